This design comes from an exercise in tuning for a short achievable clock period and few clock cycles on the open sky130 flow, not from production work.
Where RTL was checked, it was by simulation tests only, not by an equivalence proof against the original.
The runs stand in the order in which they began. Some may have run side by side, so a run need not build on the results above it, and the first need not be the original design.
The series may have gaps, and a smaller design here may also do less where the tests do not look.
The RTL of run 2 was laid out without a check of its function.

$ cat flow/constraint.sdc
create_clock -name core_clock -period 10.5 [get_ports {clk}]
set_input_delay 2.1000 -clock core_clock [delete_from_list [all_inputs] [get_ports {clk}]]
set_output_delay 2.1000 -clock core_clock [all_outputs]
set_load 0.01 [all_outputs]
$ cat flow/run.sh
#!/bin/bash
# synth_recipe.tcl (not shown) runs the flow's synth.tcl, then flattens the netlist and writes it again
# the make line also repeats each setting of config.mk as NAME=value (left out here)
make -C /OpenROAD-flow-scripts/flow DESIGN_CONFIG=/design/flow/config.mk WORK_HOME=/design/flow/orfs CLKGATE_MAP_FILE= SYNTH_SCRIPT=/design/flow/synth_recipe.tcl finish
$ cat flow/config.mk
export PLATFORM = sky130hd
export DESIGN_NAME = mips_singlecycle
export DESIGN_NICKNAME = mips_singlecycle
export VERILOG_FILES = /design/flow/design.v
export SDC_FILE = /design/flow/constraint.sdc
export NUM_CORES = 8
export LEC_CHECK = 0
export CAP_MARGIN = 20
export CORE_MARGIN = 2
export CORE_UTILIZATION = 30
export SETUP_SLACK_MARGIN = 0.2
export SLEW_MARGIN = 20
$ cat flow/design.v
`timescale 1ns / 1ps
module adder4(
        input[3:0] A,B,
        input Cin, mode,
        output[3:0] S,
        output CF, OF
    );
    wire[3:0] xb, p, g;
    xor(xb[0], B[0], mode);  
    xor(xb[1], B[1], mode);
    xor(xb[2], B[2], mode);
    xor(xb[3], B[3], mode);
    and(g[0], A[0], xb[0]);     
    and(g[1], A[1], xb[1]);
    and(g[2], A[2], xb[2]);
    and(g[3], A[3], xb[3]);
    or(p[0], A[0], xb[0]);  
    or(p[1], A[1], xb[1]);
    or(p[2], A[2], xb[2]);
    or(p[3], A[3], xb[3]);
    xor(S[0], A[0], xb[0], Cin);  
    wire u1, u2;
    and(u1, p[0], Cin);
    or(u2, g[0], u1);
    xor(S[1], A[1], xb[1], u2);  
    wire v1, v2, v3;
    and(v1, p[1], g[0]);
    and(v2, p[1], p[0], Cin);
    or(v3, g[1], v1, v2);
    xor(S[2], A[2], xb[2], v3);  
    wire w1, w2, w3, w4;
    and(w1, p[2], g[1]);
    and(w2, p[2], p[1], g[0]);
    and(w3, p[2], p[1], p[0], Cin);
    or(w4, g[2], w1, w2, w3);
    xor(S[3], A[3], xb[3], w4);  
    wire x1, x2, x3, x4;
    and(x1, p[3], g[2]);
    and(x2, p[3], p[2], g[1]);
    and(x3, p[3], p[2], p[1], g[0]);
    and(x4, p[3], p[2], p[1], p[0], Cin);
    or(CF, g[3], x1, x2, x3, x4);     
    xor(OF, w4, CF);
endmodule
`timescale 1ns / 1ps
module adder32(
        input[31:0] A, B,
        input Cin, mode,
        output[31:0] S,
        output CF, OF
    );
     wire t1, t2, t3, t4, t5, t6, t7;
     adder4 add1(A[3:0], B[3:0], Cin, mode, S[3:0], t1, w1);
     adder4 add2(A[7:4], B[7:4], t1, mode, S[7:4], t2, w2);
     adder4 add3(A[11:8], B[11:8], t2, mode, S[11:8], t3, w3);
     adder4 add4(A[15:12], B[15:12], t3, mode, S[15:12], t4, w4);
     adder4 add5(A[19:16], B[19:16], t4, mode, S[19:16], t5, w5);
     adder4 add6(A[23:20], B[23:20], t5, mode, S[23:20], t6, w6);
     adder4 add7(A[27:24], B[27:24], t6, mode, S[27:24], t7, w7);
     adder4 add8(A[31:28], B[31:28], t7, mode, S[31:28], CF, OF);
endmodule
`timescale 1ns / 1ps
module and32(result, num1, num2);
    input [31:0]num1, num2;
    output [31:0]result;
    assign result[0] = num1[0] & num2[0];
    assign result[1] = num1[1] & num2[1];
    assign result[2] = num1[2] & num2[2];
    assign result[3] = num1[3] & num2[3];
    assign result[4] = num1[4] & num2[4];
    assign result[5] = num1[5] & num2[5];
    assign result[6] = num1[6] & num2[6];
    assign result[7] = num1[7] & num2[7];
    assign result[8] = num1[8] & num2[8];
    assign result[9] = num1[9] & num2[9];
    assign result[10] = num1[10] & num2[10];
    assign result[11] = num1[11] & num2[11];
    assign result[12] = num1[12] & num2[12];
    assign result[13] = num1[13] & num2[13];
    assign result[14] = num1[14] & num2[14];
    assign result[15] = num1[15] & num2[15];
    assign result[16] = num1[16] & num2[16];
    assign result[17] = num1[17] & num2[17];
    assign result[18] = num1[18] & num2[18];
    assign result[19] = num1[19] & num2[19];
    assign result[20] = num1[20] & num2[20];
    assign result[21] = num1[21] & num2[21];
    assign result[22] = num1[22] & num2[22];
    assign result[23] = num1[23] & num2[23];
    assign result[24] = num1[24] & num2[24];
    assign result[25] = num1[25] & num2[25];
    assign result[26] = num1[26] & num2[26];
    assign result[27] = num1[27] & num2[27];
    assign result[28] = num1[28] & num2[28];
    assign result[29] = num1[29] & num2[29];
    assign result[30] = num1[30] & num2[30];
    assign result[31] = num1[31] & num2[31];
endmodule
`timescale 1ns / 1ps
module or32(result, num1, num2);
    input [31:0]num1, num2;
    output [31:0]result;
    assign result[0] = num1[0] | num2[0];
    assign result[1] = num1[1] | num2[1];
    assign result[2] = num1[2] | num2[2];
    assign result[3] = num1[3] | num2[3];
    assign result[4] = num1[4] | num2[4];
    assign result[5] = num1[5] | num2[5];
    assign result[6] = num1[6] | num2[6];
    assign result[7] = num1[7] | num2[7];
    assign result[8] = num1[8] | num2[8];
    assign result[9] = num1[9] | num2[9];
    assign result[10] = num1[10] | num2[10];
    assign result[11] = num1[11] | num2[11];
    assign result[12] = num1[12] | num2[12];
    assign result[13] = num1[13] | num2[13];
    assign result[14] = num1[14] | num2[14];
    assign result[15] = num1[15] | num2[15];
    assign result[16] = num1[16] | num2[16];
    assign result[17] = num1[17] | num2[17];
    assign result[18] = num1[18] | num2[18];
    assign result[19] = num1[19] | num2[19];
    assign result[20] = num1[20] | num2[20];
    assign result[21] = num1[21] | num2[21];
    assign result[22] = num1[22] | num2[22];
    assign result[23] = num1[23] | num2[23];
    assign result[24] = num1[24] | num2[24];
    assign result[25] = num1[25] | num2[25];
    assign result[26] = num1[26] | num2[26];
    assign result[27] = num1[27] | num2[27];
    assign result[28] = num1[28] | num2[28];
    assign result[29] = num1[29] | num2[29];
    assign result[30] = num1[30] | num2[30];
    assign result[31] = num1[31] | num2[31];
endmodule
`timescale 1ns / 1ps
module mux2x1(A, B, Ctrl, S);
	parameter N=32;
	input wire [N-1:0] A, B;
	input wire Ctrl;
	output wire [N-1:0] S;
	assign S = Ctrl? B : A;
endmodule
`timescale 1ns / 1ps
module mux4x1(        
        input [31:0]A,
        input [31:0]B,
        input [31:0]C,
        input [31:0]D,
        input [1:0]ctrl,
        output [31:0]S
    );
    wire [31:0]ta, tb, tc, td;
    and(ta[0], A[0], ~ctrl[0], ~ctrl[1]);
    and(ta[1], A[1], ~ctrl[0], ~ctrl[1]);
    and(ta[2], A[2], ~ctrl[0], ~ctrl[1]);
    and(ta[3], A[3], ~ctrl[0], ~ctrl[1]);
    and(ta[4], A[4], ~ctrl[0], ~ctrl[1]);
    and(ta[5], A[5], ~ctrl[0], ~ctrl[1]);
    and(ta[6], A[6], ~ctrl[0], ~ctrl[1]);
    and(ta[7], A[7], ~ctrl[0], ~ctrl[1]);
    and(ta[8], A[8], ~ctrl[0], ~ctrl[1]);
    and(ta[9], A[9], ~ctrl[0], ~ctrl[1]);
    and(ta[10], A[10], ~ctrl[0], ~ctrl[1]);
    and(ta[11], A[11], ~ctrl[0], ~ctrl[1]);
    and(ta[12], A[12], ~ctrl[0], ~ctrl[1]);
    and(ta[13], A[13], ~ctrl[0], ~ctrl[1]);
    and(ta[14], A[14], ~ctrl[0], ~ctrl[1]);
    and(ta[15], A[15], ~ctrl[0], ~ctrl[1]);
    and(ta[16], A[16], ~ctrl[0], ~ctrl[1]);
    and(ta[17], A[17], ~ctrl[0], ~ctrl[1]);
    and(ta[18], A[18], ~ctrl[0], ~ctrl[1]);
    and(ta[19], A[19], ~ctrl[0], ~ctrl[1]);
    and(ta[20], A[20], ~ctrl[0], ~ctrl[1]);
    and(ta[21], A[21], ~ctrl[0], ~ctrl[1]);
    and(ta[22], A[22], ~ctrl[0], ~ctrl[1]);
    and(ta[23], A[23], ~ctrl[0], ~ctrl[1]);
    and(ta[24], A[24], ~ctrl[0], ~ctrl[1]);
    and(ta[25], A[25], ~ctrl[0], ~ctrl[1]);
    and(ta[26], A[26], ~ctrl[0], ~ctrl[1]);
    and(ta[27], A[27], ~ctrl[0], ~ctrl[1]);
    and(ta[28], A[28], ~ctrl[0], ~ctrl[1]);
    and(ta[29], A[29], ~ctrl[0], ~ctrl[1]);
    and(ta[30], A[30], ~ctrl[0], ~ctrl[1]);
    and(ta[31], A[31], ~ctrl[0], ~ctrl[1]);
    and(tb[0], B[0], ctrl[0], ~ctrl[1]);
    and(tb[1], B[1], ctrl[0], ~ctrl[1]);
    and(tb[2], B[2], ctrl[0], ~ctrl[1]);
    and(tb[3], B[3], ctrl[0], ~ctrl[1]);
    and(tb[4], B[4], ctrl[0], ~ctrl[1]);
    and(tb[5], B[5], ctrl[0], ~ctrl[1]);
    and(tb[6], B[6], ctrl[0], ~ctrl[1]);
    and(tb[7], B[7], ctrl[0], ~ctrl[1]);
    and(tb[8], B[8], ctrl[0], ~ctrl[1]);
    and(tb[9], B[9], ctrl[0], ~ctrl[1]);
    and(tb[10], B[10], ctrl[0], ~ctrl[1]);
    and(tb[11], B[11], ctrl[0], ~ctrl[1]);
    and(tb[12], B[12], ctrl[0], ~ctrl[1]);
    and(tb[13], B[13], ctrl[0], ~ctrl[1]);
    and(tb[14], B[14], ctrl[0], ~ctrl[1]);
    and(tb[15], B[15], ctrl[0], ~ctrl[1]);
    and(tb[16], B[16], ctrl[0], ~ctrl[1]);
    and(tb[17], B[17], ctrl[0], ~ctrl[1]);
    and(tb[18], B[18], ctrl[0], ~ctrl[1]);
    and(tb[19], B[19], ctrl[0], ~ctrl[1]);
    and(tb[20], B[20], ctrl[0], ~ctrl[1]);
    and(tb[21], B[21], ctrl[0], ~ctrl[1]);
    and(tb[22], B[22], ctrl[0], ~ctrl[1]);
    and(tb[23], B[23], ctrl[0], ~ctrl[1]);
    and(tb[24], B[24], ctrl[0], ~ctrl[1]);
    and(tb[25], B[25], ctrl[0], ~ctrl[1]);
    and(tb[26], B[26], ctrl[0], ~ctrl[1]);
    and(tb[27], B[27], ctrl[0], ~ctrl[1]);
    and(tb[28], B[28], ctrl[0], ~ctrl[1]);
    and(tb[29], B[29], ctrl[0], ~ctrl[1]);
    and(tb[30], B[30], ctrl[0], ~ctrl[1]);
    and(tb[31], B[31], ctrl[0], ~ctrl[1]);
    and(tc[0], C[0], ~ctrl[0], ctrl[1]);
    and(tc[1], C[1], ~ctrl[0], ctrl[1]);
    and(tc[2], C[2], ~ctrl[0], ctrl[1]);
    and(tc[3], C[3], ~ctrl[0], ctrl[1]);
    and(tc[4], C[4], ~ctrl[0], ctrl[1]);
    and(tc[5], C[5], ~ctrl[0], ctrl[1]);
    and(tc[6], C[6], ~ctrl[0], ctrl[1]);
    and(tc[7], C[7], ~ctrl[0], ctrl[1]);
    and(tc[8], C[8], ~ctrl[0], ctrl[1]);
    and(tc[9], C[9], ~ctrl[0], ctrl[1]);
    and(tc[10], C[10], ~ctrl[0], ctrl[1]);
    and(tc[11], C[11], ~ctrl[0], ctrl[1]);
    and(tc[12], C[12], ~ctrl[0], ctrl[1]);
    and(tc[13], C[13], ~ctrl[0], ctrl[1]);
    and(tc[14], C[14], ~ctrl[0], ctrl[1]);
    and(tc[15], C[15], ~ctrl[0], ctrl[1]);
    and(tc[16], C[16], ~ctrl[0], ctrl[1]);
    and(tc[17], C[17], ~ctrl[0], ctrl[1]);
    and(tc[18], C[18], ~ctrl[0], ctrl[1]);
    and(tc[19], C[19], ~ctrl[0], ctrl[1]);
    and(tc[20], C[20], ~ctrl[0], ctrl[1]);
    and(tc[21], C[21], ~ctrl[0], ctrl[1]);
    and(tc[22], C[22], ~ctrl[0], ctrl[1]);
    and(tc[23], C[23], ~ctrl[0], ctrl[1]);
    and(tc[24], C[24], ~ctrl[0], ctrl[1]);
    and(tc[25], C[25], ~ctrl[0], ctrl[1]);
    and(tc[26], C[26], ~ctrl[0], ctrl[1]);
    and(tc[27], C[27], ~ctrl[0], ctrl[1]);
    and(tc[28], C[28], ~ctrl[0], ctrl[1]);
    and(tc[29], C[29], ~ctrl[0], ctrl[1]);
    and(tc[30], C[30], ~ctrl[0], ctrl[1]);
    and(tc[31], C[31], ~ctrl[0], ctrl[1]);
    and(td[0], D[0], ctrl[0], ctrl[1]);
    and(td[1], D[1], ctrl[0], ctrl[1]);
    and(td[2], D[2], ctrl[0], ctrl[1]);
    and(td[3], D[3], ctrl[0], ctrl[1]);
    and(td[4], D[4], ctrl[0], ctrl[1]);
    and(td[5], D[5], ctrl[0], ctrl[1]);
    and(td[6], D[6], ctrl[0], ctrl[1]);
    and(td[7], D[7], ctrl[0], ctrl[1]);
    and(td[8], D[8], ctrl[0], ctrl[1]);
    and(td[9], D[9], ctrl[0], ctrl[1]);
    and(td[10], D[10], ctrl[0], ctrl[1]);
    and(td[11], D[11], ctrl[0], ctrl[1]);
    and(td[12], D[12], ctrl[0], ctrl[1]);
    and(td[13], D[13], ctrl[0], ctrl[1]);
    and(td[14], D[14], ctrl[0], ctrl[1]);
    and(td[15], D[15], ctrl[0], ctrl[1]);
    and(td[16], D[16], ctrl[0], ctrl[1]);
    and(td[17], D[17], ctrl[0], ctrl[1]);
    and(td[18], D[18], ctrl[0], ctrl[1]);
    and(td[19], D[19], ctrl[0], ctrl[1]);
    and(td[20], D[20], ctrl[0], ctrl[1]);
    and(td[21], D[21], ctrl[0], ctrl[1]);
    and(td[22], D[22], ctrl[0], ctrl[1]);
    and(td[23], D[23], ctrl[0], ctrl[1]);
    and(td[24], D[24], ctrl[0], ctrl[1]);
    and(td[25], D[25], ctrl[0], ctrl[1]);
    and(td[26], D[26], ctrl[0], ctrl[1]);
    and(td[27], D[27], ctrl[0], ctrl[1]);
    and(td[28], D[28], ctrl[0], ctrl[1]);
    and(td[29], D[29], ctrl[0], ctrl[1]);
    and(td[30], D[30], ctrl[0], ctrl[1]);
    and(td[31], D[31], ctrl[0], ctrl[1]);
    or(S[0], ta[0], tb[0], tc[0], td[0]);
    or(S[1], ta[1], tb[1], tc[1], td[1]);
    or(S[2], ta[2], tb[2], tc[2], td[2]);
    or(S[3], ta[3], tb[3], tc[3], td[3]);
    or(S[4], ta[4], tb[4], tc[4], td[4]);
    or(S[5], ta[5], tb[5], tc[5], td[5]);
    or(S[6], ta[6], tb[6], tc[6], td[6]);
    or(S[7], ta[7], tb[7], tc[7], td[7]);
    or(S[8], ta[8], tb[8], tc[8], td[8]);
    or(S[9], ta[9], tb[9], tc[9], td[9]);
    or(S[10], ta[10], tb[10], tc[10], td[10]);
    or(S[11], ta[11], tb[11], tc[11], td[11]);
    or(S[12], ta[12], tb[12], tc[12], td[12]);
    or(S[13], ta[13], tb[13], tc[13], td[13]);
    or(S[14], ta[14], tb[14], tc[14], td[14]);
    or(S[15], ta[15], tb[15], tc[15], td[15]);
    or(S[16], ta[16], tb[16], tc[16], td[16]);
    or(S[17], ta[17], tb[17], tc[17], td[17]);
    or(S[18], ta[18], tb[18], tc[18], td[18]);
    or(S[19], ta[19], tb[19], tc[19], td[19]);
    or(S[20], ta[20], tb[20], tc[20], td[20]);
    or(S[21], ta[21], tb[21], tc[21], td[21]);
    or(S[22], ta[22], tb[22], tc[22], td[22]);
    or(S[23], ta[23], tb[23], tc[23], td[23]);
    or(S[24], ta[24], tb[24], tc[24], td[24]);
    or(S[25], ta[25], tb[25], tc[25], td[25]);
    or(S[26], ta[26], tb[26], tc[26], td[26]);
    or(S[27], ta[27], tb[27], tc[27], td[27]);
    or(S[28], ta[28], tb[28], tc[28], td[28]);
    or(S[29], ta[29], tb[29], tc[29], td[29]);
    or(S[30], ta[30], tb[30], tc[30], td[30]);
    or(S[31], ta[31], tb[31], tc[31], td[31]);
endmodule
`timescale 1ns / 1ps
module extend(
        input [15:0]in,
        output [31:0]out
    );
    assign out = {{16{in[15]}}, in[15:0]};
endmodule
`timescale 1ns / 1ps
module ALUctr(
        input[1:0] ALUop,
        input[5:0] Func,
        output[2:0] ALUoper
    );
    wire t1, t2;
    or (t1, Func[0], Func[3]);
    and (t2, Func[1], ALUop[1]);
    or (ALUoper[2], t2, ALUop[0]);
    or (ALUoper[1], ~Func[2], ~ALUop[1]);
    and (ALUoper[0], t1, ALUop[1]);
endmodule
`timescale 1ns / 1ps
module ALUnit(Adat, Bdat, ALUoper, Result, zero, carryout, overflow);
    input [31:0] Adat;
    input [31:0] Bdat;
    output [31:0] Result;
    input [2:0] ALUoper;
    output zero, carryout, overflow;
    wire slt, caryt, overf, cyt;
    wire[31:0] andt, orxt, addsub;  
    and32 an1(andt, Adat, Bdat);  
    or32 or1(orxt, Adat, Bdat);  
    adder32 add32(Adat, Bdat, ALUoper[2], ALUoper[2], addsub, caryt, overf);  
    xor(cyt, caryt, ALUoper[2]);  
    xor(slt, overf, addsub[31]);  
    mux4x1 mx4(andt, orxt, addsub, {31'h0,slt}, {ALUoper[1],ALUoper[0]}, Result);
    and(carryout, ALUoper[1], ~ALUoper[0], cyt);  
    and(overflow, ALUoper[1], ~ALUoper[0], overf);  
    nor(zero, Result[0], Result[ 1], Result[ 2], Result[ 3],
              Result[ 4], Result[ 5], Result[ 6], Result[ 7],
              Result[ 8], Result[ 9], Result[10], Result[11],
              Result[12], Result[13], Result[14], Result[15],
              Result[16], Result[17], Result[18], Result[19],
              Result[20], Result[21], Result[22], Result[23],
              Result[24], Result[25], Result[26], Result[27],
              Result[28], Result[29], Result[30], Result[31]);
endmodule
`timescale 1ns / 1ps
module pc(clk, rst, i_pc, o_pc);
    parameter N = 9;
    input wire clk, rst;
    input wire[N-1:0] i_pc;
    output wire[N-1:0] o_pc;
    reg[N-1:0] t_pc;
    assign o_pc = rst ? {N{1'b1}}: t_pc;
    always @(posedge clk) begin
        t_pc <= i_pc;
    end
endmodule
`timescale 1ns / 1ps
module pc4(i_pc, o_pc);
    parameter N = 9;
    input  wire[N-1:0] i_pc;
    output wire[N-1:0] o_pc;
    assign o_pc = i_pc + 1;
endmodule
`timescale 1ns / 1ps
module regFile(
        input clk,
        input rst,
        input [4:0]regA,
        input [4:0]regB,
        input [4:0]regC,
        input [4:0]regW,
        input [31:0]Wdat,
        input RegWrite,
        output [31:0]Adat,
        output [31:0]Bdat,
        output [31:0]Cdat
    );
    reg [31:0]RegMem[31:0];
    assign Adat = RegMem[regA];
    assign Bdat = RegMem[regB];
    assign Cdat = RegMem[regC];
    always @(posedge clk or posedge rst) begin
		if (rst == 1'b1) begin
			RegMem[0] <= {32{1'b0}};
			RegMem[1] <= {32{1'b0}};
			RegMem[2] <= {32{1'b0}};
			RegMem[3] <= {32{1'b0}};
			RegMem[4] <= {32{1'b0}};
			RegMem[5] <= {32{1'b0}};
			RegMem[6] <= {32{1'b0}};
			RegMem[7] <= {32{1'b0}};
			RegMem[8] <= {32{1'b0}};
			RegMem[9] <= {32{1'b0}};
			RegMem[10] <= {32{1'b0}};
			RegMem[11] <= {32{1'b0}};
			RegMem[12] <= {32{1'b0}};
			RegMem[13] <= {32{1'b0}};
			RegMem[14] <= {32{1'b0}};
			RegMem[15] <= {32{1'b0}};
			RegMem[16] <= {32{1'b0}};
			RegMem[17] <= {32{1'b0}};
			RegMem[18] <= {32{1'b0}};
			RegMem[19] <= {32{1'b0}};
			RegMem[20] <= {32{1'b0}};
			RegMem[21] <= {32{1'b0}};
			RegMem[22] <= {32{1'b0}};
			RegMem[23] <= {32{1'b0}};
			RegMem[24] <= {32{1'b0}};
			RegMem[25] <= {32{1'b0}};
			RegMem[26] <= {32{1'b0}};
			RegMem[27] <= {32{1'b0}};
			RegMem[28] <= {32{1'b0}};
			RegMem[29] <= {32{1'b0}};
			RegMem[30] <= {32{1'b0}};
			RegMem[31] <= {32{1'b0}};
		end
		else if (RegWrite) 
			RegMem[regW] <= (regW == {5{1'b0}})? {32{1'b0}}: Wdat;
    end
endmodule
`timescale 1ns / 1ps
module control(OP, ALUop, RegDst, RegWrite, Branch, Jump, MemtoReg, MemRead, MemWrite, ALUsrc, rst);
    input  wire      rst;
    input  wire[5:0] OP;
    output wire[1:0] ALUop;
    output wire RegDst, RegWrite, ALUsrc, Branch, Jump;
    output wire MemtoReg, MemRead, MemWrite;
    wire R, LW, SW, BEQ;
    assign R  = ~OP[0]&~OP[1]&~OP[2]&~OP[3]&~OP[4]&~OP[5];
    assign LW =  OP[0]& OP[1]&~OP[2]&~OP[3]&~OP[4]& OP[5];
    assign SW =  OP[0]& OP[1]&~OP[2]& OP[3]&~OP[4]& OP[5];
    assign BEQ= ~OP[0]&~OP[1]& OP[2]&~OP[3]&~OP[4]&~OP[5];
    assign J  = ~OP[0]& OP[1]&~OP[2]&~OP[3]&~OP[4]&~OP[5];
    assign ALUop[0] = ~rst & BEQ;
    assign ALUop[1] = ~rst & R;
    assign RegDst   = ~rst & R; 
    assign RegWrite = ~rst & (R | LW); 
    assign Branch   = ~rst & BEQ;
    assign ALUsrc   = ~rst & (SW | LW); 
    assign Jump     = ~rst & J; 
    assign MemtoReg = ~rst & LW; 
    assign MemRead  = ~rst & LW;
    assign MemWrite = ~rst & SW;
endmodule
`timescale 1ns / 1ps
module mips_singlecycle (
        input clk, rst,
        output [8:0]  imem_addr,
        input  [31:0] imem_rdata,
        output [8:0]  dmem_addr,
        output [31:0] dmem_wdata,
        output        dmem_we,
        input  [31:0] dmem_rdata,
        input  [4:0]  dbg_sel,
        output [31:0] dbg_data
    );
    wire [31:0] inst_one;
    wire [31:0] pc_0, pc_4, pc_new;
    wire [1:0] ALUop;
    wire RegDst, RegWrite, ALUsrc, Branch, Jump;
    wire MemtoReg, MemRead, MemWrite;
    wire [4:0] i_wreg;
    wire [31:0] i_wdata, o_rdata1, o_rdata2;
    wire [31:0] reg_display;  
    wire [31:0] alu_op2, alu_result;
    wire zero_flag;
    wire carryout_flag;
    wire overflow_flag;
    wire [2:0] alu_ctrl;
    wire [31:0] out_ext32;
    wire brh_ctr;
    wire [31:0] pc_4_j;
    wire [31:0] j_brh_0;
    wire carray_out_flag_j, overflow_flag_j;
    wire [31:0] Dmdata;
    assign pc_0[31:11] = 21'b0;
    assign pc_0[1:0] = 2'b0;
    assign pc_4[31:11] = 21'b0;
    assign pc_4[1:0] = 2'b0;
    pc p(clk, rst, pc_new[10:2], pc_0[10:2]);
    pc4 p4(pc_0[10:2], pc_4[10:2]);
    assign imem_addr = pc_0[10:2];
    assign inst_one = imem_rdata;
    adder32 add(pc_4, {out_ext32[29:0], 2'b00}, 1'b0, 1'b0, pc_4_j, carray_out_flag_j, overflow_flag_j);
    control sc(inst_one[31:26], ALUop, RegDst, RegWrite, Branch, Jump, MemtoReg, MemRead, MemWrite, ALUsrc, rst);
    regFile sg(clk, rst, inst_one[25:21], inst_one[20:16], dbg_sel, i_wreg, i_wdata, RegWrite, o_rdata1, o_rdata2, reg_display);
    assign dbg_data = reg_display;
    ALUnit sa(o_rdata1, alu_op2, alu_ctrl, alu_result, zero_flag, carryout_flag, overflow_flag);
    ALUctr sac(ALUop, inst_one[5:0], alu_ctrl);
    mux2x1 #(5) sm0(inst_one[20:16], inst_one[15:11], RegDst, i_wreg);  
    mux2x1 sm1(o_rdata2, out_ext32, ALUsrc, alu_op2);  
    mux2x1 sm2(alu_result, Dmdata, MemtoReg, i_wdata);  
    mux2x1 sm3(pc_4, pc_4_j, brh_ctr, j_brh_0);  
    mux2x1 sm4(j_brh_0, {pc_4[31:28], inst_one[25:0], 2'b00}, Jump, pc_new);  
    extend ext(inst_one[15:0], out_ext32);  
    assign dmem_addr = alu_result[10:2];
    assign dmem_wdata = o_rdata2;
    assign dmem_we = MemWrite;
    assign Dmdata = dmem_rdata;
    and (brh_ctr, Branch, zero_flag);  
endmodule
==> impl_metrics.json, run 1 <==
{
  "hpwlAfterDp_microns": 325000,
  "cts.clk_slew.worst_paths_ns": 0.06,
  "cts_buffer_depth": 3,
  "holdCritPathClass": "reg2reg",
  "rows": 163,
  "grt_max_degree": 160,
  "final_common_cell": "nand2_1",
  "mappedNetlistArea_sq_um": 59700,
  "postLayoutCoreUtil_pct": 36.2,
  "path_depth": 23,
  "path_cells": "clkdlybuf4s50_1 -> buf_4 -> nor2b_2 -> a22o_1 -> a21oi_1 -> o31ai_1 -> nor3_1 -> buf_4 -> nor2_1 -> mux2i_1 -> xnor2_1 -> ha_1 -> a21oi_1 -> nor2_1 -> nor2_1 -> nor2_1 -> nor2_1 -> nand2_1 -> fa_1 -> xor2_1 -> a32oi_1 -> o31ai_1 -> clkdlybuf4s50_1",
  "avgSynthCellArea_sq_um": 8.50,
  "drv_cap": 0,
  "synth-compound-area-share_pct": 30.9,
  "synthSimpleGateAreaFrac_pct": 16.6,
  "synth_top_family_by_area": "compound AO/OA/AOI/OAI gates",
  "cpMostUsedCell": "nor2_1",
  "worst_setup_path_start_kind": "input pin",
  "r2r_cells": 28,
  "area_growth_pct": 19.7,
  "endpoint_kind": "output port",
  "detail_route.wl_per_cell_microns": 48.1,
  "whs_path_depth": 2,
  "synth_cell_type_count": 91,
  "synth-adder-area-share_pct": 2.34,
  "cpLargestDelayFamily": "buffers and inverters",
  "drive_gt1_share_pct": 12.4,
  "gp_congestion": 1.11,
  "post-route-min-period_ns": 10.27,
  "nNetsFinal": 7297,
  "setup_violations": 0,
  "fin_skew_ns": 0.0816,
  "clock-sinks": 1033,
  "slowest_delay_ns": 0.82,
  "synth_top_area_share_pct": 42.9,
  "htree_levels": 3,
  "holdBufCountCts": 0,
  "fin_cells": 9916,
  "nFillCells": 20200,
  "antenna_found_initial": 55,
  "status": "complete, no violations",
  "yosys_warnings": 11,
  "critical_path_arrival_ns": 8.17,
  "path_class": "in2out",
  "die_w_microns": 450,
  "timing.final.crit_share_pct": 97.8,
  "placedCellCount": 9654,
  "yosys_most_used_dff": "dfrtp_1",
  "final-hold-violation-count": 0,
  "cts_tree": "yes",
  "synthMuxAreaShare_pct": 1.02,
  "coreArea_sq_um": 198000,
  "postSynthCellCount": 7031,
  "ys_seq_area_share_pct": 43.2,
  "synth-xor-area-share_pct": 0.836,
  "first_global_vias": 65200,
  "fmax_ghz": 0.0974,
  "slowest_stage": "nor2b_2",
  "ios": 154,
  "detail-route-antenna-nets": 0,
  "routed_wirelength_microns": 477000,
  "dr.pass1.iters": 14,
  "drc": 0,
  "grt.total_usage_pct": 45.5,
  "pre_cts_ws_ns": -0.127,
  "vias": 71100,
  "root_buffer": "clkbuf_16",
  "synth_edf_count": 0,
  "layout_common_cells": "nand2_1 (1,252), dfrtp_1 (1,024), o21ai_0 (990)",
  "grt_pass1_wl_microns": 626000,
  "viasPerCell": 7.17,
  "die_h_microns": 450,
  "start_util_pct": 30.2,
  "ys_seq_elements": 1033,
  "cp_max_fo": 18,
  "worst_slack_ns": 0.233,
  "setup_tns_ns": 0,
  "grt_overflow_total": 0,
  "slew_headroom_pct": 12.8,
  "ys_async_sr_fraction_pct": 99.1,
  "clk_latency_ns": 0.83,
  "worstMarginPinSlew_ns": 1.30,
  "cp.required_ns": 8.40,
  "die_area_sq_um": 203000,
  "drt_iter0_drc": 14400,
  "portBuffers": 153,
  "yosys-top-cells-area": "dfrtp_1 (43%), a22oi_1 (12%), o21ai_0 (8.3%)",
  "rsz0062_at_grt": "yes",
  "drv_slew": 0,
  "worst-path-buf-inv": 4,
  "synth_top_cell_by_area": "dfrtp_1",
  "numCtsBuffers": 119
}
## final cells by class
type	count	area, sq um	area share, %
Sequential cell	1033	25800	36.1
Antenna cell	38	95.1	0.133
Inverter	112	424	0.593
Tap cell	2640	3300	4.62
Timing Repair Buffer	652	5780	8.08
Multi-Input combinational cell	5220	31900	44.6
Clock inverter	64	872	1.22
Clock buffer	157	3330	4.66
## path summary, 6_finish.rpt
path | end | slack [ns] | start
worst max register to register | p.t_pc[2]$_DFF_P_ | 2.92 | sg.RegMem[12][8]$_DFFE_PP0P_
worst max-delay path | dmem_addr[7] | 0.23 | imem_rdata[19]
max in group asynchronous | sg.RegMem[3][7]$_DFFE_PP0P_ | 6.47 | rst
min in group asynchronous | sg.RegMem[17][24]$_DFFE_PP0P_ | 1.93 | rst
worst min register to register | sg.RegMem[31][17]$_DFFE_PP0P_ | 0.54 | sg.RegMem[31][17]$_DFFE_PP0P_
worst min-delay path | sg.RegMem[31][17]$_DFFE_PP0P_ | 0.54 | sg.RegMem[31][17]$_DFFE_PP0P_
## per-layer routing
layer	part of all wire, %	vias up	global-route usage, %
met3	15	2424	21.5
li1	-	26500	-
met4	8.9	46	31.2
met5	0.16	-	1.78
met2	38	7277	61.3
met1	37	34900	56.5
## synthesized netlist by cell type, types with 43 or more instances
master	instances
a31oi_1	43
o21ai_0	994
ha_1	78
buf_1	50
a221oi_1	190
nand2_1	1282
clkbuf_1	582
a22o_1	197
a22oi_1	961
nor3_1	87
mux2i_1	46
and2_1	43
dfrtp_1	1024
a21oi_1	175
nand4_1	162
nand3_1	148
nor2_1	294
o32a_1	43
inv_1	112
## worst reg2reg max path, delay by kind of cell, from the launching register on
family / cells / cell delay, ns
mux: 2 / 0.57
buf+inv: 2 / 0.37
xor+xnor: 1 / 0.16
compound gates: 9 / 1.97
fa+ha+maj: 2 / 0.68
flops: 1 / 0.48
simple gates: 12 / 3.24
## flip-flops by register name, indices dropped and copies added, names as in the netlist
register	flops
p.t_pc	9
sg.RegMem	1024
## repair_timing
action,4_1_cts,5_1_grt
buffers inserted,0,3
setup endpoints to repair,0,5
hold endpoints to repair,0,0
gates resized for setup,0,5
## kinds of logic after synthesis
| logic type | count (synthesis) |
|---|---|
| compound gates | 2760 |
| xor+xnor | 57 |
| fa+ha+maj | 110 |
| buf+inv | 778 |
| flops | 1033 |
| mux | 58 |
| simple gates | 2235 |
## through the flow
stage	instance area, sq um	hold slack [ns]
3_3_place_gp	67100	0.517
2_1_floorplan	59700	0.483
4_1_cts	71300	0.535
3_5_place_dp	67100	0.522
5_1_grt	71400	0.562
6_report	71500	0.542
Testbench counts, summed over its fixed seeds: cycles 153,632.
Power of run 1 is not shown: the default activity estimate is doubtful for this run.
==> inputs of run 2 (changes only) <==
==> flow/design.v (replaced) <==
`timescale 1ns / 1ps
module mips_singlecycle (
        input clk, rst,
        output [8:0]  imem_addr,
        input  [31:0] imem_rdata,
        output [8:0]  dmem_addr,
        output [31:0] dmem_wdata,
        output        dmem_we,
        input  [31:0] dmem_rdata,
        input  [4:0]  dbg_sel,
        output [31:0] dbg_data
    );
    reg  [8:0]  pc;
    reg  [31:0] rf [1:31];
    reg         ex_wen;      
    reg  [4:0]  ex_rd;
    reg         ex_ld;       
    reg  [1:0]  ex_sel;      
    reg         ex_sub;      
    reg  [31:0] ex_a, ex_b;
    reg  [8:0]  ma;          
    reg  [31:0] wd;          
    reg         we;          
    wire [31:0] bx  = ex_b ^ {32{ex_sub}};
    wire [32:0] sum = {1'b0, ex_a} + {1'b0, bx} + {32'b0, ex_sub};
    wire        lt  = (ex_a[31] ^ ex_b[31]) ? ex_a[31] : sum[31];
    reg  [31:0] alu;
    always @(*) begin
        case (ex_sel)
            2'd0: alu = sum[31:0];
            2'd1: alu = ex_a & ex_b;
            2'd2: alu = ex_a | ex_b;
            default: alu = {31'b0, lt};
        endcase
    end
    wire [31:0] ex_res = ex_ld ? dmem_rdata : alu;
    integer i;
    always @(posedge clk or posedge rst) begin
        if (rst) begin
            for (i = 1; i < 32; i = i + 1) rf[i] <= 32'b0;
        end else if (ex_wen) begin
            rf[ex_rd] <= ex_res;
        end
    end
    wire [31:0] ins = imem_rdata;
    wire [5:0]  op  = ins[31:26];
    wire [4:0]  rs  = ins[25:21];
    wire [4:0]  rt  = ins[20:16];
    wire [4:0]  rd  = ins[15:11];
    wire [5:0]  fn  = ins[5:0];
    wire is_r   = (op == 6'h00);
    wire is_lw  = (op == 6'h23);
    wire is_sw  = (op == 6'h2B);
    wire is_beq = (op == 6'h04);
    wire is_j   = (op == 6'h02);
    function [31:0] rfread(input [4:0] a);
        rfread = (a == 5'd0) ? 32'b0 : rf[a];
    endfunction
    wire [31:0] rs_rf = rfread(rs);
    wire [31:0] rt_rf = rfread(rt);
    wire [31:0] rs_v  = (ex_wen && ex_rd == rs) ? ex_res : rs_rf;
    wire [31:0] rt_v  = (ex_wen && ex_rd == rt) ? ex_res : rt_rf;
    wire        taken = is_beq && (rs_v == rt_v);
    wire [8:0]  pc1   = pc + 9'd1;
    wire [8:0]  pc_n  = is_j ? ins[8:0] : taken ? pc1 + ins[8:0] : pc1;
    wire [10:0] ea    = rs_v[10:0] + ins[10:0];
    always @(posedge clk or posedge rst) begin
        if (rst) begin
            pc     <= 9'd0;
            ex_wen <= 1'b0;
            we     <= 1'b0;
        end else begin
            pc     <= pc_n;
            ex_wen <= (is_r && rd != 5'd0) || (is_lw && rt != 5'd0);
            we     <= is_sw;
        end
    end
    always @(posedge clk) begin
        ex_rd  <= is_r ? rd : rt;
        ex_ld  <= is_lw;
        ex_sub <= fn[1];
        ex_sel <= fn[3] ? 2'd3 : fn[2] ? (fn[0] ? 2'd2 : 2'd1) : 2'd0;
        ex_a   <= rs_v;
        ex_b   <= rt_v;
        ma     <= ea[10:2];
        wd     <= rt_v;
    end
    assign imem_addr  = pc;
    assign dmem_addr  = ma;
    assign dmem_wdata = wd;
    assign dmem_we    = we;
    assign dbg_data   = rfread(dbg_sel);
endmodule
--- a/flow/config.mk
+++ b/flow/config.mk
@@ -7,2 +7,3 @@
 export LEC_CHECK = 0
+export ABC_CLOCK_PERIOD_IN_PS = 5000
 export CAP_MARGIN = 20
@@ -10,3 +11,3 @@
 export CORE_UTILIZATION = 30
-export SETUP_SLACK_MARGIN = 0.2
+export SETUP_SLACK_MARGIN = 5
 export SLEW_MARGIN = 20
==> run 2 against run 1 <==
Still clean on timing, DRC and antenna. Via count up 11%. Worst hold slack worse by 0.0098 ns. Die area up 4.1%. Final cell count up 7.1%. Clock skew down 0.030 ns. Global-route usage up 2.9 points.
==> impl_metrics.json, run 2 <==
{
  "fmax_ghz": 0.152,
  "cp_max_fo": 6,
  "whs_path_depth": 2,
  "synth_top_area_share_pct": 40.3,
  "gp_congestion": 1.09,
  "netlist_top_cells_count": "nand2_1 (1,240), o21ai_0 (1,006), dfrtp_1 (1,003)",
  "mappedNetlistArea_sq_um": 62200,
  "routed_wirelength_microns": 533000,
  "yosys_most_used_dff": "dfrtp_1",
  "die_h_microns": 459,
  "reg.largest.list": "rf x992, ex_a x32, wd x32",
  "synth_top_cell_by_area": "dfrtp_1",
  "clk_latency_ns": 0.91,
  "path_class": "in2out",
  "vias": 79000,
  "worst_setup_path_start_kind": "input pin",
  "synth_most_common_cell": "nand2_1",
  "final-hold-violation-count": 0,
  "nFillCells": 20100,
  "cts.clk_slew.worst_paths_ns": 0.06,
  "drv_cap": 0,
  "holdBufCountCts": 0,
  "path_depth": 13,
  "grt.total_usage_pct": 48.4,
  "rows": 167,
  "postLayoutCoreUtil_pct": 40.7,
  "slew_headroom_pct": 11.8,
  "die_area_sq_um": 211000,
  "fin_skew_ns": 0.0521,
  "largest_reg_flops": 992,
  "drt_iter0_drc": 16300,
  "drc": 0,
  "yosys_warnings": 2,
  "dr.pass1.iters": 17,
  "detail_route.wl_per_cell_microns": 50.2,
  "detail-route-antenna-nets": 0,
  "hpwlAfterDp_microns": 318000,
  "ys_seq_elements": 1085,
  "met1_usage_pct": 56.6,
  "antenna_found_initial": 75,
  "die_w_microns": 459,
  "htree_levels": 3,
  "layout_common_cells": "nand2_1 (1,201), dfrtp_1 (1,003), o21ai_0 (991)",
  "yosys-top-cells-area": "dfrtp_1 (40%), a22oi_1 (8.6%), o21ai_0 (8.1%)",
  "fin_hold_ws_ns": 0.533,
  "numCtsBuffers": 120,
  "busiest_layer": "met2",
  "drv_slew": 0,
  "r2r_cells": 20,
  "placedCellCount": 9732,
  "cp.required_ns": 8.40,
  "rsz0062_at_grt": "yes",
  "endpoint_kind": "output port",
  "ys_async_sr_fraction_pct": 92.4,
  "nNetsFinal": 7866,
  "critical_path_arrival_ns": 4.49,
  "clock-sinks": 1085,
  "grt_use_met3_pct": 26.7,
  "coreArea_sq_um": 207000,
  "status": "complete, no violations",
  "final_common_cell": "nand2_1",
  "portBuffers": 153,
  "first_global_vias": 70300,
  "worstMarginPinSlew_ns": 1.32,
  "drive_gt1_share_pct": 23.1,
  "grt_overflow_total": 0,
  "setup_violations": 0,
  "slowest_stage": "a21oi_4",
  "avgSynthCellArea_sq_um": 8.57,
  "slowest_delay_ns": 0.30,
  "worst-path-buf-inv": 6,
  "cpLargestDelayFamily": "buffers and inverters",
  "ys_seq_area_share_pct": 43.0,
  "post-route-min-period_ns": 6.59,
  "area_growth_pct": 35.1,
  "start_util_pct": 30.1,
  "viasPerCell": 7.43,
  "synth_edf_count": 0,
  "cts_buffer_depth": 3,
  "cts_tree": "yes",
  "timing.final.crit_share_pct": 62.7,
  "grt_max_degree": 152,
  "synth_cell_type_count": 101,
  "cpMostUsedCell": "buf_4",
  "root_buffer": "clkbuf_16",
  "holdCritPathClass": "reg2reg",
  "grt_pass1_wl_microns": 685000,
  "largest-register": "rf",
  "postSynthCellCount": 7264,
  "path_cells": "buf_12 -> nand3b_1 -> buf_4 -> buf_6 -> nor2_4 -> buf_8 -> buf_4 -> a22o_1 -> a221oi_1 -> nand4_1 -> nor3_2 -> a21oi_4 -> buf_4",
  "fin_cells": 10600,
  "ios": 154,
  "met2_usage_pct": 62.3
}
==> run 2: cell count changes after synthesis, moves of 63 or more <==
| cell | before | now |
|---|---|---|
| nor2_1 | 294 | 208 |
| a2111oi_0 | 7 | 80 |
| inv_1 | 112 | 49 |
| nand3_1 | 148 | 250 |
| buf_2 | 17 | 93 |
| dfxtp_1 | 9 | 82 |
| mux2_2 | 11 | 76 |
| a22oi_1 | 961 | 716 |
| and3_1 | 17 | 242 |
==> run 2: kinds of logic (layout without fill, tap and decap cells) <==
group                      Yosys count  count (layout)  synth area share [%]
AOI/OAI and AO/OA                 2697            2699                  29.1
and+or+nand+nor                   2475            2478                  18.8
xor gates and xnor gates            95              95                  1.34
muxes                              105             105                  1.84
DFF                               1085            1085                  43.0
other                                0              75                     0
buffers and inverters              751            1327                  4.84
adders and majority gates           56              56                  1.15
==> run 2: final timing paths <==
check / slack (ns) / start / to
worst max-delay path: 3.91 / dbg_sel[3] / dbg_data[0]
worst min-delay path: 0.53 / rf[1][24]$_DFFE_PP0P_ / rf[1][24]$_DFFE_PP0P_
worst max register to register: 4.48 / ex_sub$_DFF_P_ / pc[6]$_DFF_PP0_
worst min register to register: 0.53 / rf[1][24]$_DFFE_PP0P_ / rf[1][24]$_DFFE_PP0P_
max in group asynchronous: 6.62 / rst / rf[30][21]$_DFFE_PP0P_
min in group asynchronous: 1.74 / rst / rf[20][1]$_DFFE_PP0P_
==> run 2: layer usage <==
metal  vias to the layer above  wire length [microns]
li1                      28400                      -
met1                     38600                 186000
met2                      8806                 198000
met3                      3090                  87400
met4                        58                  60000
met5                         -                   1660
==> run 2: worst min-delay path: stages (launching register included) <==
cell     delay (ns)
dfrtp_1        0.38
nand2_1        0.05
o21ai_0        0.06
==> run 2: area by class of cell <==
class | count | area, sq um | share of cell area [%]
multi-input cells | 5433 | 36500 | 43.5
inverters | 50 | 191 | 0.228
repair buffers | 1049 | 12600 | 15.0
clock buffers | 160 | 3440 | 4.09
well taps | 2704 | 3380 | 4.02
diodes | 75 | 188 | 0.223
flip-flops and latches | 1085 | 26700 | 31.8
clock inverters | 68 | 977 | 1.16
==> run 2: repair_timing <==
action                                 CTS  global route
setup endpoints to repair               69            44
setup buffers                          479            61
cloned                                  38             9
gates resized for setup                993           171
endpoints found under the hold margin    0             0
pin swaps                              266           121
==> run 2: per-stage QoR <==
stage | area, sq um | setup TNS (ns) | setup slack [ns]
after global placement | 68200 | 0 | 1.01
after CTS | 82300 | 0 | 4.13
after detailed placement | 68300 | 0 | 0.952
after global routing | 84000 | 0 | 3.99
final | 84100 | 0 | 3.91
after floorplan | 62700 | -5436.46 | -5.42
Power of run 2 is not shown: the default activity estimate is doubtful for this run.
==> inputs of run 3 (changes only) <==
==> flow/design.v (replaced) <==
`timescale 1ns / 1ps
module rd_dec #(parameter W = 2) (input [W-1:0] s, output [(1<<W)-1:0] o);
    assign o = 1 << s;
endmodule
module rd_or #(parameter N = 4) (input [N-1:0] sel, input [N-1:0] d, output y);
    assign y = |(sel & d);
endmodule
module rd_bit (input [4:0] s, input [31:0] d, output y);
    wire [3:0] lo;
    wire [7:0] hi;
    wire [7:0] grp;
    rd_dec #(2) dlo (s[1:0], lo);
    rd_dec #(3) dhi (s[4:2], hi);
    genvar g;
    generate for (g = 0; g < 8; g = g + 1) begin : grps
        rd_or #(4) m (lo, d[4*g+3:4*g], grp[g]);
    end endgenerate
    rd_or #(8) mo (hi, grp, y);
endmodule
module rd_bitn (input [4:0] s, input [31:0] dn, output y);
    wire [3:0] lo;
    wire [7:0] hi;
    wire [7:0] grp;
    rd_dec #(2) dlo (s[1:0], lo);
    rd_dec #(3) dhi (s[4:2], hi);
    genvar g;
    generate for (g = 0; g < 8; g = g + 1) begin : grps
        rd_orn #(4) m (lo, dn[4*g+3:4*g], grp[g]);
    end endgenerate
    rd_or #(8) mo (hi, grp, y);
endmodule
module rd_orn #(parameter N = 4) (input [N-1:0] sel, input [N-1:0] dn, output y);
    assign y = |(sel & ~dn);
endmodule
module rd_port (input [1023:0] r, input [4:0] s, output [31:0] y);
    genvar b, j;
    generate for (b = 0; b < 32; b = b + 1) begin : bits
        wire [31:0] d;
        for (j = 0; j < 32; j = j + 1) begin : dj
            assign d[j] = r[32*j+b];
        end
        rd_bit m (s, d, y[b]);
    end endgenerate
endmodule
module addr_add (input [10:0] a, input [10:0] b, output [8:0] w);
    wire [10:0] s = a + b;
    assign w = s[10:2];
endmodule
`timescale 1ns / 1ps
module mips_singlecycle (
        input clk, rst,
        output [8:0]  imem_addr,
        input  [31:0] imem_rdata,
        output [8:0]  dmem_addr,
        output [31:0] dmem_wdata,
        output        dmem_we,
        input  [31:0] dmem_rdata,
        input  [4:0]  dbg_sel,
        output [31:0] dbg_data
    );
    localparam NF = 16;          
    localparam NB = 4;           
    reg  [8:0]  pc;
    reg  [31:0] rf [1:31];
    reg         a_wen, b_wen;    
    reg  [4:0]  a_rd, b_rd;
    reg         a_ld, b_ld;      
    reg  [1:0]  a_sel, b_sel;    
    reg         a_sub, b_sub;    
    reg  [31:0] a_x, a_y, b_x, b_y;
    reg  [10:0] m_base, m_imm;   
    reg  [31:0] wd;              
    reg         we;              
    reg         bv;          
    reg         bf;          
    reg         bm;          
    reg         bp;          
    reg  [8:0]  balt;        
    reg  [4:0]  bra, brb;
    reg  [NB-1:0] bent;      
    reg  [NF-1:0] fd_v, fd_c, fd_o, fd_pt;
    reg  [8:0]    fd_tag [0:NF-1];
    reg  [8:0]    fd_tgt [0:NF-1];
    reg  [4:0]    fd_ra  [0:NF-1];
    reg  [4:0]    fd_rb  [0:NF-1];
    reg  [4:0]    fd_rd  [0:NF-1];
    reg  [NF-1:0] fd_wen, fd_ld, fd_st, fd_sub;
    reg  [1:0]    fd_sel [0:NF-1];
    reg  [10:0]   fd_imm [0:NF-1];
    reg           pu_v, pu_t;
    reg  [NB-1:0] pu_e;
    function [31:0] alu(input [31:0] x, input [31:0] y, input [1:0] sel, input sub);
        reg [31:0] yy;
        reg [31:0] s;
        reg        lt;
        begin
            yy = y ^ {32{sub}};
            s  = x + yy + {31'b0, sub};
            lt = (x[31] ^ y[31]) ? x[31] : s[31];
            case (sel)
                2'd0: alu = s;
                2'd1: alu = x & y;
                2'd2: alu = x | y;
                default: alu = {31'b0, lt};
            endcase
        end
    endfunction
    wire [31:0] a_res = a_ld ? dmem_rdata : alu(a_x, a_y, a_sel, a_sub);
    wire [31:0] b_res = b_ld ? dmem_rdata : alu(b_x, b_y, b_sel, b_sub);
    integer i;
    always @(posedge clk or posedge rst) begin
        if (rst) begin
            for (i = 1; i < 32; i = i + 1) rf[i] <= 32'b0;
        end else begin
            for (i = 1; i < 32; i = i + 1)
                if (b_wen && b_rd == i) rf[i] <= b_res;
                else if (a_wen && a_rd == i) rf[i] <= a_res;
        end
    end
    reg         da_wen, db_wen;
    reg  [4:0]  da_rd, db_rd;
    reg  [31:0] da_res, db_res;
    always @(posedge clk or posedge rst) begin
        if (rst) begin
            da_wen <= 1'b0;
            db_wen <= 1'b0;
        end else begin
            da_wen <= a_wen;
            db_wen <= b_wen;
        end
    end
    always @(posedge clk) begin
        da_rd  <= a_rd;
        db_rd  <= b_rd;
        da_res <= a_res;
        db_res <= b_res;
    end
    reg  [31:0] rfn [1:31];
    always @(posedge clk or posedge rst) begin
        if (rst) begin
            for (i = 1; i < 32; i = i + 1) rfn[i] <= 32'hFFFFFFFF;
        end else begin
            for (i = 1; i < 32; i = i + 1)
                if (db_wen && db_rd == i) rfn[i] <= ~db_res;
                else if (da_wen && da_rd == i) rfn[i] <= ~da_res;
        end
    end
    function [31:0] fwd(input [4:0] r, input [31:0] v);
        fwd = (b_wen && b_rd == r) ? b_res : (a_wen && a_rd == r) ? a_res : v;
    endfunction
    wire [1023:0] rflat;
    assign rflat[31:0] = 32'b0;
    genvar gj;
    generate for (gj = 1; gj < 32; gj = gj + 1) begin : rfl
        assign rflat[32*gj+31:32*gj] = rf[gj];
    end endgenerate
    wire [31:0] va    = (b_wen && b_rd == bra) ? b_res : (a_wen && a_rd == bra) ? a_res : bm ? 32'b0 : b_x;
    wire [31:0] vb    = (b_wen && b_rd == brb) ? b_res : (a_wen && a_rd == brb) ? a_res : bm ? 32'b0 : b_y;
    wire        b_eq  = bf ? (va == vb) : (a_x == a_y);
    wire        mp    = bv && (b_eq != bp);
    wire [31:0] ins = imem_rdata;
    wire [5:0]  op  = ins[31:26];
    wire [4:0]  rs  = ins[25:21];
    wire [4:0]  rt  = ins[20:16];
    wire [4:0]  rd  = ins[15:11];
    wire [5:0]  fn  = ins[5:0];
    wire is_r   = (op == 6'h00);
    wire is_lw  = (op == 6'h23);
    wire is_sw  = (op == 6'h2B);
    wire is_beq = (op == 6'h04);
    wire is_j   = (op == 6'h02);
    wire [31:0] rs_rf, rt_rf;
    rd_port prs (rflat, rs, rs_rf);
    rd_port prt (rflat, rt, rt_rf);
    wire [31:0] rs_v  = fwd(rs, rs_rf);
    wire [31:0] rt_v  = fwd(rt, rt_rf);
    wire [4:0]  x_rd  = is_r ? rd : rt;
    wire        x_wen = (is_r && rd != 5'd0) || (is_lw && rt != 5'd0);
    wire [1:0]  x_sel = fn[3] ? 2'd3 : fn[2] ? (fn[0] ? 2'd2 : 2'd1) : 2'd0;
    wire [8:0]  pc1   = pc + 9'd1;
    wire [8:0]  pc2   = pc + 9'd2;
    wire [8:0]  pcm1  = pc - 9'd1;
    wire [8:0]  btgt  = pc1 + ins[8:0];
    wire        b_nop = is_beq && ins[15:0] == 16'd0;      
    wire        b_alw = is_beq && rs == rt && !b_nop;      
    wire        b_cnd = is_beq && rs != rt && !b_nop;      
    wire        redir = is_j || b_alw;
    wire [8:0]  r_tgt = is_j ? ins[8:0] : btgt;
    wire [NB-1:0] i1 = pc[NB-1:0];
    wire [NB-1:0] i2 = pc1[NB-1:0];
    wire [NB-1:0] i0 = pcm1[NB-1:0];
    wire [NF-1:0] r2_v, r2_o, r2_c, r2_pt, r3_v, r3_o, r3_c, r0_v;
    wire [8:0]    r2_tag [0:NF-1];
    wire [8:0]    r2_tgt [0:NF-1];
    wire [4:0]    r2_ra  [0:NF-1];
    wire [4:0]    r2_rb  [0:NF-1];
    wire [8:0]    r3_tag [0:NF-1];
    wire [8:0]    r3_tgt [0:NF-1];
    wire [8:0]    r0_tag [0:NF-1];
    genvar gk;
    generate for (gk = 0; gk < NF; gk = gk + 1) begin : rot
        assign r2_v[gk]   = fd_v[(gk+1)%NF];
        assign r2_o[gk]   = fd_o[(gk+1)%NF];
        assign r2_c[gk]   = fd_c[(gk+1)%NF];
        assign r2_pt[gk]  = fd_pt[(gk+1)%NF];
        assign r2_tag[gk] = fd_tag[(gk+1)%NF];
        assign r2_tgt[gk] = fd_tgt[(gk+1)%NF];
        assign r2_ra[gk]  = fd_ra[(gk+1)%NF];
        assign r2_rb[gk]  = fd_rb[(gk+1)%NF];
        assign r3_v[gk]   = fd_v[(gk+2)%NF];
        assign r3_o[gk]   = fd_o[(gk+2)%NF];
        assign r3_c[gk]   = fd_c[(gk+2)%NF];
        assign r3_tag[gk] = fd_tag[(gk+2)%NF];
        assign r3_tgt[gk] = fd_tgt[(gk+2)%NF];
        assign r0_v[gk]   = fd_v[(gk+NF-1)%NF];
        assign r0_tag[gk] = fd_tag[(gk+NF-1)%NF];
    end endgenerate
    wire        h1    = fd_v[i1] && fd_tag[i1] == pc;
    wire        h1c   = fd_c[i1];
    wire        h1o   = fd_o[i1];
    wire        h1p   = fd_pt[i1];
    wire [8:0]  h1t   = fd_tgt[i1];
    wire [4:0]  h1a   = fd_ra[i1];
    wire [4:0]  h1b   = fd_rb[i1];
    wire [4:0]  h1d   = fd_rd[i1];
    wire        h1w   = fd_wen[i1];
    wire        h1l   = fd_ld[i1];
    wire        h1s   = fd_st[i1];
    wire        h1u   = fd_sub[i1];
    wire [1:0]  h1sel = fd_sel[i1];
    wire [10:0] h1i   = fd_imm[i1];
    wire [NB-1:0] h1e = i1;
    wire        h2    = r2_v[i1] && !r2_o[i1] && r2_tag[i1] == pc1;
    wire        h2c   = r2_c[i1];
    wire        h2p   = r2_pt[i1];
    wire [8:0]  h2t   = r2_tgt[i1];
    wire [4:0]  h2a   = r2_ra[i1];
    wire [4:0]  h2b   = r2_rb[i1];
    wire [NB-1:0] h2e = i2;
    wire        h3    = r3_v[i1] && !r3_o[i1] && !r3_c[i1] && r3_tag[i1] == pc2;
    wire [8:0]  h3t   = r3_tgt[i1];
    wire        known = r0_v[i1] && r0_tag[i1] == pcm1;
    wire [8:0]  pc3   = pc + 9'd3;
    wire        h2u   = h2 && !h2c;
    wire [8:0]  f_nt  = h2u ? h2t : pc2;          
    wire [8:0]  f_nt2 = h3 ? h3t : pc3;           
    wire [31:0] ya_rf, yb_rf;
    rd_port pya (rflat, h1a, ya_rf);
    rd_port pyb (rflat, h1b, yb_rf);
    wire [31:0] ya_v  = fwd(h1a, ya_rf);
    wire [31:0] yb_v  = fwd(h1b, yb_rf);
    wire        x_mem = is_lw || is_sw;
    wire        y_dep = x_wen && (x_rd == h1a || x_rd == h1b);
    wire        nofold = redir || b_cnd;
    wire        use_u = h1 && !h1c && !h1o && !redir;
    wire        use_c = h1 && h1c && !nofold;
    wire        use_o = h1 && h1o && !nofold && !y_dep && !(x_mem && (h1l || h1s));
    wire        h2a_k = h2a == 5'd0 || (x_wen && x_rd == h2a) || (h1w && h1d == h2a);
    wire        h2b_k = h2b == 5'd0 || (x_wen && x_rd == h2b) || (h1w && h1d == h2b);
    wire        use_c2 = h2c && h2a_k && h2b_k;
    reg  [8:0]  pc_n;
    always @(*) begin
        if (mp)                 pc_n = balt;
        else if (redir)         pc_n = r_tgt;
        else if (use_u)         pc_n = h1t;
        else if (use_c)         pc_n = h1p ? h1t : f_nt;
        else if (use_o)         pc_n = use_c2 ? (h2p ? h2t : f_nt2) : h2c ? pc2 : f_nt;
        else                    pc_n = pc1;
    end
    wire        l_unc = is_j || b_alw || b_nop || (is_r && rd == 5'd0) || (is_lw && rt == 5'd0);
    wire        l_op  = !l_unc && (is_r || is_lw || is_sw);
    wire        learn = (l_unc || b_cnd || l_op) && !known;
    always @(posedge clk or posedge rst) begin
        if (rst) begin
            fd_v   <= {NF{1'b0}};
        end else begin
            if (pu_v) fd_pt[pu_e] <= pu_t;
            if (learn) begin
                fd_v[i0]   <= 1'b1;
                fd_c[i0]   <= b_cnd;
                fd_o[i0]   <= l_op;
                fd_pt[i0]  <= 1'b0;
                fd_tag[i0] <= pcm1;
            end
        end
    end
    always @(posedge clk) begin
        if (learn) begin
            fd_tgt[i0] <= is_j ? ins[8:0] : (b_alw || b_cnd) ? btgt : pc1;
            fd_ra[i0]  <= rs;
            fd_rb[i0]  <= rt;
            fd_rd[i0]  <= x_rd;
            fd_wen[i0] <= x_wen;
            fd_ld[i0]  <= is_lw;
            fd_st[i0]  <= is_sw;
            fd_sub[i0] <= fn[1];
            fd_sel[i0] <= x_sel;
            fd_imm[i0] <= ins[10:0];
        end
    end
    always @(posedge clk or posedge rst) begin
        if (rst) pu_v <= 1'b0;
        else     pu_v <= bv && bf;
    end
    always @(posedge clk) begin
        pu_t <= b_eq;
        pu_e <= bent;
    end
    always @(posedge clk or posedge rst) begin
        if (rst) begin
            pc    <= 9'd0;
            a_wen <= 1'b0;
            b_wen <= 1'b0;
            we    <= 1'b0;
            bv    <= 1'b0;
        end else begin
            pc    <= pc_n;
            a_wen <= !mp && x_wen;
            b_wen <= !mp && use_o && h1w;
            we    <= !mp && (is_sw || (use_o && h1s));
            bv    <= !mp && (b_cnd || use_c || (use_o && use_c2));
        end
    end
    always @(posedge clk) begin
        a_rd  <= x_rd;
        a_ld  <= is_lw;
        a_sub <= fn[1];
        a_sel <= x_sel;
        a_x   <= rs_v;
        a_y   <= rt_v;
        b_rd  <= h1d;
        b_ld  <= h1l;
        b_sub <= h1u;
        b_sel <= h1sel;
        b_x   <= ya_v;
        b_y   <= yb_v;
        m_base <= x_mem ? rs_v[10:0] : ya_v[10:0];
        m_imm  <= x_mem ? ins[10:0] : h1i;
        wd    <= x_mem ? rt_v : yb_v;
        bf    <= !b_cnd;
        bm    <= !use_c;
        bp    <= b_cnd ? 1'b0 : use_c ? h1p : h2p;
        balt  <= b_cnd ? btgt : use_c ? (h1p ? f_nt : h1t) : (h2p ? f_nt2 : h2t);
        bra   <= use_c ? h1a : h2a;
        brb   <= use_c ? h1b : h2b;
        bent  <= use_c ? h1e : h2e;
    end
    assign imem_addr  = pc;
    addr_add madd (m_base, m_imm, dmem_addr);
    assign dmem_wdata = wd;
    assign dmem_we    = we;
    genvar gb, gr;
    generate for (gb = 0; gb < 32; gb = gb + 1) begin : dbg
        wire [31:0] d;
        assign d[0] = 1'b1;
        for (gr = 1; gr < 32; gr = gr + 1) begin : r
            assign d[gr] = rfn[gr][gb];
        end
        rd_bitn m (dbg_sel, d, dbg_data[gb]);
    end endgenerate
endmodule
--- a/flow/config.mk
+++ b/flow/config.mk
@@ -7,7 +7,9 @@
 export LEC_CHECK = 0
-export ABC_CLOCK_PERIOD_IN_PS = 5000
+export ABC_CLOCK_PERIOD_IN_PS = 1000
 export CAP_MARGIN = 20
 export CORE_MARGIN = 2
-export CORE_UTILIZATION = 30
+export CORE_UTILIZATION = 35
 export SETUP_SLACK_MARGIN = 5
 export SLEW_MARGIN = 20
+export SYNTH_HIERARCHICAL = 1
+export SYNTH_MINIMUM_KEEP_SIZE = 0
==> run 3 against run 2 <==
Worst setup slack gained 0.20 ns. Non-clock buffer count shrank 77. Final cell count grew to 2.9 times the previous value. Core utilization barely moved. Die area rose to 2.9 times the previous value. Maximum frequency increased by 3.1%. Routed wire length increased by 100%. First-iteration DRC count grew 97%. Critical path depth is 5 lower. Critical endpoint is now dbg_data[23]. Clock-buffer cell count is 320 higher.
==> impl_metrics.json, run 3 <==
{
  "status": "complete, no violations",
  "netlist_top_cells_count": "a22oi_1 (2,916), nand2_1 (2,800), nor2_1 (1,655)",
  "reg2reg_from": "a_rd[0]$_DFF_P_",
  "grt_max_degree": 173,
  "synth-compound-area-share_pct": 25.8,
  "setup_tns_ns": 0,
  "cp_max_fo": 8,
  "worst_setup_path_start_kind": "input pin",
  "drive_gt1_share_pct": 25.1,
  "clock-sinks": 3169,
  "final-hold-violation-count": 0,
  "whs_endpoint": "pu_e[2]$_DFF_P_",
  "synthSimpleGateAreaFrac_pct": 19.5,
  "synth_cell_type_count": 116,
  "synth_edf_count": 848,
  "drv_slew": 0,
  "met1_usage_pct": 43.3,
  "drt_iter0_drc": 32200,
  "fin_cells": 31200,
  "grt_pass1_wl_microns": 1470000,
  "post-route-min-period_ns": 6.39,
  "area_growth_pct": 15.9,
  "reg2reg_slack_ns": 4.73,
  "cts_tree": "yes",
  "endpoint_kind": "output port",
  "ys_seq_elements": 3169,
  "worstMarginPinSlew_ns": 1.27,
  "ios": 154,
  "ys_async_sr_fraction_pct": 63.6,
  "synth_top_cell_by_area": "dfstp_2",
  "nNetsFinal": 23000,
  "cp.required_ns": 8.40,
  "holdBufCountCts": 0,
  "antenna_found_initial": 89,
  "synth_top_family_by_area": "compound AO/OA/AOI/OAI gates",
  "pre_cts_ws_ns": 2.18,
  "hpwlAfterDp_microns": 637000,
  "synthMuxAreaShare_pct": 9.19,
  "drv_cap": 0,
  "die_w_microns": 778,
  "gp_congestion": 1.00,
  "synth_most_common_cell": "a22oi_1",
  "hp-start": "bent[2]$_DFF_P_",
  "htree_levels": 5,
  "coreArea_sq_um": 597000,
  "slew_headroom_pct": 15.1,
  "yosys-top-cells-area": "dfstp_2 (12%), dfrtp_1 (12%), edfxtp_1 (12%)",
  "yosys_most_used_dff": "dfrtp_1",
  "reg.largest.list": "rf x992, rfn x992, fd_imm x176",
  "fmax_ghz": 0.157,
  "grt_use_met3_pct": 9.92,
  "die_h_microns": 778,
  "postSynthCellCount": 22800,
  "vias": 205000,
  "holdCritPathClass": "reg2reg",
  "synth_top_area_share_pct": 12.4,
  "r2r_cells": 18,
  "dpl_cell_area_sq_um": 222000,
  "drc": 0,
  "whs_path_depth": 0,
  "mappedNetlistArea_sq_um": 210000,
  "clk_latency_ns": 1.11,
  "root_buffer": "clkbuf_16",
  "ys_seq_area_share_pct": 39.7,
  "yosys_warnings": 10,
  "viasPerCell": 6.57,
  "synth-adder-area-share_pct": 1.00,
  "rsz0062_at_grt": "yes",
  "die_area_sq_um": 605000,
  "detail_route.wl_per_cell_microns": 34.2,
  "start_util_pct": 35.1,
  "routed_wirelength_microns": 1070000,
  "avgSynthCellArea_sq_um": 9.20,
  "timing.final.crit_share_pct": 60.8,
  "worst_slack_ns": 4.11,
  "worstReg2RegEnd": "pc[5]$_DFF_PP0_",
  "cts_buffer_depth": 4,
  "first_global_vias": 188000,
  "met2_usage_pct": 47.5,
  "cts.clk_slew.worst_paths_ns": 0.06,
  "grt.total_usage_pct": 33.5,
  "synth-xor-area-share_pct": 1.09,
  "detail-route-antenna-nets": 0,
  "busiest_layer": "met2",
  "dr.pass1.iters": 10,
  "fin_skew_ns": 0.109,
  "layout_common_cells": "a22oi_1 (2,845), nand2_1 (2,724), nor2_1 (1,524)",
  "path_class": "in2out",
  "final_common_cell": "a22oi_1",
  "grt_overflow_total": 0,
  "portBuffers": 153,
  "fin_area_sq_um": 243000,
  "rows": 284,
  "setup_violations": 0,
  "critical_path_arrival_ns": 4.29,
  "placedCellCount": 30100,
  "numCtsBuffers": 376
}
-- run 3: area by class of cell --
type / count / area (sq um)
clock inverters: 221 / 2930
fillers: 58400 / 354000
well taps: 8008 / 10000
diodes: 169 / 423
clock buffers: 480 / 10400
flip-flops and latches: 3169 / 83300
repair buffers: 972 / 10100
inverters: 463 / 1780
repair inverters: 2 / 10.0
multi-input cells: 17700 / 124000
-- run 3: cells by family after synthesis --
group                    Yosys count
XOR/XNOR                         261
buffers and inverters           2036
AND/OR/NAND/NOR                 7857
flip-flops                      3169
adder cells (fa/ha/maj)          166
other                              2
AO/OA/AOI/OAI                   7786
multiplexers                    1492
-- run 3: worst max-delay path, stage by stage --
cell and delay [ns]:
buf_16 0.14, buf_16 0.20, and2_4 0.19, inv_1 0.07
o2111ai_2 0.14, a22oi_2 0.21, nand4_1 0.74, buf_2 0.42
-- run 3: Yosys stat by module, one instance, submodules excluded, excerpt --
module            flip-flops and latches  area [sq um]
mips_singlecycle                    3169        160000
addr_add                               0           365
-- run 3: through the flow --
step | hold slack, ns | util [%]
after detailed placement | 0.316 | 37.2
after floorplan | 0.310 | -
after global placement | 0.316 | 37.2
final | 0.327 | 40.7
after CTS | 0.327 | 40.2
after global routing | 0.332 | 40.6
-- run 3: how the worst max path moves through the flow --
stage,startpoint,to,slack (ns),cells past startpoint
2_1_floorplan,rst,fd_pt[0]$_DFFE_PN_,-24.84,1
3_3_place_gp,dmem_rdata[7],pc[1]$_DFF_PP0_,2.24,15
3_5_place_dp,dmem_rdata[7],pc[8]$_DFF_PP0_,2.18,15
4_1_cts,dbg_sel[1],dbg_data[23],4.21,8
5_1_grt,dbg_sel[1],dbg_data[13],4.15,10
6_report,dbg_sel[0],dbg_data[23],4.11,8
-- run 3: per-layer routing --
metal  vias up  share of wire [%]
li1      85900                  -
met3      3418                 12
met1    101000                 38
met2     14600                 41
met4        40                8.6
met5         -              0.046
-- run 3: what timing repair did --
item                                    CTS  global route
buffers inserted                        163            65
setup endpoints to repair              1121           593
gates resized for setup                 673           306
gates cloned                             45             9
pin swaps                               111           130
endpoints found under the hold margin     0             0
Testbench counts for the RTL of run 3, summed over its fixed seeds: cycles 116,063.
Power of run 3 is not shown: the default activity estimate is doubtful for this run.
==> inputs of run 4 (changes only) <==
--- a/flow/design.v
+++ b/flow/design.v
@@ -19,14 +19,2 @@
 endmodule
-module rd_bitn (input [4:0] s, input [31:0] dn, output y);
-    wire [3:0] lo;
-    wire [7:0] hi;
-    wire [7:0] grp;
-    rd_dec #(2) dlo (s[1:0], lo);
-    rd_dec #(3) dhi (s[4:2], hi);
-    genvar g;
-    generate for (g = 0; g < 8; g = g + 1) begin : grps
-        rd_orn #(4) m (lo, dn[4*g+3:4*g], grp[g]);
-    end endgenerate
-    rd_or #(8) mo (hi, grp, y);
-endmodule
 module rd_orn #(parameter N = 4) (input [N-1:0] sel, input [N-1:0] dn, output y);
@@ -48,2 +36,16 @@
 endmodule
+module rd_quadn (input [4:0] s, input [127:0] dn, output [3:0] y);
+    wire [3:0] lo;
+    wire [7:0] hi;
+    rd_dec #(2) dlo (s[1:0], lo);
+    rd_dec #(3) dhi (s[4:2], hi);
+    genvar b, g;
+    generate for (b = 0; b < 4; b = b + 1) begin : bits
+        wire [7:0] grp;
+        for (g = 0; g < 8; g = g + 1) begin : grps
+            rd_orn #(4) m (lo, dn[32*b+4*g+3:32*b+4*g], grp[g]);
+        end
+        rd_or #(8) mo (hi, grp, y[b]);
+    end endgenerate
+endmodule
 `timescale 1ns / 1ps
@@ -60,5 +62,9 @@
     );
-    localparam NF = 16;          
-    localparam NB = 4;           
+    localparam NF = 32;          
+    localparam NB = 5;           
+    localparam PFD = 9'd24;      
     reg  [8:0]  pc;
+    reg  [8:0]  pf;              
+    reg         tm_r;            
+    wire [8:0]  pfm1 = pf - 9'd1;
     reg  [31:0] rf [1:31];
@@ -81,4 +87,4 @@
     reg  [NF-1:0] fd_v, fd_c, fd_o, fd_pt;
-    reg  [8:0]    fd_tag [0:NF-1];
-    reg  [8:0]    fd_tgt [0:NF-1];
+    reg  [8-NB:0] fd_tag [0:NF-1];
+    reg  [10:0]   fd_val [0:NF-1];
     reg  [4:0]    fd_ra  [0:NF-1];
@@ -88,3 +94,2 @@
     reg  [1:0]    fd_sel [0:NF-1];
-    reg  [10:0]   fd_imm [0:NF-1];
     reg           pu_v, pu_t;
@@ -107,2 +112,22 @@
     endfunction
+    function eqk(input [31:0] x, input [31:0] y, input [1:0] sel, input sub, input ld, input [31:0] k);
+        reg [31:0] yy, z, c;
+        reg [31:0] s;
+        reg        lt;
+        begin
+            yy = y ^ {32{sub}};
+            z  = x ^ yy ^ k;
+            c  = {(x[30:0] & yy[30:0]) | ((x[30:0] ^ yy[30:0]) & ~k[30:0]), sub};
+            s  = x + yy + {31'b0, sub};
+            lt = (x[31] ^ y[31]) ? x[31] : s[31];
+            if (ld)
+                eqk = dmem_rdata == k;
+            else case (sel)
+                2'd0: eqk = z == c;
+                2'd1: eqk = (x & y) == k;
+                2'd2: eqk = (x | y) == k;
+                default: eqk = k == {31'b0, lt};
+            endcase
+        end
+    endfunction
     wire [31:0] a_res = a_ld ? dmem_rdata : alu(a_x, a_y, a_sel, a_sub);
@@ -138,9 +163,10 @@
     reg  [31:0] rfn [1:31];
+    integer n;
     always @(posedge clk or posedge rst) begin
         if (rst) begin
-            for (i = 1; i < 32; i = i + 1) rfn[i] <= 32'hFFFFFFFF;
+            for (n = 1; n < 32; n = n + 1) rfn[n] <= 32'hFFFFFFFF;
         end else begin
-            for (i = 1; i < 32; i = i + 1)
-                if (db_wen && db_rd == i) rfn[i] <= ~db_res;
-                else if (da_wen && da_rd == i) rfn[i] <= ~da_res;
+            for (n = 1; n < 32; n = n + 1)
+                if (db_wen && db_rd == n) rfn[n] <= ~db_res;
+                else if (da_wen && da_rd == n) rfn[n] <= ~da_res;
         end
@@ -156,5 +182,17 @@
     end endgenerate
-    wire [31:0] va    = (b_wen && b_rd == bra) ? b_res : (a_wen && a_rd == bra) ? a_res : bm ? 32'b0 : b_x;
-    wire [31:0] vb    = (b_wen && b_rd == brb) ? b_res : (a_wen && a_rd == brb) ? a_res : bm ? 32'b0 : b_y;
-    wire        b_eq  = bf ? (va == vb) : (a_x == a_y);
+    wire [31:0] ka    = bm ? 32'b0 : b_x;         
+    wire [31:0] kb    = bm ? 32'b0 : b_y;
+    wire        ra_b  = b_wen && b_rd == bra;
+    wire        ra_a  = !ra_b && a_wen && a_rd == bra;
+    wire        rb_b  = b_wen && b_rd == brb;
+    wire        rb_a  = !rb_b && a_wen && a_rd == brb;
+    reg         b_eq;
+    always @(*) begin
+        if (!bf)        b_eq = a_x == a_y;
+        else if (ra_b)  b_eq = eqk(b_x, b_y, b_sel, b_sub, b_ld, kb);
+        else if (ra_a)  b_eq = eqk(a_x, a_y, a_sel, a_sub, a_ld, kb);
+        else if (rb_b)  b_eq = eqk(b_x, b_y, b_sel, b_sub, b_ld, ka);
+        else if (rb_a)  b_eq = eqk(a_x, a_y, a_sel, a_sub, a_ld, ka);
+        else            b_eq = ka == kb;
+    end
     wire        mp    = bv && (b_eq != bp);
@@ -162,28 +200,18 @@
     wire [5:0]  op  = ins[31:26];
-    wire [4:0]  rs  = ins[25:21];
-    wire [4:0]  rt  = ins[20:16];
-    wire [4:0]  rd  = ins[15:11];
-    wire [5:0]  fn  = ins[5:0];
-    wire is_r   = (op == 6'h00);
-    wire is_lw  = (op == 6'h23);
-    wire is_sw  = (op == 6'h2B);
-    wire is_beq = (op == 6'h04);
-    wire is_j   = (op == 6'h02);
-    wire [31:0] rs_rf, rt_rf;
-    rd_port prs (rflat, rs, rs_rf);
-    rd_port prt (rflat, rt, rt_rf);
-    wire [31:0] rs_v  = fwd(rs, rs_rf);
-    wire [31:0] rt_v  = fwd(rt, rt_rf);
-    wire [4:0]  x_rd  = is_r ? rd : rt;
-    wire        x_wen = (is_r && rd != 5'd0) || (is_lw && rt != 5'd0);
-    wire [1:0]  x_sel = fn[3] ? 2'd3 : fn[2] ? (fn[0] ? 2'd2 : 2'd1) : 2'd0;
+    wire [4:0]  i_rs = ins[25:21];
+    wire [4:0]  i_rt = ins[20:16];
+    wire [4:0]  i_rd = ins[15:11];
+    wire [5:0]  fn   = ins[5:0];
+    wire i_r    = (op == 6'h00);
+    wire i_lw   = (op == 6'h23);
+    wire i_sw   = (op == 6'h2B);
+    wire i_beq  = (op == 6'h04);
+    wire i_j    = (op == 6'h02);
+    wire [4:0]  i_xrd  = i_r ? i_rd : i_rt;
+    wire        i_wen  = (i_r && i_rd != 5'd0) || (i_lw && i_rt != 5'd0);
+    wire [1:0]  i_sel  = fn[3] ? 2'd3 : fn[2] ? (fn[0] ? 2'd2 : 2'd1) : 2'd0;
     wire [8:0]  pc1   = pc + 9'd1;
     wire [8:0]  pc2   = pc + 9'd2;
+    wire [8:0]  pc3   = pc + 9'd3;
     wire [8:0]  pcm1  = pc - 9'd1;
-    wire [8:0]  btgt  = pc1 + ins[8:0];
-    wire        b_nop = is_beq && ins[15:0] == 16'd0;      
-    wire        b_alw = is_beq && rs == rt && !b_nop;      
-    wire        b_cnd = is_beq && rs != rt && !b_nop;      
-    wire        redir = is_j || b_alw;
-    wire [8:0]  r_tgt = is_j ? ins[8:0] : btgt;
     wire [NB-1:0] i1 = pc[NB-1:0];
@@ -191,4 +219,5 @@
     wire [NB-1:0] i0 = pcm1[NB-1:0];
-    wire [NF-1:0] r2_v, r2_o, r2_c, r2_pt, r3_v, r3_o, r3_c, r0_v;
-    wire [8:0]    r2_tag [0:NF-1];
+    wire [NF-1:0] r2_v, r2_o, r2_c, r2_pt, r3_v, r3_o, r3_c;
+    wire [NF-1:0] r0_v, r0_o, r0_w, r0_l, r0_s, r0_u;
+    wire [8-NB:0] r2_tag [0:NF-1];
     wire [8:0]    r2_tgt [0:NF-1];
@@ -196,5 +225,10 @@
     wire [4:0]    r2_rb  [0:NF-1];
-    wire [8:0]    r3_tag [0:NF-1];
+    wire [8-NB:0] r3_tag [0:NF-1];
     wire [8:0]    r3_tgt [0:NF-1];
-    wire [8:0]    r0_tag [0:NF-1];
+    wire [8-NB:0] r0_tag [0:NF-1];
+    wire [4:0]    r0_ra  [0:NF-1];
+    wire [4:0]    r0_rb  [0:NF-1];
+    wire [4:0]    r0_rd  [0:NF-1];
+    wire [1:0]    r0_sel [0:NF-1];
+    wire [10:0]   r0_val [0:NF-1];
     genvar gk;
@@ -206,3 +240,3 @@
         assign r2_tag[gk] = fd_tag[(gk+1)%NF];
-        assign r2_tgt[gk] = fd_tgt[(gk+1)%NF];
+        assign r2_tgt[gk] = fd_val[(gk+1)%NF][8:0];
         assign r2_ra[gk]  = fd_ra[(gk+1)%NF];
@@ -213,7 +247,20 @@
         assign r3_tag[gk] = fd_tag[(gk+2)%NF];
-        assign r3_tgt[gk] = fd_tgt[(gk+2)%NF];
+        assign r3_tgt[gk] = fd_val[(gk+2)%NF][8:0];
         assign r0_v[gk]   = fd_v[(gk+NF-1)%NF];
+        assign r0_o[gk]   = fd_o[(gk+NF-1)%NF];
+        assign r0_w[gk]   = fd_wen[(gk+NF-1)%NF];
+        assign r0_l[gk]   = fd_ld[(gk+NF-1)%NF];
+        assign r0_s[gk]   = fd_st[(gk+NF-1)%NF];
+        assign r0_u[gk]   = fd_sub[(gk+NF-1)%NF];
         assign r0_tag[gk] = fd_tag[(gk+NF-1)%NF];
+        assign r0_ra[gk]  = fd_ra[(gk+NF-1)%NF];
+        assign r0_rb[gk]  = fd_rb[(gk+NF-1)%NF];
+        assign r0_rd[gk]  = fd_rd[(gk+NF-1)%NF];
+        assign r0_sel[gk] = fd_sel[(gk+NF-1)%NF];
+        assign r0_val[gk] = fd_val[(gk+NF-1)%NF];
     end endgenerate
-    wire        h1    = fd_v[i1] && fd_tag[i1] == pc;
+    wire        h0    = r0_v[i1] && r0_tag[i1] == pcm1[8:NB];
+    wire        h2o   = r2_v[i1] && r2_o[i1] && r2_tag[i1] == pc1[8:NB];
+    wire        h3o   = r3_v[i1] && r3_o[i1] && r3_tag[i1] == pc2[8:NB];
+    wire        h1    = fd_v[i1] && fd_tag[i1] == pc[8:NB];
     wire        h1c   = fd_c[i1];
@@ -221,3 +268,3 @@
     wire        h1p   = fd_pt[i1];
-    wire [8:0]  h1t   = fd_tgt[i1];
+    wire [8:0]  h1t   = fd_val[i1][8:0];
     wire [4:0]  h1a   = fd_ra[i1];
@@ -230,6 +277,6 @@
     wire [1:0]  h1sel = fd_sel[i1];
-    wire [10:0] h1i   = fd_imm[i1];
+    wire [10:0] h1i   = fd_val[i1];
     wire [NB-1:0] h1e = i1;
-    wire        h2    = r2_v[i1] && !r2_o[i1] && r2_tag[i1] == pc1;
-    wire        h2c   = r2_c[i1];
+    wire        h2    = r2_v[i1] && !r2_o[i1] && r2_tag[i1] == pc1[8:NB];
+    wire        h2c   = h2 && r2_c[i1];
     wire        h2p   = r2_pt[i1];
@@ -239,6 +286,4 @@
     wire [NB-1:0] h2e = i2;
-    wire        h3    = r3_v[i1] && !r3_o[i1] && !r3_c[i1] && r3_tag[i1] == pc2;
+    wire        h3    = r3_v[i1] && !r3_o[i1] && !r3_c[i1] && r3_tag[i1] == pc2[8:NB];
     wire [8:0]  h3t   = r3_tgt[i1];
-    wire        known = r0_v[i1] && r0_tag[i1] == pcm1;
-    wire [8:0]  pc3   = pc + 9'd3;
     wire        h2u   = h2 && !h2c;
@@ -246,2 +291,28 @@
     wire [8:0]  f_nt2 = h3 ? h3t : pc3;           
+    wire        tm    = tm_r;
+    wire [8:0]  pfd   = pf - pc;                  
+    wire        pf_ok = pfd != 9'd0 && !pfd[8];
+    wire        pf_go = tm && pf_ok && pfd <= PFD;
+    wire [8:0]  ia    = pf_go ? pf : pc;
+    wire [4:0]  rs    = tm ? r0_ra[i1]  : i_rs;
+    wire [4:0]  rt    = tm ? r0_rb[i1]  : i_rt;
+    wire [4:0]  x_rd  = tm ? r0_rd[i1]  : i_xrd;
+    wire        x_wen = tm ? r0_w[i1]   : i_wen;
+    wire        x_ld  = tm ? r0_l[i1]   : i_lw;
+    wire        x_st  = tm ? r0_s[i1]   : i_sw;
+    wire        x_sub = tm ? r0_u[i1]   : fn[1];
+    wire [1:0]  x_sel = tm ? r0_sel[i1] : i_sel;
+    wire [10:0] x_imm = tm ? r0_val[i1] : ins[10:0];
+    wire        x_mem = x_ld || x_st;
+    wire [31:0] rs_rf, rt_rf;
+    rd_port prs (rflat, rs, rs_rf);
+    rd_port prt (rflat, rt, rt_rf);
+    wire [31:0] rs_v  = fwd(rs, rs_rf);
+    wire [31:0] rt_v  = fwd(rt, rt_rf);
+    wire [8:0]  btgt  = pc1 + ins[8:0];
+    wire        b_nop = !tm && i_beq && ins[15:0] == 16'd0;      
+    wire        b_alw = !tm && i_beq && i_rs == i_rt && !b_nop;  
+    wire        b_cnd = !tm && i_beq && i_rs != i_rt && !b_nop;  
+    wire        redir = !tm && (i_j || b_alw);
+    wire [8:0]  r_tgt = i_j ? ins[8:0] : btgt;
     wire [31:0] ya_rf, yb_rf;
@@ -251,3 +322,2 @@
     wire [31:0] yb_v  = fwd(h1b, yb_rf);
-    wire        x_mem = is_lw || is_sw;
     wire        y_dep = x_wen && (x_rd == h1a || x_rd == h1b);
@@ -259,15 +329,52 @@
     wire        h2b_k = h2b == 5'd0 || (x_wen && x_rd == h2b) || (h1w && h1d == h2b);
-    wire        use_c2 = h2c && h2a_k && h2b_k;
+    wire        h2a_w = h2a != 5'd0;              
+    wire        h2b_w = h2b != 5'd0;
+    wire        use_c2 = h2c && h2a_k && h2b_k && !(h2a_w && h2b_w);
+    wire [8:0]  pf1   = pf + 9'd1;
+    wire [8:0]  ia1   = pf_go ? pf1 : pc1;
+    wire [8:0]  iam1  = pf_go ? pfm1 : pcm1;
+    wire [NB-1:0] il  = iam1[NB-1:0];
+    wire        hp    = r0_v[pf[NB-1:0]] && r0_tag[pf[NB-1:0]] == pfm1[8:NB];
+    wire        known = pf_go ? hp : h0;
+    wire        l_bnop = i_beq && ins[15:0] == 16'd0;
+    wire        l_balw = i_beq && i_rs == i_rt && !l_bnop;
+    wire        l_bcnd = i_beq && i_rs != i_rt && !l_bnop;
+    wire [8:0]  pf_bt  = pf1 + ins[8:0];
+    wire [8:0]  l_btgt = pf_go ? pf_bt : btgt;
+    wire        l_unc = i_j || l_balw || l_bnop || (i_r && i_rd == 5'd0) || (i_lw && i_rt == 5'd0);
+    wire        l_op  = !l_unc && (i_r || i_lw || i_sw);
+    wire        learn = (l_unc || l_bcnd || l_op) && !known && (pf_go || !tm);
+    function tgt_o(input [8:0] t);
+        reg [NB-1:0] lo;
+        reg [8-NB:0] hi;
+        begin
+            lo = t[NB-1:0] - 1'b1;                
+            hi = t[8:NB] - 1'b1;
+            tgt_o = r0_v[t[NB-1:0]] && r0_o[t[NB-1:0]] &&
+                    r0_tag[t[NB-1:0]] == (t[NB-1:0] == 0 ? hi : t[8:NB]) &&
+                    !(learn && il == lo);
+        end
+    endfunction
+    wire        o_h1t = tgt_o(h1t);
+    wire        o_h2t = tgt_o(h2t);
+    wire        o_h3t = tgt_o(h3t);
+    wire        o_rtg = tgt_o(r_tgt);
+    wire        o_alt = tgt_o(balt);
+    wire        o_pc1 = h1 && h1o && !(learn && il == pc[NB-1:0]);
+    wire        o_pc2 = h2o && !(learn && il == pc1[NB-1:0]);
+    wire        o_pc3 = h3o && !(learn && il == pc2[NB-1:0]);
     reg  [8:0]  pc_n;
+    reg         tm_n;        
     always @(*) begin
-        if (mp)                 pc_n = balt;
-        else if (redir)         pc_n = r_tgt;
-        else if (use_u)         pc_n = h1t;
-        else if (use_c)         pc_n = h1p ? h1t : f_nt;
-        else if (use_o)         pc_n = use_c2 ? (h2p ? h2t : f_nt2) : h2c ? pc2 : f_nt;
-        else                    pc_n = pc1;
-    end
-    wire        l_unc = is_j || b_alw || b_nop || (is_r && rd == 5'd0) || (is_lw && rt == 5'd0);
-    wire        l_op  = !l_unc && (is_r || is_lw || is_sw);
-    wire        learn = (l_unc || b_cnd || l_op) && !known;
+        tm_n = 1'b0;
+        if (mp)                 begin pc_n = balt; tm_n = o_alt; end
+        else if (redir)         begin pc_n = r_tgt; tm_n = o_rtg; end
+        else if (use_u)         begin pc_n = h1t; tm_n = o_h1t; end
+        else if (use_c)         begin pc_n = h1p ? h1t : f_nt;
+                                      tm_n = h1p ? o_h1t : h2u ? o_h2t : o_pc2; end
+        else if (use_o)         begin pc_n = use_c2 ? (h2p ? h2t : f_nt2) : h2c ? pc2 : f_nt;
+                                      tm_n = use_c2 ? (h2p ? o_h2t : h3 ? o_h3t : o_pc3) :
+                                             h2c ? 1'b0 : h2u ? o_h2t : o_pc2; end
+        else                    begin pc_n = pc1; tm_n = o_pc1; end
+    end
     always @(posedge clk or posedge rst) begin
@@ -278,7 +385,7 @@
             if (learn) begin
-                fd_v[i0]   <= 1'b1;
-                fd_c[i0]   <= b_cnd;
-                fd_o[i0]   <= l_op;
-                fd_pt[i0]  <= 1'b0;
-                fd_tag[i0] <= pcm1;
+                fd_v[il]   <= 1'b1;
+                fd_c[il]   <= l_bcnd;
+                fd_o[il]   <= l_op;
+                fd_pt[il]  <= 1'b0;
+                fd_tag[il] <= iam1[8:NB];
             end
@@ -288,14 +395,21 @@
         if (learn) begin
-            fd_tgt[i0] <= is_j ? ins[8:0] : (b_alw || b_cnd) ? btgt : pc1;
-            fd_ra[i0]  <= rs;
-            fd_rb[i0]  <= rt;
-            fd_rd[i0]  <= x_rd;
-            fd_wen[i0] <= x_wen;
-            fd_ld[i0]  <= is_lw;
-            fd_st[i0]  <= is_sw;
-            fd_sub[i0] <= fn[1];
-            fd_sel[i0] <= x_sel;
-            fd_imm[i0] <= ins[10:0];
+            fd_val[il] <= l_op ? ins[10:0] : {2'b0, i_j ? ins[8:0] : (l_balw || l_bcnd) ? l_btgt : ia1};
+            fd_ra[il]  <= i_rs;
+            fd_rb[il]  <= i_rt;
+            fd_rd[il]  <= i_xrd;
+            fd_wen[il] <= i_wen;
+            fd_ld[il]  <= i_lw;
+            fd_st[il]  <= i_sw;
+            fd_sub[il] <= fn[1];
+            fd_sel[il] <= i_sel;
         end
     end
+    wire [8:0]  pf_jt = i_j ? ins[8:0] : pf_bt;
+    wire [8:0]  pf_jd = pf_jt - pf;
+    wire        pf_fj = (i_j || l_balw) && pf_jd != 9'd0 && !pf_jd[8];
+    always @(posedge clk or posedge rst) begin
+        if (rst)         pf <= 9'd1;
+        else if (!pf_ok) pf <= pc1;
+        else if (pf_go)  pf <= pf_fj ? pf_jt : pf1;
+    end
     always @(posedge clk or posedge rst) begin
@@ -309,2 +423,6 @@
     always @(posedge clk or posedge rst) begin
+        if (rst) tm_r <= 1'b0;
+        else     tm_r <= tm_n;
+    end
+    always @(posedge clk or posedge rst) begin
         if (rst) begin
@@ -319,3 +437,3 @@
             b_wen <= !mp && use_o && h1w;
-            we    <= !mp && (is_sw || (use_o && h1s));
+            we    <= !mp && (x_st || (use_o && h1s));
             bv    <= !mp && (b_cnd || use_c || (use_o && use_c2));
@@ -325,4 +443,4 @@
         a_rd  <= x_rd;
-        a_ld  <= is_lw;
-        a_sub <= fn[1];
+        a_ld  <= x_ld;
+        a_sub <= x_sub;
         a_sel <= x_sel;
@@ -337,3 +455,3 @@
         m_base <= x_mem ? rs_v[10:0] : ya_v[10:0];
-        m_imm  <= x_mem ? ins[10:0] : h1i;
+        m_imm  <= x_mem ? x_imm : h1i;
         wd    <= x_mem ? rt_v : yb_v;
@@ -347,3 +465,3 @@
     end
-    assign imem_addr  = pc;
+    assign imem_addr  = ia;
     addr_add madd (m_base, m_imm, dmem_addr);
@@ -352,9 +470,12 @@
     genvar gb, gr;
-    generate for (gb = 0; gb < 32; gb = gb + 1) begin : dbg
-        wire [31:0] d;
-        assign d[0] = 1'b1;
-        for (gr = 1; gr < 32; gr = gr + 1) begin : r
-            assign d[gr] = rfn[gr][gb];
+    generate for (gb = 0; gb < 8; gb = gb + 1) begin : dbg
+        wire [127:0] d;
+        for (gr = 0; gr < 128; gr = gr + 1) begin : r
+            if (gr % 32 == 0) begin : z
+                assign d[gr] = 1'b1;
+            end else begin : v
+                assign d[gr] = rfn[gr % 32][4*gb + gr / 32];
+            end
         end
-        rd_bitn m (dbg_sel, d, dbg_data[gb]);
+        rd_quadn m (dbg_sel, d, dbg_data[4*gb+3:4*gb]);
     end endgenerate
==> run 4 against run 3 <==
Still clean on timing, DRC and antenna. Final area grew 29%. Routed wire length grew 47%. Global-route usage grew 6.7 points. Area after synthesis grew 21%. Critical endpoint is now tm_r$_DFF_PP0_. Largest cell class unchanged.
==> impl_metrics.json, run 4 <==
{
  "seq_area_sq_um": 96100,
  "synth_edf_count": 1248,
  "routed_wirelength_microns": 1560000,
  "die_w_microns": 854,
  "path_cells": "inv_12 -> buf_4 -> buf_6 -> nand2_1 -> o21ai_0 -> nor3_4 -> buf_4 -> buf_4 -> a31oi_1 -> xor2_1 -> nor4_1 -> a31oi_2 -> a2111oi_4 -> buf_6 -> o21ai_2 -> or4_4 -> o311ai_4 -> nand3b_1 -> a41oi_2",
  "drt_iter0_drc": 49500,
  "layout_common_cells": "nand2_1 (2,964), a22oi_1 (2,611), nor2_1 (1,571)",
  "fin_hold_ws_ns": 0.324,
  "die_h_microns": 854,
  "status": "complete, no violations",
  "fin_skew_ns": 0.169,
  "slowest_delay_ns": 0.61,
  "detail-route-antenna-nets": 0,
  "nNetsFinal": 28200,
  "numCtsBuffers": 419,
  "yosys_warnings": 10,
  "final_common_cell": "nand2_1",
  "grt_pass1_wl_microns": 2070000,
  "timing.final.crit_share_pct": 62.1,
  "hpwlAfterDp_microns": 910000,
  "worstMarginPinSlew_ns": 1.33,
  "ys_async_sr_fraction_pct": 56.8,
  "post-route-min-period_ns": 6.52,
  "fmax_ghz": 0.153,
  "drv_cap": 0,
  "rows": 312,
  "yosys-top-cells-area": "edfxtp_1 (15%), dfrtp_1 (10%), dfstp_2 (10%)",
  "mappedNetlistArea_sq_um": 253000,
  "final-hold-violation-count": 0,
  "synth_top_area_share_pct": 14.8,
  "cts_buffer_depth": 4,
  "clk_latency_ns": 1.23,
  "worst_setup_path_start_kind": "register",
  "setup_tns_ns": 0,
  "clock-sinks": 3597,
  "area_growth_pct": 23.5,
  "cp.required_ns": 11.56,
  "htree_levels": 5,
  "ys_seq_elements": 3597,
  "synth_most_common_cell": "a22oi_1",
  "multiInputGateArea_sq_um": 158000,
  "holdBufCountCts": 0,
  "slew_headroom_pct": 10.6,
  "endpoint_kind": "register",
  "root_buffer": "clkbuf_16",
  "coreArea_sq_um": 721000,
  "cts_tree": "yes",
  "postSynthCellCount": 27100,
  "grt.total_usage_pct": 40.2,
  "netlist_top_cells_count": "a22oi_1 (3,237), nand2_1 (3,069), nor2_1 (1,798)",
  "cts.clk_slew.worst_paths_ns": 0.07,
  "slowest_stage": "nand2_1",
  "grt_overflow_total": 0,
  "vias": 268000,
  "nFillCells": 68600,
  "die_area_sq_um": 729000,
  "first_global_vias": 241000,
  "critical_path_arrival_ns": 7.58,
  "yosys_most_used_dff": "edfxtp_1",
  "drive_gt1_share_pct": 29.7,
  "antenna_found_initial": 176,
  "avgSynthCellArea_sq_um": 9.33,
  "holdCritPathClass": "reg2reg",
  "grt_max_degree": 167,
  "ys_seq_area_share_pct": 38.0,
  "drv_slew": 0,
  "portBuffers": 153,
  "reg.largest.list": "rf x992, rfn x992, fd_val x352",
  "ios": 154,
  "synth_cell_type_count": 121,
  "gp_congestion": 1.04,
  "detail_route.wl_per_cell_microns": 41.1,
  "setup_violations": 0,
  "drc": 0,
  "cp_max_fo": 22,
  "synth_top_cell_by_area": "edfxtp_1",
  "dr.pass1.iters": 15,
  "viasPerCell": 7.04,
  "path_class": "reg2reg",
  "start_util_pct": 35.1,
  "rsz0062_at_grt": "yes",
  "cpMostUsedCell": "buf_4"
}
run 4: path summary, 6_finish.rpt:
path | startpoint | end | slack, ns | depth (start not counted)
max in group asynchronous | rst | rfn[8][18]$_DFFE_PP1P_ | 5.92 | 7
max reg2reg | pc[4]$_DFF_PP0_ | tm_r$_DFF_PP0_ | 3.98 | 19
min | bent[3]$_DFF_P_ | pu_e[3]$_DFF_P_ | 0.32 | 0
min in group asynchronous | rst | pc[1]$_DFF_PP0_ | 1.72 | 4
min reg2reg | bent[3]$_DFF_P_ | pu_e[3]$_DFF_P_ | 0.32 | 0
max | pc[4]$_DFF_PP0_ | tm_r$_DFF_PP0_ | 3.98 | 19
run 4: through the flow:
step / util [%] / worst slack [ns] / cell area, sq um / instances
3_5_place_dp: 37.3 / 1.91 / 269000 / 35800
4_1_cts: 41.7 / 4.16 / 301000 / 37400
3_3_place_gp: 37.3 / 1.97 / 269000 / 35800
2_1_floorplan: - / -26.22 / 253000 / 27200
6_report: 43.3 / 3.98 / 312000 / 38100
5_1_grt: 43.3 / 4.06 / 312000 / 38000
run 4: final cells by class:
cell class	instances	share of cell area [%]
Multi-Input combinational cell	20900	50.7
Sequential cell	3597	30.8
Antenna cell	339	0.272
Clock buffer	557	3.80
Timing Repair Buffer	2149	8.67
Timing Repair inverter	24	0.135
Inverter	690	0.942
Tap cell	9577	3.84
Clock inverter	231	0.872
run 4: logic make-up after synthesis:
kind of cell	Yosys count	synth area share, %
AOI/OAI and AO/OA	9019	25.0
and+or+nand+nor	8590	17.4
DFF	3597	38.0
buffers and inverters	2776	4.28
muxes	2065	10.8
xor gates and xnor gates	678	2.37
adders and majority gates	363	2.18
other	2	0.00297
run 4: timing repair:
item,in CTS,in global routing
gates resized for setup,1959,1514
cloned,196,59
setup endpoints to repair,2305,1660
pin swaps,437,669
setup buffers,570,302
run 4: modules after synthesis (local to each module, per instance), a selection:
module | flip-flops and latches | area (sq um) | times used
addr_add | 0 | 365 | 1
mips_singlecycle | 3597 | 205000 | 1
run 4: worst max-delay path: cells and delay by family (launching register included):
family	cells	cell delay, ns
compound gates	7	2.32
simple gates	5	1.76
buf+inv	6	1.52
flops	1	0.55
xor+xnor	1	0.15
run 4: routing by layer:
metal	global-route usage, %	share of wire (%)	wire (microns)	up-vias
met5	3.21	0.24	3710	-
met4	29.5	9.6	150000	135
met3	18.2	15	238000	6894
met2	54.1	39	607000	24300
met1	49.9	36	566000	132000
li1	-	-	-	105000
Testbench counts for the RTL of run 4, summed over its fixed seeds: cycles 98,478.
Power of run 4 is not shown: the default activity estimate is doubtful for this run.
==> inputs of run 5 (changes only) <==
--- a/flow/design.v
+++ b/flow/design.v
@@ -62,5 +62,5 @@
     );
-    localparam NF = 32;          
-    localparam NB = 5;           
-    localparam PFD = 9'd24;      
+    localparam NF = 64;          
+    localparam NB = 6;           
+    localparam PFD = 9'd48;      
     reg  [8:0]  pc;
@@ -68,2 +68,3 @@
     reg         tm_r;            
+    reg         dok_r;           
     wire [8:0]  pfm1 = pf - 9'd1;
@@ -76,5 +77,9 @@
     reg  [31:0] a_x, a_y, b_x, b_y;
-    reg  [10:0] m_base, m_imm;   
-    reg  [31:0] wd;              
-    reg         we;              
+    reg  [10:0] l_base, l_imm;
+    reg         s_v;             
+    reg  [10:0] s_base, s_imm;
+    reg  [31:0] s_data;
+    reg         sb_v;
+    reg  [8:0]  sb_a;
+    reg  [31:0] sb_d;
     reg         bv;          
@@ -123,3 +128,3 @@
             if (ld)
-                eqk = dmem_rdata == k;
+                eqk = ld_fb ? sb_d == k : dmem_rdata == k;
             else case (sel)
@@ -132,4 +137,32 @@
     endfunction
-    wire [31:0] a_res = a_ld ? dmem_rdata : alu(a_x, a_y, a_sel, a_sub);
-    wire [31:0] b_res = b_ld ? dmem_rdata : alu(b_x, b_y, b_sel, b_sub);
+    wire [8:0]  l_addr, s_addr;
+    addr_add ladd (l_base, l_imm, l_addr);
+    addr_add sadd (s_base, s_imm, s_addr);
+    wire        has_ld = a_ld || b_ld;
+    function addr_eq(input [10:0] a, input [10:0] b, input [8:0] k);
+        reg [10:0] kk, z, c;
+        reg [1:0]  lo;
+        begin
+            lo = a[1:0] + b[1:0];                
+            kk = {k, lo};
+            z  = a ^ b ^ kk;
+            c  = {(a[9:0] & b[9:0]) | ((a[9:0] ^ b[9:0]) & ~kk[9:0]), 1'b0};
+            addr_eq = z[10:2] == c[10:2];
+        end
+    endfunction
+    wire        ld_fb   = sb_v && addr_eq(l_base, l_imm, sb_a);
+    wire [31:0] ld_data = ld_fb ? sb_d : dmem_rdata;
+    wire        sb_vn  = has_ld ? (sb_v || s_v) : (sb_v && s_v);
+    always @(posedge clk or posedge rst) begin
+        if (rst) sb_v <= 1'b0;
+        else     sb_v <= sb_vn;
+    end
+    always @(posedge clk) begin
+        if (s_v && (has_ld || sb_v)) begin
+            sb_a <= s_addr;
+            sb_d <= s_data;
+        end
+    end
+    wire [31:0] a_res = a_ld ? ld_data : alu(a_x, a_y, a_sel, a_sub);
+    wire [31:0] b_res = b_ld ? ld_data : alu(b_x, b_y, b_sel, b_sub);
     integer i;
@@ -261,6 +294,16 @@
     end endgenerate
-    wire        h0    = r0_v[i1] && r0_tag[i1] == pcm1[8:NB];
-    wire        h2o   = r2_v[i1] && r2_o[i1] && r2_tag[i1] == pc1[8:NB];
-    wire        h3o   = r3_v[i1] && r3_o[i1] && r3_tag[i1] == pc2[8:NB];
-    wire        h1    = fd_v[i1] && fd_tag[i1] == pc[8:NB];
+    wire [8-NB:0] ph  = pc[8:NB];
+    wire [8-NB:0] php = ph + 1'b1;
+    wire [8-NB:0] phm = ph - 1'b1;
+    wire [NF-1:0] m0, m1, m2, m3;
+    generate for (gk = 0; gk < NF; gk = gk + 1) begin : tagm
+        assign m0[gk] = r0_v[gk] && r0_tag[gk] == (gk == 0 ? phm : ph);
+        assign m1[gk] = fd_v[gk] && fd_tag[gk] == ph;
+        assign m2[gk] = r2_v[gk] && r2_tag[gk] == (gk == NF-1 ? php : ph);
+        assign m3[gk] = r3_v[gk] && r3_tag[gk] == (gk >= NF-2 ? php : ph);
+    end endgenerate
+    wire        h0    = m0[i1];
+    wire        h2o   = m2[i1] && r2_o[i1];
+    wire        h3o   = m3[i1] && r3_o[i1];
+    wire        h1    = m1[i1];
     wire        h1c   = fd_c[i1];
@@ -279,3 +322,3 @@
     wire [NB-1:0] h1e = i1;
-    wire        h2    = r2_v[i1] && !r2_o[i1] && r2_tag[i1] == pc1[8:NB];
+    wire        h2    = m2[i1] && !r2_o[i1];
     wire        h2c   = h2 && r2_c[i1];
@@ -286,3 +329,3 @@
     wire [NB-1:0] h2e = i2;
-    wire        h3    = r3_v[i1] && !r3_o[i1] && !r3_c[i1] && r3_tag[i1] == pc2[8:NB];
+    wire        h3    = m3[i1] && !r3_o[i1] && !r3_c[i1];
     wire [8:0]  h3t   = r3_tgt[i1];
@@ -294,3 +337,3 @@
     wire        pf_ok = pfd != 9'd0 && !pfd[8];
-    wire        pf_go = tm && pf_ok && pfd <= PFD;
+    wire        pf_go = tm && dok_r;               
     wire [8:0]  ia    = pf_go ? pf : pc;
@@ -326,3 +369,4 @@
     wire        use_c = h1 && h1c && !nofold;
-    wire        use_o = h1 && h1o && !nofold && !y_dep && !(x_mem && (h1l || h1s));
+    wire        m_ok  = !(x_mem && (h1l || h1s)) || (x_ld && h1s && !sb_vn);
+    wire        use_o = h1 && h1o && !nofold && !y_dep && m_ok;
     wire        h2a_k = h2a == 5'd0 || (x_wen && x_rd == h2a) || (h1w && h1d == h2a);
@@ -345,3 +389,6 @@
     wire        l_op  = !l_unc && (i_r || i_lw || i_sw);
-    wire        learn = (l_unc || l_bcnd || l_op) && !known && (pf_go || !tm);
+    wire        pf_col = (pfm1[NB-1:0] == pc[NB-1:0]  && pfm1 != pc)  ||
+                         (pfm1[NB-1:0] == pc1[NB-1:0] && pfm1 != pc1) ||
+                         (pfm1[NB-1:0] == pc2[NB-1:0] && pfm1 != pc2);
+    wire        learn = (l_unc || l_bcnd || l_op) && !known && (pf_go ? !pf_col : !tm);
     function tgt_o(input [8:0] t);
@@ -360,7 +407,6 @@
     wire        o_h3t = tgt_o(h3t);
-    wire        o_rtg = tgt_o(r_tgt);
     wire        o_alt = tgt_o(balt);
-    wire        o_pc1 = h1 && h1o && !(learn && il == pc[NB-1:0]);
-    wire        o_pc2 = h2o && !(learn && il == pc1[NB-1:0]);
-    wire        o_pc3 = h3o && !(learn && il == pc2[NB-1:0]);
+    wire        o_pc1 = h1 && h1o;
+    wire        o_pc2 = h2o;
+    wire        o_pc3 = h3o;
     reg  [8:0]  pc_n;
@@ -370,3 +416,3 @@
         if (mp)                 begin pc_n = balt; tm_n = o_alt; end
-        else if (redir)         begin pc_n = r_tgt; tm_n = o_rtg; end
+        else if (redir)         pc_n = r_tgt;
         else if (use_u)         begin pc_n = h1t; tm_n = o_h1t; end
@@ -410,2 +456,6 @@
     always @(posedge clk or posedge rst) begin
+        if (rst) dok_r <= 1'b0;
+        else     dok_r <= pf_ok && pfd <= PFD + 9'd2;
+    end
+    always @(posedge clk or posedge rst) begin
         if (rst)         pf <= 9'd1;
@@ -431,3 +481,5 @@
             b_wen <= 1'b0;
-            we    <= 1'b0;
+            s_v   <= 1'b0;
+            a_ld  <= 1'b0;
+            b_ld  <= 1'b0;
             bv    <= 1'b0;
@@ -437,3 +489,5 @@
             b_wen <= !mp && use_o && h1w;
-            we    <= !mp && (x_st || (use_o && h1s));
+            s_v   <= !mp && (x_st || (use_o && h1s));
+            a_ld  <= !mp && x_ld;
+            b_ld  <= !mp && use_o && h1l;
             bv    <= !mp && (b_cnd || use_c || (use_o && use_c2));
@@ -443,3 +497,2 @@
         a_rd  <= x_rd;
-        a_ld  <= x_ld;
         a_sub <= x_sub;
@@ -449,3 +502,2 @@
         b_rd  <= h1d;
-        b_ld  <= h1l;
         b_sub <= h1u;
@@ -454,5 +506,7 @@
         b_y   <= yb_v;
-        m_base <= x_mem ? rs_v[10:0] : ya_v[10:0];
-        m_imm  <= x_mem ? x_imm : h1i;
-        wd    <= x_mem ? rt_v : yb_v;
+        l_base <= x_ld ? rs_v[10:0] : ya_v[10:0];
+        l_imm  <= x_ld ? x_imm : h1i;
+        s_base <= x_st ? rs_v[10:0] : ya_v[10:0];
+        s_imm  <= x_st ? x_imm : h1i;
+        s_data <= x_st ? rt_v : yb_v;
         bf    <= !b_cnd;
@@ -466,5 +520,5 @@
     assign imem_addr  = ia;
-    addr_add madd (m_base, m_imm, dmem_addr);
-    assign dmem_wdata = wd;
-    assign dmem_we    = we;
+    assign dmem_addr  = has_ld ? l_addr : sb_v ? sb_a : s_addr;
+    assign dmem_wdata = sb_v ? sb_d : s_data;
+    assign dmem_we    = !has_ld && (sb_v || s_v);
     genvar gb, gr;
--- a/flow/config.mk
+++ b/flow/config.mk
@@ -8,6 +8,6 @@
 export ABC_CLOCK_PERIOD_IN_PS = 1000
-export CAP_MARGIN = 20
+export CAP_MARGIN = 30
 export CORE_MARGIN = 2
 export CORE_UTILIZATION = 35
-export SETUP_SLACK_MARGIN = 5
+export SETUP_SLACK_MARGIN = 4.5
 export SLEW_MARGIN = 20
==> run 5 against run 4 <==
Area after synthesis grew 26%. Critical endpoint unchanged. Clock skew shrank 0.034 ns. Sequential cell count grew 1283. Die area grew 26%. Final area grew 22%. Highest routed layer unchanged. Core utilization shrank 1.4 points.
==> impl_metrics.json, run 5 <==
{
  "grt.total_usage_pct": 41.9,
  "slew_headroom_pct": 21.4,
  "drv_cap": 0,
  "slowest_stage": "dfrtp_4",
  "holdBufCountCts": 0,
  "yosys_most_used_dff": "edfxtp_1",
  "final-hold-violation-count": 0,
  "avgSynthCellArea_sq_um": 10.1,
  "cp.required_ns": 11.49,
  "root_buffer": "clkbuf_16",
  "path_class": "reg2reg",
  "hpwlAfterDp_microns": 1290000,
  "cts_buffer_depth": 5,
  "setup_violations": 0,
  "layout_common_cells": "a22oi_1 (4,044), nand2_1 (3,454), edfxtp_1 (2,473)",
  "die_area_sq_um": 920000,
  "synth_most_common_cell": "a22oi_1",
  "timing.final.crit_share_pct": 67.3,
  "htree_levels": 6,
  "yosys-top-cells-area": "edfxtp_1 (23%), a22oi_1 (10%), dfrtp_1 (8.5%)",
  "reg.largest.list": "rf x992, rfn x992, fd_val x704",
  "cts.clk_slew.worst_paths_ns": 0.06,
  "drv_slew": 0,
  "gp_congestion": 1.07,
  "coreArea_sq_um": 909000,
  "nNetsFinal": 33100,
  "dr.pass1.iters": 12,
  "ys_seq_elements": 4880,
  "rows": 350,
  "grt_max_degree": 185,
  "fin_skew_ns": 0.135,
  "detail_route.wl_per_cell_microns": 45.0,
  "numCtsBuffers": 614,
  "clock-sinks": 4880,
  "worst_setup_path_start_kind": "register",
  "postSynthCellCount": 31800,
  "die_h_microns": 959,
  "cpMostUsedCell": "buf_4",
  "routed_wirelength_microns": 2050000,
  "ys_seq_area_share_pct": 42.0,
  "ios": 154,
  "busiest_layer": "met2",
  "rsz0062_at_grt": "yes",
  "critical_path_arrival_ns": 8.05,
  "start_util_pct": 35.1,
  "synth_edf_count": 2473,
  "grt_pass1_wl_microns": 2670000,
  "synth_cell_type_count": 126,
  "die_w_microns": 959,
  "status": "complete, no violations",
  "clk_latency_ns": 1.18,
  "yosys_warnings": 10,
  "final_common_cell": "a22oi_1",
  "dpl_cell_area_sq_um": 343000,
  "mappedNetlistArea_sq_um": 319000,
  "cp_max_fo": 23,
  "area_growth_pct": 19.2,
  "slowest_delay_ns": 0.56,
  "grt_overflow_total": 0,
  "holdCritPathClass": "reg2reg",
  "first_global_vias": 294000,
  "met2_usage_pct": 57.8,
  "portBuffers": 153,
  "grt_use_met3_pct": 17.1,
  "synth_top_area_share_pct": 23.2,
  "synth_top_cell_by_area": "edfxtp_1",
  "vias": 325000,
  "ys_async_sr_fraction_pct": 42.6,
  "drt_iter0_drc": 59800,
  "detail-route-antenna-nets": 0,
  "cts_tree": "yes",
  "nFillCells": 86900,
  "drive_gt1_share_pct": 26.4,
  "netlist_top_cells_count": "a22oi_1 (4,321), nand2_1 (3,533), edfxtp_1 (2,473)",
  "fmax_ghz": 0.142,
  "antenna_found_initial": 200,
  "worstMarginPinSlew_ns": 1.17,
  "viasPerCell": 7.13,
  "met1_usage_pct": 52.1,
  "drc": 0,
  "post-route-min-period_ns": 7.06,
  "setup_tns_ns": 0,
  "fin_area_sq_um": 381000,
  "endpoint_kind": "register"
}
## run 5: what timing repair did
action / 4_1_cts / 5_1_grt
setup endpoints to repair: 3648 / 2972
gates resized for setup: 894 / 974
cloned: 52 / 73
hold endpoints to repair: 0 / 0
pin swaps: 208 / 227
setup buffers: 417 / 230
## run 5: logic make-up after synthesis
group | count (synthesis) | share of synthesized area [%]
XOR/XNOR | 923 | 2.53
buffers and inverters | 3001 | 3.70
multiplexers | 2597 | 12.3
AO/OA/AOI/OAI | 10000 | 21.9
adder cells (fa/ha/maj) | 372 | 1.78
AND/OR/NAND/NOR | 9941 | 15.8
flip-flops | 4880 | 42.0
other | 2 | 0.00235
## run 5: path summary, 6_finish.rpt
check                                start                endpoint  slack, ns  depth (start not counted)
min reg2reg                bent[1]$_DFF_P_         pu_e[1]$_DFF_P_       0.31                          0
max reg2reg                pc[1]$_DFF_PP0_          tm_r$_DFF_PP0_       3.44                         28
min                        bent[1]$_DFF_P_         pu_e[1]$_DFF_P_       0.31                          0
max in group asynchronous              rst  rfn[2][18]$_DFFE_PP1P_       5.83                          6
max                        pc[1]$_DFF_PP0_          tm_r$_DFF_PP0_       3.44                         28
min in group asynchronous              rst    fd_v[31]$_DFFE_PP0P_       1.80                          2
## run 5: worst max-delay path, delay by kind of cell, from the launching register on
kind,cells,cell delay [ns]
flip-flops,1,0.56
XOR/XNOR,1,0.19
adder cells (fa/ha/maj),2,0.41
buffers and inverters,9,1.96
AND/OR/NAND/NOR,8,1.77
AO/OA/AOI/OAI,8,2.02
## run 5: modules after synthesis (local to each module, per instance), excerpt
module	cells inside	cell area, sq um
mips_singlecycle	24900	272000
addr_add	45	365
## run 5: final cells by class
class,instances,area (sq um),share of cell area (%)
repair buffers,2343,25600,6.74
diodes,398,996,0.262
clock buffers,814,16900,4.44
repair inverters,13,233,0.0611
multi-input cells,24100,182000,47.8
flip-flops and latches,4880,134000,35.2
well taps,12100,15200,3.99
inverters,714,3010,0.792
clock inverters,252,2610,0.686
## run 5: routing by layer
layer	vias up	part of all wire (%)
met5	-	0.10
met4	101	9.6
met3	8154	14
met2	29900	40
met1	163000	36
li1	124000	-
## run 5: stage by stage
| step | hold WS (ns) | cells | worst slack, ns | util (%) |
|---|---|---|---|---|
| 6_report | 0.312 | 45600 | 3.44 | 41.9 |
| 4_1_cts | 0.271 | 44900 | 4.01 | 40.8 |
| 3_5_place_dp | 0.314 | 43300 | 1.58 | 37.7 |
| 2_1_floorplan | 0.310 | 31900 | -26.58 | - |
| 3_3_place_gp | 0.311 | 43200 | 1.41 | 37.6 |
| 5_1_grt | 0.301 | 45500 | 3.60 | 41.8 |
Testbench counts for the RTL of run 5, summed over its fixed seeds: cycles 94,134.
Power of run 5 is not shown: the default activity estimate is doubtful for this run.
==> inputs of run 6 (changes only) <==
--- a/flow/design.v
+++ b/flow/design.v
@@ -167,10 +167,15 @@
     wire [31:0] b_res = b_ld ? ld_data : alu(b_x, b_y, b_sel, b_sub);
+    reg  [31:1] rv;
     integer i;
+    always @(posedge clk) begin
+        for (i = 1; i < 32; i = i + 1)
+            if (b_wen && b_rd == i) rf[i] <= b_res;
+            else if (a_wen && a_rd == i) rf[i] <= a_res;
+    end
     always @(posedge clk or posedge rst) begin
         if (rst) begin
-            for (i = 1; i < 32; i = i + 1) rf[i] <= 32'b0;
+            rv <= 31'b0;
         end else begin
             for (i = 1; i < 32; i = i + 1)
-                if (b_wen && b_rd == i) rf[i] <= b_res;
-                else if (a_wen && a_rd == i) rf[i] <= a_res;
+                if ((b_wen && b_rd == i) || (a_wen && a_rd == i)) rv[i] <= 1'b1;
         end
@@ -196,10 +201,15 @@
     reg  [31:0] rfn [1:31];
+    reg  [31:1] dv;              
     integer n;
+    always @(posedge clk) begin
+        for (n = 1; n < 32; n = n + 1)
+            if (db_wen && db_rd == n) rfn[n] <= ~db_res;
+            else if (da_wen && da_rd == n) rfn[n] <= ~da_res;
+    end
     always @(posedge clk or posedge rst) begin
         if (rst) begin
-            for (n = 1; n < 32; n = n + 1) rfn[n] <= 32'hFFFFFFFF;
+            dv <= 31'b0;
         end else begin
             for (n = 1; n < 32; n = n + 1)
-                if (db_wen && db_rd == n) rfn[n] <= ~db_res;
-                else if (da_wen && da_rd == n) rfn[n] <= ~da_res;
+                if ((db_wen && db_rd == n) || (da_wen && da_rd == n)) dv[n] <= 1'b1;
         end
@@ -213,3 +223,3 @@
     generate for (gj = 1; gj < 32; gj = gj + 1) begin : rfl
-        assign rflat[32*gj+31:32*gj] = rf[gj];
+        assign rflat[32*gj+31:32*gj] = rf[gj] & {32{rv[gj]}};
     end endgenerate
@@ -406,3 +416,3 @@
     wire        o_h2t = tgt_o(h2t);
-    wire        o_h3t = tgt_o(h3t);
+    wire        o_h3t = 1'b0;                  
     wire        o_alt = tgt_o(balt);
@@ -530,3 +540,3 @@
             end else begin : v
-                assign d[gr] = rfn[gr % 32][4*gb + gr / 32];
+                assign d[gr] = rfn[gr % 32][4*gb + gr / 32] | !dv[gr % 32];
             end
==> run 6 against run 5 <==
Clock-buffer cell count decreased by 58. Final cell count shrank 2.9%. Die area is 0.46% higher. Synthesized cell count shrank 5.3%. Critical endpoint unchanged. Via count is 1.9% lower. The layout now fails its checks (antenna rules). Register-to-register slack hardly changed. Core utilization is 0.15 points higher.
==> impl_metrics.json, run 6 <==
{
  "die_w_microns": 962,
  "start_util_pct": 35.1,
  "die_h_microns": 962,
  "rows": 351,
  "nNetsFinal": 31500,
  "ys_async_sr_fraction_pct": 3.16,
  "area_growth_pct": 19.6,
  "mappedNetlistArea_sq_um": 321000,
  "final-hold-violation-count": 0,
  "fin_cells": 44300,
  "placedCellCount": 41900,
  "numCtsBuffers": 590,
  "yosys-top-cells-area": "edfxtp_1 (42%), a22oi_1 (10%), mux4_2 (6.5%)",
  "dr.pass1.iters": 17,
  "fin_skew_ns": 0.114,
  "yosys_most_used_dff": "edfxtp_1",
  "ys_seq_area_share_pct": 45.0,
  "worstMarginPinSlew_ns": 1.26,
  "post-route-min-period_ns": 7.05,
  "timing.final.crit_share_pct": 67.2,
  "layout_common_cells": "edfxtp_1 (4,457), a22oi_1 (4,014), nand2_1 (2,381)",
  "portBuffers": 153,
  "rsz0062_at_grt": "yes",
  "hpwlAfterDp_microns": 1320000,
  "htree_levels": 6,
  "ys_seq_elements": 4942,
  "setup_violations": 0,
  "detail_route.wl_per_cell_microns": 47.7,
  "critical_path_arrival_ns": 8.16,
  "synth_most_common_cell": "edfxtp_1",
  "ios": 154,
  "final_common_cell": "edfxtp_1",
  "postSynthCellCount": 30100,
  "drc": 0,
  "cp_max_fo": 18,
  "netlist_top_cells_count": "edfxtp_1 (4,457), a22oi_1 (4,331), nand2_1 (2,420)",
  "setup_tns_ns": 0,
  "holdCritPathClass": "reg2reg",
  "grt.total_usage_pct": 43.0,
  "status": "finished with violations",
  "cpMostUsedCell": "buf_4",
  "path_cells": "buf_4 -> and3b_1 -> buf_4 -> and3_1 -> a2111oi_2 -> nand4_1 -> nor4_4 -> buf_4 -> nand2_2 -> a32o_1 -> buf_4 -> a22oi_2 -> buf_4 -> buf_4 -> nand3_1 -> o31ai_2 -> nand3_1 -> nor4_4 -> buf_4 -> a211oi_2 -> xnor2_1 -> o311a_1 -> o41ai_2",
  "drv_slew": 0,
  "routed_wirelength_microns": 2110000,
  "slowest_stage": "dfrtp_4",
  "vias": 319000,
  "root_buffer": "clkbuf_16",
  "grt_overflow_total": 0,
  "viasPerCell": 7.20,
  "antenna_found_initial": 278,
  "grt_pass1_wl_microns": 2720000,
  "avgSynthCellArea_sq_um": 10.7,
  "synth_edf_count": 4457,
  "endpoint_kind": "register",
  "first_global_vias": 287000,
  "reg.largest.list": "rf x992, rfn x992, fd_val x704",
  "slew_headroom_pct": 16.2,
  "cts.clk_slew.worst_paths_ns": 0.06,
  "nFillCells": 86500,
  "drive_gt1_share_pct": 21.6,
  "synth_cell_type_count": 126,
  "clk_latency_ns": 1.27,
  "slowest_delay_ns": 0.64,
  "holdBufCountCts": 0,
  "drt_iter0_drc": 63100,
  "synth_top_area_share_pct": 41.7,
  "die_area_sq_um": 925000,
  "gp_congestion": 1.10,
  "worst_setup_path_start_kind": "register",
  "path_class": "reg2reg",
  "cts_tree": "yes",
  "fmax_ghz": 0.142,
  "drv_cap": 0,
  "grt_max_degree": 154,
  "yosys_warnings": 10,
  "cp.required_ns": 11.61,
  "clock-sinks": 4942,
  "cts_buffer_depth": 4,
  "detail-route-antenna-nets": 3,
  "coreArea_sq_um": 913000,
  "violations": "antenna rules",
  "synth_top_cell_by_area": "edfxtp_1"
}
[run 6: cell count changes in the layout (fill, tap and decap cells not counted), moves of 993 or more]
| cell | previous run | this run |
|---|---|---|
| nand2b_1 | 852 | 1850 |
| nand2_1 | 3454 | 2381 |
| edfxtp_1 | 2473 | 4457 |
| mux2_2 | 1208 | 164 |
| o21ai_0 | 1779 | 665 |
| dfstp_2 | 993 | 0 |
[run 6: logic make-up (layout without fill, tap and decap cells)]
kind of cell / after synthesis / after routing / synth area share [%]
flip-flops: 4942 / 4942 / 45.0
XOR/XNOR: 905 / 905 / 2.47
adder cells (fa/ha/maj): 367 / 367 / 1.75
AO/OA/AOI/OAI: 7973 / 7975 / 17.8
buffers and inverters: 2700 / 4002 / 3.31
multiplexers: 2522 / 2526 / 11.6
AND/OR/NAND/NOR: 10700 / 10700 / 18.1
other: 2 / 732 / 0.00234
[run 6: critical path, delay by kind of cell (launching register included)]
family,cells,cell delay (ns)
xor+xnor,1,0.21
buf+inv,7,1.59
compound gates,7,2.10
flops,1,0.64
simple gates,8,2.30
[run 6: layout make-up]
cell class	count	area (sq um)	area share, %
Sequential cell	4942	145000	37.6
Clock inverter	335	3800	0.989
Timing Repair Buffer	2249	24500	6.39
Inverter	646	2690	0.700
Tap cell	12200	15200	3.97
Multi-Input combinational cell	22600	175000	45.7
Clock buffer	756	16000	4.17
Timing Repair inverter	16	234	0.0609
Antenna cell	572	1430	0.373
[run 6: metal layers]
| layer | up-vias | global-route usage (%) | part of all wire, % |
|---|---|---|---|
| met1 | 157000 | 51.7 | 34 |
| met3 | 9613 | 18.3 | 15 |
| met2 | 33300 | 59.2 | 40 |
| met5 | - | 1.96 | 0.10 |
| met4 | 123 | 35.9 | 11 |
| li1 | 119000 | - | - |
[run 6: path summary, 6_finish.rpt]
kind	from	to	slack (ns)	cells after the start
min	bent[1]$_DFF_P_	pu_e[1]$_DFF_P_	0.33	0
max reg2reg	pc[4]$_DFF_PP0_	tm_r$_DFF_PP0_	3.45	23
min reg2reg	bent[1]$_DFF_P_	pu_e[1]$_DFF_P_	0.33	0
max in group asynchronous	rst	dv[20]$_DFFE_PP0P_	7.19	5
max	pc[4]$_DFF_PP0_	tm_r$_DFF_PP0_	3.45	23
min in group asynchronous	rst	fd_v[26]$_DFFE_PP0P_	1.49	3
[run 6: per-module statistics from Yosys (local to each module, per instance), excerpt]
module	copies in the design	cells
mips_singlecycle	1	23200
addr_add	2	49
[run 6: per-stage QoR]
step | hold slack, ns | worst slack, ns | utilization, % | instance area [sq um]
after floorplan | 0.310 | 2.03 | - | 322000
after global placement | 0.317 | 1.38 | 37.7 | 345000
after detailed placement | 0.319 | 1.61 | 37.9 | 346000
after CTS | 0.335 | 3.95 | 41.1 | 375000
after global routing | 0.345 | 3.63 | 41.9 | 383000
final | 0.330 | 3.45 | 42.0 | 384000
[run 6: repair_timing]
action / CTS / global route
endpoints found under the setup margin: 3453 / 1657
buffers inserted: 396 / 230
pin swaps: 193 / 266
hold endpoints to repair: 0 / 0
cloned: 76 / 50
gates resized for setup: 976 / 871
Testbench counts for the RTL of run 6, summed over its fixed seeds: cycles 95,641.
Power of run 6 is not shown: the default activity estimate is doubtful for this run.
==> inputs of run 7 (changes only) <==
--- a/flow/design.v
+++ b/flow/design.v
@@ -62,5 +62,5 @@
     );
-    localparam NF = 64;          
-    localparam NB = 6;           
-    localparam PFD = 9'd48;      
+    localparam NF = 32;          
+    localparam NB = 5;           
+    localparam PFD = 9'd24;      
     reg  [8:0]  pc;
@@ -416,3 +416,3 @@
     wire        o_h2t = tgt_o(h2t);
-    wire        o_h3t = 1'b0;                  
+    wire        o_h3t = tgt_o(h3t);
     wire        o_alt = tgt_o(balt);
==> run 7 against run 6 <==
The run now finishes clean. Routed wire length down 31%. Core utilization down 1.1 points. Clock-buffer cell count down 205. Clock skew up 0.047 ns. Final cell count down 18%. Maximum frequency up 12%. Register-to-register slack better by 0.76 ns. Area after synthesis down 20%. First-iteration DRC count down 24%.
==> impl_metrics.json, run 7 <==
{
  "critical_path_arrival_ns": 7.37,
  "timing.final.crit_share_pct": 60.0,
  "coreArea_sq_um": 732000,
  "detail_route.wl_per_cell_microns": 40.5,
  "grt_pass1_wl_microns": 1930000,
  "clock-sinks": 3724,
  "synth_top_cell_by_area": "edfxtp_1",
  "htree_levels": 5,
  "r2r_cells": 22,
  "numCtsBuffers": 429,
  "yosys-top-cells-area": "edfxtp_1 (38%), a22oi_1 (9.1%), mux2i_1 (5.4%)",
  "fmax_ghz": 0.159,
  "drc": 0,
  "clk_latency_ns": 1.21,
  "synth_most_common_cell": "edfxtp_1",
  "grt_overflow_total": 0,
  "worst_setup_path_start_kind": "register",
  "die_w_microns": 861,
  "mappedNetlistArea_sq_um": 257000,
  "ys_seq_area_share_pct": 41.9,
  "fin_cells": 36100,
  "postSynthCellCount": 25300,
  "crit_start": "pc[3]$_DFF_PP0_",
  "hpwlAfterDp_microns": 944000,
  "holdCritPathClass": "reg2reg",
  "rows": 314,
  "holdBufCountCts": 0,
  "portBuffers": 153,
  "final-hold-violation-count": 0,
  "synth_edf_count": 3273,
  "drt_iter0_drc": 48200,
  "rsz0062_at_grt": "yes",
  "synth_top_area_share_pct": 38.2,
  "ys_async_sr_fraction_pct": 3.33,
  "vias": 248000,
  "nNetsFinal": 26100,
  "reg.largest.list": "rf x992, rfn x992, fd_val x352",
  "placedCellCount": 34600,
  "whs_path_depth": 0,
  "cts_tree": "yes",
  "yosys_warnings": 10,
  "post-route-min-period_ns": 6.30,
  "die_area_sq_um": 742000,
  "root_buffer": "clkbuf_16",
  "routed_wirelength_microns": 1460000,
  "antenna_found_initial": 158,
  "grt.total_usage_pct": 37.2,
  "viasPerCell": 6.85,
  "ys_seq_elements": 3724,
  "worst_slack_ns": 4.20,
  "drv_cap": 0,
  "netlist_top_cells_count": "edfxtp_1 (3,273), a22oi_1 (3,127), nand2_1 (1,910)",
  "synth_cell_type_count": 134,
  "cp.required_ns": 11.58,
  "setup_violations": 0,
  "layout_common_cells": "edfxtp_1 (3,273), a22oi_1 (3,040), nand2_1 (1,886)",
  "dr.pass1.iters": 17,
  "die_h_microns": 861,
  "avgSynthCellArea_sq_um": 10.2,
  "yosys_most_used_dff": "edfxtp_1",
  "worstMarginPinSlew_ns": 1.17,
  "ios": 154,
  "endpoint_kind": "register",
  "cts_buffer_depth": 4,
  "pre_cts_ws_ns": 2.22,
  "fin_skew_ns": 0.160,
  "drive_gt1_share_pct": 18.1,
  "drv_slew": 0,
  "cts.clk_slew.worst_paths_ns": 0.07,
  "slew_headroom_pct": 21.7,
  "cp_max_fo": 46,
  "grt_max_degree": 118,
  "final_common_cell": "edfxtp_1",
  "status": "complete, no violations",
  "gp_congestion": 1.09,
  "hp-start": "s_data[1]$_DFF_P_",
  "reg2reg_slack_ns": 4.20,
  "detail-route-antenna-nets": 0,
  "first_global_vias": 224000,
  "setup_tns_ns": 0,
  "start_util_pct": 35.2,
  "path_class": "reg2reg",
  "area_growth_pct": 16.5,
  "reg2reg_from": "pc[3]$_DFF_PP0_"
}
==> run 7: changes by cell type in the layout (fill, tap and decap cells not counted), moves of 232 or more <==
cell and delta:
o21ai_0 -256, diode_2 -305, nand2_1 -495, buf_4 -546, a22oi_2 -232, a22oi_1 -974, mux4_2 -464, edfxtp_1 -1184
==> run 7: layout make-up <==
class                   instances  area [sq um]
well taps                    9796         12300
inverters                     687          2780
clock inverters               252          2990
diodes                        267           668
repair buffers               1435         15500
multi-input cells           19400        146000
fillers                     70200        432000
repair inverters                8          77.6
clock buffers                 551         11600
flip-flops and latches       3724        108000
==> run 7: path summary, 6_finish.rpt <==
path	endpoint
max reg2reg	tm_r$_DFF_PP0_
min reg2reg	sb_d[1]$_DFFE_PP_
max in group asynchronous	rv[10]$_DFFE_PP0P_
max	tm_r$_DFF_PP0_
min	sb_d[1]$_DFFE_PP_
min in group asynchronous	pc[0]$_DFFE_PP0P_
==> run 7: layer usage <==
metal	share of wire [%]	wire length (microns)	vias to the layer above	global-route usage, %
li1	-	-	97200	-
met1	36	526000	121000	47.1
met2	40	582000	23000	51.4
met3	15	223000	5895	14.8
met4	8.9	130000	76	26.2
met5	0.065	946	-	0.519
==> run 7: kinds of logic after synthesis <==
family | after synthesis | synth area share [%]
AND/OR/NAND/NOR | 9314 | 20.1
AO/OA/AOI/OAI | 6621 | 18.8
flip-flops | 3724 | 41.9
buffers and inverters | 2326 | 3.67
multiplexers | 2082 | 10.5
XOR/XNOR | 813 | 2.79
adder cells (fa/ha/maj) | 377 | 2.23
other | 2 | 0.00292
==> run 7: repair_timing <==
| action | in CTS | in global routing |
|---|---|---|
| gates resized for setup | 618 | 291 |
| setup buffers | 209 | 85 |
| cloned | 70 | 26 |
| pin swaps | 102 | 124 |
| setup endpoints to repair | 1694 | 525 |
==> run 7: per-module statistics from Yosys, one instance, submodules excluded, a selection <==
module            times used  flops+latches  cells inside
mips_singlecycle           1           3724         18400
addr_add                   2              0            45
==> run 7: critical path: stages, from the launching register on <==
cell	delay [ns]
dfrtp_4	0.61
buf_12	0.26
nor2b_4	0.36
buf_4	0.36
nand2_2	0.25
o22ai_1	0.24
a221o_1	0.20
nor3_1	0.10
a21oi_4	0.37
inv_2	0.15
ha_1	0.23
buf_4	0.24
a22oi_2	0.21
o211ai_1	0.14
o2111ai_1	0.15
o221ai_1	0.17
a2111oi_2	0.44
nand3_1	0.27
xnor2_1	0.21
a211o_1	0.25
a2111o_1	0.44
a41o_1	0.27
o31ai_2	0.20
==> run 7: per-stage QoR <==
stage	instance area, sq um	hold slack, ns	util, %
3_3_place_gp	275000	0.420	37.6
3_5_place_dp	276000	0.418	37.7
6_report	300000	0.448	41.0
5_1_grt	299000	0.419	40.9
2_1_floorplan	259000	0.310	-
4_1_cts	296000	0.434	40.5
Testbench counts for the RTL of run 7, summed over its fixed seeds: cycles 98,907.
Power of run 7 is not shown: the default activity estimate is doubtful for this run.
==> inputs of run 8 (changes only) <==
--- a/flow/design.v
+++ b/flow/design.v
@@ -50,2 +50,7 @@
 endmodule
+module idx_reg #(parameter W = 5) (input clk, input rst, input [W-1:0] d, output reg [W-1:0] q);
+    always @(posedge clk or posedge rst)
+        if (rst) q <= {W{1'b0}};
+        else     q <= d;
+endmodule
 `timescale 1ns / 1ps
@@ -260,2 +265,3 @@
     wire [NB-1:0] i1 = pc[NB-1:0];
+    wire [NB-1:0] ix, iy, iz, im;                
     wire [NB-1:0] i2 = pc1[NB-1:0];
@@ -314,29 +320,29 @@
     end endgenerate
-    wire        h0    = m0[i1];
-    wire        h2o   = m2[i1] && r2_o[i1];
-    wire        h3o   = m3[i1] && r3_o[i1];
-    wire        h1    = m1[i1];
-    wire        h1c   = fd_c[i1];
-    wire        h1o   = fd_o[i1];
-    wire        h1p   = fd_pt[i1];
-    wire [8:0]  h1t   = fd_val[i1][8:0];
-    wire [4:0]  h1a   = fd_ra[i1];
-    wire [4:0]  h1b   = fd_rb[i1];
-    wire [4:0]  h1d   = fd_rd[i1];
-    wire        h1w   = fd_wen[i1];
-    wire        h1l   = fd_ld[i1];
-    wire        h1s   = fd_st[i1];
-    wire        h1u   = fd_sub[i1];
-    wire [1:0]  h1sel = fd_sel[i1];
-    wire [10:0] h1i   = fd_val[i1];
-    wire [NB-1:0] h1e = i1;
-    wire        h2    = m2[i1] && !r2_o[i1];
-    wire        h2c   = h2 && r2_c[i1];
-    wire        h2p   = r2_pt[i1];
-    wire [8:0]  h2t   = r2_tgt[i1];
-    wire [4:0]  h2a   = r2_ra[i1];
-    wire [4:0]  h2b   = r2_rb[i1];
+    wire        h0    = m0[im];
+    wire        h2o   = m2[im] && r2_o[iz];
+    wire        h3o   = m3[im] && r3_o[iz];
+    wire        h1    = m1[im];
+    wire        h1c   = fd_c[iy];
+    wire        h1o   = fd_o[iy];
+    wire        h1p   = fd_pt[iy];
+    wire [8:0]  h1t   = fd_val[iy][8:0];
+    wire [4:0]  h1a   = fd_ra[iy];
+    wire [4:0]  h1b   = fd_rb[iy];
+    wire [4:0]  h1d   = fd_rd[iy];
+    wire        h1w   = fd_wen[iy];
+    wire        h1l   = fd_ld[iy];
+    wire        h1s   = fd_st[iy];
+    wire        h1u   = fd_sub[iy];
+    wire [1:0]  h1sel = fd_sel[iy];
+    wire [10:0] h1i   = fd_val[iy];
+    wire [NB-1:0] h1e = im;
+    wire        h2    = m2[im] && !r2_o[iz];
+    wire        h2c   = h2 && r2_c[iz];
+    wire        h2p   = r2_pt[iz];
+    wire [8:0]  h2t   = r2_tgt[iz];
+    wire [4:0]  h2a   = r2_ra[iz];
+    wire [4:0]  h2b   = r2_rb[iz];
     wire [NB-1:0] h2e = i2;
-    wire        h3    = m3[i1] && !r3_o[i1] && !r3_c[i1];
-    wire [8:0]  h3t   = r3_tgt[i1];
+    wire        h3    = m3[im] && !r3_o[iz] && !r3_c[iz];
+    wire [8:0]  h3t   = r3_tgt[iz];
     wire        h2u   = h2 && !h2c;
@@ -349,11 +355,11 @@
     wire [8:0]  ia    = pf_go ? pf : pc;
-    wire [4:0]  rs    = tm ? r0_ra[i1]  : i_rs;
-    wire [4:0]  rt    = tm ? r0_rb[i1]  : i_rt;
-    wire [4:0]  x_rd  = tm ? r0_rd[i1]  : i_xrd;
-    wire        x_wen = tm ? r0_w[i1]   : i_wen;
-    wire        x_ld  = tm ? r0_l[i1]   : i_lw;
-    wire        x_st  = tm ? r0_s[i1]   : i_sw;
-    wire        x_sub = tm ? r0_u[i1]   : fn[1];
-    wire [1:0]  x_sel = tm ? r0_sel[i1] : i_sel;
-    wire [10:0] x_imm = tm ? r0_val[i1] : ins[10:0];
+    wire [4:0]  rs    = tm ? r0_ra[ix]  : i_rs;
+    wire [4:0]  rt    = tm ? r0_rb[ix]  : i_rt;
+    wire [4:0]  x_rd  = tm ? r0_rd[ix]  : i_xrd;
+    wire        x_wen = tm ? r0_w[ix]   : i_wen;
+    wire        x_ld  = tm ? r0_l[ix]   : i_lw;
+    wire        x_st  = tm ? r0_s[ix]   : i_sw;
+    wire        x_sub = tm ? r0_u[ix]   : fn[1];
+    wire [1:0]  x_sel = tm ? r0_sel[ix] : i_sel;
+    wire [10:0] x_imm = tm ? r0_val[ix] : ins[10:0];
     wire        x_mem = x_ld || x_st;
@@ -435,2 +441,6 @@
     end
+    idx_reg #(NB) cx (clk, rst, pc_n[NB-1:0], ix);
+    idx_reg #(NB) cy (clk, rst, pc_n[NB-1:0], iy);
+    idx_reg #(NB) cz (clk, rst, pc_n[NB-1:0], iz);
+    idx_reg #(NB) cm (clk, rst, pc_n[NB-1:0], im);
     always @(posedge clk or posedge rst) begin
==> run 8 against run 7 <==
Global-route usage fell by 0.053 points. Die area is 0.54% higher. Critical path depth fell by 4. Core utilization is 0.26 points lower. Register-to-register slack worse by 0.23 ns. Maximum frequency down 3.6%. Non-clock buffer count is 12 higher. Now fails the layout checks on antenna rules. Highest routed layer unchanged.
==> impl_metrics.json, run 8 <==
{
  "numCtsBuffers": 432,
  "cts_tree": "yes",
  "fin_hold_ws_ns": 0.330,
  "timing.final.crit_share_pct": 62.2,
  "synth-xor-area-share_pct": 2.77,
  "final_common_cell": "edfxtp_1",
  "coreArea_sq_um": 736000,
  "yosys-top-cells-area": "edfxtp_1 (38%), a22oi_1 (9.3%), mux2i_1 (5.3%)",
  "clk_latency_ns": 1.18,
  "holdBufCountCts": 0,
  "synth_top_area_share_pct": 38.0,
  "drt_iter0_drc": 47200,
  "dr.pass1.iters": 14,
  "synth_top_cell_by_area": "edfxtp_1",
  "synth_edf_count": 3273,
  "ys_seq_elements": 3744,
  "dpl_cell_area_sq_um": 278000,
  "synthSimpleGateAreaFrac_pct": 21.0,
  "cp_max_fo": 46,
  "drc": 0,
  "fin_area_sq_um": 300000,
  "ios": 154,
  "root_buffer": "clkbuf_16",
  "post-route-min-period_ns": 6.53,
  "setup_tns_ns": 0,
  "slowest_stage": "nor2_1",
  "viasPerCell": 6.80,
  "area_growth_pct": 15.9,
  "endpoint_kind": "register",
  "detail-route-antenna-nets": 2,
  "synth_most_common_cell": "edfxtp_1",
  "cts_buffer_depth": 4,
  "status": "finished with violations",
  "reg.largest.list": "rf x992, rfn x992, fd_val x352",
  "grt_pass1_wl_microns": 1950000,
  "synthMuxAreaShare_pct": 10.4,
  "postSynthCellCount": 25700,
  "vias": 249000,
  "path_cells": "buf_4 -> buf_4 -> mux4_2 -> mux2i_1 -> o22ai_1 -> a211oi_4 -> buf_12 -> inv_1 -> nor2_1 -> a22o_1 -> nand2_1 -> nand4_1 -> a211o_1 -> o21ai_0 -> xnor2_1 -> or4_1 -> o311ai_1 -> mux2_2",
  "synth-compound-area-share_pct": 18.2,
  "hpwlAfterDp_microns": 930000,
  "setup_violations": 0,
  "grt_max_degree": 158,
  "yosys_most_used_dff": "edfxtp_1",
  "start_util_pct": 35.1,
  "cts.clk_slew.worst_paths_ns": 0.07,
  "grt_overflow_total": 0,
  "netlist_top_cells_count": "edfxtp_1 (3,273), a22oi_1 (3,192), nand2_1 (1,918)",
  "detail_route.wl_per_cell_microns": 40.2,
  "htree_levels": 5,
  "worstMarginPinSlew_ns": 1.18,
  "avgSynthCellArea_sq_um": 10.1,
  "mappedNetlistArea_sq_um": 259000,
  "first_global_vias": 227000,
  "clock-sinks": 3744,
  "violations": "antenna rules",
  "critical_path_arrival_ns": 7.57,
  "routed_wirelength_microns": 1470000,
  "slew_headroom_pct": 21.1,
  "portBuffers": 153,
  "path_class": "reg2reg",
  "slowest_delay_ns": 0.74,
  "die_h_microns": 864,
  "yosys_warnings": 11,
  "die_area_sq_um": 746000,
  "layout_common_cells": "edfxtp_1 (3,273), a22oi_1 (3,127), nand2_1 (1,897)",
  "ys_async_sr_fraction_pct": 3.85,
  "antenna_found_initial": 153,
  "die_w_microns": 864,
  "nNetsFinal": 26500,
  "drv_cap": 0,
  "synth_cell_type_count": 122,
  "worst_setup_path_start_kind": "register",
  "cpMostUsedCell": "buf_4",
  "fmax_ghz": 0.153,
  "ys_seq_area_share_pct": 41.9,
  "drive_gt1_share_pct": 17.8,
  "synth-adder-area-share_pct": 2.20,
  "final-hold-violation-count": 0,
  "gp_congestion": 1.05,
  "cp.required_ns": 11.54,
  "grt.total_usage_pct": 37.2,
  "holdCritPathClass": "reg2reg",
  "rsz0062_at_grt": "yes",
  "fin_skew_ns": 0.161,
  "rows": 315,
  "drv_slew": 0,
  "synth_top_family_by_area": "simple AND/OR/NAND/NOR gates"
}
## run 8: worst max-delay path: cells and delay by family, from the launching register on
family,cells,cell delay (ns)
XOR/XNOR,1,0.32
multiplexers,3,0.78
AO/OA/AOI/OAI,6,1.38
flip-flops,1,0.65
buffers and inverters,4,1.79
AND/OR/NAND/NOR,4,1.43
## run 8: cell families after synthesis
family | after synthesis
AOI/OAI and AO/OA | 6552
xor gates and xnor gates | 819
adders and majority gates | 372
buffers and inverters | 2319
DFF | 3744
muxes | 2070
other | 2
and+or+nand+nor | 9794
## run 8: Yosys stat by module (local to each module, per instance), a selection
module,cells inside,copies in the design,area (sq um),flops+latches
addr_add,45,2,365,0
mips_singlecycle,18800,1,210000,3724
## run 8: worst paths after layout
kind	start	end	slack [ns]	cells past startpoint
setup / recovery	cy.q[3]$_DFF_PP0_	tm_r$_DFF_PP0_	3.97	18
hold / removal	bent[0]$_DFF_P_	pu_e[0]$_DFF_P_	0.33	0
setup reg to reg	cy.q[3]$_DFF_PP0_	tm_r$_DFF_PP0_	3.97	18
hold reg to reg	bent[0]$_DFF_P_	pu_e[0]$_DFF_P_	0.33	0
max in group asynchronous	rst	dv[31]$_DFFE_PP0P_	6.27	5
min in group asynchronous	rst	cm.q[3]$_DFF_PP0_	1.57	3
## run 8: area by class of cell
cell class | count | area [sq um]
repair inverters | 10 | 65.1
diodes | 326 | 816
inverters | 642 | 2560
multi-input cells | 19800 | 147000
clock buffers | 606 | 12300
repair buffers | 1447 | 14300
fillers | 71100 | 436000
flip-flops and latches | 3744 | 109000
clock inverters | 208 | 2100
well taps | 9827 | 12300
## run 8: routing by layer
layer / track usage, % / up-vias / routed length (microns)
li1: - / 98500 / -
met3: 13.6 / 6017 / 209000
met1: 45.9 / 122000 / 523000
met4: 28.9 / 70 / 140000
met2: 52.5 / 22600 / 599000
met5: 0.216 / - / 919
## run 8: what timing repair did
action | CTS | global route
gates resized for setup | 549 | 295
setup buffers | 173 | 80
setup endpoints to repair | 1434 | 655
pin swaps | 97 | 110
gates cloned | 51 | 30
## run 8: stage by stage
step	std cells	worst slack, ns	util [%]
floorplan	25800	4.37	-
finish	36600	3.97	40.7
global placement	35100	1.30	37.6
CTS	36200	4.12	40.2
detailed placement	35100	1.90	37.7
global route	36400	4.08	40.6
Testbench counts for the RTL of run 8, summed over its fixed seeds: cycles 98,907.
Power of run 8 is not shown: the default activity estimate is doubtful for this run.
==> inputs of run 9 (changes only) <==
--- a/flow/design.v
+++ b/flow/design.v
@@ -409,11 +409,12 @@
     wire        learn = (l_unc || l_bcnd || l_op) && !known && (pf_go ? !pf_col : !tm);
+    wire [NF-1:0] r0_vo = r0_v & r0_o;
+    wire [NB-1:0] il1   = il + 1'b1;              
     function tgt_o(input [8:0] t);
-        reg [NB-1:0] lo;
-        reg [8-NB:0] hi;
+        reg [8-NB:0] tg, hi;
         begin
-            lo = t[NB-1:0] - 1'b1;                
-            hi = t[8:NB] - 1'b1;
-            tgt_o = r0_v[t[NB-1:0]] && r0_o[t[NB-1:0]] &&
-                    r0_tag[t[NB-1:0]] == (t[NB-1:0] == 0 ? hi : t[8:NB]) &&
-                    !(learn && il == lo);
+            tg = r0_tag[t[NB-1:0]];
+            hi = t[8:NB] - 1'b1;                  
+            tgt_o = r0_vo[t[NB-1:0]] &&
+                    (t[NB-1:0] == 0 ? tg == hi : tg == t[8:NB]) &&
+                    !(learn && il1 == t[NB-1:0]);
         end
==> run 9 against run 8 <==
Now clean on timing, DRC and antenna. Non-clock buffer count grew 117. Global-route usage up 1.0 points. Final cell count down 0.20%. Die area is 0.35% lower. Sequential share of layout area is 0.15 points lower.
==> impl_metrics.json, run 9 <==
{
  "ys_async_sr_fraction_pct": 3.85,
  "detail-route-antenna-nets": 0,
  "slew_headroom_pct": 17.4,
  "final_common_cell": "edfxtp_1",
  "postSynthCellCount": 25500,
  "vias": 247000,
  "yosys_warnings": 11,
  "drc": 0,
  "start_util_pct": 35.1,
  "first_global_vias": 227000,
  "avgSynthCellArea_sq_um": 10.1,
  "netlist_top_cells_count": "edfxtp_1 (3,273), a22oi_1 (3,149), nand2_1 (1,913)",
  "drv_cap": 0,
  "slowest_delay_ns": 0.53,
  "synth_cell_type_count": 113,
  "setup_tns_ns": 0,
  "area_growth_pct": 16.7,
  "clk_latency_ns": 1.16,
  "numCtsBuffers": 438,
  "fin_skew_ns": 0.112,
  "slowest_stage": "nand4_1",
  "ys_seq_area_share_pct": 42.1,
  "grt.total_usage_pct": 38.2,
  "routed_wirelength_microns": 1490000,
  "drt_iter0_drc": 44500,
  "holdBufCountCts": 0,
  "cp_max_fo": 12,
  "synthSimpleGateAreaFrac_pct": 20.9,
  "detail_route.wl_per_cell_microns": 40.8,
  "layout_common_cells": "edfxtp_1 (3,273), a22oi_1 (3,063), nand2_1 (1,893)",
  "die_w_microns": 862,
  "synth-xor-area-share_pct": 2.77,
  "path_cells": "buf_16 -> buf_12 -> buf_16 -> nor2_4 -> clkbuf_16 -> buf_4 -> nand2b_1 -> o2111ai_2 -> a22oi_1 -> nand4_1 -> buf_2",
  "viasPerCell": 6.76,
  "worstMarginPinSlew_ns": 1.24,
  "synth_top_area_share_pct": 38.1,
  "fmax_ghz": 0.157,
  "cts.clk_slew.worst_paths_ns": 0.06,
  "cpLargestDelayFamily": "buffers and inverters",
  "root_buffer": "clkbuf_16",
  "die_area_sq_um": 743000,
  "grt_pass1_wl_microns": 1980000,
  "synth_top_family_by_area": "simple AND/OR/NAND/NOR gates",
  "antenna_found_initial": 175,
  "cp.required_ns": 8.40,
  "gp_congestion": 1.06,
  "critical_path_arrival_ns": 4.26,
  "hpwlAfterDp_microns": 959000,
  "yosys-top-cells-area": "edfxtp_1 (38%), a22oi_1 (9.2%), mux2i_1 (5.6%)",
  "coreArea_sq_um": 735000,
  "synth_top_cell_by_area": "edfxtp_1",
  "ios": 154,
  "grt_overflow_total": 0,
  "synth_most_common_cell": "edfxtp_1",
  "portBuffers": 153,
  "status": "complete, no violations",
  "rsz0062_at_grt": "yes",
  "nNetsFinal": 26500,
  "cpMostUsedCell": "buf_16",
  "drv_slew": 0,
  "timing.final.crit_share_pct": 60.6,
  "grt_max_degree": 138,
  "synthMuxAreaShare_pct": 10.8,
  "holdCritPathClass": "reg2reg",
  "htree_levels": 5,
  "cts_buffer_depth": 4,
  "reg.largest.list": "rf x992, rfn x992, fd_val x352",
  "setup_violations": 0,
  "endpoint_kind": "output port",
  "cts_tree": "yes",
  "yosys_most_used_dff": "edfxtp_1",
  "die_h_microns": 862,
  "rows": 315,
  "post-route-min-period_ns": 6.36,
  "mappedNetlistArea_sq_um": 258000,
  "synth_edf_count": 3273,
  "final-hold-violation-count": 0,
  "worst_setup_path_start_kind": "input pin",
  "worst-path-buf-inv": 6,
  "synth-adder-area-share_pct": 2.13,
  "ys_seq_elements": 3744,
  "dr.pass1.iters": 10,
  "clock-sinks": 3744,
  "synth-compound-area-share_pct": 17.8,
  "drive_gt1_share_pct": 18.6,
  "path_class": "in2out"
}
run 9: changes by cell type after synthesis, sizes merged, moves of 20 or more:
cell,delta
a2111oi,-25
a21o,-21
a21oi,-111
a22o,+44
a22oi,-43
and3,-79
clkbuf,-54
mux2,+20
mux2i,+60
nand2b,-25
nand3b,-24
nand4,-22
nor4,+30
xor2,-26
run 9: layout make-up:
class                      count  area [sq um]
fill                       70800        434000
tap                         9827         12300
antenna                      294           736
clock inverter               268          3150
timing repair buffer        1564         15300
timing repair inverter         7          45.0
inverter                     647          2610
sequential                  3744        109000
multi-input combinational  19600        146000
clock buffer                 560         12000
run 9: cells by family (layout without fill, tap and decap cells):
logic type / count (synthesis) / count (layout)
simple gates: 9735 / 9770
compound gates: 6372 / 6373
flops: 3744 / 3744
buf+inv: 2287 / 3046
mux: 2159 / 2162
xor+xnor: 813 / 813
fa+ha+maj: 356 / 356
other cells: 2 / 454
run 9: worst paths after layout:
kind	from	endpoint	slack, ns	cells past startpoint
max in group asynchronous	rst	rv[16]$_DFFE_PP0P_	6.39	6
min in group asynchronous	rst	cx.q[1]$_DFF_PP0_	1.49	3
worst max register to register	cx.q[2]$_DFF_PP0_	s_data[31]$_DFF_P_	4.24	21
worst max-delay path	dbg_sel[0]	dbg_data[16]	4.14	11
worst min register to register	bent[2]$_DFF_P_	pu_e[2]$_DFF_P_	0.33	0
worst min-delay path	bent[2]$_DFF_P_	pu_e[2]$_DFF_P_	0.33	0
run 9: modules after synthesis (local to each module, per instance), excerpt:
module / times used / cells / area, sq um / flops+latches
addr_add: 2 / 43 / 364 / 0
mips_singlecycle: 1 / 18600 / 210000 / 3724
run 9: repair_timing:
action                                 4_1_cts  5_1_grt
pin swaps                                  114      146
gates cloned                                47       21
endpoints found under the hold margin        0        0
resized for setup                          571      305
buffers inserted                           182      129
setup endpoints to repair                 1677      917
run 9: metrics by stage:
stage / utilization (%) / area, sq um / setup slack [ns] / std cells / hold slack [ns]
detailed placement: 37.8 / 278000 / 2.31 / 35000 / 0.318
floorplan: - / 259000 / 3.50 / 25600 / 0.310
global placement: 37.6 / 277000 / 2.09 / 34900 / 0.322
CTS: 40.4 / 297000 / 4.15 / 36100 / 0.326
global route: 40.9 / 300000 / 4.15 / 36400 / 0.333
finish: 40.9 / 301000 / 4.14 / 36500 / 0.327
run 9: per-layer routing:
layer	GRT usage [%]	share of wire [%]	routed length (microns)	up-vias
li1	-	-	-	97900
met1	47.2	36	533000	122000
met2	55.8	42	624000	21600
met3	11.7	13	194000	5602
met4	29.1	9.4	141000	56
met5	0.0256	0.028	413	-
Testbench counts for the RTL of run 9, summed over its fixed seeds: cycles 98,907.
Power of run 9 is not shown: the default activity estimate is doubtful for this run.

-- what the ideal ports hide --
The results above use ideal ports. As a check the final layouts listed here were re-extracted and re-timed, cells and wires unchanged.
Step 1 (the two cells are an assumption about what drives the block):
set clk [get_ports {clk}]
set_driving_cell -lib_cell sky130_fd_sc_hd__clkbuf_16 $clk
set_driving_cell -lib_cell sky130_fd_sc_hd__buf_2 [delete_from_list [all_inputs] $clk]
Step 2, shift: input delay + t, output delay - t, t = (earliest + latest rising clock arrival at the registers) / 2. This alone moves slack from input paths to output paths.
Slacks: ideal ports / drivers / drivers and shift; pairs: ideal ports / drivers.
run	shift t [ns]	setup WS [ns]	worst setup path after step 2
run 1	0.889	0.233 / 0.174 / -0.520	input to register
run 2	0.976	3.915 / 3.493 / 3.258	input to register
run 3	1.186	4.112 / 3.744 / 3.667	input to register
run 4	1.272	3.976 / 3.976 / 3.128	input to register
run 5	1.280	3.439 / 3.439 / 3.063	input to register
run 6	1.369	3.447 / 3.447 / 2.780	input to register
run 7	1.254	4.204 / 4.133 / 3.506	input to register
run 8	1.255	3.972 / 3.972 / 3.263	input to register
run 9	1.252	4.141 / 3.922 / 3.350	input to register
Met with ideal ports but missed after step 2: setup timing in run 1. For run 4, which loses most, drivers alone change the setup slack by 0.000 ns; drivers and shift together by -0.848 ns.
